Source: an optimization exercise on an open RTL-to-GDS flow (aim: small area and a short achievable clock period). Production flows keep margins and buffers that such runs may drop.
At most, simulation tests tie the RTL to the original design; equivalence was not proved.
The runs stand in the order in which they began. Some may have run side by side, so a run need not build on the results above it, and the first need not be the original design.
Not every run is shown, and edits may drop behaviour that the tests do not exercise.
For runs 2 and 3, only the layout was checked, not whether the RTL still works.
Power figures rest on the tool's default switching activity, not on a simulated workload.

==> design/flow/config.mk <==
export PLATFORM = sky130hd
export DESIGN_NAME = divider
export DESIGN_NICKNAME = divider
export VERILOG_FILES = /design/flow/design.v
export SDC_FILE = /design/flow/constraint.sdc
export NUM_CORES = 4
export LEC_CHECK = 0
export CAP_MARGIN = 20
export CORE_MARGIN = 2
export CORE_UTILIZATION = 40
export SLEW_MARGIN = 20
==> design/flow/constraint.sdc <==
create_clock -name core_clock -period 150.0 [get_ports {clock}]
set_input_delay 30.0000 -clock core_clock [delete_from_list [all_inputs] [get_ports {clock}]]
set_output_delay 30.0000 -clock core_clock [all_outputs]
set_load 0.01 [all_outputs]
==> design/flow/design.v <==
module divider
        (
                input wire signed [31:0] data1,
                input wire signed [31:0] data2,
                input wire clock, 
                input wire reset_n,
                output reg signed [31:0] q,
                output reg signed [31:0] r
        );
        always @ ( posedge clock)
                begin
                        if ( !reset_n )
                                begin
                                        q = 0;
                                        r = 0;
                                end
                        else
                                begin
                                        q = (data2 == 0) ? 0 : (data2 == -1) ? -data1 : data1 / data2;
                                        r = data1 - (data2*q);
                                end
                end
endmodule
==> design/flow/run.sh <==
#!/bin/bash
# synth_recipe.tcl (not shown) runs the flow's synth.tcl, then flattens the netlist and writes it again
# the make line also repeats each setting of config.mk as NAME=value (left out here)
make -C /OpenROAD-flow-scripts/flow DESIGN_CONFIG=/design/flow/config.mk WORK_HOME=/design/flow/orfs CLKGATE_MAP_FILE= SYNTH_SCRIPT=/design/flow/synth_recipe.tcl finish
==> results of run 1 <==
==> per-stage QoR <==
stage / std cells / util / hold slack, ns
3_5_place_dp: 8215 / 0.431 / 30.71
5_1_grt: 8233 / 0.434 / 30.34
6_report: 8234 / 0.434 / 30.31
4_1_cts: 8231 / 0.434 / 30.27
2_1_floorplan: 6584 / - / 30.24
3_3_place_gp: 8213 / 0.431 / 30.71
==> kinds of logic after synthesis <==
kind of cell | count (synthesis) | share of synthesized area
compound gates | 1555 | 0.211
xor+xnor | 480 | 0.0873
fa+ha+maj | 1135 | 0.354
buf+inv | 923 | 0.0709
flops | 64 | 0.0259
mux | 101 | 0.0224
simple gates | 2326 | 0.229
==> flip-flops by register name, summed over array words and instances, names as in the netlist <==
signal,cells
q,32
r,32
==> worst max-delay path, delay by kind of cell <==
| family | cells | cell delay (ns) |
|---|---|---|
| buffers and inverters | 35 | 8.14 |
| AND/OR/NAND/NOR | 89 | 26.27 |
| multiplexers | 3 | 1.15 |
| AO/OA/AOI/OAI | 172 | 46.74 |
| XOR/XNOR | 17 | 3.95 |
| adder cells (fa/ha/maj) | 41 | 14.91 |
==> cell type report <==
class / count / share of cell area
tap: 1637 / 0.0383
timing repair buffer: 269 / 0.0430
clock inverter: 6 / 0.00175
inverter: 648 / 0.0455
antenna: 3 / 0.000140
multi-input combinational: 5597 / 0.843
clock buffer: 10 / 0.00428
sequential: 64 / 0.0240
==> how the worst max path moves through the flow <==
| stage | start | endpoint | depth (start not counted) |
|---|---|---|---|
| final | data2[0] | r[31]$_SDFF_PN0_ | 357 |
| after global routing | data2[0] | r[31]$_SDFF_PN0_ | 359 |
| after CTS | data2[0] | r[31]$_SDFF_PN0_ | 354 |
| after detailed placement | data2[0] | r[31]$_SDFF_PN0_ | 355 |
| after global placement | data2[0] | r[31]$_SDFF_PN0_ | 353 |
| after floorplan | data2[31] | r[31]$_SDFF_PN0_ | 387 |
==> placed cells by master (no fill, tap or decap), drive strengths merged, types with 121 or more instances in the layout <==
cell	count
o21a	151
nor2	508
buf	148
xnor2	298
a21oi	389
clkdlybuf4s50	121
xor2	174
fa	440
o21ai	289
nor3	222
nand3	127
inv	646
and2	231
a21o	195
ha	695
nand2	716
==> metal layers <==
layer  global-route usage  vias up  wire length [um]
met2                0.472     2594             85000
li1                     -    22921                 -
met5                    0        -                81
met1                0.451    24316             90600
met3               0.0685      469             22200
met4                0.134       12              9760
==> results.sh, run 1 <==
export IMPL_cts_sinks=64
export IMPL_core_um2=123000
export IMPL_max_freq_ghz=0.00763
export IMPL_drive_gt1_frac=0.0634
export IMPL_hold_violations=0
export IMPL_cpPeakStageDelay_ns=0.89
export IMPL_netlist_area_leader_share=0.178
export IMPL_yosysWarnings=1
export IMPL_period_needed_ns=131.15
export IMPL_grt_use_total=0.321
export IMPL_fin_tns_setup_ns=0
export IMPL_crit_path_end_kind="register"
export IMPL_ff_latch_area_um2=1280
export IMPL_synth_top_area_cell="fa_1"
export IMPL_hold_path_end="r[28]$_SDFF_PN0_"
export IMPL_synth_edf_count=0
export IMPL_cts_hold_buf=0
export IMPL_crit_slowest_cell="nor2b_1"
export IMPL_viasPerCell=6.11
export IMPL_fin_ws_ns=18.85
export IMPL_htree_levels=3
export IMPL_design_area_um2=53500
export IMPL_die_width_um=356
export IMPL_rsz0062_at_grt="no"
export IMPL_synth_commonest_cells="nand2_1, ha_1, inv_1"
export IMPL_critPathKind="input port to register"
export IMPL_cts_root_buf="clkbuf_16"
export IMPL_placed_area_um2=53100
export IMPL_num_rows=129
export IMPL_cts_tree="yes"
export IMPL_period_share=0.874
export IMPL_hold_class="input port to register"
export IMPL_yosysMostFrequentCell="nand2_1"
export IMPL_critPathLaunchType="input port"
export IMPL_slew_headroom=0.211
export IMPL_ios=130
export IMPL_drtPass1Iterations=6
export IMPL_routed_wirelength_mm=208
export IMPL_dp_hpwl_mm=163
export IMPL_clk_pin_slew_worst_paths_ns=0.08
export IMPL_vias=50312
export IMPL_nets=7790
export IMPL_synth_area_um2=49500
export IMPL_synth_area_per_cell_um2=7.51
export IMPL_synthDistinctLibCells=104
export IMPL_grt_max_degree=65
export IMPL_grt_ovfl_total=0
export IMPL_ant_nets=0
export IMPL_worstPathArrival_ns=131.48
export IMPL_maxCapViolCount=0
export IMPL_pre_cts_ws_ns=20.96
export IMPL_path_max_fanout=39
export IMPL_required_ns=150.33
export IMPL_synth_area_leaders="fa_1, ha_1, nand2_1"
export IMPL_status="finished clean"
export IMPL_syn_to_final_growth_pct=8.10
export IMPL_cts_resized=0
export IMPL_routabilityCongestion=1.03
export IMPL_synth_ff_type="dfxtp_1"
export IMPL_cts_buffer_depth=2
export IMPL_dieHeight_um=356
export IMPL_async_flop_share=0
export IMPL_ys_seq_elements=64
export IMPL_syn_nets=7785
export IMPL_fillerInstances=12480
export IMPL_worst_path_most_repeated_cell="ha_1"
export IMPL_setup_viol=0
export IMPL_initialDrtViolationCount=5919
export IMPL_hold_depth=3
export IMPL_synthCells=6584
export IMPL_portBuffers=129
export IMPL_min_from="reset_n"
export IMPL_slew_viol_final=0
export IMPL_die_area_um2=126000
export IMPL_post_drt_wl_per_cell_um=25.2
export IMPL_antenna_found_initial=13
export IMPL_drc_errors=0
export IMPL_numCtsBuffers=9
export IMPL_grt_first_pass_wirelength_mm=308
export IMPL_multiInputGateArea_um2=45100
export IMPL_worstMarginPinSlew_ns=1.18
export IMPL_postCtsSetupRepairBufs=0
export IMPL_first_global_vias=48520
export IMPL_synth_seq_area_share=0.0259
export IMPL_initial_utilization=0.402
Power of run 1 is left out: the tool's default activity adds up to more than one toggle a clock period on the data nets, which glitch-free logic cannot reach.
## Run 2: large edit since run 1, in outline
design/flow/design.v: 23 -> 2199 lines; modules unchanged: 0
  divider: edited, 23 -> 2199 lines, shown in part
==> module divider, changes in run 2, first 47 of 2212 lines <==
@@ -2,22 +2,2198 @@
         (
                 input wire signed [31:0] data1,
                 input wire signed [31:0] data2,
-                input wire clock, 
+                input wire clock,
                 input wire reset_n,
                 output reg signed [31:0] q,
                 output reg signed [31:0] r
         );
-        always @ ( posedge clock)
-                begin
-                        if ( !reset_n )
-                                begin
-                                        q = 0;
-                                        r = 0;
-                                end
-                        else
-                                begin
-                                        q = (data2 == 0) ? 0 : (data2 == -1) ? -data1 : data1 / data2;
-                                        r = data1 - (data2*q);
-                                end
+        wire        sa = data1[31];
+        wire        sb = data2[31];
+        wire        sq = sa ^ sb;
+        wire        bz = ~|data2;
+        wire [31:0] ora, orb;
+        assign ora[0] = 1'b0;
+        assign orb[0] = 1'b0;
+        genvar j;
+        generate
+                for (j = 1; j < 32; j = j + 1) begin : neg_in
+                        assign ora[j] = ora[j-1] | data1[j-1];
+                        assign orb[j] = orb[j-1] | data2[j-1];
                 end
+        endgenerate
+        wire [31:0] ua = data1 ^ ({32{sa}} & ora);
+        wire [31:0] ub = data2 ^ ({32{sb}} & orb);
+        wire [31:0] nb = ~ub;
+        wire [31:0] hz;
+        assign hz[31] = 1'b1;
+        generate
+                for (j = 30; j >= 0; j = j - 1) begin : hzc
+                        assign hz[j] = hz[j+1] & ~ub[j+1];
+                end
+        endgenerate
+        wire [31:0] uq;
--- a/design/flow/config.mk
+++ b/design/flow/config.mk
@@ -5,6 +5,7 @@
 export SDC_FILE = /design/flow/constraint.sdc
 export NUM_CORES = 4
 export LEC_CHECK = 0
+export ABC_AREA = 1
 export CAP_MARGIN = 20
 export CORE_MARGIN = 2
 export CORE_UTILIZATION = 40
==> run 2 against run 1 <==
Still clean on timing, DRC and antenna. Non-clock buffer count decreased by 76. Critical path depth up 253. Synthesized cell count is 13% lower. Design area shrank 29%. Critical endpoint is now r[30]$_SDFF_PN0_. Largest cell class unchanged.
==> results.sh, run 2 <==
export IMPL_postCtsSetupRepairBufs=0
export IMPL_crit_path_end_kind="register"
export IMPL_dieHeight_um=308
export IMPL_netlist_area_leader_share=0.165
export IMPL_synth_seq_area_share=0.0345
export IMPL_synth_ff_type="dfxtp_1"
export IMPL_ys_seq_elements=64
export IMPL_rsz0062_at_grt="no"
export IMPL_hold_path_end="r[31]$_SDFF_PN0_"
export IMPL_nets=5752
export IMPL_status="finished clean"
export IMPL_fin_tns_setup_ns=0
export IMPL_final_cell_mix="nand2_1, inv_1, nand3_1"
export IMPL_whs_ns=30.28
export IMPL_drtPass1Iterations=5
export IMPL_worstMarginPinSlew_ns=1.08
export IMPL_synth_edf_count=0
export IMPL_synth_area_leaders="nand2_1, nand3_2, xor2_1"
export IMPL_grt_use_total=0.229
export IMPL_post_drt_wl_per_cell_um=15.8
export IMPL_critPathTopFamily="simple AND/OR/NAND/NOR gates"
export IMPL_cts_sinks=64
export IMPL_path_max_fanout=29
export IMPL_required_ns=150.26
export IMPL_worstPathArrival_ns=103.36
export IMPL_layout_commonest_cell="nand2_1"
export IMPL_portBuffers=129
export IMPL_cts_buffer_depth=2
export IMPL_worst_path_most_repeated_cell="nand3_2"
export IMPL_core_um2=91800
export IMPL_max_freq_ghz=0.00970
export IMPL_cp_num_cells=610
export IMPL_critPathKind="input port to register"
export IMPL_hold_violations=0
export IMPL_crit_path_end="r[30]$_SDFF_PN0_"
export IMPL_numCtsBuffers=9
export IMPL_final_cells=6934
export IMPL_num_rows=111
export IMPL_placed_cells=6918
export IMPL_drive_gt1_frac=0.244
export IMPL_hold_depth=4
export IMPL_cpPeakStageDelay_ns=0.95
export IMPL_initial_utilization=0.404
export IMPL_synth_top_area_cell="nand2_1"
export IMPL_crit_buf_inv=33
export IMPL_slew_viol_final=0
export IMPL_synthDistinctLibCells=81
export IMPL_dp_hpwl_mm=85.1
export IMPL_yosysMostFrequentCell="nand2_1"
export IMPL_viasPerCell=5.01
export IMPL_critPathLaunchType="input port"
export IMPL_vias=34752
export IMPL_yosysWarnings=1
export IMPL_antenna_found_initial=3
export IMPL_grt_first_pass_wirelength_mm=175
export IMPL_crit_start="data2[2]"
export IMPL_ios=130
export IMPL_ant_nets=0
export IMPL_maxCapViolCount=0
export IMPL_synth_commonest_cells="nand2_1, inv_1, nand3_1"
export IMPL_synth_area_per_cell_um2=6.48
export IMPL_synthCells=5722
export IMPL_num_antenna_cells=0
export IMPL_syn_nets=5788
export IMPL_initialDrtViolationCount=2231
export IMPL_die_width_um=308
export IMPL_setup_viol=0
export IMPL_htree_levels=3
export IMPL_clk_pin_slew_worst_paths_ns=0.07
export IMPL_grt_max_degree=77
export IMPL_min_from="reset_n"
export IMPL_cts_resized=0
export IMPL_first_global_vias=32451
export IMPL_drc_errors=0
export IMPL_async_flop_share=0
export IMPL_synth_area_um2=37100
export IMPL_hold_class="input port to register"
export IMPL_cts_hold_buf=0
export IMPL_period_needed_ns=103.10
export IMPL_syn_to_final_growth_pct=2.14
export IMPL_die_area_um2=95200
export IMPL_slew_headroom=0.278
export IMPL_routabilityCongestion=0.917
export IMPL_routed_wirelength_mm=110
export IMPL_cts_tree="yes"
export IMPL_grt_ovfl_total=0
export IMPL_period_share=0.687
export IMPL_cts_root_buf="clkbuf_16"
export IMPL_crit_slowest_cell="a2111oi_1"
==> run 2: changes by cell type after synthesis, moves of 216 or more <==
cell,before,now
a21oi_1,388,89
and2_1,229,0
clkbuf_1,226,5
fa_1,440,0
ha_1,695,0
nand2_1,716,1635
nand3_1,125,521
nand3_2,2,454
nor3_1,219,3
xor2_1,174,417
==> run 2: kinds of logic after synthesis <==
family                     Yosys count  share of synthesized area
DFF                                 64                     0.0345
and+or+nand+nor                   3618                      0.569
xor gates and xnor gates           605                      0.161
AOI/OAI and AO/OA                  339                     0.0538
adders and majority gates            4                    0.00108
buffers and inverters             1092                      0.180
==> run 2: layout make-up <==
type                    count  area [um^2]
clock inverters             7          125
repair buffers            193         1770
flip-flops and latches     64         1280
fillers                  9945        53900
multi-input cells        4566        29400
well taps                1243         1560
inverters                 852         3470
clock buffers               9          225
==> run 2: per-stage QoR <==
stage               setup slack [ns]  cell area [um^2]   util
global route                   38.46             37900  0.413
detailed placement             46.99             37500  0.409
CTS                            47.14             37900  0.413
finish                         46.90             37900  0.413
floorplan                      63.14             37100      -
global placement               48.04             37500  0.409
==> run 2: metal layers <==
layer	up-vias	part of all wire	GRT usage
li1	17802	-	-
met1	15968	0.44	0.291
met2	823	0.48	0.411
met3	159	0.045	0.0177
met4	0	0.033	0.0701
met5	-	0	0
Power of run 2 is not shown: the default activity estimate is doubtful for this run.
==> inputs of run 3 (changes only) <==
==> design/flow/design.v (replaced) <==
module divider
        (
                input wire signed [31:0] data1,
                input wire signed [31:0] data2,
                input wire clock,
                input wire reset_n,
                output reg signed [31:0] q,
                output reg signed [31:0] r
        );
        wire        sa = data1[31];
        wire        sb = data2[31];
        wire        sq = sa ^ sb;
        wire        bz = ~|data2;
        wire ora_l0_1 = data1[1] | data1[0];
        wire ora_l0_3 = data1[3] | data1[2];
        wire ora_l0_5 = data1[5] | data1[4];
        wire ora_l0_7 = data1[7] | data1[6];
        wire ora_l0_9 = data1[9] | data1[8];
        wire ora_l0_11 = data1[11] | data1[10];
        wire ora_l0_13 = data1[13] | data1[12];
        wire ora_l0_15 = data1[15] | data1[14];
        wire ora_l0_17 = data1[17] | data1[16];
        wire ora_l0_19 = data1[19] | data1[18];
        wire ora_l0_21 = data1[21] | data1[20];
        wire ora_l0_23 = data1[23] | data1[22];
        wire ora_l0_25 = data1[25] | data1[24];
        wire ora_l0_27 = data1[27] | data1[26];
        wire ora_l0_29 = data1[29] | data1[28];
        wire ora_l1_2 = data1[2] | ora_l0_1;
        wire ora_l1_3 = ora_l0_3 | ora_l0_1;
        wire ora_l1_6 = data1[6] | ora_l0_5;
        wire ora_l1_7 = ora_l0_7 | ora_l0_5;
        wire ora_l1_10 = data1[10] | ora_l0_9;
        wire ora_l1_11 = ora_l0_11 | ora_l0_9;
        wire ora_l1_14 = data1[14] | ora_l0_13;
        wire ora_l1_15 = ora_l0_15 | ora_l0_13;
        wire ora_l1_18 = data1[18] | ora_l0_17;
        wire ora_l1_19 = ora_l0_19 | ora_l0_17;
        wire ora_l1_22 = data1[22] | ora_l0_21;
        wire ora_l1_23 = ora_l0_23 | ora_l0_21;
        wire ora_l1_26 = data1[26] | ora_l0_25;
        wire ora_l1_27 = ora_l0_27 | ora_l0_25;
        wire ora_l1_30 = data1[30] | ora_l0_29;
        wire ora_l2_4 = data1[4] | ora_l1_3;
        wire ora_l2_5 = ora_l0_5 | ora_l1_3;
        wire ora_l2_6 = ora_l1_6 | ora_l1_3;
        wire ora_l2_7 = ora_l1_7 | ora_l1_3;
        wire ora_l2_12 = data1[12] | ora_l1_11;
        wire ora_l2_13 = ora_l0_13 | ora_l1_11;
        wire ora_l2_14 = ora_l1_14 | ora_l1_11;
        wire ora_l2_15 = ora_l1_15 | ora_l1_11;
        wire ora_l2_20 = data1[20] | ora_l1_19;
        wire ora_l2_21 = ora_l0_21 | ora_l1_19;
        wire ora_l2_22 = ora_l1_22 | ora_l1_19;
        wire ora_l2_23 = ora_l1_23 | ora_l1_19;
        wire ora_l2_28 = data1[28] | ora_l1_27;
        wire ora_l2_29 = ora_l0_29 | ora_l1_27;
        wire ora_l2_30 = ora_l1_30 | ora_l1_27;
        wire ora_l3_8 = data1[8] | ora_l2_7;
        wire ora_l3_9 = ora_l0_9 | ora_l2_7;
        wire ora_l3_10 = ora_l1_10 | ora_l2_7;
        wire ora_l3_11 = ora_l1_11 | ora_l2_7;
        wire ora_l3_12 = ora_l2_12 | ora_l2_7;
        wire ora_l3_13 = ora_l2_13 | ora_l2_7;
        wire ora_l3_14 = ora_l2_14 | ora_l2_7;
        wire ora_l3_15 = ora_l2_15 | ora_l2_7;
        wire ora_l3_24 = data1[24] | ora_l2_23;
        wire ora_l3_25 = ora_l0_25 | ora_l2_23;
        wire ora_l3_26 = ora_l1_26 | ora_l2_23;
        wire ora_l3_27 = ora_l1_27 | ora_l2_23;
        wire ora_l3_28 = ora_l2_28 | ora_l2_23;
        wire ora_l3_29 = ora_l2_29 | ora_l2_23;
        wire ora_l3_30 = ora_l2_30 | ora_l2_23;
        wire ora_l4_16 = data1[16] | ora_l3_15;
        wire ora_l4_17 = ora_l0_17 | ora_l3_15;
        wire ora_l4_18 = ora_l1_18 | ora_l3_15;
        wire ora_l4_19 = ora_l1_19 | ora_l3_15;
        wire ora_l4_20 = ora_l2_20 | ora_l3_15;
        wire ora_l4_21 = ora_l2_21 | ora_l3_15;
        wire ora_l4_22 = ora_l2_22 | ora_l3_15;
        wire ora_l4_23 = ora_l2_23 | ora_l3_15;
        wire ora_l4_24 = ora_l3_24 | ora_l3_15;
        wire ora_l4_25 = ora_l3_25 | ora_l3_15;
        wire ora_l4_26 = ora_l3_26 | ora_l3_15;
        wire ora_l4_27 = ora_l3_27 | ora_l3_15;
        wire ora_l4_28 = ora_l3_28 | ora_l3_15;
        wire ora_l4_29 = ora_l3_29 | ora_l3_15;
        wire ora_l4_30 = ora_l3_30 | ora_l3_15;
        wire [31:0] ora;
        assign ora[0] = 1'b0;
        assign ora[1] = data1[0];
        assign ora[2] = ora_l0_1;
        assign ora[3] = ora_l1_2;
        assign ora[4] = ora_l1_3;
        assign ora[5] = ora_l2_4;
        assign ora[6] = ora_l2_5;
        assign ora[7] = ora_l2_6;
        assign ora[8] = ora_l2_7;
        assign ora[9] = ora_l3_8;
        assign ora[10] = ora_l3_9;
        assign ora[11] = ora_l3_10;
        assign ora[12] = ora_l3_11;
        assign ora[13] = ora_l3_12;
        assign ora[14] = ora_l3_13;
        assign ora[15] = ora_l3_14;
        assign ora[16] = ora_l3_15;
        assign ora[17] = ora_l4_16;
        assign ora[18] = ora_l4_17;
        assign ora[19] = ora_l4_18;
        assign ora[20] = ora_l4_19;
        assign ora[21] = ora_l4_20;
        assign ora[22] = ora_l4_21;
        assign ora[23] = ora_l4_22;
        assign ora[24] = ora_l4_23;
        assign ora[25] = ora_l4_24;
        assign ora[26] = ora_l4_25;
        assign ora[27] = ora_l4_26;
        assign ora[28] = ora_l4_27;
        assign ora[29] = ora_l4_28;
        assign ora[30] = ora_l4_29;
        assign ora[31] = ora_l4_30;
        wire orb_l0_1 = data2[1] | data2[0];
        wire orb_l0_3 = data2[3] | data2[2];
        wire orb_l0_5 = data2[5] | data2[4];
        wire orb_l0_7 = data2[7] | data2[6];
        wire orb_l0_9 = data2[9] | data2[8];
        wire orb_l0_11 = data2[11] | data2[10];
        wire orb_l0_13 = data2[13] | data2[12];
        wire orb_l0_15 = data2[15] | data2[14];
        wire orb_l0_17 = data2[17] | data2[16];
        wire orb_l0_19 = data2[19] | data2[18];
        wire orb_l0_21 = data2[21] | data2[20];
        wire orb_l0_23 = data2[23] | data2[22];
        wire orb_l0_25 = data2[25] | data2[24];
        wire orb_l0_27 = data2[27] | data2[26];
        wire orb_l0_29 = data2[29] | data2[28];
        wire orb_l1_2 = data2[2] | orb_l0_1;
        wire orb_l1_3 = orb_l0_3 | orb_l0_1;
        wire orb_l1_6 = data2[6] | orb_l0_5;
        wire orb_l1_7 = orb_l0_7 | orb_l0_5;
        wire orb_l1_10 = data2[10] | orb_l0_9;
        wire orb_l1_11 = orb_l0_11 | orb_l0_9;
        wire orb_l1_14 = data2[14] | orb_l0_13;
        wire orb_l1_15 = orb_l0_15 | orb_l0_13;
        wire orb_l1_18 = data2[18] | orb_l0_17;
        wire orb_l1_19 = orb_l0_19 | orb_l0_17;
        wire orb_l1_22 = data2[22] | orb_l0_21;
        wire orb_l1_23 = orb_l0_23 | orb_l0_21;
        wire orb_l1_26 = data2[26] | orb_l0_25;
        wire orb_l1_27 = orb_l0_27 | orb_l0_25;
        wire orb_l1_30 = data2[30] | orb_l0_29;
        wire orb_l2_4 = data2[4] | orb_l1_3;
        wire orb_l2_5 = orb_l0_5 | orb_l1_3;
        wire orb_l2_6 = orb_l1_6 | orb_l1_3;
        wire orb_l2_7 = orb_l1_7 | orb_l1_3;
        wire orb_l2_12 = data2[12] | orb_l1_11;
        wire orb_l2_13 = orb_l0_13 | orb_l1_11;
        wire orb_l2_14 = orb_l1_14 | orb_l1_11;
        wire orb_l2_15 = orb_l1_15 | orb_l1_11;
        wire orb_l2_20 = data2[20] | orb_l1_19;
        wire orb_l2_21 = orb_l0_21 | orb_l1_19;
        wire orb_l2_22 = orb_l1_22 | orb_l1_19;
        wire orb_l2_23 = orb_l1_23 | orb_l1_19;
        wire orb_l2_28 = data2[28] | orb_l1_27;
        wire orb_l2_29 = orb_l0_29 | orb_l1_27;
        wire orb_l2_30 = orb_l1_30 | orb_l1_27;
        wire orb_l3_8 = data2[8] | orb_l2_7;
        wire orb_l3_9 = orb_l0_9 | orb_l2_7;
        wire orb_l3_10 = orb_l1_10 | orb_l2_7;
        wire orb_l3_11 = orb_l1_11 | orb_l2_7;
        wire orb_l3_12 = orb_l2_12 | orb_l2_7;
        wire orb_l3_13 = orb_l2_13 | orb_l2_7;
        wire orb_l3_14 = orb_l2_14 | orb_l2_7;
        wire orb_l3_15 = orb_l2_15 | orb_l2_7;
        wire orb_l3_24 = data2[24] | orb_l2_23;
        wire orb_l3_25 = orb_l0_25 | orb_l2_23;
        wire orb_l3_26 = orb_l1_26 | orb_l2_23;
        wire orb_l3_27 = orb_l1_27 | orb_l2_23;
        wire orb_l3_28 = orb_l2_28 | orb_l2_23;
        wire orb_l3_29 = orb_l2_29 | orb_l2_23;
        wire orb_l3_30 = orb_l2_30 | orb_l2_23;
        wire orb_l4_16 = data2[16] | orb_l3_15;
        wire orb_l4_17 = orb_l0_17 | orb_l3_15;
        wire orb_l4_18 = orb_l1_18 | orb_l3_15;
        wire orb_l4_19 = orb_l1_19 | orb_l3_15;
        wire orb_l4_20 = orb_l2_20 | orb_l3_15;
        wire orb_l4_21 = orb_l2_21 | orb_l3_15;
        wire orb_l4_22 = orb_l2_22 | orb_l3_15;
        wire orb_l4_23 = orb_l2_23 | orb_l3_15;
        wire orb_l4_24 = orb_l3_24 | orb_l3_15;
        wire orb_l4_25 = orb_l3_25 | orb_l3_15;
        wire orb_l4_26 = orb_l3_26 | orb_l3_15;
        wire orb_l4_27 = orb_l3_27 | orb_l3_15;
        wire orb_l4_28 = orb_l3_28 | orb_l3_15;
        wire orb_l4_29 = orb_l3_29 | orb_l3_15;
        wire orb_l4_30 = orb_l3_30 | orb_l3_15;
        wire [31:0] orb;
        assign orb[0] = 1'b0;
        assign orb[1] = data2[0];
        assign orb[2] = orb_l0_1;
        assign orb[3] = orb_l1_2;
        assign orb[4] = orb_l1_3;
        assign orb[5] = orb_l2_4;
        assign orb[6] = orb_l2_5;
        assign orb[7] = orb_l2_6;
        assign orb[8] = orb_l2_7;
        assign orb[9] = orb_l3_8;
        assign orb[10] = orb_l3_9;
        assign orb[11] = orb_l3_10;
        assign orb[12] = orb_l3_11;
        assign orb[13] = orb_l3_12;
        assign orb[14] = orb_l3_13;
        assign orb[15] = orb_l3_14;
        assign orb[16] = orb_l3_15;
        assign orb[17] = orb_l4_16;
        assign orb[18] = orb_l4_17;
        assign orb[19] = orb_l4_18;
        assign orb[20] = orb_l4_19;
        assign orb[21] = orb_l4_20;
        assign orb[22] = orb_l4_21;
        assign orb[23] = orb_l4_22;
        assign orb[24] = orb_l4_23;
        assign orb[25] = orb_l4_24;
        assign orb[26] = orb_l4_25;
        assign orb[27] = orb_l4_26;
        assign orb[28] = orb_l4_27;
        assign orb[29] = orb_l4_28;
        assign orb[30] = orb_l4_29;
        assign orb[31] = orb_l4_30;
        wire [31:0] ua = data1 ^ ({32{sa}} & ora);
        wire [31:0] ub = data2 ^ ({32{sb}} & orb);
        wire [31:0] nb = ~ub;
        wire [31:0] ubr;
        genvar j;
        generate
                for (j = 0; j < 32; j = j + 1) begin : rev
                        assign ubr[j] = ub[31-j];
                end
        endgenerate
        wire hzr_l0_1 = ubr[1] | ubr[0];
        wire hzr_l0_3 = ubr[3] | ubr[2];
        wire hzr_l0_5 = ubr[5] | ubr[4];
        wire hzr_l0_7 = ubr[7] | ubr[6];
        wire hzr_l0_9 = ubr[9] | ubr[8];
        wire hzr_l0_11 = ubr[11] | ubr[10];
        wire hzr_l0_13 = ubr[13] | ubr[12];
        wire hzr_l0_15 = ubr[15] | ubr[14];
        wire hzr_l0_17 = ubr[17] | ubr[16];
        wire hzr_l0_19 = ubr[19] | ubr[18];
        wire hzr_l0_21 = ubr[21] | ubr[20];
        wire hzr_l0_23 = ubr[23] | ubr[22];
        wire hzr_l0_25 = ubr[25] | ubr[24];
        wire hzr_l0_27 = ubr[27] | ubr[26];
        wire hzr_l0_29 = ubr[29] | ubr[28];
        wire hzr_l1_2 = ubr[2] | hzr_l0_1;
        wire hzr_l1_3 = hzr_l0_3 | hzr_l0_1;
        wire hzr_l1_6 = ubr[6] | hzr_l0_5;
        wire hzr_l1_7 = hzr_l0_7 | hzr_l0_5;
        wire hzr_l1_10 = ubr[10] | hzr_l0_9;
        wire hzr_l1_11 = hzr_l0_11 | hzr_l0_9;
        wire hzr_l1_14 = ubr[14] | hzr_l0_13;
        wire hzr_l1_15 = hzr_l0_15 | hzr_l0_13;
        wire hzr_l1_18 = ubr[18] | hzr_l0_17;
        wire hzr_l1_19 = hzr_l0_19 | hzr_l0_17;
        wire hzr_l1_22 = ubr[22] | hzr_l0_21;
        wire hzr_l1_23 = hzr_l0_23 | hzr_l0_21;
        wire hzr_l1_26 = ubr[26] | hzr_l0_25;
        wire hzr_l1_27 = hzr_l0_27 | hzr_l0_25;
        wire hzr_l1_30 = ubr[30] | hzr_l0_29;
        wire hzr_l2_4 = ubr[4] | hzr_l1_3;
        wire hzr_l2_5 = hzr_l0_5 | hzr_l1_3;
        wire hzr_l2_6 = hzr_l1_6 | hzr_l1_3;
        wire hzr_l2_7 = hzr_l1_7 | hzr_l1_3;
        wire hzr_l2_12 = ubr[12] | hzr_l1_11;
        wire hzr_l2_13 = hzr_l0_13 | hzr_l1_11;
        wire hzr_l2_14 = hzr_l1_14 | hzr_l1_11;
        wire hzr_l2_15 = hzr_l1_15 | hzr_l1_11;
        wire hzr_l2_20 = ubr[20] | hzr_l1_19;
        wire hzr_l2_21 = hzr_l0_21 | hzr_l1_19;
        wire hzr_l2_22 = hzr_l1_22 | hzr_l1_19;
        wire hzr_l2_23 = hzr_l1_23 | hzr_l1_19;
        wire hzr_l2_28 = ubr[28] | hzr_l1_27;
        wire hzr_l2_29 = hzr_l0_29 | hzr_l1_27;
        wire hzr_l2_30 = hzr_l1_30 | hzr_l1_27;
        wire hzr_l3_8 = ubr[8] | hzr_l2_7;
        wire hzr_l3_9 = hzr_l0_9 | hzr_l2_7;
        wire hzr_l3_10 = hzr_l1_10 | hzr_l2_7;
        wire hzr_l3_11 = hzr_l1_11 | hzr_l2_7;
        wire hzr_l3_12 = hzr_l2_12 | hzr_l2_7;
        wire hzr_l3_13 = hzr_l2_13 | hzr_l2_7;
        wire hzr_l3_14 = hzr_l2_14 | hzr_l2_7;
        wire hzr_l3_15 = hzr_l2_15 | hzr_l2_7;
        wire hzr_l3_24 = ubr[24] | hzr_l2_23;
        wire hzr_l3_25 = hzr_l0_25 | hzr_l2_23;
        wire hzr_l3_26 = hzr_l1_26 | hzr_l2_23;
        wire hzr_l3_27 = hzr_l1_27 | hzr_l2_23;
        wire hzr_l3_28 = hzr_l2_28 | hzr_l2_23;
        wire hzr_l3_29 = hzr_l2_29 | hzr_l2_23;
        wire hzr_l3_30 = hzr_l2_30 | hzr_l2_23;
        wire hzr_l4_16 = ubr[16] | hzr_l3_15;
        wire hzr_l4_17 = hzr_l0_17 | hzr_l3_15;
        wire hzr_l4_18 = hzr_l1_18 | hzr_l3_15;
        wire hzr_l4_19 = hzr_l1_19 | hzr_l3_15;
        wire hzr_l4_20 = hzr_l2_20 | hzr_l3_15;
        wire hzr_l4_21 = hzr_l2_21 | hzr_l3_15;
        wire hzr_l4_22 = hzr_l2_22 | hzr_l3_15;
        wire hzr_l4_23 = hzr_l2_23 | hzr_l3_15;
        wire hzr_l4_24 = hzr_l3_24 | hzr_l3_15;
        wire hzr_l4_25 = hzr_l3_25 | hzr_l3_15;
        wire hzr_l4_26 = hzr_l3_26 | hzr_l3_15;
        wire hzr_l4_27 = hzr_l3_27 | hzr_l3_15;
        wire hzr_l4_28 = hzr_l3_28 | hzr_l3_15;
        wire hzr_l4_29 = hzr_l3_29 | hzr_l3_15;
        wire hzr_l4_30 = hzr_l3_30 | hzr_l3_15;
        wire [31:0] hzr;
        assign hzr[0] = 1'b0;
        assign hzr[1] = ubr[0];
        assign hzr[2] = hzr_l0_1;
        assign hzr[3] = hzr_l1_2;
        assign hzr[4] = hzr_l1_3;
        assign hzr[5] = hzr_l2_4;
        assign hzr[6] = hzr_l2_5;
        assign hzr[7] = hzr_l2_6;
        assign hzr[8] = hzr_l2_7;
        assign hzr[9] = hzr_l3_8;
        assign hzr[10] = hzr_l3_9;
        assign hzr[11] = hzr_l3_10;
        assign hzr[12] = hzr_l3_11;
        assign hzr[13] = hzr_l3_12;
        assign hzr[14] = hzr_l3_13;
        assign hzr[15] = hzr_l3_14;
        assign hzr[16] = hzr_l3_15;
        assign hzr[17] = hzr_l4_16;
        assign hzr[18] = hzr_l4_17;
        assign hzr[19] = hzr_l4_18;
        assign hzr[20] = hzr_l4_19;
        assign hzr[21] = hzr_l4_20;
        assign hzr[22] = hzr_l4_21;
        assign hzr[23] = hzr_l4_22;
        assign hzr[24] = hzr_l4_23;
        assign hzr[25] = hzr_l4_24;
        assign hzr[26] = hzr_l4_25;
        assign hzr[27] = hzr_l4_26;
        assign hzr[28] = hzr_l4_27;
        assign hzr[29] = hzr_l4_28;
        assign hzr[30] = hzr_l4_29;
        assign hzr[31] = hzr_l4_30;
        wire [31:0] hz;
        assign hz[31] = 1'b1;
        assign hz[0] = ~hzr[31];
        assign hz[1] = ~hzr[30];
        assign hz[2] = ~hzr[29];
        assign hz[3] = ~hzr[28];
        assign hz[4] = ~hzr[27];
        assign hz[5] = ~hzr[26];
        assign hz[6] = ~hzr[25];
        assign hz[7] = ~hzr[24];
        assign hz[8] = ~hzr[23];
        assign hz[9] = ~hzr[22];
        assign hz[10] = ~hzr[21];
        assign hz[11] = ~hzr[20];
        assign hz[12] = ~hzr[19];
        assign hz[13] = ~hzr[18];
        assign hz[14] = ~hzr[17];
        assign hz[15] = ~hzr[16];
        assign hz[16] = ~hzr[15];
        assign hz[17] = ~hzr[14];
        assign hz[18] = ~hzr[13];
        assign hz[19] = ~hzr[12];
        assign hz[20] = ~hzr[11];
        assign hz[21] = ~hzr[10];
        assign hz[22] = ~hzr[9];
        assign hz[23] = ~hzr[8];
        assign hz[24] = ~hzr[7];
        assign hz[25] = ~hzr[6];
        assign hz[26] = ~hzr[5];
        assign hz[27] = ~hzr[4];
        assign hz[28] = ~hzr[3];
        assign hz[29] = ~hzr[2];
        assign hz[30] = ~hzr[1];
        wire [31:0] uq;
        wire [0:0] t0, r0;
        wire [1:0] c0;
        assign t0 = ua[31];
        assign c0[0] = 1'b1;
        assign c0[1] = (t0[0] & nb[0]) | (c0[0] & (t0[0] | nb[0]));
        assign uq[31] = c0[1] & hz[0] & ~bz;
        assign r0 = t0 ^ ({1{uq[31]}} & (nb[0:0] ^ c0[0:0]));
        wire [1:0] t1, r1;
        wire [2:0] c1;
        assign t1 = {r0, ua[30]};
        assign c1[0] = 1'b1;
        assign c1[1] = (t1[0] & nb[0]) | (c1[0] & (t1[0] | nb[0]));
        assign c1[2] = (t1[1] & nb[1]) | (c1[1] & (t1[1] | nb[1]));
        assign uq[30] = c1[2] & hz[1] & ~bz;
        assign r1 = t1 ^ ({2{uq[30]}} & (nb[1:0] ^ c1[1:0]));
        wire [2:0] t2, r2;
        wire [3:0] c2;
        assign t2 = {r1, ua[29]};
        assign c2[0] = 1'b1;
        assign c2[1] = (t2[0] & nb[0]) | (c2[0] & (t2[0] | nb[0]));
        assign c2[2] = (t2[1] & nb[1]) | (c2[1] & (t2[1] | nb[1]));
        assign c2[3] = (t2[2] & nb[2]) | (c2[2] & (t2[2] | nb[2]));
        assign uq[29] = c2[3] & hz[2] & ~bz;
        assign r2 = t2 ^ ({3{uq[29]}} & (nb[2:0] ^ c2[2:0]));
        wire [3:0] t3, r3;
        wire [4:0] c3;
        assign t3 = {r2, ua[28]};
        assign c3[0] = 1'b1;
        assign c3[1] = (t3[0] & nb[0]) | (c3[0] & (t3[0] | nb[0]));
        assign c3[2] = (t3[1] & nb[1]) | (c3[1] & (t3[1] | nb[1]));
        assign c3[3] = (t3[2] & nb[2]) | (c3[2] & (t3[2] | nb[2]));
        assign c3[4] = (t3[3] & nb[3]) | (c3[3] & (t3[3] | nb[3]));
        assign uq[28] = c3[4] & hz[3] & ~bz;
        assign r3 = t3 ^ ({4{uq[28]}} & (nb[3:0] ^ c3[3:0]));
        wire [4:0] t4, r4;
        wire [5:0] c4;
        assign t4 = {r3, ua[27]};
        assign c4[0] = 1'b1;
        assign c4[1] = (t4[0] & nb[0]) | (c4[0] & (t4[0] | nb[0]));
        assign c4[2] = (t4[1] & nb[1]) | (c4[1] & (t4[1] | nb[1]));
        assign c4[3] = (t4[2] & nb[2]) | (c4[2] & (t4[2] | nb[2]));
        assign c4[4] = (t4[3] & nb[3]) | (c4[3] & (t4[3] | nb[3]));
        assign c4[5] = (t4[4] & nb[4]) | (c4[4] & (t4[4] | nb[4]));
        assign uq[27] = c4[5] & hz[4] & ~bz;
        assign r4 = t4 ^ ({5{uq[27]}} & (nb[4:0] ^ c4[4:0]));
        wire [5:0] t5, r5;
        wire [6:0] c5;
        assign t5 = {r4, ua[26]};
        assign c5[0] = 1'b1;
        assign c5[1] = (t5[0] & nb[0]) | (c5[0] & (t5[0] | nb[0]));
        assign c5[2] = (t5[1] & nb[1]) | (c5[1] & (t5[1] | nb[1]));
        assign c5[3] = (t5[2] & nb[2]) | (c5[2] & (t5[2] | nb[2]));
        assign c5[4] = (t5[3] & nb[3]) | (c5[3] & (t5[3] | nb[3]));
        assign c5[5] = (t5[4] & nb[4]) | (c5[4] & (t5[4] | nb[4]));
        assign c5[6] = (t5[5] & nb[5]) | (c5[5] & (t5[5] | nb[5]));
        assign uq[26] = c5[6] & hz[5] & ~bz;
        assign r5 = t5 ^ ({6{uq[26]}} & (nb[5:0] ^ c5[5:0]));
        wire [6:0] t6, r6;
        wire [7:0] c6;
        assign t6 = {r5, ua[25]};
        assign c6[0] = 1'b1;
        assign c6[1] = (t6[0] & nb[0]) | (c6[0] & (t6[0] | nb[0]));
        assign c6[2] = (t6[1] & nb[1]) | (c6[1] & (t6[1] | nb[1]));
        assign c6[3] = (t6[2] & nb[2]) | (c6[2] & (t6[2] | nb[2]));
        assign c6[4] = (t6[3] & nb[3]) | (c6[3] & (t6[3] | nb[3]));
        assign c6[5] = (t6[4] & nb[4]) | (c6[4] & (t6[4] | nb[4]));
        assign c6[6] = (t6[5] & nb[5]) | (c6[5] & (t6[5] | nb[5]));
        assign c6[7] = (t6[6] & nb[6]) | (c6[6] & (t6[6] | nb[6]));
        assign uq[25] = c6[7] & hz[6] & ~bz;
        assign r6 = t6 ^ ({7{uq[25]}} & (nb[6:0] ^ c6[6:0]));
        wire [7:0] t7, r7;
        wire [8:0] c7;
        assign t7 = {r6, ua[24]};
        assign c7[0] = 1'b1;
        assign c7[1] = (t7[0] & nb[0]) | (c7[0] & (t7[0] | nb[0]));
        assign c7[2] = (t7[1] & nb[1]) | (c7[1] & (t7[1] | nb[1]));
        assign c7[3] = (t7[2] & nb[2]) | (c7[2] & (t7[2] | nb[2]));
        assign c7[4] = (t7[3] & nb[3]) | (c7[3] & (t7[3] | nb[3]));
        assign c7[5] = (t7[4] & nb[4]) | (c7[4] & (t7[4] | nb[4]));
        assign c7[6] = (t7[5] & nb[5]) | (c7[5] & (t7[5] | nb[5]));
        assign c7[7] = (t7[6] & nb[6]) | (c7[6] & (t7[6] | nb[6]));
        assign c7[8] = (t7[7] & nb[7]) | (c7[7] & (t7[7] | nb[7]));
        assign uq[24] = c7[8] & hz[7] & ~bz;
        assign r7 = t7 ^ ({8{uq[24]}} & (nb[7:0] ^ c7[7:0]));
        wire [8:0] t8, r8;
        wire [9:0] c8;
        assign t8 = {r7, ua[23]};
        assign c8[0] = 1'b1;
        assign c8[1] = (t8[0] & nb[0]) | (c8[0] & (t8[0] | nb[0]));
        assign c8[2] = (t8[1] & nb[1]) | (c8[1] & (t8[1] | nb[1]));
        assign c8[3] = (t8[2] & nb[2]) | (c8[2] & (t8[2] | nb[2]));
        assign c8[4] = (t8[3] & nb[3]) | (c8[3] & (t8[3] | nb[3]));
        assign c8[5] = (t8[4] & nb[4]) | (c8[4] & (t8[4] | nb[4]));
        assign c8[6] = (t8[5] & nb[5]) | (c8[5] & (t8[5] | nb[5]));
        assign c8[7] = (t8[6] & nb[6]) | (c8[6] & (t8[6] | nb[6]));
        assign c8[8] = (t8[7] & nb[7]) | (c8[7] & (t8[7] | nb[7]));
        assign c8[9] = (t8[8] & nb[8]) | (c8[8] & (t8[8] | nb[8]));
        assign uq[23] = c8[9] & hz[8] & ~bz;
        assign r8 = t8 ^ ({9{uq[23]}} & (nb[8:0] ^ c8[8:0]));
        wire [9:0] t9, r9;
        wire [10:0] c9;
        assign t9 = {r8, ua[22]};
        assign c9[0] = 1'b1;
        assign c9[1] = (t9[0] & nb[0]) | (c9[0] & (t9[0] | nb[0]));
        assign c9[2] = (t9[1] & nb[1]) | (c9[1] & (t9[1] | nb[1]));
        assign c9[3] = (t9[2] & nb[2]) | (c9[2] & (t9[2] | nb[2]));
        assign c9[4] = (t9[3] & nb[3]) | (c9[3] & (t9[3] | nb[3]));
        assign c9[5] = (t9[4] & nb[4]) | (c9[4] & (t9[4] | nb[4]));
        assign c9[6] = (t9[5] & nb[5]) | (c9[5] & (t9[5] | nb[5]));
        assign c9[7] = (t9[6] & nb[6]) | (c9[6] & (t9[6] | nb[6]));
        assign c9[8] = (t9[7] & nb[7]) | (c9[7] & (t9[7] | nb[7]));
        assign c9[9] = (t9[8] & nb[8]) | (c9[8] & (t9[8] | nb[8]));
        assign c9[10] = (t9[9] & nb[9]) | (c9[9] & (t9[9] | nb[9]));
        assign uq[22] = c9[10] & hz[9] & ~bz;
        assign r9 = t9 ^ ({10{uq[22]}} & (nb[9:0] ^ c9[9:0]));
        wire [10:0] t10, r10;
        wire [11:0] c10;
        assign t10 = {r9, ua[21]};
        assign c10[0] = 1'b1;
        assign c10[1] = (t10[0] & nb[0]) | (c10[0] & (t10[0] | nb[0]));
        assign c10[2] = (t10[1] & nb[1]) | (c10[1] & (t10[1] | nb[1]));
        assign c10[3] = (t10[2] & nb[2]) | (c10[2] & (t10[2] | nb[2]));
        assign c10[4] = (t10[3] & nb[3]) | (c10[3] & (t10[3] | nb[3]));
        assign c10[5] = (t10[4] & nb[4]) | (c10[4] & (t10[4] | nb[4]));
        assign c10[6] = (t10[5] & nb[5]) | (c10[5] & (t10[5] | nb[5]));
        assign c10[7] = (t10[6] & nb[6]) | (c10[6] & (t10[6] | nb[6]));
        assign c10[8] = (t10[7] & nb[7]) | (c10[7] & (t10[7] | nb[7]));
        assign c10[9] = (t10[8] & nb[8]) | (c10[8] & (t10[8] | nb[8]));
        assign c10[10] = (t10[9] & nb[9]) | (c10[9] & (t10[9] | nb[9]));
        assign c10[11] = (t10[10] & nb[10]) | (c10[10] & (t10[10] | nb[10]));
        assign uq[21] = c10[11] & hz[10] & ~bz;
        assign r10 = t10 ^ ({11{uq[21]}} & (nb[10:0] ^ c10[10:0]));
        wire [11:0] t11, r11;
        wire [12:0] c11;
        assign t11 = {r10, ua[20]};
        assign c11[0] = 1'b1;
        assign c11[1] = (t11[0] & nb[0]) | (c11[0] & (t11[0] | nb[0]));
        assign c11[2] = (t11[1] & nb[1]) | (c11[1] & (t11[1] | nb[1]));
        assign c11[3] = (t11[2] & nb[2]) | (c11[2] & (t11[2] | nb[2]));
        assign c11[4] = (t11[3] & nb[3]) | (c11[3] & (t11[3] | nb[3]));
        assign c11[5] = (t11[4] & nb[4]) | (c11[4] & (t11[4] | nb[4]));
        assign c11[6] = (t11[5] & nb[5]) | (c11[5] & (t11[5] | nb[5]));
        assign c11[7] = (t11[6] & nb[6]) | (c11[6] & (t11[6] | nb[6]));
        assign c11[8] = (t11[7] & nb[7]) | (c11[7] & (t11[7] | nb[7]));
        assign c11[9] = (t11[8] & nb[8]) | (c11[8] & (t11[8] | nb[8]));
        assign c11[10] = (t11[9] & nb[9]) | (c11[9] & (t11[9] | nb[9]));
        assign c11[11] = (t11[10] & nb[10]) | (c11[10] & (t11[10] | nb[10]));
        assign c11[12] = (t11[11] & nb[11]) | (c11[11] & (t11[11] | nb[11]));
        assign uq[20] = c11[12] & hz[11] & ~bz;
        assign r11 = t11 ^ ({12{uq[20]}} & (nb[11:0] ^ c11[11:0]));
        wire [12:0] t12, r12;
        wire [13:0] c12;
        assign t12 = {r11, ua[19]};
        assign c12[0] = 1'b1;
        assign c12[1] = (t12[0] & nb[0]) | (c12[0] & (t12[0] | nb[0]));
        assign c12[2] = (t12[1] & nb[1]) | (c12[1] & (t12[1] | nb[1]));
        assign c12[3] = (t12[2] & nb[2]) | (c12[2] & (t12[2] | nb[2]));
        assign c12[4] = (t12[3] & nb[3]) | (c12[3] & (t12[3] | nb[3]));
        assign c12[5] = (t12[4] & nb[4]) | (c12[4] & (t12[4] | nb[4]));
        assign c12[6] = (t12[5] & nb[5]) | (c12[5] & (t12[5] | nb[5]));
        assign c12[7] = (t12[6] & nb[6]) | (c12[6] & (t12[6] | nb[6]));
        assign c12[8] = (t12[7] & nb[7]) | (c12[7] & (t12[7] | nb[7]));
        assign c12[9] = (t12[8] & nb[8]) | (c12[8] & (t12[8] | nb[8]));
        assign c12[10] = (t12[9] & nb[9]) | (c12[9] & (t12[9] | nb[9]));
        assign c12[11] = (t12[10] & nb[10]) | (c12[10] & (t12[10] | nb[10]));
        assign c12[12] = (t12[11] & nb[11]) | (c12[11] & (t12[11] | nb[11]));
        assign c12[13] = (t12[12] & nb[12]) | (c12[12] & (t12[12] | nb[12]));
        assign uq[19] = c12[13] & hz[12] & ~bz;
        assign r12 = t12 ^ ({13{uq[19]}} & (nb[12:0] ^ c12[12:0]));
        wire [13:0] t13, r13;
        wire [14:0] c13;
        assign t13 = {r12, ua[18]};
        assign c13[0] = 1'b1;
        assign c13[1] = (t13[0] & nb[0]) | (c13[0] & (t13[0] | nb[0]));
        assign c13[2] = (t13[1] & nb[1]) | (c13[1] & (t13[1] | nb[1]));
        assign c13[3] = (t13[2] & nb[2]) | (c13[2] & (t13[2] | nb[2]));
        assign c13[4] = (t13[3] & nb[3]) | (c13[3] & (t13[3] | nb[3]));
        assign c13[5] = (t13[4] & nb[4]) | (c13[4] & (t13[4] | nb[4]));
        assign c13[6] = (t13[5] & nb[5]) | (c13[5] & (t13[5] | nb[5]));
        assign c13[7] = (t13[6] & nb[6]) | (c13[6] & (t13[6] | nb[6]));
        assign c13[8] = (t13[7] & nb[7]) | (c13[7] & (t13[7] | nb[7]));
        assign c13[9] = (t13[8] & nb[8]) | (c13[8] & (t13[8] | nb[8]));
        assign c13[10] = (t13[9] & nb[9]) | (c13[9] & (t13[9] | nb[9]));
        assign c13[11] = (t13[10] & nb[10]) | (c13[10] & (t13[10] | nb[10]));
        assign c13[12] = (t13[11] & nb[11]) | (c13[11] & (t13[11] | nb[11]));
        assign c13[13] = (t13[12] & nb[12]) | (c13[12] & (t13[12] | nb[12]));
        assign c13[14] = (t13[13] & nb[13]) | (c13[13] & (t13[13] | nb[13]));
        assign uq[18] = c13[14] & hz[13] & ~bz;
        assign r13 = t13 ^ ({14{uq[18]}} & (nb[13:0] ^ c13[13:0]));
        wire [14:0] t14, r14;
        wire [15:0] c14;
        assign t14 = {r13, ua[17]};
        assign c14[0] = 1'b1;
        assign c14[1] = (t14[0] & nb[0]) | (c14[0] & (t14[0] | nb[0]));
        assign c14[2] = (t14[1] & nb[1]) | (c14[1] & (t14[1] | nb[1]));
        assign c14[3] = (t14[2] & nb[2]) | (c14[2] & (t14[2] | nb[2]));
        assign c14[4] = (t14[3] & nb[3]) | (c14[3] & (t14[3] | nb[3]));
        assign c14[5] = (t14[4] & nb[4]) | (c14[4] & (t14[4] | nb[4]));
        assign c14[6] = (t14[5] & nb[5]) | (c14[5] & (t14[5] | nb[5]));
        assign c14[7] = (t14[6] & nb[6]) | (c14[6] & (t14[6] | nb[6]));
        assign c14[8] = (t14[7] & nb[7]) | (c14[7] & (t14[7] | nb[7]));
        assign c14[9] = (t14[8] & nb[8]) | (c14[8] & (t14[8] | nb[8]));
        assign c14[10] = (t14[9] & nb[9]) | (c14[9] & (t14[9] | nb[9]));
        assign c14[11] = (t14[10] & nb[10]) | (c14[10] & (t14[10] | nb[10]));
        assign c14[12] = (t14[11] & nb[11]) | (c14[11] & (t14[11] | nb[11]));
        assign c14[13] = (t14[12] & nb[12]) | (c14[12] & (t14[12] | nb[12]));
        assign c14[14] = (t14[13] & nb[13]) | (c14[13] & (t14[13] | nb[13]));
        assign c14[15] = (t14[14] & nb[14]) | (c14[14] & (t14[14] | nb[14]));
        assign uq[17] = c14[15] & hz[14] & ~bz;
        assign r14 = t14 ^ ({15{uq[17]}} & (nb[14:0] ^ c14[14:0]));
        wire [15:0] t15, r15;
        wire [16:0] c15;
        assign t15 = {r14, ua[16]};
        assign c15[0] = 1'b1;
        assign c15[1] = (t15[0] & nb[0]) | (c15[0] & (t15[0] | nb[0]));
        assign c15[2] = (t15[1] & nb[1]) | (c15[1] & (t15[1] | nb[1]));
        assign c15[3] = (t15[2] & nb[2]) | (c15[2] & (t15[2] | nb[2]));
        assign c15[4] = (t15[3] & nb[3]) | (c15[3] & (t15[3] | nb[3]));
        assign c15[5] = (t15[4] & nb[4]) | (c15[4] & (t15[4] | nb[4]));
        assign c15[6] = (t15[5] & nb[5]) | (c15[5] & (t15[5] | nb[5]));
        assign c15[7] = (t15[6] & nb[6]) | (c15[6] & (t15[6] | nb[6]));
        assign c15[8] = (t15[7] & nb[7]) | (c15[7] & (t15[7] | nb[7]));
        assign c15[9] = (t15[8] & nb[8]) | (c15[8] & (t15[8] | nb[8]));
        assign c15[10] = (t15[9] & nb[9]) | (c15[9] & (t15[9] | nb[9]));
        assign c15[11] = (t15[10] & nb[10]) | (c15[10] & (t15[10] | nb[10]));
        assign c15[12] = (t15[11] & nb[11]) | (c15[11] & (t15[11] | nb[11]));
        assign c15[13] = (t15[12] & nb[12]) | (c15[12] & (t15[12] | nb[12]));
        assign c15[14] = (t15[13] & nb[13]) | (c15[13] & (t15[13] | nb[13]));
        assign c15[15] = (t15[14] & nb[14]) | (c15[14] & (t15[14] | nb[14]));
        assign c15[16] = (t15[15] & nb[15]) | (c15[15] & (t15[15] | nb[15]));
        assign uq[16] = c15[16] & hz[15] & ~bz;
        assign r15 = t15 ^ ({16{uq[16]}} & (nb[15:0] ^ c15[15:0]));
        wire [16:0] t16, r16;
        wire [17:0] c16;
        assign t16 = {r15, ua[15]};
        assign c16[0] = 1'b1;
        assign c16[1] = (t16[0] & nb[0]) | (c16[0] & (t16[0] | nb[0]));
        assign c16[2] = (t16[1] & nb[1]) | (c16[1] & (t16[1] | nb[1]));
        assign c16[3] = (t16[2] & nb[2]) | (c16[2] & (t16[2] | nb[2]));
        assign c16[4] = (t16[3] & nb[3]) | (c16[3] & (t16[3] | nb[3]));
        assign c16[5] = (t16[4] & nb[4]) | (c16[4] & (t16[4] | nb[4]));
        assign c16[6] = (t16[5] & nb[5]) | (c16[5] & (t16[5] | nb[5]));
        assign c16[7] = (t16[6] & nb[6]) | (c16[6] & (t16[6] | nb[6]));
        assign c16[8] = (t16[7] & nb[7]) | (c16[7] & (t16[7] | nb[7]));
        assign c16[9] = (t16[8] & nb[8]) | (c16[8] & (t16[8] | nb[8]));
        assign c16[10] = (t16[9] & nb[9]) | (c16[9] & (t16[9] | nb[9]));
        assign c16[11] = (t16[10] & nb[10]) | (c16[10] & (t16[10] | nb[10]));
        assign c16[12] = (t16[11] & nb[11]) | (c16[11] & (t16[11] | nb[11]));
        assign c16[13] = (t16[12] & nb[12]) | (c16[12] & (t16[12] | nb[12]));
        assign c16[14] = (t16[13] & nb[13]) | (c16[13] & (t16[13] | nb[13]));
        assign c16[15] = (t16[14] & nb[14]) | (c16[14] & (t16[14] | nb[14]));
        assign c16[16] = (t16[15] & nb[15]) | (c16[15] & (t16[15] | nb[15]));
        assign c16[17] = (t16[16] & nb[16]) | (c16[16] & (t16[16] | nb[16]));
        assign uq[15] = c16[17] & hz[16] & ~bz;
        assign r16 = t16 ^ ({17{uq[15]}} & (nb[16:0] ^ c16[16:0]));
        wire [17:0] t17, r17;
        wire [18:0] c17;
        assign t17 = {r16, ua[14]};
        assign c17[0] = 1'b1;
        assign c17[1] = (t17[0] & nb[0]) | (c17[0] & (t17[0] | nb[0]));
        assign c17[2] = (t17[1] & nb[1]) | (c17[1] & (t17[1] | nb[1]));
        assign c17[3] = (t17[2] & nb[2]) | (c17[2] & (t17[2] | nb[2]));
        assign c17[4] = (t17[3] & nb[3]) | (c17[3] & (t17[3] | nb[3]));
        assign c17[5] = (t17[4] & nb[4]) | (c17[4] & (t17[4] | nb[4]));
        assign c17[6] = (t17[5] & nb[5]) | (c17[5] & (t17[5] | nb[5]));
        assign c17[7] = (t17[6] & nb[6]) | (c17[6] & (t17[6] | nb[6]));
        assign c17[8] = (t17[7] & nb[7]) | (c17[7] & (t17[7] | nb[7]));
        assign c17[9] = (t17[8] & nb[8]) | (c17[8] & (t17[8] | nb[8]));
        assign c17[10] = (t17[9] & nb[9]) | (c17[9] & (t17[9] | nb[9]));
        assign c17[11] = (t17[10] & nb[10]) | (c17[10] & (t17[10] | nb[10]));
        assign c17[12] = (t17[11] & nb[11]) | (c17[11] & (t17[11] | nb[11]));
        assign c17[13] = (t17[12] & nb[12]) | (c17[12] & (t17[12] | nb[12]));
        assign c17[14] = (t17[13] & nb[13]) | (c17[13] & (t17[13] | nb[13]));
        assign c17[15] = (t17[14] & nb[14]) | (c17[14] & (t17[14] | nb[14]));
        assign c17[16] = (t17[15] & nb[15]) | (c17[15] & (t17[15] | nb[15]));
        assign c17[17] = (t17[16] & nb[16]) | (c17[16] & (t17[16] | nb[16]));
        assign c17[18] = (t17[17] & nb[17]) | (c17[17] & (t17[17] | nb[17]));
        assign uq[14] = c17[18] & hz[17] & ~bz;
        assign r17 = t17 ^ ({18{uq[14]}} & (nb[17:0] ^ c17[17:0]));
        wire [18:0] t18, r18;
        wire [19:0] c18;
        assign t18 = {r17, ua[13]};
        assign c18[0] = 1'b1;
        assign c18[1] = (t18[0] & nb[0]) | (c18[0] & (t18[0] | nb[0]));
        assign c18[2] = (t18[1] & nb[1]) | (c18[1] & (t18[1] | nb[1]));
        assign c18[3] = (t18[2] & nb[2]) | (c18[2] & (t18[2] | nb[2]));
        assign c18[4] = (t18[3] & nb[3]) | (c18[3] & (t18[3] | nb[3]));
        assign c18[5] = (t18[4] & nb[4]) | (c18[4] & (t18[4] | nb[4]));
        assign c18[6] = (t18[5] & nb[5]) | (c18[5] & (t18[5] | nb[5]));
        assign c18[7] = (t18[6] & nb[6]) | (c18[6] & (t18[6] | nb[6]));
        assign c18[8] = (t18[7] & nb[7]) | (c18[7] & (t18[7] | nb[7]));
        assign c18[9] = (t18[8] & nb[8]) | (c18[8] & (t18[8] | nb[8]));
        assign c18[10] = (t18[9] & nb[9]) | (c18[9] & (t18[9] | nb[9]));
        assign c18[11] = (t18[10] & nb[10]) | (c18[10] & (t18[10] | nb[10]));
        assign c18[12] = (t18[11] & nb[11]) | (c18[11] & (t18[11] | nb[11]));
        assign c18[13] = (t18[12] & nb[12]) | (c18[12] & (t18[12] | nb[12]));
        assign c18[14] = (t18[13] & nb[13]) | (c18[13] & (t18[13] | nb[13]));
        assign c18[15] = (t18[14] & nb[14]) | (c18[14] & (t18[14] | nb[14]));
        assign c18[16] = (t18[15] & nb[15]) | (c18[15] & (t18[15] | nb[15]));
        assign c18[17] = (t18[16] & nb[16]) | (c18[16] & (t18[16] | nb[16]));
        assign c18[18] = (t18[17] & nb[17]) | (c18[17] & (t18[17] | nb[17]));
        assign c18[19] = (t18[18] & nb[18]) | (c18[18] & (t18[18] | nb[18]));
        assign uq[13] = c18[19] & hz[18] & ~bz;
        assign r18 = t18 ^ ({19{uq[13]}} & (nb[18:0] ^ c18[18:0]));
        wire [19:0] t19, r19;
        wire [20:0] c19;
        assign t19 = {r18, ua[12]};
        assign c19[0] = 1'b1;
        assign c19[1] = (t19[0] & nb[0]) | (c19[0] & (t19[0] | nb[0]));
        assign c19[2] = (t19[1] & nb[1]) | (c19[1] & (t19[1] | nb[1]));
        assign c19[3] = (t19[2] & nb[2]) | (c19[2] & (t19[2] | nb[2]));
        assign c19[4] = (t19[3] & nb[3]) | (c19[3] & (t19[3] | nb[3]));
        assign c19[5] = (t19[4] & nb[4]) | (c19[4] & (t19[4] | nb[4]));
        assign c19[6] = (t19[5] & nb[5]) | (c19[5] & (t19[5] | nb[5]));
        assign c19[7] = (t19[6] & nb[6]) | (c19[6] & (t19[6] | nb[6]));
        assign c19[8] = (t19[7] & nb[7]) | (c19[7] & (t19[7] | nb[7]));
        assign c19[9] = (t19[8] & nb[8]) | (c19[8] & (t19[8] | nb[8]));
        assign c19[10] = (t19[9] & nb[9]) | (c19[9] & (t19[9] | nb[9]));
        assign c19[11] = (t19[10] & nb[10]) | (c19[10] & (t19[10] | nb[10]));
        assign c19[12] = (t19[11] & nb[11]) | (c19[11] & (t19[11] | nb[11]));
        assign c19[13] = (t19[12] & nb[12]) | (c19[12] & (t19[12] | nb[12]));
        assign c19[14] = (t19[13] & nb[13]) | (c19[13] & (t19[13] | nb[13]));
        assign c19[15] = (t19[14] & nb[14]) | (c19[14] & (t19[14] | nb[14]));
        assign c19[16] = (t19[15] & nb[15]) | (c19[15] & (t19[15] | nb[15]));
        assign c19[17] = (t19[16] & nb[16]) | (c19[16] & (t19[16] | nb[16]));
        assign c19[18] = (t19[17] & nb[17]) | (c19[17] & (t19[17] | nb[17]));
        assign c19[19] = (t19[18] & nb[18]) | (c19[18] & (t19[18] | nb[18]));
        assign c19[20] = (t19[19] & nb[19]) | (c19[19] & (t19[19] | nb[19]));
        assign uq[12] = c19[20] & hz[19] & ~bz;
        assign r19 = t19 ^ ({20{uq[12]}} & (nb[19:0] ^ c19[19:0]));
        wire [20:0] t20, r20;
        wire [21:0] c20;
        assign t20 = {r19, ua[11]};
        assign c20[0] = 1'b1;
        assign c20[1] = (t20[0] & nb[0]) | (c20[0] & (t20[0] | nb[0]));
        assign c20[2] = (t20[1] & nb[1]) | (c20[1] & (t20[1] | nb[1]));
        assign c20[3] = (t20[2] & nb[2]) | (c20[2] & (t20[2] | nb[2]));
        assign c20[4] = (t20[3] & nb[3]) | (c20[3] & (t20[3] | nb[3]));
        assign c20[5] = (t20[4] & nb[4]) | (c20[4] & (t20[4] | nb[4]));
        assign c20[6] = (t20[5] & nb[5]) | (c20[5] & (t20[5] | nb[5]));
        assign c20[7] = (t20[6] & nb[6]) | (c20[6] & (t20[6] | nb[6]));
        assign c20[8] = (t20[7] & nb[7]) | (c20[7] & (t20[7] | nb[7]));
        assign c20[9] = (t20[8] & nb[8]) | (c20[8] & (t20[8] | nb[8]));
        assign c20[10] = (t20[9] & nb[9]) | (c20[9] & (t20[9] | nb[9]));
        assign c20[11] = (t20[10] & nb[10]) | (c20[10] & (t20[10] | nb[10]));
        assign c20[12] = (t20[11] & nb[11]) | (c20[11] & (t20[11] | nb[11]));
        assign c20[13] = (t20[12] & nb[12]) | (c20[12] & (t20[12] | nb[12]));
        assign c20[14] = (t20[13] & nb[13]) | (c20[13] & (t20[13] | nb[13]));
        assign c20[15] = (t20[14] & nb[14]) | (c20[14] & (t20[14] | nb[14]));
        assign c20[16] = (t20[15] & nb[15]) | (c20[15] & (t20[15] | nb[15]));
        assign c20[17] = (t20[16] & nb[16]) | (c20[16] & (t20[16] | nb[16]));
        assign c20[18] = (t20[17] & nb[17]) | (c20[17] & (t20[17] | nb[17]));
        assign c20[19] = (t20[18] & nb[18]) | (c20[18] & (t20[18] | nb[18]));
        assign c20[20] = (t20[19] & nb[19]) | (c20[19] & (t20[19] | nb[19]));
        assign c20[21] = (t20[20] & nb[20]) | (c20[20] & (t20[20] | nb[20]));
        assign uq[11] = c20[21] & hz[20] & ~bz;
        assign r20 = t20 ^ ({21{uq[11]}} & (nb[20:0] ^ c20[20:0]));
        wire [21:0] t21, r21;
        wire [22:0] c21;
        assign t21 = {r20, ua[10]};
        assign c21[0] = 1'b1;
        assign c21[1] = (t21[0] & nb[0]) | (c21[0] & (t21[0] | nb[0]));
        assign c21[2] = (t21[1] & nb[1]) | (c21[1] & (t21[1] | nb[1]));
        assign c21[3] = (t21[2] & nb[2]) | (c21[2] & (t21[2] | nb[2]));
        assign c21[4] = (t21[3] & nb[3]) | (c21[3] & (t21[3] | nb[3]));
        assign c21[5] = (t21[4] & nb[4]) | (c21[4] & (t21[4] | nb[4]));
        assign c21[6] = (t21[5] & nb[5]) | (c21[5] & (t21[5] | nb[5]));
        assign c21[7] = (t21[6] & nb[6]) | (c21[6] & (t21[6] | nb[6]));
        assign c21[8] = (t21[7] & nb[7]) | (c21[7] & (t21[7] | nb[7]));
        assign c21[9] = (t21[8] & nb[8]) | (c21[8] & (t21[8] | nb[8]));
        assign c21[10] = (t21[9] & nb[9]) | (c21[9] & (t21[9] | nb[9]));
        assign c21[11] = (t21[10] & nb[10]) | (c21[10] & (t21[10] | nb[10]));
        assign c21[12] = (t21[11] & nb[11]) | (c21[11] & (t21[11] | nb[11]));
        assign c21[13] = (t21[12] & nb[12]) | (c21[12] & (t21[12] | nb[12]));
        assign c21[14] = (t21[13] & nb[13]) | (c21[13] & (t21[13] | nb[13]));
        assign c21[15] = (t21[14] & nb[14]) | (c21[14] & (t21[14] | nb[14]));
        assign c21[16] = (t21[15] & nb[15]) | (c21[15] & (t21[15] | nb[15]));
        assign c21[17] = (t21[16] & nb[16]) | (c21[16] & (t21[16] | nb[16]));
        assign c21[18] = (t21[17] & nb[17]) | (c21[17] & (t21[17] | nb[17]));
        assign c21[19] = (t21[18] & nb[18]) | (c21[18] & (t21[18] | nb[18]));
        assign c21[20] = (t21[19] & nb[19]) | (c21[19] & (t21[19] | nb[19]));
        assign c21[21] = (t21[20] & nb[20]) | (c21[20] & (t21[20] | nb[20]));
        assign c21[22] = (t21[21] & nb[21]) | (c21[21] & (t21[21] | nb[21]));
        assign uq[10] = c21[22] & hz[21] & ~bz;
        assign r21 = t21 ^ ({22{uq[10]}} & (nb[21:0] ^ c21[21:0]));
        wire [22:0] t22, r22;
        wire [23:0] c22;
        assign t22 = {r21, ua[9]};
        assign c22[0] = 1'b1;
        assign c22[1] = (t22[0] & nb[0]) | (c22[0] & (t22[0] | nb[0]));
        assign c22[2] = (t22[1] & nb[1]) | (c22[1] & (t22[1] | nb[1]));
        assign c22[3] = (t22[2] & nb[2]) | (c22[2] & (t22[2] | nb[2]));
        assign c22[4] = (t22[3] & nb[3]) | (c22[3] & (t22[3] | nb[3]));
        assign c22[5] = (t22[4] & nb[4]) | (c22[4] & (t22[4] | nb[4]));
        assign c22[6] = (t22[5] & nb[5]) | (c22[5] & (t22[5] | nb[5]));
        assign c22[7] = (t22[6] & nb[6]) | (c22[6] & (t22[6] | nb[6]));
        assign c22[8] = (t22[7] & nb[7]) | (c22[7] & (t22[7] | nb[7]));
        assign c22[9] = (t22[8] & nb[8]) | (c22[8] & (t22[8] | nb[8]));
        assign c22[10] = (t22[9] & nb[9]) | (c22[9] & (t22[9] | nb[9]));
        assign c22[11] = (t22[10] & nb[10]) | (c22[10] & (t22[10] | nb[10]));
        assign c22[12] = (t22[11] & nb[11]) | (c22[11] & (t22[11] | nb[11]));
        assign c22[13] = (t22[12] & nb[12]) | (c22[12] & (t22[12] | nb[12]));
        assign c22[14] = (t22[13] & nb[13]) | (c22[13] & (t22[13] | nb[13]));
        assign c22[15] = (t22[14] & nb[14]) | (c22[14] & (t22[14] | nb[14]));
        assign c22[16] = (t22[15] & nb[15]) | (c22[15] & (t22[15] | nb[15]));
        assign c22[17] = (t22[16] & nb[16]) | (c22[16] & (t22[16] | nb[16]));
        assign c22[18] = (t22[17] & nb[17]) | (c22[17] & (t22[17] | nb[17]));
        assign c22[19] = (t22[18] & nb[18]) | (c22[18] & (t22[18] | nb[18]));
        assign c22[20] = (t22[19] & nb[19]) | (c22[19] & (t22[19] | nb[19]));
        assign c22[21] = (t22[20] & nb[20]) | (c22[20] & (t22[20] | nb[20]));
        assign c22[22] = (t22[21] & nb[21]) | (c22[21] & (t22[21] | nb[21]));
        assign c22[23] = (t22[22] & nb[22]) | (c22[22] & (t22[22] | nb[22]));
        assign uq[9] = c22[23] & hz[22] & ~bz;
        assign r22 = t22 ^ ({23{uq[9]}} & (nb[22:0] ^ c22[22:0]));
        wire [23:0] t23, r23;
        wire [24:0] c23;
        assign t23 = {r22, ua[8]};
        assign c23[0] = 1'b1;
        assign c23[1] = (t23[0] & nb[0]) | (c23[0] & (t23[0] | nb[0]));
        assign c23[2] = (t23[1] & nb[1]) | (c23[1] & (t23[1] | nb[1]));
        assign c23[3] = (t23[2] & nb[2]) | (c23[2] & (t23[2] | nb[2]));
        assign c23[4] = (t23[3] & nb[3]) | (c23[3] & (t23[3] | nb[3]));
        assign c23[5] = (t23[4] & nb[4]) | (c23[4] & (t23[4] | nb[4]));
        assign c23[6] = (t23[5] & nb[5]) | (c23[5] & (t23[5] | nb[5]));
        assign c23[7] = (t23[6] & nb[6]) | (c23[6] & (t23[6] | nb[6]));
        assign c23[8] = (t23[7] & nb[7]) | (c23[7] & (t23[7] | nb[7]));
        assign c23[9] = (t23[8] & nb[8]) | (c23[8] & (t23[8] | nb[8]));
        assign c23[10] = (t23[9] & nb[9]) | (c23[9] & (t23[9] | nb[9]));
        assign c23[11] = (t23[10] & nb[10]) | (c23[10] & (t23[10] | nb[10]));
        assign c23[12] = (t23[11] & nb[11]) | (c23[11] & (t23[11] | nb[11]));
        assign c23[13] = (t23[12] & nb[12]) | (c23[12] & (t23[12] | nb[12]));
        assign c23[14] = (t23[13] & nb[13]) | (c23[13] & (t23[13] | nb[13]));
        assign c23[15] = (t23[14] & nb[14]) | (c23[14] & (t23[14] | nb[14]));
        assign c23[16] = (t23[15] & nb[15]) | (c23[15] & (t23[15] | nb[15]));
        assign c23[17] = (t23[16] & nb[16]) | (c23[16] & (t23[16] | nb[16]));
        assign c23[18] = (t23[17] & nb[17]) | (c23[17] & (t23[17] | nb[17]));
        assign c23[19] = (t23[18] & nb[18]) | (c23[18] & (t23[18] | nb[18]));
        assign c23[20] = (t23[19] & nb[19]) | (c23[19] & (t23[19] | nb[19]));
        assign c23[21] = (t23[20] & nb[20]) | (c23[20] & (t23[20] | nb[20]));
        assign c23[22] = (t23[21] & nb[21]) | (c23[21] & (t23[21] | nb[21]));
        assign c23[23] = (t23[22] & nb[22]) | (c23[22] & (t23[22] | nb[22]));
        assign c23[24] = (t23[23] & nb[23]) | (c23[23] & (t23[23] | nb[23]));
        assign uq[8] = c23[24] & hz[23] & ~bz;
        assign r23 = t23 ^ ({24{uq[8]}} & (nb[23:0] ^ c23[23:0]));
        wire [24:0] t24, r24;
        wire [25:0] c24;
        assign t24 = {r23, ua[7]};
        assign c24[0] = 1'b1;
        assign c24[1] = (t24[0] & nb[0]) | (c24[0] & (t24[0] | nb[0]));
        assign c24[2] = (t24[1] & nb[1]) | (c24[1] & (t24[1] | nb[1]));
        assign c24[3] = (t24[2] & nb[2]) | (c24[2] & (t24[2] | nb[2]));
        assign c24[4] = (t24[3] & nb[3]) | (c24[3] & (t24[3] | nb[3]));
        assign c24[5] = (t24[4] & nb[4]) | (c24[4] & (t24[4] | nb[4]));
        assign c24[6] = (t24[5] & nb[5]) | (c24[5] & (t24[5] | nb[5]));
        assign c24[7] = (t24[6] & nb[6]) | (c24[6] & (t24[6] | nb[6]));
        assign c24[8] = (t24[7] & nb[7]) | (c24[7] & (t24[7] | nb[7]));
        assign c24[9] = (t24[8] & nb[8]) | (c24[8] & (t24[8] | nb[8]));
        assign c24[10] = (t24[9] & nb[9]) | (c24[9] & (t24[9] | nb[9]));
        assign c24[11] = (t24[10] & nb[10]) | (c24[10] & (t24[10] | nb[10]));
        assign c24[12] = (t24[11] & nb[11]) | (c24[11] & (t24[11] | nb[11]));
        assign c24[13] = (t24[12] & nb[12]) | (c24[12] & (t24[12] | nb[12]));
        assign c24[14] = (t24[13] & nb[13]) | (c24[13] & (t24[13] | nb[13]));
        assign c24[15] = (t24[14] & nb[14]) | (c24[14] & (t24[14] | nb[14]));
        assign c24[16] = (t24[15] & nb[15]) | (c24[15] & (t24[15] | nb[15]));
        assign c24[17] = (t24[16] & nb[16]) | (c24[16] & (t24[16] | nb[16]));
        assign c24[18] = (t24[17] & nb[17]) | (c24[17] & (t24[17] | nb[17]));
        assign c24[19] = (t24[18] & nb[18]) | (c24[18] & (t24[18] | nb[18]));
        assign c24[20] = (t24[19] & nb[19]) | (c24[19] & (t24[19] | nb[19]));
        assign c24[21] = (t24[20] & nb[20]) | (c24[20] & (t24[20] | nb[20]));
        assign c24[22] = (t24[21] & nb[21]) | (c24[21] & (t24[21] | nb[21]));
        assign c24[23] = (t24[22] & nb[22]) | (c24[22] & (t24[22] | nb[22]));
        assign c24[24] = (t24[23] & nb[23]) | (c24[23] & (t24[23] | nb[23]));
        assign c24[25] = (t24[24] & nb[24]) | (c24[24] & (t24[24] | nb[24]));
        assign uq[7] = c24[25] & hz[24] & ~bz;
        assign r24 = t24 ^ ({25{uq[7]}} & (nb[24:0] ^ c24[24:0]));
        wire [25:0] t25, r25;
        wire [26:0] c25;
        assign t25 = {r24, ua[6]};
        assign c25[0] = 1'b1;
        assign c25[1] = (t25[0] & nb[0]) | (c25[0] & (t25[0] | nb[0]));
        assign c25[2] = (t25[1] & nb[1]) | (c25[1] & (t25[1] | nb[1]));
        assign c25[3] = (t25[2] & nb[2]) | (c25[2] & (t25[2] | nb[2]));
        assign c25[4] = (t25[3] & nb[3]) | (c25[3] & (t25[3] | nb[3]));
        assign c25[5] = (t25[4] & nb[4]) | (c25[4] & (t25[4] | nb[4]));
        assign c25[6] = (t25[5] & nb[5]) | (c25[5] & (t25[5] | nb[5]));
        assign c25[7] = (t25[6] & nb[6]) | (c25[6] & (t25[6] | nb[6]));
        assign c25[8] = (t25[7] & nb[7]) | (c25[7] & (t25[7] | nb[7]));
        assign c25[9] = (t25[8] & nb[8]) | (c25[8] & (t25[8] | nb[8]));
        assign c25[10] = (t25[9] & nb[9]) | (c25[9] & (t25[9] | nb[9]));
        assign c25[11] = (t25[10] & nb[10]) | (c25[10] & (t25[10] | nb[10]));
        assign c25[12] = (t25[11] & nb[11]) | (c25[11] & (t25[11] | nb[11]));
        assign c25[13] = (t25[12] & nb[12]) | (c25[12] & (t25[12] | nb[12]));
        assign c25[14] = (t25[13] & nb[13]) | (c25[13] & (t25[13] | nb[13]));
        assign c25[15] = (t25[14] & nb[14]) | (c25[14] & (t25[14] | nb[14]));
        assign c25[16] = (t25[15] & nb[15]) | (c25[15] & (t25[15] | nb[15]));
        assign c25[17] = (t25[16] & nb[16]) | (c25[16] & (t25[16] | nb[16]));
        assign c25[18] = (t25[17] & nb[17]) | (c25[17] & (t25[17] | nb[17]));
        assign c25[19] = (t25[18] & nb[18]) | (c25[18] & (t25[18] | nb[18]));
        assign c25[20] = (t25[19] & nb[19]) | (c25[19] & (t25[19] | nb[19]));
        assign c25[21] = (t25[20] & nb[20]) | (c25[20] & (t25[20] | nb[20]));
        assign c25[22] = (t25[21] & nb[21]) | (c25[21] & (t25[21] | nb[21]));
        assign c25[23] = (t25[22] & nb[22]) | (c25[22] & (t25[22] | nb[22]));
        assign c25[24] = (t25[23] & nb[23]) | (c25[23] & (t25[23] | nb[23]));
        assign c25[25] = (t25[24] & nb[24]) | (c25[24] & (t25[24] | nb[24]));
        assign c25[26] = (t25[25] & nb[25]) | (c25[25] & (t25[25] | nb[25]));
        assign uq[6] = c25[26] & hz[25] & ~bz;
        assign r25 = t25 ^ ({26{uq[6]}} & (nb[25:0] ^ c25[25:0]));
        wire [26:0] t26, r26;
        wire [27:0] c26;
        assign t26 = {r25, ua[5]};
        assign c26[0] = 1'b1;
        assign c26[1] = (t26[0] & nb[0]) | (c26[0] & (t26[0] | nb[0]));
        assign c26[2] = (t26[1] & nb[1]) | (c26[1] & (t26[1] | nb[1]));
        assign c26[3] = (t26[2] & nb[2]) | (c26[2] & (t26[2] | nb[2]));
        assign c26[4] = (t26[3] & nb[3]) | (c26[3] & (t26[3] | nb[3]));
        assign c26[5] = (t26[4] & nb[4]) | (c26[4] & (t26[4] | nb[4]));
        assign c26[6] = (t26[5] & nb[5]) | (c26[5] & (t26[5] | nb[5]));
        assign c26[7] = (t26[6] & nb[6]) | (c26[6] & (t26[6] | nb[6]));
        assign c26[8] = (t26[7] & nb[7]) | (c26[7] & (t26[7] | nb[7]));
        assign c26[9] = (t26[8] & nb[8]) | (c26[8] & (t26[8] | nb[8]));
        assign c26[10] = (t26[9] & nb[9]) | (c26[9] & (t26[9] | nb[9]));
        assign c26[11] = (t26[10] & nb[10]) | (c26[10] & (t26[10] | nb[10]));
        assign c26[12] = (t26[11] & nb[11]) | (c26[11] & (t26[11] | nb[11]));
        assign c26[13] = (t26[12] & nb[12]) | (c26[12] & (t26[12] | nb[12]));
        assign c26[14] = (t26[13] & nb[13]) | (c26[13] & (t26[13] | nb[13]));
        assign c26[15] = (t26[14] & nb[14]) | (c26[14] & (t26[14] | nb[14]));
        assign c26[16] = (t26[15] & nb[15]) | (c26[15] & (t26[15] | nb[15]));
        assign c26[17] = (t26[16] & nb[16]) | (c26[16] & (t26[16] | nb[16]));
        assign c26[18] = (t26[17] & nb[17]) | (c26[17] & (t26[17] | nb[17]));
        assign c26[19] = (t26[18] & nb[18]) | (c26[18] & (t26[18] | nb[18]));
        assign c26[20] = (t26[19] & nb[19]) | (c26[19] & (t26[19] | nb[19]));
        assign c26[21] = (t26[20] & nb[20]) | (c26[20] & (t26[20] | nb[20]));
        assign c26[22] = (t26[21] & nb[21]) | (c26[21] & (t26[21] | nb[21]));
        assign c26[23] = (t26[22] & nb[22]) | (c26[22] & (t26[22] | nb[22]));
        assign c26[24] = (t26[23] & nb[23]) | (c26[23] & (t26[23] | nb[23]));
        assign c26[25] = (t26[24] & nb[24]) | (c26[24] & (t26[24] | nb[24]));
        assign c26[26] = (t26[25] & nb[25]) | (c26[25] & (t26[25] | nb[25]));
        assign c26[27] = (t26[26] & nb[26]) | (c26[26] & (t26[26] | nb[26]));
        assign uq[5] = c26[27] & hz[26] & ~bz;
        assign r26 = t26 ^ ({27{uq[5]}} & (nb[26:0] ^ c26[26:0]));
        wire [27:0] t27, r27;
        wire [28:0] c27;
        assign t27 = {r26, ua[4]};
        assign c27[0] = 1'b1;
        assign c27[1] = (t27[0] & nb[0]) | (c27[0] & (t27[0] | nb[0]));
        assign c27[2] = (t27[1] & nb[1]) | (c27[1] & (t27[1] | nb[1]));
        assign c27[3] = (t27[2] & nb[2]) | (c27[2] & (t27[2] | nb[2]));
        assign c27[4] = (t27[3] & nb[3]) | (c27[3] & (t27[3] | nb[3]));
        assign c27[5] = (t27[4] & nb[4]) | (c27[4] & (t27[4] | nb[4]));
        assign c27[6] = (t27[5] & nb[5]) | (c27[5] & (t27[5] | nb[5]));
        assign c27[7] = (t27[6] & nb[6]) | (c27[6] & (t27[6] | nb[6]));
        assign c27[8] = (t27[7] & nb[7]) | (c27[7] & (t27[7] | nb[7]));
        assign c27[9] = (t27[8] & nb[8]) | (c27[8] & (t27[8] | nb[8]));
        assign c27[10] = (t27[9] & nb[9]) | (c27[9] & (t27[9] | nb[9]));
        assign c27[11] = (t27[10] & nb[10]) | (c27[10] & (t27[10] | nb[10]));
        assign c27[12] = (t27[11] & nb[11]) | (c27[11] & (t27[11] | nb[11]));
        assign c27[13] = (t27[12] & nb[12]) | (c27[12] & (t27[12] | nb[12]));
        assign c27[14] = (t27[13] & nb[13]) | (c27[13] & (t27[13] | nb[13]));
        assign c27[15] = (t27[14] & nb[14]) | (c27[14] & (t27[14] | nb[14]));
        assign c27[16] = (t27[15] & nb[15]) | (c27[15] & (t27[15] | nb[15]));
        assign c27[17] = (t27[16] & nb[16]) | (c27[16] & (t27[16] | nb[16]));
        assign c27[18] = (t27[17] & nb[17]) | (c27[17] & (t27[17] | nb[17]));
        assign c27[19] = (t27[18] & nb[18]) | (c27[18] & (t27[18] | nb[18]));
        assign c27[20] = (t27[19] & nb[19]) | (c27[19] & (t27[19] | nb[19]));
        assign c27[21] = (t27[20] & nb[20]) | (c27[20] & (t27[20] | nb[20]));
        assign c27[22] = (t27[21] & nb[21]) | (c27[21] & (t27[21] | nb[21]));
        assign c27[23] = (t27[22] & nb[22]) | (c27[22] & (t27[22] | nb[22]));
        assign c27[24] = (t27[23] & nb[23]) | (c27[23] & (t27[23] | nb[23]));
        assign c27[25] = (t27[24] & nb[24]) | (c27[24] & (t27[24] | nb[24]));
        assign c27[26] = (t27[25] & nb[25]) | (c27[25] & (t27[25] | nb[25]));
        assign c27[27] = (t27[26] & nb[26]) | (c27[26] & (t27[26] | nb[26]));
        assign c27[28] = (t27[27] & nb[27]) | (c27[27] & (t27[27] | nb[27]));
        assign uq[4] = c27[28] & hz[27] & ~bz;
        assign r27 = t27 ^ ({28{uq[4]}} & (nb[27:0] ^ c27[27:0]));
        wire [28:0] t28, r28;
        wire [29:0] c28;
        assign t28 = {r27, ua[3]};
        assign c28[0] = 1'b1;
        assign c28[1] = (t28[0] & nb[0]) | (c28[0] & (t28[0] | nb[0]));
        assign c28[2] = (t28[1] & nb[1]) | (c28[1] & (t28[1] | nb[1]));
        assign c28[3] = (t28[2] & nb[2]) | (c28[2] & (t28[2] | nb[2]));
        assign c28[4] = (t28[3] & nb[3]) | (c28[3] & (t28[3] | nb[3]));
        assign c28[5] = (t28[4] & nb[4]) | (c28[4] & (t28[4] | nb[4]));
        assign c28[6] = (t28[5] & nb[5]) | (c28[5] & (t28[5] | nb[5]));
        assign c28[7] = (t28[6] & nb[6]) | (c28[6] & (t28[6] | nb[6]));
        assign c28[8] = (t28[7] & nb[7]) | (c28[7] & (t28[7] | nb[7]));
        assign c28[9] = (t28[8] & nb[8]) | (c28[8] & (t28[8] | nb[8]));
        assign c28[10] = (t28[9] & nb[9]) | (c28[9] & (t28[9] | nb[9]));
        assign c28[11] = (t28[10] & nb[10]) | (c28[10] & (t28[10] | nb[10]));
        assign c28[12] = (t28[11] & nb[11]) | (c28[11] & (t28[11] | nb[11]));
        assign c28[13] = (t28[12] & nb[12]) | (c28[12] & (t28[12] | nb[12]));
        assign c28[14] = (t28[13] & nb[13]) | (c28[13] & (t28[13] | nb[13]));
        assign c28[15] = (t28[14] & nb[14]) | (c28[14] & (t28[14] | nb[14]));
        assign c28[16] = (t28[15] & nb[15]) | (c28[15] & (t28[15] | nb[15]));
        assign c28[17] = (t28[16] & nb[16]) | (c28[16] & (t28[16] | nb[16]));
        assign c28[18] = (t28[17] & nb[17]) | (c28[17] & (t28[17] | nb[17]));
        assign c28[19] = (t28[18] & nb[18]) | (c28[18] & (t28[18] | nb[18]));
        assign c28[20] = (t28[19] & nb[19]) | (c28[19] & (t28[19] | nb[19]));
        assign c28[21] = (t28[20] & nb[20]) | (c28[20] & (t28[20] | nb[20]));
        assign c28[22] = (t28[21] & nb[21]) | (c28[21] & (t28[21] | nb[21]));
        assign c28[23] = (t28[22] & nb[22]) | (c28[22] & (t28[22] | nb[22]));
        assign c28[24] = (t28[23] & nb[23]) | (c28[23] & (t28[23] | nb[23]));
        assign c28[25] = (t28[24] & nb[24]) | (c28[24] & (t28[24] | nb[24]));
        assign c28[26] = (t28[25] & nb[25]) | (c28[25] & (t28[25] | nb[25]));
        assign c28[27] = (t28[26] & nb[26]) | (c28[26] & (t28[26] | nb[26]));
        assign c28[28] = (t28[27] & nb[27]) | (c28[27] & (t28[27] | nb[27]));
        assign c28[29] = (t28[28] & nb[28]) | (c28[28] & (t28[28] | nb[28]));
        assign uq[3] = c28[29] & hz[28] & ~bz;
        assign r28 = t28 ^ ({29{uq[3]}} & (nb[28:0] ^ c28[28:0]));
        wire [29:0] t29, r29;
        wire [30:0] c29;
        assign t29 = {r28, ua[2]};
        assign c29[0] = 1'b1;
        assign c29[1] = (t29[0] & nb[0]) | (c29[0] & (t29[0] | nb[0]));
        assign c29[2] = (t29[1] & nb[1]) | (c29[1] & (t29[1] | nb[1]));
        assign c29[3] = (t29[2] & nb[2]) | (c29[2] & (t29[2] | nb[2]));
        assign c29[4] = (t29[3] & nb[3]) | (c29[3] & (t29[3] | nb[3]));
        assign c29[5] = (t29[4] & nb[4]) | (c29[4] & (t29[4] | nb[4]));
        assign c29[6] = (t29[5] & nb[5]) | (c29[5] & (t29[5] | nb[5]));
        assign c29[7] = (t29[6] & nb[6]) | (c29[6] & (t29[6] | nb[6]));
        assign c29[8] = (t29[7] & nb[7]) | (c29[7] & (t29[7] | nb[7]));
        assign c29[9] = (t29[8] & nb[8]) | (c29[8] & (t29[8] | nb[8]));
        assign c29[10] = (t29[9] & nb[9]) | (c29[9] & (t29[9] | nb[9]));
        assign c29[11] = (t29[10] & nb[10]) | (c29[10] & (t29[10] | nb[10]));
        assign c29[12] = (t29[11] & nb[11]) | (c29[11] & (t29[11] | nb[11]));
        assign c29[13] = (t29[12] & nb[12]) | (c29[12] & (t29[12] | nb[12]));
        assign c29[14] = (t29[13] & nb[13]) | (c29[13] & (t29[13] | nb[13]));
        assign c29[15] = (t29[14] & nb[14]) | (c29[14] & (t29[14] | nb[14]));
        assign c29[16] = (t29[15] & nb[15]) | (c29[15] & (t29[15] | nb[15]));
        assign c29[17] = (t29[16] & nb[16]) | (c29[16] & (t29[16] | nb[16]));
        assign c29[18] = (t29[17] & nb[17]) | (c29[17] & (t29[17] | nb[17]));
        assign c29[19] = (t29[18] & nb[18]) | (c29[18] & (t29[18] | nb[18]));
        assign c29[20] = (t29[19] & nb[19]) | (c29[19] & (t29[19] | nb[19]));
        assign c29[21] = (t29[20] & nb[20]) | (c29[20] & (t29[20] | nb[20]));
        assign c29[22] = (t29[21] & nb[21]) | (c29[21] & (t29[21] | nb[21]));
        assign c29[23] = (t29[22] & nb[22]) | (c29[22] & (t29[22] | nb[22]));
        assign c29[24] = (t29[23] & nb[23]) | (c29[23] & (t29[23] | nb[23]));
        assign c29[25] = (t29[24] & nb[24]) | (c29[24] & (t29[24] | nb[24]));
        assign c29[26] = (t29[25] & nb[25]) | (c29[25] & (t29[25] | nb[25]));
        assign c29[27] = (t29[26] & nb[26]) | (c29[26] & (t29[26] | nb[26]));
        assign c29[28] = (t29[27] & nb[27]) | (c29[27] & (t29[27] | nb[27]));
        assign c29[29] = (t29[28] & nb[28]) | (c29[28] & (t29[28] | nb[28]));
        assign c29[30] = (t29[29] & nb[29]) | (c29[29] & (t29[29] | nb[29]));
        assign uq[2] = c29[30] & hz[29] & ~bz;
        assign r29 = t29 ^ ({30{uq[2]}} & (nb[29:0] ^ c29[29:0]));
        wire [30:0] t30, r30;
        wire [31:0] c30;
        assign t30 = {r29, ua[1]};
        assign c30[0] = 1'b1;
        assign c30[1] = (t30[0] & nb[0]) | (c30[0] & (t30[0] | nb[0]));
        assign c30[2] = (t30[1] & nb[1]) | (c30[1] & (t30[1] | nb[1]));
        assign c30[3] = (t30[2] & nb[2]) | (c30[2] & (t30[2] | nb[2]));
        assign c30[4] = (t30[3] & nb[3]) | (c30[3] & (t30[3] | nb[3]));
        assign c30[5] = (t30[4] & nb[4]) | (c30[4] & (t30[4] | nb[4]));
        assign c30[6] = (t30[5] & nb[5]) | (c30[5] & (t30[5] | nb[5]));
        assign c30[7] = (t30[6] & nb[6]) | (c30[6] & (t30[6] | nb[6]));
        assign c30[8] = (t30[7] & nb[7]) | (c30[7] & (t30[7] | nb[7]));
        assign c30[9] = (t30[8] & nb[8]) | (c30[8] & (t30[8] | nb[8]));
        assign c30[10] = (t30[9] & nb[9]) | (c30[9] & (t30[9] | nb[9]));
        assign c30[11] = (t30[10] & nb[10]) | (c30[10] & (t30[10] | nb[10]));
        assign c30[12] = (t30[11] & nb[11]) | (c30[11] & (t30[11] | nb[11]));
        assign c30[13] = (t30[12] & nb[12]) | (c30[12] & (t30[12] | nb[12]));
        assign c30[14] = (t30[13] & nb[13]) | (c30[13] & (t30[13] | nb[13]));
        assign c30[15] = (t30[14] & nb[14]) | (c30[14] & (t30[14] | nb[14]));
        assign c30[16] = (t30[15] & nb[15]) | (c30[15] & (t30[15] | nb[15]));
        assign c30[17] = (t30[16] & nb[16]) | (c30[16] & (t30[16] | nb[16]));
        assign c30[18] = (t30[17] & nb[17]) | (c30[17] & (t30[17] | nb[17]));
        assign c30[19] = (t30[18] & nb[18]) | (c30[18] & (t30[18] | nb[18]));
        assign c30[20] = (t30[19] & nb[19]) | (c30[19] & (t30[19] | nb[19]));
        assign c30[21] = (t30[20] & nb[20]) | (c30[20] & (t30[20] | nb[20]));
        assign c30[22] = (t30[21] & nb[21]) | (c30[21] & (t30[21] | nb[21]));
        assign c30[23] = (t30[22] & nb[22]) | (c30[22] & (t30[22] | nb[22]));
        assign c30[24] = (t30[23] & nb[23]) | (c30[23] & (t30[23] | nb[23]));
        assign c30[25] = (t30[24] & nb[24]) | (c30[24] & (t30[24] | nb[24]));
        assign c30[26] = (t30[25] & nb[25]) | (c30[25] & (t30[25] | nb[25]));
        assign c30[27] = (t30[26] & nb[26]) | (c30[26] & (t30[26] | nb[26]));
        assign c30[28] = (t30[27] & nb[27]) | (c30[27] & (t30[27] | nb[27]));
        assign c30[29] = (t30[28] & nb[28]) | (c30[28] & (t30[28] | nb[28]));
        assign c30[30] = (t30[29] & nb[29]) | (c30[29] & (t30[29] | nb[29]));
        assign c30[31] = (t30[30] & nb[30]) | (c30[30] & (t30[30] | nb[30]));
        assign uq[1] = c30[31] & hz[30] & ~bz;
        assign r30 = t30 ^ ({31{uq[1]}} & (nb[30:0] ^ c30[30:0]));
        wire [31:0] t31, r31;
        wire [32:0] c31;
        assign t31 = {r30, ua[0]};
        assign c31[0] = 1'b1;
        assign c31[1] = (t31[0] & nb[0]) | (c31[0] & (t31[0] | nb[0]));
        assign c31[2] = (t31[1] & nb[1]) | (c31[1] & (t31[1] | nb[1]));
        assign c31[3] = (t31[2] & nb[2]) | (c31[2] & (t31[2] | nb[2]));
        assign c31[4] = (t31[3] & nb[3]) | (c31[3] & (t31[3] | nb[3]));
        assign c31[5] = (t31[4] & nb[4]) | (c31[4] & (t31[4] | nb[4]));
        assign c31[6] = (t31[5] & nb[5]) | (c31[5] & (t31[5] | nb[5]));
        assign c31[7] = (t31[6] & nb[6]) | (c31[6] & (t31[6] | nb[6]));
        assign c31[8] = (t31[7] & nb[7]) | (c31[7] & (t31[7] | nb[7]));
        assign c31[9] = (t31[8] & nb[8]) | (c31[8] & (t31[8] | nb[8]));
        assign c31[10] = (t31[9] & nb[9]) | (c31[9] & (t31[9] | nb[9]));
        assign c31[11] = (t31[10] & nb[10]) | (c31[10] & (t31[10] | nb[10]));
        assign c31[12] = (t31[11] & nb[11]) | (c31[11] & (t31[11] | nb[11]));
        assign c31[13] = (t31[12] & nb[12]) | (c31[12] & (t31[12] | nb[12]));
        assign c31[14] = (t31[13] & nb[13]) | (c31[13] & (t31[13] | nb[13]));
        assign c31[15] = (t31[14] & nb[14]) | (c31[14] & (t31[14] | nb[14]));
        assign c31[16] = (t31[15] & nb[15]) | (c31[15] & (t31[15] | nb[15]));
        assign c31[17] = (t31[16] & nb[16]) | (c31[16] & (t31[16] | nb[16]));
        assign c31[18] = (t31[17] & nb[17]) | (c31[17] & (t31[17] | nb[17]));
        assign c31[19] = (t31[18] & nb[18]) | (c31[18] & (t31[18] | nb[18]));
        assign c31[20] = (t31[19] & nb[19]) | (c31[19] & (t31[19] | nb[19]));
        assign c31[21] = (t31[20] & nb[20]) | (c31[20] & (t31[20] | nb[20]));
        assign c31[22] = (t31[21] & nb[21]) | (c31[21] & (t31[21] | nb[21]));
        assign c31[23] = (t31[22] & nb[22]) | (c31[22] & (t31[22] | nb[22]));
        assign c31[24] = (t31[23] & nb[23]) | (c31[23] & (t31[23] | nb[23]));
        assign c31[25] = (t31[24] & nb[24]) | (c31[24] & (t31[24] | nb[24]));
        assign c31[26] = (t31[25] & nb[25]) | (c31[25] & (t31[25] | nb[25]));
        assign c31[27] = (t31[26] & nb[26]) | (c31[26] & (t31[26] | nb[26]));
        assign c31[28] = (t31[27] & nb[27]) | (c31[27] & (t31[27] | nb[27]));
        assign c31[29] = (t31[28] & nb[28]) | (c31[28] & (t31[28] | nb[28]));
        assign c31[30] = (t31[29] & nb[29]) | (c31[29] & (t31[29] | nb[29]));
        assign c31[31] = (t31[30] & nb[30]) | (c31[30] & (t31[30] | nb[30]));
        assign c31[32] = (t31[31] & nb[31]) | (c31[31] & (t31[31] | nb[31]));
        assign uq[0] = c31[32] & hz[31] & ~bz;
        assign r31 = t31 ^ ({32{uq[0]}} & (nb[31:0] ^ c31[31:0]));
        wire [31:0] uqh = {uq[31:1], 1'b0};
        wire orqh_l0_1 = uqh[1] | uqh[0];
        wire orqh_l0_3 = uqh[3] | uqh[2];
        wire orqh_l0_5 = uqh[5] | uqh[4];
        wire orqh_l0_7 = uqh[7] | uqh[6];
        wire orqh_l0_9 = uqh[9] | uqh[8];
        wire orqh_l0_11 = uqh[11] | uqh[10];
        wire orqh_l0_13 = uqh[13] | uqh[12];
        wire orqh_l0_15 = uqh[15] | uqh[14];
        wire orqh_l0_17 = uqh[17] | uqh[16];
        wire orqh_l0_19 = uqh[19] | uqh[18];
        wire orqh_l0_21 = uqh[21] | uqh[20];
        wire orqh_l0_23 = uqh[23] | uqh[22];
        wire orqh_l0_25 = uqh[25] | uqh[24];
        wire orqh_l0_27 = uqh[27] | uqh[26];
        wire orqh_l0_29 = uqh[29] | uqh[28];
        wire orqh_l1_2 = uqh[2] | orqh_l0_1;
        wire orqh_l1_3 = orqh_l0_3 | orqh_l0_1;
        wire orqh_l1_6 = uqh[6] | orqh_l0_5;
        wire orqh_l1_7 = orqh_l0_7 | orqh_l0_5;
        wire orqh_l1_10 = uqh[10] | orqh_l0_9;
        wire orqh_l1_11 = orqh_l0_11 | orqh_l0_9;
        wire orqh_l1_14 = uqh[14] | orqh_l0_13;
        wire orqh_l1_15 = orqh_l0_15 | orqh_l0_13;
        wire orqh_l1_18 = uqh[18] | orqh_l0_17;
        wire orqh_l1_19 = orqh_l0_19 | orqh_l0_17;
        wire orqh_l1_22 = uqh[22] | orqh_l0_21;
        wire orqh_l1_23 = orqh_l0_23 | orqh_l0_21;
        wire orqh_l1_26 = uqh[26] | orqh_l0_25;
        wire orqh_l1_27 = orqh_l0_27 | orqh_l0_25;
        wire orqh_l1_30 = uqh[30] | orqh_l0_29;
        wire orqh_l2_4 = uqh[4] | orqh_l1_3;
        wire orqh_l2_5 = orqh_l0_5 | orqh_l1_3;
        wire orqh_l2_6 = orqh_l1_6 | orqh_l1_3;
        wire orqh_l2_7 = orqh_l1_7 | orqh_l1_3;
        wire orqh_l2_12 = uqh[12] | orqh_l1_11;
        wire orqh_l2_13 = orqh_l0_13 | orqh_l1_11;
        wire orqh_l2_14 = orqh_l1_14 | orqh_l1_11;
        wire orqh_l2_15 = orqh_l1_15 | orqh_l1_11;
        wire orqh_l2_20 = uqh[20] | orqh_l1_19;
        wire orqh_l2_21 = orqh_l0_21 | orqh_l1_19;
        wire orqh_l2_22 = orqh_l1_22 | orqh_l1_19;
        wire orqh_l2_23 = orqh_l1_23 | orqh_l1_19;
        wire orqh_l2_28 = uqh[28] | orqh_l1_27;
        wire orqh_l2_29 = orqh_l0_29 | orqh_l1_27;
        wire orqh_l2_30 = orqh_l1_30 | orqh_l1_27;
        wire orqh_l3_8 = uqh[8] | orqh_l2_7;
        wire orqh_l3_9 = orqh_l0_9 | orqh_l2_7;
        wire orqh_l3_10 = orqh_l1_10 | orqh_l2_7;
        wire orqh_l3_11 = orqh_l1_11 | orqh_l2_7;
        wire orqh_l3_12 = orqh_l2_12 | orqh_l2_7;
        wire orqh_l3_13 = orqh_l2_13 | orqh_l2_7;
        wire orqh_l3_14 = orqh_l2_14 | orqh_l2_7;
        wire orqh_l3_15 = orqh_l2_15 | orqh_l2_7;
        wire orqh_l3_24 = uqh[24] | orqh_l2_23;
        wire orqh_l3_25 = orqh_l0_25 | orqh_l2_23;
        wire orqh_l3_26 = orqh_l1_26 | orqh_l2_23;
        wire orqh_l3_27 = orqh_l1_27 | orqh_l2_23;
        wire orqh_l3_28 = orqh_l2_28 | orqh_l2_23;
        wire orqh_l3_29 = orqh_l2_29 | orqh_l2_23;
        wire orqh_l3_30 = orqh_l2_30 | orqh_l2_23;
        wire orqh_l4_16 = uqh[16] | orqh_l3_15;
        wire orqh_l4_17 = orqh_l0_17 | orqh_l3_15;
        wire orqh_l4_18 = orqh_l1_18 | orqh_l3_15;
        wire orqh_l4_19 = orqh_l1_19 | orqh_l3_15;
        wire orqh_l4_20 = orqh_l2_20 | orqh_l3_15;
        wire orqh_l4_21 = orqh_l2_21 | orqh_l3_15;
        wire orqh_l4_22 = orqh_l2_22 | orqh_l3_15;
        wire orqh_l4_23 = orqh_l2_23 | orqh_l3_15;
        wire orqh_l4_24 = orqh_l3_24 | orqh_l3_15;
        wire orqh_l4_25 = orqh_l3_25 | orqh_l3_15;
        wire orqh_l4_26 = orqh_l3_26 | orqh_l3_15;
        wire orqh_l4_27 = orqh_l3_27 | orqh_l3_15;
        wire orqh_l4_28 = orqh_l3_28 | orqh_l3_15;
        wire orqh_l4_29 = orqh_l3_29 | orqh_l3_15;
        wire orqh_l4_30 = orqh_l3_30 | orqh_l3_15;
        wire [31:0] orqh;
        assign orqh[0] = 1'b0;
        assign orqh[1] = uqh[0];
        assign orqh[2] = orqh_l0_1;
        assign orqh[3] = orqh_l1_2;
        assign orqh[4] = orqh_l1_3;
        assign orqh[5] = orqh_l2_4;
        assign orqh[6] = orqh_l2_5;
        assign orqh[7] = orqh_l2_6;
        assign orqh[8] = orqh_l2_7;
        assign orqh[9] = orqh_l3_8;
        assign orqh[10] = orqh_l3_9;
        assign orqh[11] = orqh_l3_10;
        assign orqh[12] = orqh_l3_11;
        assign orqh[13] = orqh_l3_12;
        assign orqh[14] = orqh_l3_13;
        assign orqh[15] = orqh_l3_14;
        assign orqh[16] = orqh_l3_15;
        assign orqh[17] = orqh_l4_16;
        assign orqh[18] = orqh_l4_17;
        assign orqh[19] = orqh_l4_18;
        assign orqh[20] = orqh_l4_19;
        assign orqh[21] = orqh_l4_20;
        assign orqh[22] = orqh_l4_21;
        assign orqh[23] = orqh_l4_22;
        assign orqh[24] = orqh_l4_23;
        assign orqh[25] = orqh_l4_24;
        assign orqh[26] = orqh_l4_25;
        assign orqh[27] = orqh_l4_26;
        assign orqh[28] = orqh_l4_27;
        assign orqh[29] = orqh_l4_28;
        assign orqh[30] = orqh_l4_29;
        assign orqh[31] = orqh_l4_30;
        wire [31:0] orq = {orqh[31:1] | {31{uq[0]}}, 1'b0};
        wire orr_l0_1 = r31[1] | r31[0];
        wire orr_l0_3 = r31[3] | r31[2];
        wire orr_l0_5 = r31[5] | r31[4];
        wire orr_l0_7 = r31[7] | r31[6];
        wire orr_l0_9 = r31[9] | r31[8];
        wire orr_l0_11 = r31[11] | r31[10];
        wire orr_l0_13 = r31[13] | r31[12];
        wire orr_l0_15 = r31[15] | r31[14];
        wire orr_l0_17 = r31[17] | r31[16];
        wire orr_l0_19 = r31[19] | r31[18];
        wire orr_l0_21 = r31[21] | r31[20];
        wire orr_l0_23 = r31[23] | r31[22];
        wire orr_l0_25 = r31[25] | r31[24];
        wire orr_l0_27 = r31[27] | r31[26];
        wire orr_l0_29 = r31[29] | r31[28];
        wire orr_l1_2 = r31[2] | orr_l0_1;
        wire orr_l1_3 = orr_l0_3 | orr_l0_1;
        wire orr_l1_6 = r31[6] | orr_l0_5;
        wire orr_l1_7 = orr_l0_7 | orr_l0_5;
        wire orr_l1_10 = r31[10] | orr_l0_9;
        wire orr_l1_11 = orr_l0_11 | orr_l0_9;
        wire orr_l1_14 = r31[14] | orr_l0_13;
        wire orr_l1_15 = orr_l0_15 | orr_l0_13;
        wire orr_l1_18 = r31[18] | orr_l0_17;
        wire orr_l1_19 = orr_l0_19 | orr_l0_17;
        wire orr_l1_22 = r31[22] | orr_l0_21;
        wire orr_l1_23 = orr_l0_23 | orr_l0_21;
        wire orr_l1_26 = r31[26] | orr_l0_25;
        wire orr_l1_27 = orr_l0_27 | orr_l0_25;
        wire orr_l1_30 = r31[30] | orr_l0_29;
        wire orr_l2_4 = r31[4] | orr_l1_3;
        wire orr_l2_5 = orr_l0_5 | orr_l1_3;
        wire orr_l2_6 = orr_l1_6 | orr_l1_3;
        wire orr_l2_7 = orr_l1_7 | orr_l1_3;
        wire orr_l2_12 = r31[12] | orr_l1_11;
        wire orr_l2_13 = orr_l0_13 | orr_l1_11;
        wire orr_l2_14 = orr_l1_14 | orr_l1_11;
        wire orr_l2_15 = orr_l1_15 | orr_l1_11;
        wire orr_l2_20 = r31[20] | orr_l1_19;
        wire orr_l2_21 = orr_l0_21 | orr_l1_19;
        wire orr_l2_22 = orr_l1_22 | orr_l1_19;
        wire orr_l2_23 = orr_l1_23 | orr_l1_19;
        wire orr_l2_28 = r31[28] | orr_l1_27;
        wire orr_l2_29 = orr_l0_29 | orr_l1_27;
        wire orr_l2_30 = orr_l1_30 | orr_l1_27;
        wire orr_l3_8 = r31[8] | orr_l2_7;
        wire orr_l3_9 = orr_l0_9 | orr_l2_7;
        wire orr_l3_10 = orr_l1_10 | orr_l2_7;
        wire orr_l3_11 = orr_l1_11 | orr_l2_7;
        wire orr_l3_12 = orr_l2_12 | orr_l2_7;
        wire orr_l3_13 = orr_l2_13 | orr_l2_7;
        wire orr_l3_14 = orr_l2_14 | orr_l2_7;
        wire orr_l3_15 = orr_l2_15 | orr_l2_7;
        wire orr_l3_24 = r31[24] | orr_l2_23;
        wire orr_l3_25 = orr_l0_25 | orr_l2_23;
        wire orr_l3_26 = orr_l1_26 | orr_l2_23;
        wire orr_l3_27 = orr_l1_27 | orr_l2_23;
        wire orr_l3_28 = orr_l2_28 | orr_l2_23;
        wire orr_l3_29 = orr_l2_29 | orr_l2_23;
        wire orr_l3_30 = orr_l2_30 | orr_l2_23;
        wire orr_l4_16 = r31[16] | orr_l3_15;
        wire orr_l4_17 = orr_l0_17 | orr_l3_15;
        wire orr_l4_18 = orr_l1_18 | orr_l3_15;
        wire orr_l4_19 = orr_l1_19 | orr_l3_15;
        wire orr_l4_20 = orr_l2_20 | orr_l3_15;
        wire orr_l4_21 = orr_l2_21 | orr_l3_15;
        wire orr_l4_22 = orr_l2_22 | orr_l3_15;
        wire orr_l4_23 = orr_l2_23 | orr_l3_15;
        wire orr_l4_24 = orr_l3_24 | orr_l3_15;
        wire orr_l4_25 = orr_l3_25 | orr_l3_15;
        wire orr_l4_26 = orr_l3_26 | orr_l3_15;
        wire orr_l4_27 = orr_l3_27 | orr_l3_15;
        wire orr_l4_28 = orr_l3_28 | orr_l3_15;
        wire orr_l4_29 = orr_l3_29 | orr_l3_15;
        wire orr_l4_30 = orr_l3_30 | orr_l3_15;
        wire [31:0] orr;
        assign orr[0] = 1'b0;
        assign orr[1] = r31[0];
        assign orr[2] = orr_l0_1;
        assign orr[3] = orr_l1_2;
        assign orr[4] = orr_l1_3;
        assign orr[5] = orr_l2_4;
        assign orr[6] = orr_l2_5;
        assign orr[7] = orr_l2_6;
        assign orr[8] = orr_l2_7;
        assign orr[9] = orr_l3_8;
        assign orr[10] = orr_l3_9;
        assign orr[11] = orr_l3_10;
        assign orr[12] = orr_l3_11;
        assign orr[13] = orr_l3_12;
        assign orr[14] = orr_l3_13;
        assign orr[15] = orr_l3_14;
        assign orr[16] = orr_l3_15;
        assign orr[17] = orr_l4_16;
        assign orr[18] = orr_l4_17;
        assign orr[19] = orr_l4_18;
        assign orr[20] = orr_l4_19;
        assign orr[21] = orr_l4_20;
        assign orr[22] = orr_l4_21;
        assign orr[23] = orr_l4_22;
        assign orr[24] = orr_l4_23;
        assign orr[25] = orr_l4_24;
        assign orr[26] = orr_l4_25;
        assign orr[27] = orr_l4_26;
        assign orr[28] = orr_l4_27;
        assign orr[29] = orr_l4_28;
        assign orr[30] = orr_l4_29;
        assign orr[31] = orr_l4_30;
        wire [31:0] qs = uq ^ ({32{sq}} & orq);
        wire [31:0] rs = r31 ^ ({32{sa}} & orr);
        always @(posedge clock) begin
                if (!reset_n) begin
                        q <= 32'd0;
                        r <= 32'd0;
                end else begin
                        q <= qs;
                        r <= rs;
                end
        end
endmodule
==> design/flow/flow/run.sh (new file) <==
#!/bin/bash
# Standard ORFS layout, but technology mapping in synthesis uses flow/abc.script
# (no delay-driven upsizing); everything else is the standard flow.
set -euo pipefail
HERE=$(pwd)
# synthesis script: the standard flow's, with abc pointed at our own mapping script
{
  echo 'proc abc {args} {'
  echo '  set i [lsearch -exact $args -script]'
  echo "  lset args [expr {\$i + 1}] $HERE/flow/abc.script"
  echo '  yosys abc {*}$args'
  echo '}'
  cat synth_recipe.tcl
} > own_synth.tcl
sed "s#SYNTH_SCRIPT=[^ ]*#SYNTH_SCRIPT=$HERE/own_synth.tcl#" standard.sh > own_standard.sh
grep -q "SYNTH_SCRIPT=$HERE/own_synth.tcl" own_standard.sh
bash own_standard.sh > flow_make.log 2>&1
==> design/flow/flow/abc.script (new file) <==
strash
dch
map -B 0.9
topo
stime -c
==> design/flow/standard.sh (new file) <==
#!/bin/bash
# synth_recipe.tcl (not shown) runs the flow's synth.tcl, then flattens the netlist and writes it again
# the make line also repeats each setting of config.mk as NAME=value (left out here)
make -C /OpenROAD-flow-scripts/flow DESIGN_CONFIG=/design/flow/config.mk WORK_HOME=/design/flow/orfs CLKGATE_MAP_FILE= SYNTH_SCRIPT=/design/flow/synth_recipe.tcl "${@:-finish}"
--- a/design/flow/config.mk
+++ b/design/flow/config.mk
@@ -5,7 +5,6 @@
 export SDC_FILE = /design/flow/constraint.sdc
 export NUM_CORES = 4
 export LEC_CHECK = 0
-export ABC_AREA = 1
 export CAP_MARGIN = 20
 export CORE_MARGIN = 2
 export CORE_UTILIZATION = 40
removed: design/flow/run.sh
==> run 3 against run 2 <==
Via count up 12%. Still clean. Sequential share of layout area is 0.50 points higher. Die area down 21%. Global-route usage is 7.8 points higher. Cell count grew 5.0%.
==> results.sh, run 3 <==
export IMPL_dieHeight_um=275
export IMPL_synth_area_um2=29300
export IMPL_routed_wirelength_mm=119
export IMPL_hold_violations=0
export IMPL_hold_depth=4
export IMPL_crit_start="data2[5]"
export IMPL_layout_commonest_cell="nand2_1"
export IMPL_path_max_fanout=60
export IMPL_crit_path_end_kind="register"
export IMPL_clk_pin_slew_worst_paths_ns=0.07
export IMPL_critPathKind="input port to register"
export IMPL_nets=6380
export IMPL_core_um2=72800
export IMPL_rsz0062_at_grt="no"
export IMPL_grt_ovfl_total=0
export IMPL_yosysWarnings=1
export IMPL_syn_to_final_growth_pct=12.3
export IMPL_antenna_found_initial=2
export IMPL_crit_slowest_cell="nor2_1"
export IMPL_fillerInstances=8352
export IMPL_viasPerCell=5.33
export IMPL_grt_max_degree=61
export IMPL_cp_num_cells=600
export IMPL_worstPathArrival_ns=119.30
export IMPL_die_width_um=275
export IMPL_post_drt_wl_per_cell_um=16.4
export IMPL_synth_area_leaders="nand2_1, nand3_1, xor2_1"
export IMPL_critPathTopFamily="simple AND/OR/NAND/NOR gates"
export IMPL_grt_first_pass_wirelength_mm=184
export IMPL_placed_area_um2=32600
export IMPL_required_ns=150.29
export IMPL_initialDrtViolationCount=3390
export IMPL_first_global_vias=33407
export IMPL_synthCells=6095
export IMPL_cts_tree="yes"
export IMPL_critPathLaunchType="input port"
export IMPL_yosysMostFrequentCell="nand2_1"
export IMPL_status="finished clean"
export IMPL_crit_buf_inv=53
export IMPL_vias=38810
export IMPL_dp_hpwl_mm=90.9
export IMPL_ios=130
export IMPL_setup_viol=0
export IMPL_synth_area_per_cell_um2=4.81
export IMPL_drc_errors=0
export IMPL_synth_edf_count=0
export IMPL_cts_buffer_depth=2
export IMPL_worstMarginPinSlew_ns=1.11
export IMPL_period_needed_ns=119.02
export IMPL_drtPass1Iterations=9
export IMPL_cts_hold_buf=0
export IMPL_postCtsSetupRepairBufs=0
export IMPL_synth_ff_type="dfxtp_1"
export IMPL_cts_resized=0
export IMPL_portBuffers=129
export IMPL_grt_use_total=0.308
export IMPL_syn_nets=6161
export IMPL_slew_viol_final=0
export IMPL_die_area_um2=75600
export IMPL_synthDistinctLibCells=34
export IMPL_hold_class="input port to register"
export IMPL_ff_latch_area_um2=1280
export IMPL_final_cell_mix="nand2_1, nand3_1, clkinv_1"
export IMPL_slew_headroom=0.258
export IMPL_netlist_area_leader_share=0.277
export IMPL_worst_path_most_repeated_cell="nand3_1"
export IMPL_multiInputGateArea_um2=24600
export IMPL_post_route_util=0.453
export IMPL_drive_gt1_frac=0.0421
export IMPL_initial_utilization=0.403
export IMPL_synth_commonest_cells="nand2_1, nand3_1, clkinv_1"
export IMPL_ant_nets=0
export IMPL_max_freq_ghz=0.00840
export IMPL_period_share=0.793
export IMPL_cts_sinks=64
export IMPL_num_rows=99
export IMPL_ys_seq_elements=64
export IMPL_min_from="reset_n"
export IMPL_crit_path_end="r[18]$_SDFF_PN0_"
export IMPL_numCtsBuffers=9
export IMPL_synth_seq_area_share=0.0437
export IMPL_maxCapViolCount=0
export IMPL_cts_root_buf="clkbuf_16"
export IMPL_routabilityCongestion=0.964
export IMPL_cpPeakStageDelay_ns=0.92
export IMPL_synth_top_area_cell="nand2_1"
export IMPL_htree_levels=3
export IMPL_async_flop_share=0
export IMPL_fin_tns_setup_ns=0
export IMPL_design_area_um2=33000
export IMPL_hold_path_end="r[15]$_SDFF_PN0_"
run 3: cell count changes in the layout (fill, tap and decap cells not counted), moves of 213 or more:
cell | before | now
nand2_1 | 1635 | 2158
clkinv_1 | 11 | 961
nand3_1 | 521 | 1060
nand3_2 | 454 | 0
nor2_1 | 394 | 607
inv_1 | 644 | 0
run 3: logic make-up (layout without fill, tap and decap cells):
group	count (synthesis)	in the layout	share of synthesized area
buffers and inverters	967	1191	0.124
DFF	64	64	0.0437
AOI/OAI and AO/OA	347	347	0.0651
other	0	1	0
and+or+nand+nor	4216	4216	0.618
xor gates and xnor gates	501	501	0.150
run 3: metrics by stage:
step                      hold WS [ns]  setup slack (ns)  std cells
after CTS                        30.18             31.94       7277
after floorplan                  30.10             42.54       6095
after detailed placement         30.58             31.64       7261
final                            30.20             30.98       7279
after global placement           30.57             34.03       7261
after global routing             30.21             18.54       7279
run 3: per-layer routing:
metal / share of wire / global-route usage / up-vias / wire length (um)
li1: - / - / 19887 / -
met1: 0.44 / 0.411 / 17256 / 52700
met2: 0.45 / 0.514 / 1436 / 53700
met3: 0.076 / 0.0343 / 231 / 9090
met4: 0.033 / 0.101 / 0 / 3920
met5: 0 / 0 / - / 0
run 3: cell type report:
type,instances,area share
Sequential cell,64,0.0389
Timing Repair Buffer,208,0.0565
Inverter,967,0.110
Clock buffer,9,0.00683
Multi-Input combinational cell,5064,0.747
Antenna cell,1,0.0000759
Clock inverter,7,0.00380
Tap cell,959,0.0364
Power of run 3 is not shown: the default activity estimate is doubtful for this run.
==> run 4: too many edits to list; what changed since run 3 <==
design/flow/design.v: 1331 -> 2787 lines; modules unchanged: 0
  divider: edited, 1331 -> 2787 lines, shown in part
==> module divider as of run 4, first 50 of 2787 lines <==
module divider
        (
                input wire signed [31:0] data1,
                input wire signed [31:0] data2,
                input wire clock,
                input wire reset_n,
                output reg signed [31:0] q,
                output reg signed [31:0] r
        );
        wire        sa = data1[31];
        wire        sb = data2[31];
        wire        sq = sa ^ sb;
        wire        bz = ~|data2;
        wire [31:0] ora, orb;
        assign ora[0] = 1'b0;
        assign orb[0] = 1'b0;
        genvar j;
        generate
                for (j = 1; j < 32; j = j + 1) begin : neg_in
                        assign ora[j] = ora[j-1] | data1[j-1];
                        assign orb[j] = orb[j-1] | data2[j-1];
                end
        endgenerate
        wire [31:0] ua = data1 ^ ({32{sa}} & ora);
        wire [31:0] ub = data2 ^ ({32{sb}} & orb);
        wire [31:0] nb = ~ub;
        wire [31:0] hz;
        assign hz[31] = 1'b1;
        generate
                for (j = 30; j >= 0; j = j - 1) begin : hzc
                        assign hz[j] = hz[j+1] & ~ub[j+1];
                end
        endgenerate
        wire [31:0] uq;
        wire [0:0] t0, r0;
        assign t0 = ua[31];
        wire g0_b0 = t0[0] | nb[0];
        assign uq[31] = g0_b0 & hz[0] & ~bz;
        assign r0[0] = t0[0] ^ (uq[31] & (nb[0] ^ 1'b1));
        wire [1:0] t1, r1;
        assign t1 = {r0, ua[30]};
        wire g1_b0 = t1[0] | nb[0];
        wire g1_b1 = t1[1] & nb[1];
        wire p1_b1 = t1[1] | nb[1];
        wire g1_0 = g1_b1 | (p1_b1 & g1_b0);
        assign uq[30] = g1_0 & hz[1] & ~bz;
        assign r1[0] = t1[0] ^ (uq[30] & (nb[0] ^ 1'b1));
        assign r1[1] = t1[1] ^ (uq[30] & (nb[1] ^ g1_b0));
        wire [2:0] t2, r2;
        assign t2 = {r1, ua[29]};
removed: design/flow/flow/run.sh
removed: design/flow/flow/abc.script
removed: design/flow/standard.sh
==> design/flow/run.sh (new file) <==
#!/bin/bash
# synth_recipe.tcl (not shown) runs the flow's synth.tcl, then flattens the netlist and writes it again
# the make line also repeats each setting of config.mk as NAME=value (left out here)
make -C /OpenROAD-flow-scripts/flow DESIGN_CONFIG=/design/flow/config.mk WORK_HOME=/design/flow/orfs CLKGATE_MAP_FILE= SYNTH_SCRIPT=/design/flow/synth_recipe.tcl finish
--- a/design/flow/config.mk
+++ b/design/flow/config.mk
@@ -5,6 +5,7 @@
 export SDC_FILE = /design/flow/constraint.sdc
 export NUM_CORES = 4
 export LEC_CHECK = 0
+export ABC_AREA = 1
 export CAP_MARGIN = 20
 export CORE_MARGIN = 2
 export CORE_UTILIZATION = 40
==> run 4 against run 3 <==
Still clean on timing, DRC and antenna. Sequential share of layout area is 0.57 points lower. Cell count is 4.5% higher. Worst hold slack better by 0.16 ns. Via count is 1.6% higher. Design area is 17% higher. Worst setup slack better by 33 ns. Count of clock-buffer cells in the layout stayed put. Critical endpoint is now q[31]$_SDFF_PN0_.
==> results.sh, run 4 <==
export IMPL_status="finished clean"
export IMPL_vias=39412
export IMPL_die_width_um=312
export IMPL_cts_sinks=64
export IMPL_seqPwrFrac=0.067
export IMPL_layout_commonest_cell="nand2_1"
export IMPL_htree_levels=3
export IMPL_synth_top_area_cell="nand2_1"
export IMPL_syn_nets=6452
export IMPL_routabilityCongestion=0.900
export IMPL_power_density_nw_per_um2=9.37
export IMPL_numCtsBuffers=9
export IMPL_final_cell_mix="nand2_1, inv_1, nand3_1"
export IMPL_ios=130
export IMPL_clk_pin_slew_worst_paths_ns=0.08
export IMPL_swShare=0.623
export IMPL_initial_utilization=0.405
export IMPL_netlist_area_leader_share=0.201
export IMPL_ir_drop_mv=0.00532
export IMPL_max_freq_ghz=0.0116
export IMPL_p_switching_uw=225
export IMPL_synthDistinctLibCells=87
export IMPL_cts_tree="yes"
export IMPL_total_power_uw=362
export IMPL_cts_buffer_depth=2
export IMPL_slew_headroom=0.236
export IMPL_crit_path_end="q[31]$_SDFF_PN0_"
export IMPL_yosysWarnings=1
export IMPL_post_drt_wl_per_cell_um=16.1
export IMPL_syn_to_final_growth_pct=2.07
export IMPL_num_rows=112
export IMPL_synth_seq_area_share=0.0339
export IMPL_grt_first_pass_wirelength_mm=196
export IMPL_postCtsSetupRepairBufs=0
export IMPL_placed_area_um2=38300
export IMPL_worstMarginPinSlew_ns=1.14
export IMPL_viasPerCell=5.18
export IMPL_synth_area_per_cell_um2=5.92
export IMPL_comb_power_share=0.866
export IMPL_die_area_um2=97000
export IMPL_synth_commonest_cells="nand2_1, inv_1, nand3_1"
export IMPL_crit_path_end_kind="register"
export IMPL_synth_ff_type="dfxtp_1"
export IMPL_setup_viol=0
export IMPL_cts_root_buf="clkbuf_16"
export IMPL_cts_hold_buf=0
export IMPL_critPathLaunchType="input port"
export IMPL_fillerInstances=10258
export IMPL_async_flop_share=0
export IMPL_yosysMostFrequentCell="nand2_1"
export IMPL_drc_errors=0
export IMPL_hold_depth=4
export IMPL_dieHeight_um=312
export IMPL_drtPass1Iterations=8
export IMPL_portBuffers=129
export IMPL_rsz0062_at_grt="no"
export IMPL_grt_use_total=0.248
export IMPL_ant_nets=0
export IMPL_core_um2=93500
export IMPL_clkPwrFrac=0.067
export IMPL_slew_viol_final=0
export IMPL_antenna_found_initial=2
export IMPL_cpPeakStageDelay_ns=0.69
export IMPL_synth_area_leaders="nand2_1, xor2_1, nand3_1"
export IMPL_ys_seq_elements=64
export IMPL_design_area_um2=38600
export IMPL_grt_max_degree=57
export IMPL_cts_resized=0
export IMPL_period_needed_ns=85.91
export IMPL_worstPathArrival_ns=86.21
export IMPL_crit_slowest_cell="a21boi_4"
export IMPL_grt_ovfl_total=0
export IMPL_critPathKind="input port to register"
export IMPL_worst_path_most_repeated_cell="nand2_4"
export IMPL_maxCapViolCount=0
export IMPL_hold_class="input port to register"
export IMPL_hold_violations=0
export IMPL_drive_gt1_frac=0.181
export IMPL_power_leakage_nw=19.5
export IMPL_first_global_vias=36100
export IMPL_path_max_fanout=27
export IMPL_required_ns=150.30
export IMPL_synthCells=6386
export IMPL_dp_hpwl_mm=96.3
export IMPL_synth_area_um2=37800
export IMPL_initialDrtViolationCount=3181
export IMPL_routed_wirelength_mm=123
export IMPL_post_route_util=0.413
export IMPL_fin_tns_setup_ns=0
export IMPL_p_int_uw=136
export IMPL_period_share=0.573
export IMPL_crit_start="data2[2]"
export IMPL_synth_edf_count=0
export IMPL_nets=6414
run 4: changes by cell type after synthesis, moves of 67 or more:
cell / previous run / this run
clkbuf_8: 0 / 161
clkinv_1: 967 / 31
inv_1: 0 / 665
nand2_1: 2163 / 2021
nand2_2: 0 / 283
nand2_4: 0 / 134
nand3_1: 1061 / 644
nand3_2: 0 / 137
nand3_4: 0 / 67
nor2_1: 608 / 435
o21ai_1: 0 / 139
run 4: power by group through the flow:
| stage | combinational, mW | clock (mW) | sequential [mW] |
|---|---|---|---|
| 6_report | 0.313 | 0.0241 | 0.0244 |
| 5_1_grt | 0.349 | 0.0255 | 0.0250 |
| 4_1_cts | 0.311 | 0.0250 | 0.0245 |
| 3_5_place_dp | 0.310 | 0 | 0.0249 |
| 3_3_place_gp | 0.308 | 0 | 0.0249 |
| 2_1_floorplan | 0.250 | 0 | 0.0275 |
run 4: area by class of cell:
type	count	area (um^2)	share of cell area
timing repair buffer	195	1810	0.0468
tap	1254	1570	0.0406
sequential	64	1280	0.0332
multi-input combinational	5280	30500	0.789
clock inverter	7	70.1	0.00181
antenna	1	2.50	0.0000648
inverter	798	3200	0.0828
clock buffer	9	225	0.00583
run 4: worst min-delay path by stage:
stage,to,from,slack (ns)
6_report,r[2]$_SDFF_PN0_,reset_n,30.35
2_1_floorplan,r[0]$_SDFF_PN0_,data1[0],30.27
4_1_cts,r[2]$_SDFF_PN0_,reset_n,30.31
3_5_place_dp,q[12],q[12]$_SDFF_PN0_,30.74
3_3_place_gp,r[9],r[9]$_SDFF_PN0_,30.74
5_1_grt,r[29]$_SDFF_PN0_,reset_n,30.35
run 4: metal layers:
layer  up-vias  wire [um]  GRT usage
li1      20236          -          -
met1     17901      57800      0.343
met2      1107      54600      0.411
met3       166       7020     0.0200
met4         2       3450     0.0687
met5         -          7          0
run 4: stage by stage:
stage | std cells | setup WS [ns] | hold WS [ns]
finish | 7608 | 64.09 | 30.35
global route | 7607 | 58.42 | 30.35
CTS | 7605 | 63.65 | 30.31
detailed placement | 7589 | 63.45 | 30.74
global placement | 7589 | 64.41 | 30.74
floorplan | 6386 | 78.43 | 30.27
run 4: logic make-up after synthesis:
logic type / Yosys count / share of synthesized area
flops: 64 / 0.0339
xor+xnor: 489 / 0.119
simple gates: 4131 / 0.567
buf+inv: 1042 / 0.169
fa+ha+maj: 3 / 0.000827
compound gates: 657 / 0.109
run 4: worst max-delay path: cells and delay by family:
kind | cells | cell delay (ns)
xor gates and xnor gates | 13 | 3.46
AOI/OAI and AO/OA | 28 | 6.97
and+or+nand+nor | 349 | 40.72
buffers and inverters | 29 | 4.67
==> inputs of run 5 (changes only) <==
--- a/design/flow/config.mk
+++ b/design/flow/config.mk
@@ -8,5 +8,6 @@
 export ABC_AREA = 1
 export CAP_MARGIN = 20
 export CORE_MARGIN = 2
-export CORE_UTILIZATION = 40
+export CORE_UTILIZATION = 60
+export PLACE_DENSITY = 0.8
 export SLEW_MARGIN = 20
==> run 5 against run 4 <==
Still clean on timing, DRC and antenna. Fmax is 0.72% lower. Combinational power hardly changed. Count of clock-buffer cells in the layout stayed put. Die area is 33% lower. Cell count is 5.4% lower. Synthesized cell count stayed put. Worst setup slack worse by 0.62 ns. Clock power is 19% higher. Design area is 1.4% lower. First-iteration DRC count is 6.3% higher. Largest cell class unchanged.
==> results.sh, run 5 <==
export IMPL_nets=6409
export IMPL_ys_seq_elements=64
export IMPL_grt_use_total=0.340
export IMPL_period_needed_ns=86.53
export IMPL_drc_errors=0
export IMPL_placed_area_um2=37700
export IMPL_hold_violations=0
export IMPL_design_area_um2=38100
export IMPL_routed_wirelength_mm=112
export IMPL_swShare=0.614
export IMPL_synth_edf_count=0
export IMPL_max_freq_ghz=0.0116
export IMPL_die_width_um=255
export IMPL_final_cells=7194
export IMPL_cts_buffer_depth=2
export IMPL_whs_ns=30.28
export IMPL_path_max_fanout=27
export IMPL_period_share=0.577
export IMPL_cts_root_buf="clkbuf_16"
export IMPL_cpPeakStageDelay_ns=0.87
export IMPL_p_switching_uw=223
export IMPL_syn_to_final_growth_pct=0.599
export IMPL_synth_seq_area_share=0.0339
export IMPL_layout_commonest_cell="nand2_1"
export IMPL_numCtsBuffers=9
export IMPL_synthDistinctLibCells=87
export IMPL_yosysMostFrequentCell="nand2_1"
export IMPL_ant_nets=0
export IMPL_clkPwrFrac=0.079
export IMPL_critPathTopFamily="simple AND/OR/NAND/NOR gates"
export IMPL_netlist_area_leader_share=0.201
export IMPL_synth_top_area_cell="nand2_1"
export IMPL_synth_area_um2=37800
export IMPL_power_leakage_nw=19.5
export IMPL_rsz0062_at_grt="no"
export IMPL_routabilityCongestion=0.980
export IMPL_crit_slowest_cell="a21boi_4"
export IMPL_seqPwrFrac=0.067
export IMPL_synth_area_leaders="nand2_1, xor2_1, nand3_1"
export IMPL_htree_levels=3
export IMPL_synth_ff_type="dfxtp_1"
export IMPL_critPathLaunchType="input port"
export IMPL_critPathKind="input port to register"
export IMPL_slew_headroom=0.264
export IMPL_ios=130
export IMPL_drtPass1Iterations=7
export IMPL_initialDrtViolationCount=3382
export IMPL_cts_resized=0
export IMPL_cts_sinks=64
export IMPL_hold_class="input port to register"
export IMPL_p_int_uw=140
export IMPL_vias=40132
export IMPL_power_density_nw_per_um2=9.52
export IMPL_setup_viol=0
export IMPL_final_cell_mix="nand2_1, inv_1, nand3_1"
export IMPL_worstMarginPinSlew_ns=1.10
export IMPL_ir_drop_mv=0.00714
export IMPL_placed_cells=7178
export IMPL_postCtsSetupRepairBufs=0
export IMPL_num_rows=92
export IMPL_synth_area_per_cell_um2=5.92
export IMPL_comb_power_share=0.854
export IMPL_status="finished clean"
export IMPL_worst_path_most_repeated_cell="nand2_4"
export IMPL_initial_utilization=0.603
export IMPL_antenna_found_initial=2
export IMPL_cts_hold_buf=0
export IMPL_maxCapViolCount=0
export IMPL_drive_gt1_frac=0.179
export IMPL_cts_tree="yes"
export IMPL_grt_max_degree=62
export IMPL_num_antenna_cells=0
export IMPL_async_flop_share=0
export IMPL_viasPerCell=5.58
export IMPL_dieHeight_um=255
export IMPL_portBuffers=129
export IMPL_dp_hpwl_mm=86.6
export IMPL_post_drt_wl_per_cell_um=15.6
export IMPL_syn_nets=6452
export IMPL_crit_path_end_kind="register"
export IMPL_yosysWarnings=1
export IMPL_synthCells=6386
export IMPL_die_area_um2=65100
export IMPL_grt_first_pass_wirelength_mm=181
export IMPL_slew_viol_final=0
export IMPL_clk_pin_slew_worst_paths_ns=0.07
export IMPL_required_ns=150.30
export IMPL_fin_tns_setup_ns=0
export IMPL_first_global_vias=36263
export IMPL_worstPathArrival_ns=86.83
export IMPL_grt_ovfl_total=0
export IMPL_crit_buf_inv=26
export IMPL_synth_commonest_cells="nand2_1, inv_1, nand3_1"
export IMPL_core_um2=62700
## run 5: cell count changes in the layout (fill, tap and decap cells not counted), sizes merged
cell,delta
buf,-5
clkinvlp,-1
clkinv,-1
diode,-1
bufinv,+2
## run 5: layer usage
metal / GRT usage / share of wire / up-vias / wire [um]
met5: 0 / 0 / - / 0
met4: 0.174 / 0.054 / 0 / 6050
met3: 0.0419 / 0.078 / 350 / 8720
met2: 0.570 / 0.45 / 1600 / 50200
met1: 0.427 / 0.42 / 17971 / 47000
li1: - / - / 20211 / -
## run 5: final timing paths
path	endpoint	slack, ns	startpoint	cells past startpoint
worst min-delay path	r[2]$_SDFF_PN0_	30.28	reset_n	4
worst max-delay path	q[31]$_SDFF_PN0_	63.47	data2[1]	413
## run 5: layout make-up
cell class,count,area (um^2)
Multi-Input combinational cell,5280,30400
Fill cell,6214,24700
Inverter,798,3200
Timing Repair Buffer,190,1730
Sequential cell,64,1280
Tap cell,846,1060
Clock buffer,9,225
Clock inverter,7,128
## run 5: per-stage QoR
stage          setup WS, ns  utilization  total power, mW
2_1_floorplan         78.43            -            0.278
3_3_place_gp          65.24        0.601            0.324
3_5_place_dp          64.03        0.601            0.329
4_1_cts               64.25        0.607            0.359
5_1_grt               58.22        0.607            0.397
6_report              63.47        0.607            0.362
## run 5: power groups by stage
stage | sequential [mW] | combinational, mW | clock [mW]
2_1_floorplan | 0.0275 | 0.250 | 0
3_3_place_gp | 0.0247 | 0.299 | 0
3_5_place_dp | 0.0247 | 0.304 | 0
4_1_cts | 0.0244 | 0.305 | 0.0288
5_1_grt | 0.0249 | 0.343 | 0.0293
6_report | 0.0243 | 0.310 | 0.0286
## run 5: worst min-delay path, cell delays in order
cell and delay, ns:
buf_2 0.10, buf_4 0.34, nand2_1 0.15, nor2_1 0.03
## run 5: cell families after synthesis
| logic type | after synthesis | synth area share |
|---|---|---|
| AND/OR/NAND/NOR | 4131 | 0.567 |
| buffers and inverters | 1042 | 0.169 |
| AO/OA/AOI/OAI | 657 | 0.109 |
| XOR/XNOR | 489 | 0.119 |
| flip-flops | 64 | 0.0339 |
| adder cells (fa/ha/maj) | 3 | 0.000827 |
==> inputs of run 6 (changes only) <==
==> design/flow/flow/run.sh (new file) <==
#!/bin/bash
# The standard ORFS layout with two changes:
#  - synthesis maps with flow/abc.script (area-oriented, no upsizing to a
#    0-delay target), so the netlist starts small;
#  - repair_timing (after CTS and after global routing) aims for a setup
#    slack of flow/setup_margin ns instead of 0, sizing up only the gates
#    the placed design needs to run faster.
# The design's SDC and clock period are used unchanged everywhere.
set -euo pipefail
HERE=$(pwd)
MARGIN=$(cat flow/setup_margin)
{
  echo 'proc abc {args} {'
  echo '  set i [lsearch -exact $args -script]'
  echo "  lset args [expr {\$i + 1}] $HERE/flow/abc.script"
  echo '  yosys abc {*}$args'
  echo '}'
  cat synth_recipe.tcl
} > own_synth.tcl
sed "s#SYNTH_SCRIPT=[^ ]*#SYNTH_SCRIPT=$HERE/own_synth.tcl#" standard.sh > own_standard.sh
grep -q "SYNTH_SCRIPT=$HERE/own_synth.tcl" own_standard.sh
bash own_standard.sh SETUP_SLACK_MARGIN=$MARGIN finish > flow_make.log 2>&1
==> design/flow/flow/abc.script (new file) <==
strash
dch
map -B 0.9
topo
stime -c
==> design/flow/flow/setup_margin (new file) <==
60
==> design/flow/standard.sh (new file) <==
#!/bin/bash
# synth_recipe.tcl (not shown) runs the flow's synth.tcl, then flattens the netlist and writes it again
# the make line also repeats each setting of config.mk as NAME=value (left out here)
make -C /OpenROAD-flow-scripts/flow DESIGN_CONFIG=/design/flow/config.mk WORK_HOME=/design/flow/orfs CLKGATE_MAP_FILE= SYNTH_SCRIPT=/design/flow/synth_recipe.tcl "${@:-finish}"
==> design/flow/config.mk (replaced) <==
export PLATFORM = sky130hd
export DESIGN_NAME = divider
export DESIGN_NICKNAME = divider
export VERILOG_FILES = /design/flow/design.v
export SDC_FILE = /design/flow/constraint.sdc
export NUM_CORES = 4
export LEC_CHECK = 0
export CAP_MARGIN = 20
export CORE_MARGIN = 2
export CORE_UTILIZATION = 40
export SLEW_MARGIN = 20
removed: design/flow/run.sh
==> run 6 against run 5 <==
Still clean. Combinational power fell by 7.4%. Design area shrank 7.2%. Worst setup slack better by 1.9 ns. First-iteration DRC count is 26% higher. Sequential power about the same. Fmax is 2.2% higher. Critical path type unchanged. Critical endpoint unchanged. Highest routed layer is now met5.
==> results.sh, run 6 <==
export IMPL_first_global_vias=35282
export IMPL_clk_pin_slew_worst_paths_ns=0.07
export IMPL_synth_area_leaders="nand2_1, nand3_1, xor2_1"
export IMPL_required_ns=150.28
export IMPL_dp_hpwl_mm=95.3
export IMPL_synth_area_um2=29500
export IMPL_synth_commonest_cells="nand2_1, nand3_1, clkinv_1"
export IMPL_cts_root_buf="clkbuf_16"
export IMPL_crit_start="data2[18]"
export IMPL_syn_nets=6208
export IMPL_num_rows=99
export IMPL_hold_violations=0
export IMPL_routabilityCongestion=0.984
export IMPL_synth_simple_area_share=0.590
export IMPL_syn_to_final_growth_pct=19.6
export IMPL_grt_use_total=0.323
export IMPL_synth_area_per_cell_um2=4.81
export IMPL_crit_path_end_kind="register"
export IMPL_drc_errors=0
export IMPL_setup_viol=0
export IMPL_clkPwrFrac=0.076
export IMPL_swShare=0.614
export IMPL_dieHeight_um=276
export IMPL_period_needed_ns=84.63
export IMPL_yosysMostFrequentCell="nand2_1"
export IMPL_period_share=0.564
export IMPL_slew_viol_final=0
export IMPL_die_area_um2=76000
export IMPL_cts_tree="yes"
export IMPL_synth_ff_type="dfxtp_1"
export IMPL_drtPass1Iterations=26
export IMPL_comb_power_share=0.851
export IMPL_power_density_nw_per_um2=9.53
export IMPL_synth_xor_area_share=0.145
export IMPL_hold_depth=4
export IMPL_drive_gt1_frac=0.0831
export IMPL_crit_slowest_cell="a31oi_1"
export IMPL_slew_headroom=0.178
export IMPL_grt_first_pass_wirelength_mm=194
export IMPL_synthCells=6142
export IMPL_nets=6514
export IMPL_rsz0062_at_grt="no"
export IMPL_yosysWarnings=1
export IMPL_max_freq_ghz=0.0118
export IMPL_viasPerCell=5.56
export IMPL_synth_compound_area_share=0.119
export IMPL_synth_seq_area_share=0.0434
export IMPL_yosys_area_share_adder=0.00102
export IMPL_worstPathArrival_ns=84.91
export IMPL_initialDrtViolationCount=4260
export IMPL_synth_top_family_by_area="simple AND/OR/NAND/NOR gates"
export IMPL_maxCapViolCount=0
export IMPL_core_um2=73100
export IMPL_async_flop_share=0
export IMPL_power_leakage_nw=16.4
export IMPL_final_cell_mix="nand2_1, nand3_1, clkinv_1"
export IMPL_grt_ovfl_total=0
export IMPL_path_max_fanout=23
export IMPL_cts_buffer_depth=2
export IMPL_worstMarginPinSlew_ns=1.22
export IMPL_synthDistinctLibCells=34
export IMPL_initial_utilization=0.404
export IMPL_antenna_found_initial=4
export IMPL_netlist_area_leader_share=0.310
export IMPL_critPathKind="input port to register"
export IMPL_critPathLaunchType="input port"
export IMPL_htree_levels=3
export IMPL_hold_class="input port to register"
export IMPL_crit_path_end="q[31]$_SDFF_PN0_"
export IMPL_post_drt_wl_per_cell_um=17.4
export IMPL_fin_tns_setup_ns=0
export IMPL_die_width_um=276
export IMPL_ant_nets=0
export IMPL_layout_commonest_cell="nand2_1"
export IMPL_seqPwrFrac=0.073
export IMPL_cpPeakStageDelay_ns=0.50
export IMPL_synth_mux_area_frac=0
export IMPL_ir_drop_mv=0.00494
export IMPL_p_switching_uw=207
export IMPL_synth_edf_count=0
export IMPL_synth_top_area_cell="nand2_1"
export IMPL_p_int_uw=130
export IMPL_routed_wirelength_mm=129
export IMPL_ios=130
export IMPL_status="finished clean"
export IMPL_numCtsBuffers=9
export IMPL_cts_sinks=64
export IMPL_placed_cells=7320
export IMPL_final_cells=7414
export IMPL_fillerInstances=8051
export IMPL_ys_seq_elements=64
export IMPL_grt_max_degree=55
export IMPL_portBuffers=129
export IMPL_vias=41258
export IMPL_worst_path_most_repeated_cell="nand2_1"
==> run 6: changes by cell type in the layout (fill, tap and decap cells not counted), sizes merged, moves of 3 or more <==
| cell | previous run | this run |
|---|---|---|
| buf | 65 | 160 |
| bufinv | 8 | 2 |
| clkdlybuf4s50 | 125 | 114 |
| clkinv | 40 | 779 |
| clkinvlp | 1 | 6 |
| dlymetal6s2s | 0 | 12 |
| inv | 756 | 18 |
| nand2 | 2443 | 2446 |
| nand3 | 848 | 852 |
==> run 6: cell families after synthesis <==
family,count (synthesis)
DFF,64
and+or+nand+nor,4131
AOI/OAI and AO/OA,657
adders and majority gates,3
buffers and inverters,798
xor gates and xnor gates,489
==> run 6: power groups by stage <==
| stage | Sequential (mW) | Combinational (mW) | Clock [mW] |
|---|---|---|---|
| after floorplan | 0.0275 | 0.188 | 0 |
| after global placement | 0.0249 | 0.265 | 0 |
| after detailed placement | 0.0250 | 0.267 | 0 |
| after CTS | 0.0246 | 0.269 | 0.0261 |
| after global routing | 0.0250 | 0.318 | 0.0263 |
| final | 0.0245 | 0.287 | 0.0255 |
==> run 6: final cells by class <==
cell class / count / area, um^2 / share of cell area
timing repair buffer: 288 / 2600 / 0.0736
sequential: 64 / 1280 / 0.0363
inverter: 798 / 3060 / 0.0866
tap: 959 / 1200 / 0.0340
antenna: 2 / 5.00 / 0.000142
clock inverter: 7 / 103 / 0.00291
clock buffer: 9 / 225 / 0.00638
multi-input combinational: 5287 / 26800 / 0.760
==> run 6: worst max-delay path: cells and delay by family <==
family / cells / cell delay [ns]
simple gates: 335 / 39.41
xor+xnor: 11 / 2.64
compound gates: 32 / 5.97
buf+inv: 47 / 6.65
==> run 6: how the worst min path moves through the flow <==
stage | slack [ns] | from | end
5_1_grt | 30.17 | reset_n | q[8]$_SDFF_PN0_
6_report | 30.15 | reset_n | r[26]$_SDFF_PN0_
3_5_place_dp | 30.56 | reset_n | r[26]$_SDFF_PN0_
4_1_cts | 30.13 | reset_n | r[26]$_SDFF_PN0_
2_1_floorplan | 30.10 | reset_n | q[31]$_SDFF_PN0_
3_3_place_gp | 30.56 | reset_n | r[26]$_SDFF_PN0_
==> run 6: per-stage QoR <==
stage | util | setup slack [ns] | cell area, um^2 | power (mW) | hold slack (ns)
finish | 0.483 | 65.37 | 35300 | 0.337 | 30.15
detailed placement | 0.452 | 49.26 | 33000 | 0.292 | 30.56
CTS | 0.461 | 60.01 | 33700 | 0.320 | 30.13
global route | 0.483 | 59.54 | 35300 | 0.369 | 30.17
floorplan | - | 60.26 | 29500 | 0.216 | 30.10
global placement | 0.452 | 51.11 | 33000 | 0.290 | 30.56
==> run 6: repair_timing <==
action | 4_1_cts | 5_1_grt
setup buffers | 15 | 52
endpoints found under the setup margin | 64 | 64
gates resized for setup | 80 | 270
gates cloned | 0 | 9
pin swaps | 6 | 45
hold buffers | 0 | 0
==> run 6: routing by layer <==
metal	share of wire	track usage	up-vias
li1	-	-	20485
met1	0.41	0.418	18365
met2	0.44	0.526	2034
met3	0.10	0.0565	372
met4	0.046	0.139	2
met5	0.00010	0	-
## Run 7: large edit since run 6, in outline
design/flow/design.v: 2787 -> 3170 lines; modules unchanged: 0
  divider: edited, 2787 -> 3170 lines, shown in part
==> module divider, changes in run 7, first 41 of 3382 lines <==
@@ -12,25 +12,232 @@
         wire        sq = sa ^ sb;
         wire        bz = ~|data2;
         wire [31:0] ora, orb;
-        assign ora[0] = 1'b0;
         assign orb[0] = 1'b0;
         genvar j;
         generate
                 for (j = 1; j < 32; j = j + 1) begin : neg_in
-                        assign ora[j] = ora[j-1] | data1[j-1];
                         assign orb[j] = orb[j-1] | data2[j-1];
                 end
         endgenerate
+        wire ora_l0_1 = data1[1] | data1[0];
+        wire ora_l0_3 = data1[3] | data1[2];
+        wire ora_l0_5 = data1[5] | data1[4];
+        wire ora_l0_7 = data1[7] | data1[6];
+        wire ora_l0_9 = data1[9] | data1[8];
+        wire ora_l0_11 = data1[11] | data1[10];
+        wire ora_l0_13 = data1[13] | data1[12];
+        wire ora_l0_15 = data1[15] | data1[14];
+        wire ora_l0_17 = data1[17] | data1[16];
+        wire ora_l0_19 = data1[19] | data1[18];
+        wire ora_l0_21 = data1[21] | data1[20];
+        wire ora_l0_23 = data1[23] | data1[22];
+        wire ora_l0_25 = data1[25] | data1[24];
+        wire ora_l0_27 = data1[27] | data1[26];
+        wire ora_l0_29 = data1[29] | data1[28];
+        wire ora_l1_2 = data1[2] | ora_l0_1;
+        wire ora_l1_3 = ora_l0_3 | ora_l0_1;
+        wire ora_l1_6 = data1[6] | ora_l0_5;
+        wire ora_l1_7 = ora_l0_7 | ora_l0_5;
+        wire ora_l1_10 = data1[10] | ora_l0_9;
+        wire ora_l1_11 = ora_l0_11 | ora_l0_9;
+        wire ora_l1_14 = data1[14] | ora_l0_13;
+        wire ora_l1_15 = ora_l0_15 | ora_l0_13;
+        wire ora_l1_18 = data1[18] | ora_l0_17;
+        wire ora_l1_19 = ora_l0_19 | ora_l0_17;
+        wire ora_l1_22 = data1[22] | ora_l0_21;
+        wire ora_l1_23 = ora_l0_23 | ora_l0_21;
+        wire ora_l1_26 = data1[26] | ora_l0_25;
removed: design/flow/flow/run.sh
removed: design/flow/flow/abc.script
removed: design/flow/flow/setup_margin
removed: design/flow/standard.sh
==> design/flow/run.sh (new file) <==
#!/bin/bash
# synth_recipe.tcl (not shown) runs the flow's synth.tcl, then flattens the netlist and writes it again
# the make line also repeats each setting of config.mk as NAME=value (left out here)
make -C /OpenROAD-flow-scripts/flow DESIGN_CONFIG=/design/flow/config.mk WORK_HOME=/design/flow/orfs CLKGATE_MAP_FILE= SYNTH_SCRIPT=/design/flow/synth_recipe.tcl finish
--- a/design/flow/config.mk
+++ b/design/flow/config.mk
@@ -5,6 +5,7 @@
 export SDC_FILE = /design/flow/constraint.sdc
 export NUM_CORES = 4
 export LEC_CHECK = 0
+export ABC_AREA = 1
 export CAP_MARGIN = 20
 export CORE_MARGIN = 2
 export CORE_UTILIZATION = 40
==> run 7 against run 6 <==
Fmax increased by 3.6%. Core utilization decreased by 7.0 points. Area after synthesis increased by 30%. Synthesized cell count increased by 13%. Worst hold slack got worse by 0.021 ns. Sequential power increased by 2%. Critical path type unchanged. Largest cell class unchanged. Highest routed layer is now met4.
==> results.sh, run 7 <==
export IMPL_status="finished clean"
export IMPL_slew_headroom=0.299
export IMPL_dp_hpwl_mm=112
export IMPL_ant_nets=0
export IMPL_htree_levels=3
export IMPL_die_area_um2=98400
export IMPL_routabilityCongestion=0.988
export IMPL_drtPass1Iterations=7
export IMPL_cpPeakStageDelay_ns=0.74
export IMPL_fin_ws_ns=68.33
export IMPL_ys_seq_elements=64
export IMPL_initialDrtViolationCount=4048
export IMPL_syn_to_final_growth_pct=2.37
export IMPL_fin_tns_setup_ns=0
export IMPL_clkPwrFrac=0.068
export IMPL_max_freq_ghz=0.0122
export IMPL_async_flop_share=0
export IMPL_p_int_uw=153
export IMPL_num_antenna_cells=0
export IMPL_path_max_fanout=66
export IMPL_crit_path_end_kind="register"
export IMPL_synth_commonest_cells="nand2_1, nand3_1, inv_1"
export IMPL_hold_class="input port to register"
export IMPL_synth_mux_area_frac=0
export IMPL_yosysMostFrequentCell="nand2_1"
export IMPL_final_cell_mix="nand2_1, nand3_1, inv_1"
export IMPL_yosys_area_share_adder=0.000326
export IMPL_synthDistinctLibCells=100
export IMPL_swShare=0.628
export IMPL_antenna_found_initial=3
export IMPL_portBuffers=129
export IMPL_vias=43573
export IMPL_numCtsBuffers=9
export IMPL_cts_resized=0
export IMPL_hold_path_end="q[21]$_SDFF_PN0_"
export IMPL_synth_simple_area_share=0.584
export IMPL_period_share=0.544
export IMPL_cts_buffer_depth=2
export IMPL_first_global_vias=38182
export IMPL_dieHeight_um=314
export IMPL_grt_use_total=0.275
export IMPL_synth_xor_area_share=0.113
export IMPL_synth_top_area_cell="nand2_1"
export IMPL_pre_cts_ws_ns=68.49
export IMPL_final_cells=8168
export IMPL_rsz0062_at_grt="no"
export IMPL_power_density_nw_per_um2=10.5
export IMPL_seqPwrFrac=0.061
export IMPL_worstMarginPinSlew_ns=1.05
export IMPL_ir_drop_mv=0.00949
export IMPL_hold_violations=0
export IMPL_worst_path_most_repeated_cell="nand2_2"
export IMPL_crit_start="data2[31]"
export IMPL_fillerInstances=10613
export IMPL_critPathLaunchType="input port"
export IMPL_post_drt_wl_per_cell_um=17.2
export IMPL_synth_seq_area_share=0.0334
export IMPL_synth_compound_area_share=0.0996
export IMPL_syn_nets=7015
export IMPL_synth_top_family_by_area="simple AND/OR/NAND/NOR gates"
export IMPL_drc_errors=0
export IMPL_hold_depth=3
export IMPL_maxCapViolCount=0
export IMPL_setup_viol=0
export IMPL_yosysWarnings=1
export IMPL_power_leakage_nw=20.5
export IMPL_core_um2=95000
export IMPL_cts_hold_buf=0
export IMPL_synth_area_leaders="nand2_1, nand3_1, xor2_1"
export IMPL_placed_cells=8151
export IMPL_ios=130
export IMPL_layout_commonest_cell="nand2_1"
export IMPL_synth_edf_count=0
export IMPL_initial_utilization=0.404
export IMPL_p_switching_uw=258
export IMPL_whs_ns=30.13
export IMPL_comb_power_share=0.871
export IMPL_die_width_um=314
export IMPL_critPathKind="input port to register"
export IMPL_synth_ff_type="dfxtp_1"
export IMPL_cts_root_buf="clkbuf_16"
export IMPL_netlist_area_leader_share=0.226
export IMPL_synth_area_per_cell_um2=5.52
export IMPL_crit_slowest_cell="nor2_2"
export IMPL_routed_wirelength_mm=141
export IMPL_worstPathArrival_ns=82.02
export IMPL_min_from="reset_n"
export IMPL_grt_first_pass_wirelength_mm=216
export IMPL_grt_ovfl_total=0
export IMPL_grt_max_degree=67
export IMPL_drive_gt1_frac=0.148
export IMPL_viasPerCell=5.33
export IMPL_clk_pin_slew_worst_paths_ns=0.09
export IMPL_num_rows=113
export IMPL_synthCells=6948
export IMPL_cts_tree="yes"
export IMPL_required_ns=150.36
export IMPL_period_needed_ns=81.67
export IMPL_slew_viol_final=0
export IMPL_postCtsSetupRepairBufs=0
export IMPL_nets=6965
export IMPL_synth_area_um2=38400
export IMPL_cts_sinks=64
run 7: changes by cell type in the layout (fill, tap and decap cells not counted), moves of 43 or more:
cell / change
o21ai_1: +90
a21oi_1: -83
nand3_2: +161
or2_1: +43
nand2_2: +259
inv_2: +67
buf_4: -74
inv_1: +768
o21ai_0: -145
clkinv_1: -745
run 7: worst max path at each step:
stage / end / depth (start not counted) / slack (ns)
after detailed placement: q[21]$_SDFF_PN0_ / 349 / 68.49
after CTS: q[21]$_SDFF_PN0_ / 349 / 68.71
after global placement: q[21]$_SDFF_PN0_ / 344 / 69.08
after floorplan: r[19]$_SDFF_PN0_ / 377 / 83.13
after global routing: q[21]$_SDFF_PN0_ / 353 / 63.50
final: q[21]$_SDFF_PN0_ / 349 / 68.33
run 7: power groups by stage:
stage / Clock (mW) / Combinational [mW] / Sequential [mW]
6_report: 0.0279 / 0.358 / 0.0249
2_1_floorplan: 0 / 0.281 / 0.0278
3_5_place_dp: 0 / 0.353 / 0.0255
4_1_cts: 0.0282 / 0.354 / 0.0252
3_3_place_gp: 0 / 0.350 / 0.0255
5_1_grt: 0.0288 / 0.400 / 0.0255
run 7: cell families after synthesis:
family                   after synthesis
buffers and inverters               1164
flip-flops                            64
XOR/XNOR                             478
AO/OA/AOI/OAI                        596
AND/OR/NAND/NOR                     4645
adder cells (fa/ha/maj)                1
run 7: per-stage QoR:
stage / utilization / total power [mW] / instance area, um^2
floorplan: - / 0.309 / 38400
global placement: 0.410 / 0.375 / 38900
detailed placement: 0.410 / 0.378 / 38900
CTS: 0.413 / 0.407 / 39300
global route: 0.414 / 0.454 / 39300
finish: 0.414 / 0.411 / 39300
run 7: cell type report:
| cell class | instances | area (um^2) | share of cell area |
|---|---|---|---|
| inverter | 901 | 3510 | 0.0894 |
| timing repair buffer | 202 | 1840 | 0.0469 |
| sequential | 64 | 1280 | 0.0326 |
| clock buffer | 10 | 239 | 0.00608 |
| tap | 1265 | 1580 | 0.0403 |
| clock inverter | 6 | 91.3 | 0.00232 |
| multi-input combinational | 5720 | 30700 | 0.782 |
run 7: worst max-delay path: cells and delay by family:
kind	cells	cell delay [ns]
AOI/OAI and AO/OA	20	5.60
xor gates and xnor gates	18	5.59
adders and majority gates	1	0.37
buffers and inverters	38	6.49
and+or+nand+nor	272	33.64
run 7: per-layer routing:
| metal | vias to the layer above | global-route usage | routed length, um |
|---|---|---|---|
| met2 | 1647 | 0.449 | 62300 |
| met4 | 0 | 0.103 | 5810 |
| li1 | 21998 | - | - |
| met3 | 263 | 0.0288 | 10200 |
| met5 | - | 0 | 0 |
| met1 | 19665 | 0.371 | 62600 |
==> inputs of run 8 (changes only) <==
==> design/flow/flow/run.sh (new file) <==
#!/bin/bash
set -euo pipefail
MARGIN=$(cat flow/setup_margin)
bash standard.sh SETUP_SLACK_MARGIN=$MARGIN SKIP_GATE_CLONING=1 finish > flow_make.log 2>&1
==> design/flow/flow/setup_margin (new file) <==
76
==> design/flow/standard.sh (new file) <==
#!/bin/bash
# synth_recipe.tcl (not shown) runs the flow's synth.tcl, then flattens the netlist and writes it again
# the make line also repeats each setting of config.mk as NAME=value (left out here)
make -C /OpenROAD-flow-scripts/flow DESIGN_CONFIG=/design/flow/config.mk WORK_HOME=/design/flow/orfs CLKGATE_MAP_FILE= SYNTH_SCRIPT=/design/flow/synth_recipe.tcl "${@:-finish}"
removed: design/flow/run.sh
==> run 8 against run 7 <==
Die area unchanged. Power up 5.1%. Critical path depth up 30. Worst setup slack better by 7.4 ns. First-iteration DRC count up 8.0%. Area after synthesis unchanged. Design area up 5.3%. Sequential share of layout area down 0.17 points. Via count up 1.5%. Routed wire length up 2.9%. Core utilization up 2.2 points. Critical endpoint is now r[31]$_SDFF_PN0_. Largest cell class unchanged. Highest routed layer unchanged.
==> results.sh, run 8 <==
export IMPL_dp_hpwl_mm=112
export IMPL_final_cell_mix="nand2_1, nand3_1, inv_1"
export IMPL_critPathLaunchType="input port"
export IMPL_die_width_um=314
export IMPL_synth_xor_area_share=0.113
export IMPL_routabilityCongestion=0.988
export IMPL_num_rows=113
export IMPL_netlist_area_leader_share=0.226
export IMPL_synth_simple_area_share=0.584
export IMPL_grt_ovfl_total=0
export IMPL_numCtsBuffers=9
export IMPL_setup_viol=0
export IMPL_grt_first_pass_wirelength_mm=221
export IMPL_synth_top_family_by_area="simple AND/OR/NAND/NOR gates"
export IMPL_worst_path_most_repeated_cell="nand2_2"
export IMPL_crit_start="data2[1]"
export IMPL_ys_seq_elements=64
export IMPL_power_leakage_nw=21.3
export IMPL_yosysWarnings=1
export IMPL_slew_headroom=0.251
export IMPL_critPathKind="input port to register"
export IMPL_p_switching_uw=268
export IMPL_required_ns=150.30
export IMPL_maxCapViolCount=0
export IMPL_crit_buf_inv=49
export IMPL_clkPwrFrac=0.065
export IMPL_power_density_nw_per_um2=10.4
export IMPL_synthCells=6948
export IMPL_cts_sinks=64
export IMPL_grt_max_degree=60
export IMPL_min_from="reset_n"
export IMPL_crit_slowest_cell="clkdlybuf4s50_1"
export IMPL_crit_path_end_kind="register"
export IMPL_viasPerCell=5.35
export IMPL_path_max_fanout=23
export IMPL_initialDrtViolationCount=4371
export IMPL_comb_power_share=0.877
export IMPL_drtPass1Iterations=9
export IMPL_total_power_uw=432
export IMPL_async_flop_share=0
export IMPL_seqPwrFrac=0.058
export IMPL_synth_ff_type="dfxtp_1"
export IMPL_critPathTopFamily="simple AND/OR/NAND/NOR gates"
export IMPL_synth_area_per_cell_um2=5.52
export IMPL_nets=7060
export IMPL_synth_mux_area_frac=0
export IMPL_antenna_found_initial=3
export IMPL_period_needed_ns=74.26
export IMPL_p_int_uw=164
export IMPL_ir_drop_mv=0.00801
export IMPL_rsz0062_at_grt="yes"
export IMPL_vias=44228
export IMPL_first_global_vias=38857
export IMPL_grt_use_total=0.282
export IMPL_layout_commonest_cell="nand2_1"
export IMPL_cts_buffer_depth=2
export IMPL_slew_viol_final=0
export IMPL_hold_violations=0
export IMPL_yosysMostFrequentCell="nand2_1"
export IMPL_worstPathArrival_ns=74.56
export IMPL_cts_tree="yes"
export IMPL_cts_root_buf="clkbuf_16"
export IMPL_swShare=0.621
export IMPL_ant_nets=0
export IMPL_drc_errors=0
export IMPL_yosys_area_share_adder=0.000326
export IMPL_max_freq_ghz=0.0135
export IMPL_hold_class="input port to register"
export IMPL_synth_commonest_cells="nand2_1, nand3_1, inv_1"
export IMPL_synth_area_um2=38400
export IMPL_cpPeakStageDelay_ns=0.46
export IMPL_htree_levels=3
export IMPL_status="finished clean"
export IMPL_routed_wirelength_mm=145
export IMPL_worstMarginPinSlew_ns=1.12
export IMPL_clk_pin_slew_worst_paths_ns=0.10
export IMPL_post_drt_wl_per_cell_um=17.5
export IMPL_period_share=0.495
export IMPL_initial_utilization=0.404
export IMPL_syn_to_final_growth_pct=7.84
export IMPL_dieHeight_um=314
export IMPL_core_um2=95000
export IMPL_ios=130
export IMPL_portBuffers=129
export IMPL_synth_edf_count=0
export IMPL_synth_top_area_cell="nand2_1"
export IMPL_synthDistinctLibCells=100
export IMPL_synth_area_leaders="nand2_1, nand3_1, xor2_1"
export IMPL_synth_seq_area_share=0.0334
export IMPL_die_area_um2=98400
export IMPL_fin_tns_setup_ns=0
export IMPL_syn_nets=7015
export IMPL_drive_gt1_frac=0.178
export IMPL_synth_compound_area_share=0.0996
run 8: cell count changes in the layout (fill, tap and decap cells not counted), sizes merged:
| cell | change |
|---|---|
| buf | +95 |
| clkdlybuf4s50 | -6 |
| clkinv | +1 |
| diode | +1 |
| dlygate4sd2 | +3 |
| dlymetal6s2s | +3 |
| inv | -1 |
run 8: final timing paths:
check / to / slack (ns) / depth (start not counted)
worst min-delay path: q[21]$_SDFF_PN0_ / 30.12 / 3
worst max-delay path: r[31]$_SDFF_PN0_ / 75.74 / 379
run 8: metrics by stage:
stage                     hold slack [ns]  instances  setup WS (ns)   util  cell area (um^2)
after detailed placement            30.54       8151          68.49  0.410             38900
final                               30.12       8264          75.74  0.436             41400
after CTS                           30.09       8240          76.01  0.429             40700
after global placement              30.54       8151          69.08  0.410             38900
after global routing                30.13       8264          71.65  0.436             41400
after floorplan                     30.18       6948          83.13      -             38400
run 8: worst min-delay path, stage by stage:
cell and delay [ns]:
buf_2 0.31, nand2_1 0.15, nor2_1 0.04
run 8: area by class of cell:
| type | count | area, um^2 |
|---|---|---|
| timing repair buffer | 297 | 2800 |
| multi-input combinational | 5720 | 31800 |
| fill | 10415 | 53600 |
| clock buffer | 10 | 239 |
| inverter | 901 | 3580 |
| sequential | 64 | 1280 |
| tap | 1265 | 1580 |
| clock inverter | 6 | 91.3 |
| antenna | 1 | 2.50 |
run 8: layer usage:
layer / track usage / wire length [um] / up-vias
met5: 0 / 0 / -
met2: 0.464 / 64600 / 1714
met3: 0.0288 / 10500 / 264
li1: - / - / 22170
met1: 0.378 / 63500 / 20080
met4: 0.106 / 6280 / 0
run 8: timing repair:
item / in CTS / in global routing
endpoints found under the setup margin: 64 / 64
setup buffers: 73 / 22
gates cloned: 0 / 0
pin swaps: 24 / 28
gates resized for setup: 137 / 96
hold buffers: 0 / 0
run 8: power groups by stage:
stage               registers (mW)  logic, mW  clock network (mW)
finish                      0.0250      0.379              0.0280
CTS                         0.0252      0.369              0.0282
detailed placement          0.0255      0.353                   0
global placement            0.0255      0.350                   0
floorplan                   0.0278      0.281                   0
global route                0.0255      0.421              0.0288
run 8: cells by family after synthesis:
kind of cell / count (synthesis)
AO/OA/AOI/OAI: 596
adder cells (fa/ha/maj): 1
AND/OR/NAND/NOR: 4645
XOR/XNOR: 478
buffers and inverters: 1164
flip-flops: 64
--- run 9: outline of the changes from run 8 ---
design/flow/design.v: 3170 -> 3190 lines; modules unchanged: 0
  divider: edited, 3170 -> 3190 lines, shown in part
==> module divider, changes in run 9, first 40 of 2788 lines <==
@@ -348,16 +348,18 @@
         wire g6_1 = g6_b2 | (p6_b2 & g6_0);
         wire g6_2 = g6_b3 | (p6_b3 & g6_1);
         wire g6_3 = g6_b4 | (p6_b4 & g6_2);
-        wire g6_4 = g6_b5 | (p6_b5 & g6_3);
-        wire g6_5 = g6_b6 | (p6_b6 & g6_4);
-        assign uq[25] = g6_5 & hz[6] & ~bz;
+        wire g6_4 = g6_b6 | (p6_b6 & g6_b5);
+        wire p6_4 = p6_b6 & p6_b5;
+        wire g6_5 = g6_b5 | (p6_b5 & g6_3);
+        wire g6_6 = g6_4 | (p6_4 & g6_3);
+        assign uq[25] = g6_6 & hz[6] & ~bz;
         assign r6[0] = t6[0] ^ (uq[25] & (nb[0] ^ 1'b1));
         assign r6[1] = t6[1] ^ (uq[25] & (nb[1] ^ g6_b0));
         assign r6[2] = t6[2] ^ (uq[25] & (nb[2] ^ g6_0));
         assign r6[3] = t6[3] ^ (uq[25] & (nb[3] ^ g6_1));
         assign r6[4] = t6[4] ^ (uq[25] & (nb[4] ^ g6_2));
         assign r6[5] = t6[5] ^ (uq[25] & (nb[5] ^ g6_3));
-        assign r6[6] = t6[6] ^ (uq[25] & (nb[6] ^ g6_4));
+        assign r6[6] = t6[6] ^ (uq[25] & (nb[6] ^ g6_5));
         wire [7:0] t7, r7;
         assign t7 = {r6, ua[24]};
         wire g7_b0 = t7[0] | nb[0];
@@ -379,20 +381,22 @@
         wire g7_1 = g7_b2 | (p7_b2 & g7_0);
         wire g7_2 = g7_b3 | (p7_b3 & g7_1);
         wire g7_3 = g7_b4 | (p7_b4 & g7_2);
-        wire g7_4 = g7_b5 | (p7_b5 & g7_3);
-        wire g7_5 = g7_b7 | (p7_b7 & g7_b6);
-        wire p7_5 = p7_b7 & p7_b6;
-        wire g7_6 = g7_b6 | (p7_b6 & g7_4);
-        wire g7_7 = g7_5 | (p7_5 & g7_4);
-        assign uq[24] = g7_7 & hz[7] & ~bz;
+        wire g7_4 = g7_b6 | (p7_b6 & g7_b5);
+        wire p7_4 = p7_b6 & p7_b5;
+        wire g7_5 = g7_b7 | (p7_b7 & g7_4);
+        wire p7_5 = p7_b7 & p7_4;
+        wire g7_6 = g7_b5 | (p7_b5 & g7_3);
+        wire g7_7 = g7_4 | (p7_4 & g7_3);
+        wire g7_8 = g7_5 | (p7_5 & g7_3);
removed: design/flow/flow/run.sh
removed: design/flow/flow/setup_margin
removed: design/flow/standard.sh
==> design/flow/run.sh (new file) <==
#!/bin/bash
# synth_recipe.tcl (not shown) runs the flow's synth.tcl, then flattens the netlist and writes it again
# the make line also repeats each setting of config.mk as NAME=value (left out here)
make -C /OpenROAD-flow-scripts/flow DESIGN_CONFIG=/design/flow/config.mk WORK_HOME=/design/flow/orfs CLKGATE_MAP_FILE= SYNTH_SCRIPT=/design/flow/synth_recipe.tcl finish
==> run 9 against run 8 <==
Sequential share of layout area increased by 0.077 points. Combinational power rose by 5.8%. Routed wire length shrank 3.1%.
==> results.sh, run 9 <==
export IMPL_rsz0062_at_grt="no"
export IMPL_grt_max_degree=70
export IMPL_numCtsBuffers=9
export IMPL_synth_area_leaders="nand2_1, nand3_1, xor2_1"
export IMPL_vias=42988
export IMPL_worstPathArrival_ns=79.25
export IMPL_antenna_found_initial=3
export IMPL_initialDrtViolationCount=3771
export IMPL_synthDistinctLibCells=96
export IMPL_total_power_uw=448
export IMPL_layout_commonest_cell="nand2_1"
export IMPL_crit_slowest_cell="a21boi_2"
export IMPL_core_um2=98600
export IMPL_dieHeight_um=320
export IMPL_num_rows=115
export IMPL_cts_tree="yes"
export IMPL_slew_viol_final=0
export IMPL_synthCells=6800
export IMPL_cts_hold_buf=0
export IMPL_postCtsSetupRepairBufs=0
export IMPL_drive_gt1_frac=0.198
export IMPL_netlist_area_leader_share=0.203
export IMPL_critPathKind="input port to register"
export IMPL_post_drt_wl_per_cell_um=17.4
export IMPL_dp_hpwl_mm=108
export IMPL_die_width_um=320
export IMPL_portBuffers=129
export IMPL_grt_ovfl_total=0
export IMPL_cts_root_buf="clkbuf_16"
export IMPL_period_needed_ns=78.95
export IMPL_clk_pin_slew_worst_paths_ns=0.07
export IMPL_drc_errors=0
export IMPL_crit_path_end_kind="register"
export IMPL_yosysWarnings=1
export IMPL_maxCapViolCount=0
export IMPL_status="finished clean"
export IMPL_drtPass1Iterations=6
export IMPL_max_freq_ghz=0.0127
export IMPL_period_share=0.526
export IMPL_grt_use_total=0.265
export IMPL_routed_wirelength_mm=140
export IMPL_initial_utilization=0.404
export IMPL_synth_edf_count=0
export IMPL_ant_nets=0
export IMPL_setup_viol=0
export IMPL_worst_path_most_repeated_cell="nand2_2"
export IMPL_synth_top_area_cell="nand2_1"
export IMPL_ys_seq_elements=64
export IMPL_hold_class="input port to register"
export IMPL_die_area_um2=102000
export IMPL_htree_levels=3
export IMPL_hold_violations=0
export IMPL_routabilityCongestion=0.965
export IMPL_viasPerCell=5.34
export IMPL_syn_nets=6867
export IMPL_nets=6828
export IMPL_slew_headroom=0.229
export IMPL_power_leakage_nw=20.4
export IMPL_synth_seq_area_share=0.0322
export IMPL_cts_resized=0
export IMPL_required_ns=150.30
export IMPL_worstMarginPinSlew_ns=1.14
export IMPL_cts_buffer_depth=2
export IMPL_synth_commonest_cells="nand2_1, nand3_1, inv_1"
export IMPL_fin_tns_setup_ns=0
export IMPL_async_flop_share=0
export IMPL_ios=130
export IMPL_yosysMostFrequentCell="nand2_1"
export IMPL_synth_ff_type="dfxtp_1"
export IMPL_grt_first_pass_wirelength_mm=215
export IMPL_final_cell_mix="nand2_1, nand3_1, inv_1"
export IMPL_critPathLaunchType="input port"
export IMPL_syn_to_final_growth_pct=1.38
export IMPL_cpPeakStageDelay_ns=0.74
export IMPL_placed_cells=8036
export IMPL_first_global_vias=37929
export IMPL_cts_sinks=64
export IMPL_final_cells=8054
export IMPL_path_max_fanout=69
export IMPL_synth_area_per_cell_um2=5.86
export IMPL_power_density_nw_per_um2=11.1
export IMPL_ir_drop_mv=0.00704
export IMPL_synth_area_um2=39800
## run 9: worst max-delay path, delay by kind of cell
| kind | cells | cell delay (ns) |
|---|---|---|
| AND/OR/NAND/NOR | 286 | 32.33 |
| XOR/XNOR | 17 | 4.83 |
| adder cells (fa/ha/maj) | 1 | 0.27 |
| AO/OA/AOI/OAI | 26 | 6.48 |
| buffers and inverters | 37 | 5.01 |
## run 9: path summary, 6_finish.rpt
path	start	endpoint	slack, ns	cells past startpoint
min	reset_n	q[22]$_SDFF_PN0_	30.36	4
max	data2[31]	r[11]$_SDFF_PN0_	71.05	367
## run 9: logic make-up (layout without fill, tap and decap cells)
logic type               count (synthesis)  after routing  synth area share
AND/OR/NAND/NOR                       4568           4568             0.586
buffers and inverters                 1076           1042             0.169
AO/OA/AOI/OAI                          630            630             0.106
XOR/XNOR                               461            461             0.107
flip-flops                              64             64            0.0322
adder cells (fa/ha/maj)                  1              1          0.000314
other                                    0              1                 0
## run 9: through the flow
step	cell area, um^2	util	hold slack [ns]	setup slack, ns
floorplan	39800	-	30.25	83.39
global placement	40100	0.407	30.74	71.59
detailed placement	40100	0.407	30.73	70.82
CTS	40300	0.409	30.33	71.12
global route	40400	0.410	30.37	65.96
finish	40400	0.410	30.36	71.05
## run 9: per-layer routing
metal	up-vias	track usage	wire length, um
li1	21599	-	-
met1	19685	0.369	64400
met2	1467	0.427	61200
met3	237	0.0245	9620
met4	0	0.0872	5160
met5	-	0	0
## run 9: where the power goes
| group | internal [mW] | leakage [nW] | switching (mW) | total, mW |
|---|---|---|---|---|
| sequential | 0.0231 | 0.533 | 0.00216 | 0.0252 |
| clock | 0.0117 | 0.139 | 0.0103 | 0.0220 |
| combinational | 0.127 | 19.8 | 0.274 | 0.401 |
| total | 0.161 | 20.4 | 0.286 | 0.448 |
## run 9: area by class of cell
| type | count | area, um^2 |
|---|---|---|
| Tap cell | 1287 | 1610 |
| Inverter | 824 | 3350 |
| Fill cell | 10725 | 58200 |
| Sequential cell | 64 | 1280 |
| Clock inverter | 6 | 43.8 |
| Multi-Input combinational cell | 5660 | 32000 |
| Timing Repair Buffer | 202 | 1840 |
| Clock buffer | 10 | 239 |
| Antenna cell | 1 | 2.50 |
--- run 10: outline of the changes from run 9 ---
design/flow/design.v: 3190 -> 3170 lines; modules unchanged: 0
  divider: edited, 3190 -> 3170 lines, shown in part
==> module divider, changes in run 10, first 38 of 2250 lines <==
@@ -934,54 +934,52 @@
         wire g16_1 = g16_b2 | (p16_b2 & g16_0);
         wire g16_2 = g16_b3 | (p16_b3 & g16_1);
         wire g16_3 = g16_b4 | (p16_b4 & g16_2);
-        wire g16_4 = g16_b6 | (p16_b6 & g16_b5);
-        wire p16_4 = p16_b6 & p16_b5;
-        wire g16_5 = g16_b7 | (p16_b7 & g16_4);
-        wire p16_5 = p16_b7 & p16_4;
-        wire g16_6 = g16_b8 | (p16_b8 & g16_5);
-        wire p16_6 = p16_b8 & p16_5;
+        wire g16_4 = g16_b5 | (p16_b5 & g16_3);
+        wire g16_5 = g16_b6 | (p16_b6 & g16_4);
+        wire g16_6 = g16_b8 | (p16_b8 & g16_b7);
+        wire p16_6 = p16_b8 & p16_b7;
         wire g16_7 = g16_b9 | (p16_b9 & g16_6);
         wire p16_7 = p16_b9 & p16_6;
-        wire g16_8 = g16_b5 | (p16_b5 & g16_3);
-        wire g16_9 = g16_4 | (p16_4 & g16_3);
-        wire g16_10 = g16_5 | (p16_5 & g16_3);
-        wire g16_11 = g16_6 | (p16_6 & g16_3);
-        wire g16_12 = g16_7 | (p16_7 & g16_3);
-        wire g16_13 = g16_b11 | (p16_b11 & g16_b10);
-        wire p16_13 = p16_b11 & p16_b10;
-        wire g16_14 = g16_b12 | (p16_b12 & g16_13);
-        wire p16_14 = p16_b12 & p16_13;
-        wire g16_15 = g16_b13 | (p16_b13 & g16_14);
-        wire p16_15 = p16_b13 & p16_14;
-        wire g16_16 = g16_b14 | (p16_b14 & g16_15);
-        wire p16_16 = p16_b14 & p16_15;
-        wire g16_17 = g16_b10 | (p16_b10 & g16_12);
-        wire g16_18 = g16_13 | (p16_13 & g16_12);
-        wire g16_19 = g16_14 | (p16_14 & g16_12);
-        wire g16_20 = g16_15 | (p16_15 & g16_12);
-        wire g16_21 = g16_16 | (p16_16 & g16_12);
-        wire g16_22 = g16_b16 | (p16_b16 & g16_b15);
-        wire p16_22 = p16_b16 & p16_b15;
-        wire g16_23 = g16_b15 | (p16_b15 & g16_21);
-        wire g16_24 = g16_22 | (p16_22 & g16_21);
==> run 10 against run 9 <==
Non-clock buffer count is 2 lower. Sequential share of layout area up 0.087 points. Die area shrank 3.7%. Fmax down 1.5%. Routed wire length is 6.2% lower. Area after synthesis is 3.7% lower. Synthesized cell count grew 2.0%. Cell count up 1.3%. Power down 9.5%. Global-route usage down 0.29 points. First-iteration DRC count down 17%. Highest routed layer unchanged.
==> results.sh, run 10 <==
export IMPL_status="finished clean"
export IMPL_hold_class="input port to register"
export IMPL_ys_seq_elements=64
export IMPL_yosysWarnings=1
export IMPL_period_needed_ns=80.17
export IMPL_drtPass1Iterations=5
export IMPL_cts_buffer_depth=2
export IMPL_synthCells=6935
export IMPL_cts_tree="yes"
export IMPL_critPathKind="input port to register"
export IMPL_die_area_um2=98400
export IMPL_synth_ff_type="dfxtp_1"
export IMPL_hold_violations=0
export IMPL_slew_headroom=0.270
export IMPL_dp_hpwl_mm=105
export IMPL_maxCapViolCount=0
export IMPL_grt_first_pass_wirelength_mm=208
export IMPL_drive_gt1_frac=0.148
export IMPL_synth_area_leaders="nand2_1, nand3_1, xor2_1"
export IMPL_initialDrtViolationCount=3113
export IMPL_crit_start="data2[31]"
export IMPL_critPathLaunchType="input port"
export IMPL_synth_area_um2=38400
export IMPL_grt_max_degree=53
export IMPL_ios=130
export IMPL_num_rows=113
export IMPL_synth_commonest_cells="nand2_1, nand3_1, inv_1"
export IMPL_core_um2=95000
export IMPL_synth_seq_area_share=0.0334
export IMPL_final_cell_mix="nand2_1, nand3_1, inv_1"
export IMPL_routed_wirelength_mm=132
export IMPL_placed_cells=8139
export IMPL_layout_commonest_cell="nand2_1"
export IMPL_max_freq_ghz=0.0125
export IMPL_synth_area_per_cell_um2=5.53
export IMPL_worstPathArrival_ns=80.48
export IMPL_nets=6953
export IMPL_drc_errors=0
export IMPL_required_ns=150.31
export IMPL_grt_use_total=0.262
export IMPL_path_max_fanout=52
export IMPL_synthDistinctLibCells=97
export IMPL_vias=43218
export IMPL_routabilityCongestion=0.969
export IMPL_cts_resized=0
export IMPL_worst_path_most_repeated_cell="nand2_2"
export IMPL_viasPerCell=5.30
export IMPL_syn_to_final_growth_pct=2.45
export IMPL_synth_edf_count=0
export IMPL_netlist_area_leader_share=0.231
export IMPL_htree_levels=3
export IMPL_postCtsSetupRepairBufs=0
export IMPL_period_share=0.534
export IMPL_async_flop_share=0
export IMPL_hold_depth=3
export IMPL_ant_nets=0
export IMPL_initial_utilization=0.404
export IMPL_placed_area_um2=38900
export IMPL_crit_path_end_kind="register"
export IMPL_fin_tns_setup_ns=0
export IMPL_rsz0062_at_grt="no"
export IMPL_clk_pin_slew_worst_paths_ns=0.06
export IMPL_grt_ovfl_total=0
export IMPL_portBuffers=129
export IMPL_power_density_nw_per_um2=10.3
export IMPL_fillerInstances=10581
export IMPL_numCtsBuffers=9
export IMPL_cts_hold_buf=0
export IMPL_final_cells=8156
export IMPL_post_route_util=0.414
export IMPL_worstMarginPinSlew_ns=1.10
export IMPL_yosysMostFrequentCell="nand2_1"
export IMPL_antenna_found_initial=1
export IMPL_post_drt_wl_per_cell_um=16.2
export IMPL_die_width_um=314
export IMPL_cts_sinks=64
export IMPL_ir_drop_mv=0.00805
export IMPL_first_global_vias=39359
export IMPL_setup_viol=0
export IMPL_power_leakage_nw=20.6
export IMPL_design_area_um2=39300
export IMPL_dieHeight_um=314
export IMPL_syn_nets=7002
export IMPL_synth_top_area_cell="nand2_1"
export IMPL_cpPeakStageDelay_ns=0.73
export IMPL_crit_slowest_cell="a21boi_2"
export IMPL_cts_root_buf="clkbuf_16"
export IMPL_slew_viol_final=0
export IMPL_crit_path_end="r[16]$_SDFF_PN0_"
-- run 10: cell type report --
cell class              instances  area, um^2  share of cell area
flip-flops and latches         64        1280              0.0326
multi-input cells            5719       30800               0.783
diodes                          1        2.50           0.0000637
clock buffers                  10         239             0.00608
inverters                     892        3490              0.0888
clock inverters                 5         104             0.00264
repair buffers                200        1810              0.0461
well taps                    1265        1580              0.0403
-- run 10: worst min-delay path by stage --
| stage | slack [ns] | start | endpoint |
|---|---|---|---|
| floorplan | 30.18 | reset_n | q[0]$_SDFF_PN0_ |
| global placement | 30.65 | reset_n | r[4]$_SDFF_PN0_ |
| detailed placement | 30.64 | reset_n | r[8]$_SDFF_PN0_ |
| CTS | 30.18 | reset_n | r[21]$_SDFF_PN0_ |
| global route | 30.25 | reset_n | r[24]$_SDFF_PN0_ |
| finish | 30.21 | reset_n | r[9]$_SDFF_PN0_ |
-- run 10: cells by family (layout without fill, tap and decap cells) --
group	count (synthesis)	count (layout)	synth area share
AO/OA/AOI/OAI	634	634	0.104
XOR/XNOR	454	454	0.108
adder cells (fa/ha/maj)	2	2	0.000587
buffers and inverters	1152	1107	0.169
flip-flops	64	64	0.0334
other	0	1	0
AND/OR/NAND/NOR	4629	4629	0.585
-- run 10: worst max-delay path, delay by kind of cell --
kind,cells,cell delay (ns)
xor+xnor,16,3.91
buf+inv,48,7.21
compound gates,23,6.11
fa+ha+maj,1,0.41
simple gates,284,32.57
-- run 10: layer usage --
layer	part of all wire	vias up	GRT usage
li1	-	22002	-
met1	0.44	19722	0.330
met2	0.48	1275	0.467
met3	0.055	219	0.0245
met4	0.028	0	0.0849
met5	0	-	0
-- run 10: stage by stage --
step / power, mW / hold slack, ns / setup slack, ns
after floorplan: 0.306 / 30.18 / 83.00
after global placement: 0.372 / 30.65 / 70.92
after detailed placement: 0.375 / 30.64 / 69.85
after CTS: 0.405 / 30.18 / 70.15
after global routing: 0.450 / 30.25 / 64.38
final: 0.405 / 30.21 / 69.83
-- run 10: where the power goes --
part           leakage (nW)  total [mW]  internal (mW)  switching, mW
Sequential            0.532      0.0249         0.0231        0.00178
Combinational          19.9       0.353          0.113          0.240
Clock                 0.169      0.0275         0.0166         0.0109
Total                  20.6       0.405          0.153          0.253
==> inputs of run 11 (changes only) <==
==> design/flow/design.v: back to that of run 7 <==
==> design/flow/flow/run.sh (new file) <==
#!/bin/bash
# The standard layout (standard.sh, standard synthesis included), except
# that repair_timing after CTS and after global routing aims for a setup
# slack of flow/setup_margin ns instead of 0, using gate up-sizing only (no
# buffering, pin swaps or cloning), so the netlist keeps the synthesized
# structure. The design's SDC and clock period are used unchanged.
set -euo pipefail
MARGIN=$(cat flow/setup_margin)
bash standard.sh SETUP_SLACK_MARGIN=$MARGIN SETUP_MOVE_SEQUENCE=sizeup \
  SKIP_GATE_CLONING=1 SKIP_PIN_SWAP=1 finish > flow_make.log 2>&1
==> design/flow/flow/setup_margin (new file) <==
74
==> design/flow/standard.sh (new file) <==
#!/bin/bash
# synth_recipe.tcl (not shown) runs the flow's synth.tcl, then flattens the netlist and writes it again
# the make line also repeats each setting of config.mk as NAME=value (left out here)
make -C /OpenROAD-flow-scripts/flow DESIGN_CONFIG=/design/flow/config.mk WORK_HOME=/design/flow/orfs CLKGATE_MAP_FILE= SYNTH_SCRIPT=/design/flow/synth_recipe.tcl "${@:-finish}"
removed: design/flow/run.sh
==> run 11 against run 10 <==
Still clean on timing, DRC and antenna. Worst hold slack worse by 0.12 ns. Worst setup slack better by 5.3 ns. Count of clock-buffer cells in the layout unchanged. Critical path depth down 33. Cell count is 0.15% higher. Routed wire length is 11% higher. Via count up 2.7%. Fmax is 7.1% higher. Power rose by 11%. Area after synthesis is essentially flat. Global-route usage is 1.4 points higher. Core utilization is 4.9 points higher. Critical path type unchanged. Highest routed layer unchanged.
==> results.sh, run 11 <==
export IMPL_status="finished clean"
export IMPL_crit_path_end_kind="register"
export IMPL_synth_top_area_cell="nand2_1"
export IMPL_postCtsSetupRepairBufs=0
export IMPL_yosysMostFrequentCell="nand2_1"
export IMPL_synth_seq_area_share=0.0334
export IMPL_synth_area_per_cell_um2=5.52
export IMPL_grt_max_degree=67
export IMPL_fillerInstances=10147
export IMPL_cts_hold_buf=0
export IMPL_numCtsBuffers=9
export IMPL_portBuffers=129
export IMPL_crit_start="data2[18]"
export IMPL_nets=6965
export IMPL_placed_area_um2=38900
export IMPL_design_area_um2=44000
export IMPL_synth_ff_type="dfxtp_1"
export IMPL_wl_met1_mm=62.4
export IMPL_cts_tree="yes"
export IMPL_cts_root_buf="clkbuf_16"
export IMPL_synthDistinctLibCells=100
export IMPL_htree_levels=3
export IMPL_synth_area_leaders="nand2_1, nand3_1, xor2_1"
export IMPL_setup_viol=0
export IMPL_required_ns=150.36
export IMPL_worstPathArrival_ns=75.23
export IMPL_hold_class="input port to register"
export IMPL_vias=44387
export IMPL_worstMarginPinSlew_ns=1.10
export IMPL_comb_power_share=0.882
export IMPL_rsz0062_at_grt="yes"
export IMPL_die_area_um2=98400
export IMPL_ant_nets=0
export IMPL_antenna_found_initial=3
export IMPL_drtPass1Iterations=6
export IMPL_wl_met3_mm=11.1
export IMPL_synth_commonest_cells="nand2_1, nand3_1, inv_1"
export IMPL_slew_viol_final=0
export IMPL_routed_top_layer="met4"
export IMPL_initialDrtViolationCount=3985
export IMPL_path_max_fanout=66
export IMPL_cts_sinks=64
export IMPL_hold_violations=0
export IMPL_layout_commonest_cell="nand2_1"
export IMPL_core_um2=95000
export IMPL_ios=130
export IMPL_power_leakage_nw=21.8
export IMPL_min_from="data1[0]"
export IMPL_dp_hpwl_mm=112
export IMPL_synth_edf_count=0
export IMPL_yosysWarnings=1
export IMPL_num_antenna_cells=0
export IMPL_crit_path_end="q[21]$_SDFF_PN0_"
export IMPL_grt_use_total=0.276
export IMPL_power_density_nw_per_um2=10.2
export IMPL_swShare=0.629
export IMPL_initial_utilization=0.404
export IMPL_routabilityCongestion=0.988
export IMPL_p_switching_uw=283
export IMPL_drive_gt1_frac=0.233
export IMPL_final_cell_mix="nand2_1, inv_1, nand3_1"
export IMPL_ir_drop_mv=0.0102
export IMPL_worst_path_most_repeated_cell="nand2_4"
export IMPL_period_share=0.499
export IMPL_netlist_area_leader_share=0.226
export IMPL_p_int_uw=166
export IMPL_syn_to_final_growth_pct=14.5
export IMPL_grt_first_pass_wirelength_mm=217
export IMPL_syn_nets=7015
export IMPL_cts_buffer_depth=2
export IMPL_maxCapViolCount=0
export IMPL_wl_met2_mm=65.2
export IMPL_hold_depth=5
export IMPL_routed_wirelength_mm=146
export IMPL_ys_seq_elements=64
export IMPL_fin_tns_setup_ns=0
export IMPL_critPathKind="input port to register"
export IMPL_dieHeight_um=314
export IMPL_drc_errors=0
export IMPL_die_width_um=314
export IMPL_seqPwrFrac=0.056
export IMPL_cpPeakStageDelay_ns=0.82
export IMPL_clk_pin_slew_worst_paths_ns=0.10
export IMPL_clkPwrFrac=0.062
export IMPL_max_freq_ghz=0.0134
export IMPL_first_global_vias=38420
export IMPL_grt_ovfl_total=0
export IMPL_num_rows=113
export IMPL_synth_area_um2=38400
export IMPL_slew_headroom=0.261
export IMPL_post_drt_wl_per_cell_um=17.8
export IMPL_async_flop_share=0
export IMPL_critPathLaunchType="input port"
export IMPL_viasPerCell=5.43
export IMPL_period_needed_ns=74.87
export IMPL_synthCells=6948
export IMPL_crit_slowest_cell="a21oi_4"
[run 11: cell types whose count changed in the layout (fill, tap and decap cells not counted), sizes merged, moves of 14 or more]
cell	delta
nand4	+34
clkdlybuf4s50	-22
dlymetal6s2s	+21
xor2	+20
a21oi	-17
a31oi	-15
nand3	-14
[run 11: stage by stage]
step / power [mW] / instances / util / worst slack, ns / hold WS, ns
6_report: 0.449 / 8168 / 0.463 / 75.13 / 30.10
5_1_grt: 0.493 / 8168 / 0.463 / 72.22 / 30.13
4_1_cts: 0.412 / 8167 / 0.421 / 74.05 / 30.09
3_5_place_dp: 0.378 / 8151 / 0.410 / 68.49 / 30.54
3_3_place_gp: 0.375 / 8151 / 0.410 / 69.08 / 30.54
2_1_floorplan: 0.309 / 6948 / - / 83.13 / 30.18
[run 11: cells by family after synthesis]
kind of cell / share of synthesized area
simple gates: 0.584
buf+inv: 0.170
compound gates: 0.0996
xor+xnor: 0.113
flops: 0.0334
fa+ha+maj: 0.000326
[run 11: layout make-up]
type	count	area [um^2]	area share
sequential	64	1280	0.0292
multi-input combinational	5720	35000	0.797
clock buffer	10	239	0.00544
timing repair buffer	202	1950	0.0445
tap	1265	1580	0.0360
clock inverter	6	91.3	0.00208
inverter	901	3760	0.0855
[run 11: critical path, delay by kind of cell]
family	cells	cell delay, ns
compound gates	26	6.78
xor+xnor	17	4.12
simple gates	260	29.62
buf+inv	36	4.28
[run 11: how the worst min path moves through the flow]
stage | to
after global routing | q[22]$_SDFF_PN0_
after CTS | q[20]$_SDFF_PN0_
after detailed placement | q[23]$_SDFF_PN0_
final | r[0]$_SDFF_PN0_
after global placement | q[20]$_SDFF_PN0_
after floorplan | q[0]$_SDFF_PN0_
[run 11: power by group through the flow]
stage,Sequential [mW],Combinational [mW],Clock (mW)
after floorplan,0.0278,0.281,0
after global placement,0.0255,0.350,0
after detailed placement,0.0255,0.353,0
final,0.0250,0.396,0.0279
after global routing,0.0255,0.438,0.0288
after CTS,0.0252,0.358,0.0282
[run 11: timing repair]
action / in CTS / in global routing
pin swaps: 0 / 0
resized for setup: 119 / 862
setup endpoints to repair: 64 / 64
[run 11: routing by layer]
layer / GRT usage / vias to the layer above
met5: 0 / -
met4: 0.107 / 0
met3: 0.0303 / 337
met2: 0.451 / 1864
met1: 0.371 / 20209
li1: - / 21977
==> inputs of run 12 (changes only) <==
==> design/flow/design.v: back to that of run 10 <==
==> run 12 against run 11 <==
Power is 0.40% lower. Worst hold slack better by 0.12 ns. Area after synthesis hardly changed. Still clean. First-iteration DRC count is 22% lower. Routed wire length is 6.1% lower. Global-route usage is 1.3 points lower. Cell count is 0.15% lower. Combinational power hardly changed. Largest cell class unchanged. Worst setup slack better by 0.72 ns. Highest routed layer unchanged. Die area hardly changed. Fmax is 0.97% higher. Critical endpoint is now r[18]$_SDFF_PN0_. Core utilization is 0.75 points higher. Largest power group unchanged.
==> results.sh, run 12 <==
export IMPL_status="finished clean"
export IMPL_syn_to_final_growth_pct=16.5
export IMPL_die_width_um=314
export IMPL_post_route_util=0.470
export IMPL_dp_hpwl_mm=105
export IMPL_routed_wirelength_mm=137
export IMPL_cpPeakStageDelay_ns=0.76
export IMPL_design_area_um2=44700
export IMPL_p_switching_uw=279
export IMPL_yosysWarnings=1
export IMPL_clkPwrFrac=0.062
export IMPL_synth_area_um2=38400
export IMPL_worstMarginPinSlew_ns=1.08
export IMPL_slew_headroom=0.274
export IMPL_comb_power_share=0.883
export IMPL_num_rows=113
export IMPL_placed_area_um2=38900
export IMPL_synthDistinctLibCells=97
export IMPL_post_drt_wl_per_cell_um=16.8
export IMPL_swShare=0.623
export IMPL_vias=44011
export IMPL_synth_area_leaders="nand2_1, nand3_1, xor2_1"
export IMPL_nets=6953
export IMPL_ios=130
export IMPL_drive_gt1_frac=0.254
export IMPL_core_um2=95000
export IMPL_drc_errors=0
export IMPL_critPathLaunchType="input port"
export IMPL_placed_cells=8139
export IMPL_rsz0062_at_grt="yes"
export IMPL_drtPass1Iterations=9
export IMPL_viasPerCell=5.40
export IMPL_path_max_fanout=52
export IMPL_syn_nets=7002
export IMPL_synth_ff_type="dfxtp_1"
export IMPL_netlist_area_leader_share=0.231
export IMPL_worst_path_most_repeated_cell="nand2_4"
export IMPL_grt_ovfl_total=0
export IMPL_antenna_found_initial=0
export IMPL_layout_commonest_cell="nand2_1"
export IMPL_routabilityCongestion=0.969
export IMPL_fin_ws_ns=75.84
export IMPL_cts_hold_buf=0
export IMPL_total_power_uw=447
export IMPL_p_int_uw=169
export IMPL_synth_commonest_cells="nand2_1, nand3_1, inv_1"
export IMPL_hold_class="input port to register"
export IMPL_period_needed_ns=74.16
export IMPL_htree_levels=3
export IMPL_grt_max_degree=53
export IMPL_yosysMostFrequentCell="nand2_1"
export IMPL_postCtsSetupRepairBufs=0
export IMPL_hold_depth=3
export IMPL_numCtsBuffers=9
export IMPL_critPathKind="input port to register"
export IMPL_power_leakage_nw=22.1
export IMPL_crit_path_end_kind="register"
export IMPL_hold_violations=0
export IMPL_max_freq_ghz=0.0135
export IMPL_cts_root_buf="clkbuf_16"
export IMPL_setup_viol=0
export IMPL_crit_slowest_cell="a21boi_4"
export IMPL_async_flop_share=0
export IMPL_final_cell_mix="nand2_1, inv_1, nand3_1"
export IMPL_clk_pin_slew_worst_paths_ns=0.06
export IMPL_whs_ns=30.21
export IMPL_first_global_vias=39565
export IMPL_die_area_um2=98400
export IMPL_maxCapViolCount=0
export IMPL_power_density_nw_per_um2=10.0
export IMPL_ys_seq_elements=64
export IMPL_pre_cts_ws_ns=69.85
export IMPL_cts_tree="yes"
export IMPL_cts_buffer_depth=2
export IMPL_period_share=0.494
export IMPL_synthCells=6935
export IMPL_synth_seq_area_share=0.0334
export IMPL_ir_drop_mv=0.00821
export IMPL_required_ns=150.36
export IMPL_worstPathArrival_ns=74.52
export IMPL_synth_edf_count=0
export IMPL_initialDrtViolationCount=3102
export IMPL_fin_tns_setup_ns=0
export IMPL_ant_nets=0
export IMPL_final_cells=8156
export IMPL_seqPwrFrac=0.056
export IMPL_cts_sinks=64
export IMPL_initial_utilization=0.404
export IMPL_portBuffers=129
export IMPL_grt_first_pass_wirelength_mm=209
export IMPL_synth_area_per_cell_um2=5.53
export IMPL_synth_top_area_cell="nand2_1"
export IMPL_slew_viol_final=0
export IMPL_grt_use_total=0.263
export IMPL_dieHeight_um=314
[run 12: final timing paths]
path	start	endpoint
hold / removal	reset_n	r[9]$_SDFF_PN0_
setup / recovery	data2[14]	r[18]$_SDFF_PN0_
[run 12: power groups by stage]
stage               clock, mW  combinational, mW  sequential [mW]
floorplan                   0              0.278           0.0280
global placement            0              0.347           0.0252
detailed placement          0              0.350           0.0254
CTS                    0.0287              0.356           0.0250
global route           0.0289              0.438           0.0254
finish                 0.0275              0.395           0.0249
[run 12: final cells by class]
type,instances,area (um^2)
inverter,892,3760
antenna,1,2.50
sequential,64,1280
tap,1265,1580
clock buffer,10,239
clock inverter,5,104
multi-input combinational,5719,35700
timing repair buffer,200,2020
fill,10099,50300
[run 12: worst max-delay path, delay by kind of cell]
kind,cells,cell delay (ns)
buffers and inverters,47,5.17
AND/OR/NAND/NOR,275,29.18
XOR/XNOR,12,2.54
AO/OA/AOI/OAI,31,7.25
[run 12: timing repair]
| item | in CTS | in global routing |
|---|---|---|
| pin swaps | 0 | 0 |
| resized for setup | 113 | 1084 |
| setup endpoints to repair | 64 | 64 |
[run 12: layer usage]
metal	GRT usage	vias to the layer above	share of wire
met2	0.469	1343	0.48
met5	0	-	0
met3	0.0261	308	0.057
met1	0.330	20372	0.42
li1	-	21988	-
met4	0.0846	0	0.037
[run 12: cell families (layout without fill, tap and decap cells)]
group,count (synthesis),after routing,synth area share
buffers and inverters,1152,1107,0.169
flip-flops,64,64,0.0334
AND/OR/NAND/NOR,4629,4629,0.585
XOR/XNOR,454,454,0.108
adder cells (fa/ha/maj),2,2,0.000587
AO/OA/AOI/OAI,634,634,0.104
other,0,1,0
==> inputs of run 13 (changes only) <==
--- a/design/flow/design.v
+++ b/design/flow/design.v
@@ -632,40 +632,38 @@
         wire g12_1 = g12_b2 | (p12_b2 & g12_0);
         wire g12_2 = g12_b3 | (p12_b3 & g12_1);
         wire g12_3 = g12_b4 | (p12_b4 & g12_2);
-        wire g12_4 = g12_b6 | (p12_b6 & g12_b5);
-        wire p12_4 = p12_b6 & p12_b5;
-        wire g12_5 = g12_b7 | (p12_b7 & g12_4);
-        wire p12_5 = p12_b7 & p12_4;
-        wire g12_6 = g12_b8 | (p12_b8 & g12_5);
-        wire p12_6 = p12_b8 & p12_5;
+        wire g12_4 = g12_b5 | (p12_b5 & g12_3);
+        wire g12_5 = g12_b6 | (p12_b6 & g12_4);
+        wire g12_6 = g12_b8 | (p12_b8 & g12_b7);
+        wire p12_6 = p12_b8 & p12_b7;
         wire g12_7 = g12_b9 | (p12_b9 & g12_6);
         wire p12_7 = p12_b9 & p12_6;
-        wire g12_8 = g12_b5 | (p12_b5 & g12_3);
-        wire g12_9 = g12_4 | (p12_4 & g12_3);
-        wire g12_10 = g12_5 | (p12_5 & g12_3);
-        wire g12_11 = g12_6 | (p12_6 & g12_3);
-        wire g12_12 = g12_7 | (p12_7 & g12_3);
-        wire g12_13 = g12_b11 | (p12_b11 & g12_b10);
-        wire p12_13 = p12_b11 & p12_b10;
-        wire g12_14 = g12_b12 | (p12_b12 & g12_13);
-        wire p12_14 = p12_b12 & p12_13;
-        wire g12_15 = g12_b10 | (p12_b10 & g12_12);
-        wire g12_16 = g12_13 | (p12_13 & g12_12);
-        wire g12_17 = g12_14 | (p12_14 & g12_12);
-        assign uq[19] = g12_17 & hz[12] & ~bz;
+        wire g12_8 = g12_b10 | (p12_b10 & g12_7);
+        wire p12_8 = p12_b10 & p12_7;
+        wire g12_9 = g12_b11 | (p12_b11 & g12_8);
+        wire p12_9 = p12_b11 & p12_8;
+        wire g12_10 = g12_b12 | (p12_b12 & g12_9);
+        wire p12_10 = p12_b12 & p12_9;
+        wire g12_11 = g12_b7 | (p12_b7 & g12_5);
+        wire g12_12 = g12_6 | (p12_6 & g12_5);
+        wire g12_13 = g12_7 | (p12_7 & g12_5);
+        wire g12_14 = g12_8 | (p12_8 & g12_5);
+        wire g12_15 = g12_9 | (p12_9 & g12_5);
+        wire g12_16 = g12_10 | (p12_10 & g12_5);
+        assign uq[19] = g12_16 & hz[12] & ~bz;
         assign r12[0] = t12[0] ^ (uq[19] & (nb[0] ^ 1'b1));
         assign r12[1] = t12[1] ^ (uq[19] & (nb[1] ^ g12_b0));
         assign r12[2] = t12[2] ^ (uq[19] & (nb[2] ^ g12_0));
         assign r12[3] = t12[3] ^ (uq[19] & (nb[3] ^ g12_1));
         assign r12[4] = t12[4] ^ (uq[19] & (nb[4] ^ g12_2));
         assign r12[5] = t12[5] ^ (uq[19] & (nb[5] ^ g12_3));
-        assign r12[6] = t12[6] ^ (uq[19] & (nb[6] ^ g12_8));
-        assign r12[7] = t12[7] ^ (uq[19] & (nb[7] ^ g12_9));
-        assign r12[8] = t12[8] ^ (uq[19] & (nb[8] ^ g12_10));
-        assign r12[9] = t12[9] ^ (uq[19] & (nb[9] ^ g12_11));
-        assign r12[10] = t12[10] ^ (uq[19] & (nb[10] ^ g12_12));
-        assign r12[11] = t12[11] ^ (uq[19] & (nb[11] ^ g12_15));
-        assign r12[12] = t12[12] ^ (uq[19] & (nb[12] ^ g12_16));
+        assign r12[6] = t12[6] ^ (uq[19] & (nb[6] ^ g12_4));
+        assign r12[7] = t12[7] ^ (uq[19] & (nb[7] ^ g12_5));
+        assign r12[8] = t12[8] ^ (uq[19] & (nb[8] ^ g12_11));
+        assign r12[9] = t12[9] ^ (uq[19] & (nb[9] ^ g12_12));
+        assign r12[10] = t12[10] ^ (uq[19] & (nb[10] ^ g12_13));
+        assign r12[11] = t12[11] ^ (uq[19] & (nb[11] ^ g12_14));
+        assign r12[12] = t12[12] ^ (uq[19] & (nb[12] ^ g12_15));
         wire [13:0] t13, r13;
         assign t13 = {r12, ua[18]};
         wire g13_b0 = t13[0] | nb[0];
@@ -699,44 +697,42 @@
         wire g13_1 = g13_b2 | (p13_b2 & g13_0);
         wire g13_2 = g13_b3 | (p13_b3 & g13_1);
         wire g13_3 = g13_b4 | (p13_b4 & g13_2);
-        wire g13_4 = g13_b6 | (p13_b6 & g13_b5);
-        wire p13_4 = p13_b6 & p13_b5;
-        wire g13_5 = g13_b7 | (p13_b7 & g13_4);
-        wire p13_5 = p13_b7 & p13_4;
-        wire g13_6 = g13_b8 | (p13_b8 & g13_5);
-        wire p13_6 = p13_b8 & p13_5;
+        wire g13_4 = g13_b5 | (p13_b5 & g13_3);
+        wire g13_5 = g13_b6 | (p13_b6 & g13_4);
+        wire g13_6 = g13_b8 | (p13_b8 & g13_b7);
+        wire p13_6 = p13_b8 & p13_b7;
         wire g13_7 = g13_b9 | (p13_b9 & g13_6);
         wire p13_7 = p13_b9 & p13_6;
-        wire g13_8 = g13_b5 | (p13_b5 & g13_3);
-        wire g13_9 = g13_4 | (p13_4 & g13_3);
-        wire g13_10 = g13_5 | (p13_5 & g13_3);
-        wire g13_11 = g13_6 | (p13_6 & g13_3);
-        wire g13_12 = g13_7 | (p13_7 & g13_3);
-        wire g13_13 = g13_b11 | (p13_b11 & g13_b10);
-        wire p13_13 = p13_b11 & p13_b10;
-        wire g13_14 = g13_b12 | (p13_b12 & g13_13);
-        wire p13_14 = p13_b12 & p13_13;
-        wire g13_15 = g13_b13 | (p13_b13 & g13_14);
-        wire p13_15 = p13_b13 & p13_14;
-        wire g13_16 = g13_b10 | (p13_b10 & g13_12);
-        wire g13_17 = g13_13 | (p13_13 & g13_12);
-        wire g13_18 = g13_14 | (p13_14 & g13_12);
-        wire g13_19 = g13_15 | (p13_15 & g13_12);
-        assign uq[18] = g13_19 & hz[13] & ~bz;
+        wire g13_8 = g13_b10 | (p13_b10 & g13_7);
+        wire p13_8 = p13_b10 & p13_7;
+        wire g13_9 = g13_b11 | (p13_b11 & g13_8);
+        wire p13_9 = p13_b11 & p13_8;
+        wire g13_10 = g13_b12 | (p13_b12 & g13_9);
+        wire p13_10 = p13_b12 & p13_9;
+        wire g13_11 = g13_b13 | (p13_b13 & g13_10);
+        wire p13_11 = p13_b13 & p13_10;
+        wire g13_12 = g13_b7 | (p13_b7 & g13_5);
+        wire g13_13 = g13_6 | (p13_6 & g13_5);
+        wire g13_14 = g13_7 | (p13_7 & g13_5);
+        wire g13_15 = g13_8 | (p13_8 & g13_5);
+        wire g13_16 = g13_9 | (p13_9 & g13_5);
+        wire g13_17 = g13_10 | (p13_10 & g13_5);
+        wire g13_18 = g13_11 | (p13_11 & g13_5);
+        assign uq[18] = g13_18 & hz[13] & ~bz;
         assign r13[0] = t13[0] ^ (uq[18] & (nb[0] ^ 1'b1));
         assign r13[1] = t13[1] ^ (uq[18] & (nb[1] ^ g13_b0));
         assign r13[2] = t13[2] ^ (uq[18] & (nb[2] ^ g13_0));
         assign r13[3] = t13[3] ^ (uq[18] & (nb[3] ^ g13_1));
         assign r13[4] = t13[4] ^ (uq[18] & (nb[4] ^ g13_2));
         assign r13[5] = t13[5] ^ (uq[18] & (nb[5] ^ g13_3));
-        assign r13[6] = t13[6] ^ (uq[18] & (nb[6] ^ g13_8));
-        assign r13[7] = t13[7] ^ (uq[18] & (nb[7] ^ g13_9));
-        assign r13[8] = t13[8] ^ (uq[18] & (nb[8] ^ g13_10));
-        assign r13[9] = t13[9] ^ (uq[18] & (nb[9] ^ g13_11));
-        assign r13[10] = t13[10] ^ (uq[18] & (nb[10] ^ g13_12));
-        assign r13[11] = t13[11] ^ (uq[18] & (nb[11] ^ g13_16));
-        assign r13[12] = t13[12] ^ (uq[18] & (nb[12] ^ g13_17));
-        assign r13[13] = t13[13] ^ (uq[18] & (nb[13] ^ g13_18));
+        assign r13[6] = t13[6] ^ (uq[18] & (nb[6] ^ g13_4));
+        assign r13[7] = t13[7] ^ (uq[18] & (nb[7] ^ g13_5));
+        assign r13[8] = t13[8] ^ (uq[18] & (nb[8] ^ g13_12));
+        assign r13[9] = t13[9] ^ (uq[18] & (nb[9] ^ g13_13));
+        assign r13[10] = t13[10] ^ (uq[18] & (nb[10] ^ g13_14));
+        assign r13[11] = t13[11] ^ (uq[18] & (nb[11] ^ g13_15));
+        assign r13[12] = t13[12] ^ (uq[18] & (nb[12] ^ g13_16));
+        assign r13[13] = t13[13] ^ (uq[18] & (nb[13] ^ g13_17));
         wire [14:0] t14, r14;
         assign t14 = {r13, ua[17]};
         wire g14_b0 = t14[0] | nb[0];
@@ -772,48 +768,44 @@
         wire g14_1 = g14_b2 | (p14_b2 & g14_0);
         wire g14_2 = g14_b3 | (p14_b3 & g14_1);
         wire g14_3 = g14_b4 | (p14_b4 & g14_2);
-        wire g14_4 = g14_b6 | (p14_b6 & g14_b5);
-        wire p14_4 = p14_b6 & p14_b5;
-        wire g14_5 = g14_b7 | (p14_b7 & g14_4);
-        wire p14_5 = p14_b7 & p14_4;
-        wire g14_6 = g14_b8 | (p14_b8 & g14_5);
-        wire p14_6 = p14_b8 & p14_5;
+        wire g14_4 = g14_b5 | (p14_b5 & g14_3);
+        wire g14_5 = g14_b6 | (p14_b6 & g14_4);
+        wire g14_6 = g14_b8 | (p14_b8 & g14_b7);
+        wire p14_6 = p14_b8 & p14_b7;
         wire g14_7 = g14_b9 | (p14_b9 & g14_6);
         wire p14_7 = p14_b9 & p14_6;
-        wire g14_8 = g14_b5 | (p14_b5 & g14_3);
-        wire g14_9 = g14_4 | (p14_4 & g14_3);
-        wire g14_10 = g14_5 | (p14_5 & g14_3);
-        wire g14_11 = g14_6 | (p14_6 & g14_3);
-        wire g14_12 = g14_7 | (p14_7 & g14_3);
-        wire g14_13 = g14_b11 | (p14_b11 & g14_b10);
-        wire p14_13 = p14_b11 & p14_b10;
-        wire g14_14 = g14_b12 | (p14_b12 & g14_13);
-        wire p14_14 = p14_b12 & p14_13;
-        wire g14_15 = g14_b13 | (p14_b13 & g14_14);
-        wire p14_15 = p14_b13 & p14_14;
-        wire g14_16 = g14_b14 | (p14_b14 & g14_15);
-        wire p14_16 = p14_b14 & p14_15;
-        wire g14_17 = g14_b10 | (p14_b10 & g14_12);
-        wire g14_18 = g14_13 | (p14_13 & g14_12);
-        wire g14_19 = g14_14 | (p14_14 & g14_12);
-        wire g14_20 = g14_15 | (p14_15 & g14_12);
-        wire g14_21 = g14_16 | (p14_16 & g14_12);
-        assign uq[17] = g14_21 & hz[14] & ~bz;
+        wire g14_8 = g14_b10 | (p14_b10 & g14_7);
+        wire p14_8 = p14_b10 & p14_7;
+        wire g14_9 = g14_b11 | (p14_b11 & g14_8);
+        wire p14_9 = p14_b11 & p14_8;
+        wire g14_10 = g14_b12 | (p14_b12 & g14_9);
+        wire p14_10 = p14_b12 & p14_9;
+        wire g14_11 = g14_b13 | (p14_b13 & g14_10);
+        wire p14_11 = p14_b13 & p14_10;
+        wire g14_12 = g14_b7 | (p14_b7 & g14_5);
+        wire g14_13 = g14_6 | (p14_6 & g14_5);
+        wire g14_14 = g14_7 | (p14_7 & g14_5);
+        wire g14_15 = g14_8 | (p14_8 & g14_5);
+        wire g14_16 = g14_9 | (p14_9 & g14_5);
+        wire g14_17 = g14_10 | (p14_10 & g14_5);
+        wire g14_18 = g14_11 | (p14_11 & g14_5);
+        wire g14_19 = g14_b14 | (p14_b14 & g14_18);
+        assign uq[17] = g14_19 & hz[14] & ~bz;
         assign r14[0] = t14[0] ^ (uq[17] & (nb[0] ^ 1'b1));
         assign r14[1] = t14[1] ^ (uq[17] & (nb[1] ^ g14_b0));
         assign r14[2] = t14[2] ^ (uq[17] & (nb[2] ^ g14_0));
         assign r14[3] = t14[3] ^ (uq[17] & (nb[3] ^ g14_1));
         assign r14[4] = t14[4] ^ (uq[17] & (nb[4] ^ g14_2));
         assign r14[5] = t14[5] ^ (uq[17] & (nb[5] ^ g14_3));
-        assign r14[6] = t14[6] ^ (uq[17] & (nb[6] ^ g14_8));
-        assign r14[7] = t14[7] ^ (uq[17] & (nb[7] ^ g14_9));
-        assign r14[8] = t14[8] ^ (uq[17] & (nb[8] ^ g14_10));
-        assign r14[9] = t14[9] ^ (uq[17] & (nb[9] ^ g14_11));
-        assign r14[10] = t14[10] ^ (uq[17] & (nb[10] ^ g14_12));
-        assign r14[11] = t14[11] ^ (uq[17] & (nb[11] ^ g14_17));
-        assign r14[12] = t14[12] ^ (uq[17] & (nb[12] ^ g14_18));
-        assign r14[13] = t14[13] ^ (uq[17] & (nb[13] ^ g14_19));
-        assign r14[14] = t14[14] ^ (uq[17] & (nb[14] ^ g14_20));
+        assign r14[6] = t14[6] ^ (uq[17] & (nb[6] ^ g14_4));
+        assign r14[7] = t14[7] ^ (uq[17] & (nb[7] ^ g14_5));
+        assign r14[8] = t14[8] ^ (uq[17] & (nb[8] ^ g14_12));
+        assign r14[9] = t14[9] ^ (uq[17] & (nb[9] ^ g14_13));
+        assign r14[10] = t14[10] ^ (uq[17] & (nb[10] ^ g14_14));
+        assign r14[11] = t14[11] ^ (uq[17] & (nb[11] ^ g14_15));
+        assign r14[12] = t14[12] ^ (uq[17] & (nb[12] ^ g14_16));
+        assign r14[13] = t14[13] ^ (uq[17] & (nb[13] ^ g14_17));
+        assign r14[14] = t14[14] ^ (uq[17] & (nb[14] ^ g14_18));
         wire [15:0] t15, r15;
         assign t15 = {r14, ua[16]};
         wire g15_b0 = t15[0] | nb[0];
@@ -851,50 +843,48 @@
         wire g15_1 = g15_b2 | (p15_b2 & g15_0);
         wire g15_2 = g15_b3 | (p15_b3 & g15_1);
         wire g15_3 = g15_b4 | (p15_b4 & g15_2);
-        wire g15_4 = g15_b6 | (p15_b6 & g15_b5);
-        wire p15_4 = p15_b6 & p15_b5;
-        wire g15_5 = g15_b7 | (p15_b7 & g15_4);
-        wire p15_5 = p15_b7 & p15_4;
-        wire g15_6 = g15_b8 | (p15_b8 & g15_5);
-        wire p15_6 = p15_b8 & p15_5;
+        wire g15_4 = g15_b5 | (p15_b5 & g15_3);
+        wire g15_5 = g15_b6 | (p15_b6 & g15_4);
+        wire g15_6 = g15_b8 | (p15_b8 & g15_b7);
+        wire p15_6 = p15_b8 & p15_b7;
         wire g15_7 = g15_b9 | (p15_b9 & g15_6);
         wire p15_7 = p15_b9 & p15_6;
-        wire g15_8 = g15_b5 | (p15_b5 & g15_3);
-        wire g15_9 = g15_4 | (p15_4 & g15_3);
-        wire g15_10 = g15_5 | (p15_5 & g15_3);
-        wire g15_11 = g15_6 | (p15_6 & g15_3);
-        wire g15_12 = g15_7 | (p15_7 & g15_3);
-        wire g15_13 = g15_b11 | (p15_b11 & g15_b10);
-        wire p15_13 = p15_b11 & p15_b10;
-        wire g15_14 = g15_b12 | (p15_b12 & g15_13);
-        wire p15_14 = p15_b12 & p15_13;
-        wire g15_15 = g15_b13 | (p15_b13 & g15_14);
-        wire p15_15 = p15_b13 & p15_14;
-        wire g15_16 = g15_b14 | (p15_b14 & g15_15);
-        wire p15_16 = p15_b14 & p15_15;
-        wire g15_17 = g15_b10 | (p15_b10 & g15_12);
-        wire g15_18 = g15_13 | (p15_13 & g15_12);
-        wire g15_19 = g15_14 | (p15_14 & g15_12);
-        wire g15_20 = g15_15 | (p15_15 & g15_12);
-        wire g15_21 = g15_16 | (p15_16 & g15_12);
-        wire g15_22 = g15_b15 | (p15_b15 & g15_21);
-        assign uq[16] = g15_22 & hz[15] & ~bz;
+        wire g15_8 = g15_b10 | (p15_b10 & g15_7);
+        wire p15_8 = p15_b10 & p15_7;
+        wire g15_9 = g15_b11 | (p15_b11 & g15_8);
+        wire p15_9 = p15_b11 & p15_8;
+        wire g15_10 = g15_b12 | (p15_b12 & g15_9);
+        wire p15_10 = p15_b12 & p15_9;
+        wire g15_11 = g15_b13 | (p15_b13 & g15_10);
+        wire p15_11 = p15_b13 & p15_10;
+        wire g15_12 = g15_b7 | (p15_b7 & g15_5);
+        wire g15_13 = g15_6 | (p15_6 & g15_5);
+        wire g15_14 = g15_7 | (p15_7 & g15_5);
+        wire g15_15 = g15_8 | (p15_8 & g15_5);
+        wire g15_16 = g15_9 | (p15_9 & g15_5);
+        wire g15_17 = g15_10 | (p15_10 & g15_5);
+        wire g15_18 = g15_11 | (p15_11 & g15_5);
+        wire g15_19 = g15_b15 | (p15_b15 & g15_b14);
+        wire p15_19 = p15_b15 & p15_b14;
+        wire g15_20 = g15_b14 | (p15_b14 & g15_18);
+        wire g15_21 = g15_19 | (p15_19 & g15_18);
+        assign uq[16] = g15_21 & hz[15] & ~bz;
         assign r15[0] = t15[0] ^ (uq[16] & (nb[0] ^ 1'b1));
         assign r15[1] = t15[1] ^ (uq[16] & (nb[1] ^ g15_b0));
         assign r15[2] = t15[2] ^ (uq[16] & (nb[2] ^ g15_0));
         assign r15[3] = t15[3] ^ (uq[16] & (nb[3] ^ g15_1));
         assign r15[4] = t15[4] ^ (uq[16] & (nb[4] ^ g15_2));
         assign r15[5] = t15[5] ^ (uq[16] & (nb[5] ^ g15_3));
-        assign r15[6] = t15[6] ^ (uq[16] & (nb[6] ^ g15_8));
-        assign r15[7] = t15[7] ^ (uq[16] & (nb[7] ^ g15_9));
-        assign r15[8] = t15[8] ^ (uq[16] & (nb[8] ^ g15_10));
-        assign r15[9] = t15[9] ^ (uq[16] & (nb[9] ^ g15_11));
-        assign r15[10] = t15[10] ^ (uq[16] & (nb[10] ^ g15_12));
-        assign r15[11] = t15[11] ^ (uq[16] & (nb[11] ^ g15_17));
-        assign r15[12] = t15[12] ^ (uq[16] & (nb[12] ^ g15_18));
-        assign r15[13] = t15[13] ^ (uq[16] & (nb[13] ^ g15_19));
-        assign r15[14] = t15[14] ^ (uq[16] & (nb[14] ^ g15_20));
-        assign r15[15] = t15[15] ^ (uq[16] & (nb[15] ^ g15_21));
+        assign r15[6] = t15[6] ^ (uq[16] & (nb[6] ^ g15_4));
+        assign r15[7] = t15[7] ^ (uq[16] & (nb[7] ^ g15_5));
+        assign r15[8] = t15[8] ^ (uq[16] & (nb[8] ^ g15_12));
+        assign r15[9] = t15[9] ^ (uq[16] & (nb[9] ^ g15_13));
+        assign r15[10] = t15[10] ^ (uq[16] & (nb[10] ^ g15_14));
+        assign r15[11] = t15[11] ^ (uq[16] & (nb[11] ^ g15_15));
+        assign r15[12] = t15[12] ^ (uq[16] & (nb[12] ^ g15_16));
+        assign r15[13] = t15[13] ^ (uq[16] & (nb[13] ^ g15_17));
+        assign r15[14] = t15[14] ^ (uq[16] & (nb[14] ^ g15_18));
+        assign r15[15] = t15[15] ^ (uq[16] & (nb[15] ^ g15_20));
         wire [16:0] t16, r16;
         assign t16 = {r15, ua[15]};
         wire g16_b0 = t16[0] | nb[0];
==> design/flow/run.sh (new file) <==
#!/bin/bash
# synth_recipe.tcl (not shown) runs the flow's synth.tcl, then flattens the netlist and writes it again
# the make line also repeats each setting of config.mk as NAME=value (left out here)
make -C /OpenROAD-flow-scripts/flow DESIGN_CONFIG=/design/flow/config.mk WORK_HOME=/design/flow/orfs CLKGATE_MAP_FILE= SYNTH_SCRIPT=/design/flow/synth_recipe.tcl finish
removed: design/flow/flow/run.sh
removed: design/flow/flow/setup_margin
removed: design/flow/standard.sh
==> run 13 against run 12 <==
Still clean on timing, DRC and antenna. Die area decreased by 3.4%. Non-clock buffer count decreased by 2. Sequential share of layout area rose by 0.49 points. Synthesized cell count down 2.2%. Count of clock-buffer cells in the layout is 1 higher. Sequential power is 2% higher. Largest power group unchanged. Highest routed layer is now met5.
==> results.sh, run 13 <==
export IMPL_status="finished clean"
export IMPL_drc_errors=0
export IMPL_whs_ns=30.07
export IMPL_power_leakage_nw=20.1
export IMPL_dieHeight_um=308
export IMPL_initial_utilization=0.404
export IMPL_ios=130
export IMPL_syn_to_final_growth_pct=2.91
export IMPL_synth_area_leaders="nand2_1, nand3_1, xor2_1"
export IMPL_ant_nets=0
export IMPL_required_ns=150.24
export IMPL_drtPass1Iterations=6
export IMPL_portBuffers=129
export IMPL_async_flop_share=0
export IMPL_synth_commonest_cells="nand2_1, nand3_1, inv_1"
export IMPL_synth_seq_area_share=0.0346
export IMPL_maxCapViolCount=0
export IMPL_pre_cts_ws_ns=70.09
export IMPL_grt_use_total=0.277
export IMPL_hold_depth=3
export IMPL_drive_gt1_frac=0.130
export IMPL_cpPeakStageDelay_ns=0.85
export IMPL_cts_sinks=64
export IMPL_yosysWarnings=1
export IMPL_cts_root_buf="clkbuf_16"
export IMPL_comb_power_share=0.871
export IMPL_swShare=0.628
export IMPL_hold_class="input port to register"
export IMPL_placed_cells=7910
export IMPL_slew_viol_final=0
export IMPL_grt_first_pass_wirelength_mm=210
export IMPL_critPathKind="input port to register"
export IMPL_die_area_um2=95000
export IMPL_synth_edf_count=0
export IMPL_worstMarginPinSlew_ns=1.09
export IMPL_seqPwrFrac=0.064
export IMPL_p_switching_uw=251
export IMPL_crit_slowest_cell="a21boi_2"
export IMPL_max_freq_ghz=0.0125
export IMPL_nets=6802
export IMPL_hold_violations=0
export IMPL_layout_commonest_cell="nand2_1"
export IMPL_vias=42404
export IMPL_path_max_fanout=49
export IMPL_cts_resized=0
export IMPL_p_int_uw=149
export IMPL_routabilityCongestion=0.963
export IMPL_final_cell_mix="nand2_1, nand3_1, inv_1"
export IMPL_post_drt_wl_per_cell_um=17.0
export IMPL_hold_path_end="q[12]$_SDFF_PN0_"
export IMPL_grt_max_degree=55
export IMPL_ir_drop_mv=0.00928
export IMPL_dp_hpwl_mm=107
export IMPL_slew_headroom=0.274
export IMPL_initialDrtViolationCount=3391
export IMPL_synth_area_um2=37000
export IMPL_final_cells=7927
export IMPL_clkPwrFrac=0.065
export IMPL_grt_ovfl_total=0
export IMPL_viasPerCell=5.35
export IMPL_numCtsBuffers=9
export IMPL_antenna_found_initial=5
export IMPL_cts_buffer_depth=2
export IMPL_period_share=0.535
export IMPL_fin_tns_setup_ns=0
export IMPL_synth_area_per_cell_um2=5.46
export IMPL_synth_top_area_cell="nand2_1"
export IMPL_power_density_nw_per_um2=10.5
export IMPL_min_from="reset_n"
export IMPL_critPathLaunchType="input port"
export IMPL_die_width_um=308
export IMPL_netlist_area_leader_share=0.232
export IMPL_synthDistinctLibCells=85
export IMPL_num_rows=111
export IMPL_htree_levels=3
export IMPL_clk_pin_slew_worst_paths_ns=0.09
export IMPL_crit_path_end_kind="register"
export IMPL_synth_ff_type="dfxtp_1"
export IMPL_first_global_vias=37810
export IMPL_setup_viol=0
export IMPL_cts_tree="yes"
export IMPL_core_um2=91700
export IMPL_cts_hold_buf=0
export IMPL_ys_seq_elements=64
export IMPL_fillerInstances=10198
export IMPL_yosysMostFrequentCell="nand2_1"
export IMPL_worstPathArrival_ns=80.53
export IMPL_routed_wirelength_mm=135
export IMPL_period_needed_ns=80.29
export IMPL_fin_ws_ns=69.71
export IMPL_syn_nets=6851
export IMPL_worst_path_most_repeated_cell="nand2_1"
export IMPL_synthCells=6784
export IMPL_postCtsSetupRepairBufs=0
export IMPL_rsz0062_at_grt="no"
[run 13: changes by cell type after synthesis, sizes merged, moves of 8 or more]
cell | previous run | this run
nand2 | 2698 | 2577
nor2 | 552 | 517
a21oi | 232 | 213
clkbuf | 110 | 92
buf | 146 | 163
a31oi | 37 | 22
xor2 | 401 | 416
nor3 | 24 | 38
o21ai | 275 | 286
clkinv | 37 | 27
nand3 | 1000 | 1008
nand3b | 38 | 30
nand4 | 193 | 201
or2 | 88 | 80
[run 13: cell type report]
| class | count | area, um^2 | share of cell area |
|---|---|---|---|
| Inverter | 888 | 3460 | 0.0908 |
| Multi-Input combinational cell | 5574 | 29800 | 0.781 |
| Clock inverter | 5 | 80.1 | 0.00210 |
| Sequential cell | 64 | 1280 | 0.0336 |
| Tap cell | 1186 | 1480 | 0.0389 |
| Timing Repair Buffer | 198 | 1800 | 0.0471 |
| Clock buffer | 11 | 243 | 0.00637 |
| Antenna cell | 1 | 2.50 | 0.0000657 |
[run 13: worst max-delay path, delay by kind of cell]
| kind | cells | cell delay [ns] |
|---|---|---|
| XOR/XNOR | 15 | 4.55 |
| AO/OA/AOI/OAI | 18 | 5.11 |
| buffers and inverters | 34 | 6.32 |
| AND/OR/NAND/NOR | 290 | 34.22 |
[run 13: worst max-delay path by stage]
stage | startpoint | endpoint | slack [ns] | cells after the start
floorplan | data2[31] | r[20]$_SDFF_PN0_ | 83.32 | 380
global route | data1[0] | r[21]$_SDFF_PN0_ | 64.76 | 354
CTS | data1[0] | q[8]$_SDFF_PN0_ | 70.35 | 358
finish | data1[0] | q[25]$_SDFF_PN0_ | 69.71 | 357
global placement | data1[0] | q[8]$_SDFF_PN0_ | 70.89 | 357
detailed placement | data1[0] | q[8]$_SDFF_PN0_ | 70.09 | 357
[run 13: cell families (layout without fill, tap and decap cells)]
| logic type | count (synthesis) | after routing | synth area share |
|---|---|---|---|
| buffers and inverters | 1146 | 1102 | 0.167 |
| and+or+nand+nor | 4489 | 4489 | 0.579 |
| AOI/OAI and AO/OA | 609 | 609 | 0.0997 |
| DFF | 64 | 64 | 0.0346 |
| other | 0 | 1 | 0 |
| adders and majority gates | 2 | 2 | 0.000608 |
| xor gates and xnor gates | 474 | 474 | 0.119 |
[run 13: per-layer routing]
| metal | global-route usage | up-vias | wire [um] |
|---|---|---|---|
| met4 | 0.129 | 2 | 6930 |
| met3 | 0.0294 | 290 | 10200 |
| met2 | 0.448 | 1617 | 58500 |
| li1 | - | 21487 | - |
| met1 | 0.369 | 19008 | 59400 |
| met5 | 0 | - | 13 |
[run 13: metrics by stage]
step	cell area, um^2	utilization	power [mW]
3_5_place_dp	37800	0.412	0.369
3_3_place_gp	37800	0.412	0.367
4_1_cts	38100	0.416	0.397
2_1_floorplan	37000	-	0.298
6_report	38100	0.416	0.400
5_1_grt	38100	0.416	0.443
[run 13: power by group through the flow]
stage / Combinational, mW / Sequential (mW) / Clock (mW)
after floorplan: 0.269 / 0.0285 / 0
after global placement: 0.341 / 0.0260 / 0
after detailed placement: 0.343 / 0.0260 / 0
after CTS: 0.344 / 0.0257 / 0.0266
after global routing: 0.390 / 0.0260 / 0.0271
final: 0.349 / 0.0255 / 0.0260
==> inputs of run 14 (changes only) <==
==> design/flow/flow/run.sh (new file) <==
#!/bin/bash
# The standard layout (standard.sh, standard synthesis included), run in
# two parts: up to CTS, the post-CTS repair_timing aims for a setup slack of
# flow/setup_margin ns instead of 0, using gate up-sizing only (no
# buffering, pin swaps or cloning), so the netlist keeps the synthesized
# structure; the rest (global route with its usual repairs, detailed route,
# finish) is standard. The design's SDC and clock period are used unchanged.
set -euo pipefail
MARGIN=$(cat flow/setup_margin)
bash standard.sh SETUP_SLACK_MARGIN=$MARGIN SETUP_MOVE_SEQUENCE=sizeup \
  SKIP_GATE_CLONING=1 SKIP_PIN_SWAP=1 cts > flow_make_cts.log 2>&1
bash standard.sh finish > flow_make.log 2>&1
==> design/flow/flow/setup_margin (new file) <==
74
==> design/flow/standard.sh (new file) <==
#!/bin/bash
# synth_recipe.tcl (not shown) runs the flow's synth.tcl, then flattens the netlist and writes it again
# the make line also repeats each setting of config.mk as NAME=value (left out here)
make -C /OpenROAD-flow-scripts/flow DESIGN_CONFIG=/design/flow/config.mk WORK_HOME=/design/flow/orfs CLKGATE_MAP_FILE= SYNTH_SCRIPT=/design/flow/synth_recipe.tcl "${@:-finish}"
removed: design/flow/run.sh
==> run 14 against run 13 <==
Critical path type unchanged. Sequential cell count unchanged. Routed wire length is 0.30% higher. Fmax up 4.9%.
==> results.sh, run 14 <==
export IMPL_synth_area_leaders="nand2_1, nand3_1, xor2_1"
export IMPL_synth_compound_area_share=0.0997
export IMPL_ant_nets=0
export IMPL_synth_seq_area_share=0.0346
export IMPL_yosysMostFrequentCell="nand2_1"
export IMPL_yosysWarnings=1
export IMPL_rsz0062_at_grt="no"
export IMPL_routabilityCongestion=0.963
export IMPL_hold_path_end="q[12]$_SDFF_PN0_"
export IMPL_comb_power_share=0.872
export IMPL_fin_ws_ns=73.46
export IMPL_syn_to_final_growth_pct=4.39
export IMPL_numCtsBuffers=9
export IMPL_period_needed_ns=76.54
export IMPL_synth_commonest_cells="nand2_1, nand3_1, inv_1"
export IMPL_synth_edf_count=0
export IMPL_async_flop_share=0
export IMPL_portBuffers=129
export IMPL_num_antenna_cells=0
export IMPL_cp_num_cells=363
export IMPL_cpPeakStageDelay_ns=0.80
export IMPL_hold_violations=0
export IMPL_dieHeight_um=308
export IMPL_pre_cts_ws_ns=70.09
export IMPL_routed_wirelength_mm=135
export IMPL_slew_headroom=0.198
export IMPL_ios=130
export IMPL_synthDistinctLibCells=85
export IMPL_critPathTopFamily="simple AND/OR/NAND/NOR gates"
export IMPL_synth_ff_type="dfxtp_1"
export IMPL_drtPass1Iterations=8
export IMPL_die_area_um2=95000
export IMPL_synth_xor_area_share=0.119
export IMPL_nets=6802
export IMPL_cts_hold_buf=0
export IMPL_post_drt_wl_per_cell_um=17.1
export IMPL_max_freq_ghz=0.0131
export IMPL_power_density_nw_per_um2=10.4
export IMPL_required_ns=150.22
export IMPL_maxCapViolCount=0
export IMPL_slew_viol_final=0
export IMPL_clk_pin_slew_worst_paths_ns=0.09
export IMPL_antenna_found_initial=4
export IMPL_initialDrtViolationCount=3516
export IMPL_drc_errors=0
export IMPL_ir_drop_mv=0.0106
export IMPL_layout_commonest_cell="nand2_1"
export IMPL_num_rows=111
export IMPL_setup_viol=0
export IMPL_hold_depth=3
export IMPL_status="finished clean"
export IMPL_min_from="reset_n"
export IMPL_synthCells=6784
export IMPL_grt_ovfl_total=0
export IMPL_power_leakage_nw=20.2
export IMPL_p_switching_uw=253
export IMPL_cts_sinks=64
export IMPL_p_int_uw=150
export IMPL_post_route_util=0.422
export IMPL_dp_hpwl_mm=107
export IMPL_yosys_area_share_adder=0.000608
export IMPL_netlist_area_leader_share=0.232
export IMPL_synth_area_per_cell_um2=5.46
export IMPL_cts_tree="yes"
export IMPL_htree_levels=3
export IMPL_viasPerCell=5.35
export IMPL_grt_first_pass_wirelength_mm=211
export IMPL_worst_path_most_repeated_cell="nand2_1"
export IMPL_drive_gt1_frac=0.137
export IMPL_total_power_uw=403
export IMPL_seqPwrFrac=0.063
export IMPL_syn_nets=6851
export IMPL_grt_use_total=0.279
export IMPL_synth_top_area_cell="nand2_1"
export IMPL_final_cell_mix="nand2_1, nand3_1, inv_1"
export IMPL_crit_buf_inv=28
export IMPL_synth_top_family_by_area="simple AND/OR/NAND/NOR gates"
export IMPL_crit_path_end_kind="register"
export IMPL_critPathKind="input port to register"
export IMPL_die_width_um=308
export IMPL_critPathLaunchType="input port"
export IMPL_worstPathArrival_ns=76.76
export IMPL_worstMarginPinSlew_ns=1.20
export IMPL_core_um2=91700
export IMPL_swShare=0.627
export IMPL_initial_utilization=0.404
export IMPL_cts_root_buf="clkbuf_16"
export IMPL_path_max_fanout=29
export IMPL_synth_area_um2=37000
export IMPL_period_share=0.510
export IMPL_clkPwrFrac=0.064
export IMPL_first_global_vias=38025
export IMPL_cts_buffer_depth=2
export IMPL_crit_slowest_cell="a21boi_4"
export IMPL_fin_tns_setup_ns=0
export IMPL_synth_mux_area_frac=0
export IMPL_ys_seq_elements=64
export IMPL_grt_max_degree=55
export IMPL_synth_simple_area_share=0.579
export IMPL_hold_class="input port to register"
export IMPL_vias=42399
-- run 14: cell counts after synthesis --
No cell type changed its count.
-- run 14: cell families (layout without fill, tap and decap cells) --
kind of cell / count (synthesis) / in the layout
buf+inv: 1146 / 1102
compound gates: 609 / 609
simple gates: 4489 / 4489
fa+ha+maj: 2 / 2
xor+xnor: 474 / 474
flops: 64 / 64
-- run 14: metrics by stage --
step                      cells  cell area [um^2]  hold WS, ns
after floorplan            6784             37000        30.23
after global placement     7910             37800        30.48
after detailed placement   7910             37800        30.48
after CTS                  7926             38700        30.04
after global routing       7926             38700        30.06
final                      7926             38700        30.08
-- run 14: metal layers --
layer | wire, um | part of all wire | global-route usage
met5 | 13 | 0.000096 | 0
met4 | 7350 | 0.054 | 0.133
met3 | 10500 | 0.077 | 0.0314
met1 | 59300 | 0.44 | 0.369
met2 | 58300 | 0.43 | 0.449
-- run 14: area by class of cell --
cell class	count	area, um^2
multi-input cells	5574	30200
clock buffers	11	243
inverters	888	3550
clock inverters	5	80.1
well taps	1186	1480
fillers	10141	53000
repair buffers	198	1830
flip-flops and latches	64	1280
-- run 14: worst max path at each step --
stage               startpoint          endpoint
finish               data2[22]  r[31]$_SDFF_PN0_
detailed placement    data1[0]   q[8]$_SDFF_PN0_
floorplan            data2[31]  r[20]$_SDFF_PN0_
CTS                   data1[1]  r[31]$_SDFF_PN0_
global placement      data1[0]   q[8]$_SDFF_PN0_
global route          data1[1]  r[21]$_SDFF_PN0_
-- run 14: power by group through the flow --
stage	Combinational (mW)	Sequential, mW	Clock, mW
after floorplan	0.269	0.0285	0
after global placement	0.341	0.0260	0
after detailed placement	0.343	0.0260	0
after CTS	0.348	0.0257	0.0266
after global routing	0.394	0.0260	0.0271
final	0.352	0.0255	0.0260
-- run 14: repair_timing --
item,CTS,global route
buffers inserted,0,0
endpoints found under the setup margin,64,0
resized for setup,111,0
-- run 14: tightest hold or removal path, stage by stage --
cell and delay [ns]:
buf_2 0.26, nand2_1 0.13, nor2_1 0.04
==> inputs of run 15 (changes only) <==
==> design/flow/flow/run.sh (replaced) <==
#!/bin/bash
# The standard layout (standard.sh, standard synthesis included), except
# that the buffers ORFS puts on every input and output port are
# sky130_fd_sc_hd__buf_1 cells, instead of the delay cells
# (clkdlybuf4s50_1) that buffer_ports picks by itself. Every port still
# gets its own buffer; the design's SDC and clock period are unchanged.
set -euo pipefail
bash standard.sh "BUFFER_PORTS_ARGS=-buffer_cell sky130_fd_sc_hd__buf_1" finish > flow_make.log 2>&1
removed: design/flow/flow/setup_margin
==> run 15 against run 14 <==
Sequential power hardly changed. First-iteration DRC count is 3.7% higher. Fmax is 3.7% lower. Sequential cell count stayed put. Routed wire length is 1.3% lower. Still clean. Largest cell class unchanged. Worst setup slack worse by 2.9 ns. Core utilization is 1.4 points lower. Count of clock-buffer cells in the layout is 1 lower. Sequential share of layout area is 0.12 points higher.
==> results.sh, run 15 <==
export IMPL_setup_viol=0
export IMPL_min_from="reset_n"
export IMPL_drc_errors=0
export IMPL_synthDistinctLibCells=85
export IMPL_critPathLaunchType="input port"
export IMPL_routed_top_layer="met4"
export IMPL_crit_path_end_kind="register"
export IMPL_cts_buffer_depth=2
export IMPL_grt_use_total=0.275
export IMPL_cts_hold_buf=0
export IMPL_numCtsBuffers=9
export IMPL_wl_met1_mm=59.5
export IMPL_async_flop_share=0
export IMPL_syn_nets=6851
export IMPL_hold_class="input port to register"
export IMPL_synth_area_um2=37000
export IMPL_cts_tree="yes"
export IMPL_routed_wirelength_mm=134
export IMPL_worstPathArrival_ns=79.75
export IMPL_htree_levels=3
export IMPL_clk_pin_slew_worst_paths_ns=0.10
export IMPL_ant_nets=0
export IMPL_synth_area_per_cell_um2=5.46
export IMPL_grt_first_pass_wirelength_mm=207
export IMPL_synth_area_leaders="nand2_1, nand3_1, xor2_1"
export IMPL_ys_seq_elements=64
export IMPL_core_um2=91700
export IMPL_post_route_util=0.407
export IMPL_initialDrtViolationCount=3645
export IMPL_grt_max_degree=55
export IMPL_synth_edf_count=0
export IMPL_syn_to_final_growth_pct=0.855
export IMPL_wl_met3_mm=9.39
export IMPL_die_area_um2=95000
export IMPL_cts_resized=0
export IMPL_first_global_vias=36983
export IMPL_portBuffers=129
export IMPL_viasPerCell=5.33
export IMPL_die_width_um=308
export IMPL_netlist_area_leader_share=0.232
export IMPL_slew_headroom=0.222
export IMPL_num_rows=111
export IMPL_drtPass1Iterations=6
export IMPL_status="finished clean"
export IMPL_worst_path_most_repeated_cell="nand2_2"
export IMPL_final_cell_mix="nand2_1, nand3_1, inv_1"
export IMPL_period_needed_ns=79.48
export IMPL_hold_violations=0
export IMPL_cts_root_buf="clkbuf_16"
export IMPL_cpPeakStageDelay_ns=0.87
export IMPL_dieHeight_um=308
export IMPL_postCtsSetupRepairBufs=0
export IMPL_fillerInstances=10280
export IMPL_slew_viol_final=0
export IMPL_ir_drop_mv=0.00846
export IMPL_path_max_fanout=49
export IMPL_power_density_nw_per_um2=10.5
export IMPL_fin_tns_setup_ns=0
export IMPL_yosysMostFrequentCell="nand2_1"
export IMPL_required_ns=150.27
export IMPL_antenna_found_initial=3
export IMPL_synth_commonest_cells="nand2_1, nand3_1, inv_1"
export IMPL_synth_ff_type="dfxtp_1"
export IMPL_grt_ovfl_total=0
export IMPL_vias=42266
export IMPL_ff_latch_area_um2=1280
export IMPL_post_drt_wl_per_cell_um=16.9
export IMPL_multiInputGateArea_um2=29800
export IMPL_crit_start="data2[0]"
export IMPL_power_leakage_nw=19.8
export IMPL_crit_slowest_cell="a21boi_2"
export IMPL_initial_utilization=0.404
export IMPL_max_freq_ghz=0.0126
export IMPL_worstMarginPinSlew_ns=1.16
export IMPL_cts_sinks=64
export IMPL_ios=130
export IMPL_layout_commonest_cell="nand2_1"
export IMPL_synthCells=6784
export IMPL_synth_top_area_cell="nand2_1"
export IMPL_dp_hpwl_mm=107
export IMPL_nets=6805
export IMPL_maxCapViolCount=0
export IMPL_synth_seq_area_share=0.0346
export IMPL_period_share=0.530
export IMPL_drive_gt1_frac=0.130
export IMPL_yosysWarnings=1
export IMPL_routabilityCongestion=0.970
export IMPL_rsz0062_at_grt="no"
export IMPL_critPathKind="input port to register"
export IMPL_wl_met2_mm=58.9
==> run 15: cell counts after synthesis <==
Identical to the previous run, type by type.
==> run 15: metal layers <==
metal | up-vias | GRT usage
li1 | 21501 | -
met1 | 19030 | 0.368
met2 | 1497 | 0.448
met3 | 238 | 0.0302
met4 | 0 | 0.108
met5 | - | 0
==> run 15: report_power, final <==
part | switching [mW] | total [mW] | internal (mW)
Combinational | 0.237 | 0.339 | 0.102
Sequential | 0.00233 | 0.0256 | 0.0233
Clock | 0.0110 | 0.0260 | 0.0149
Total | 0.250 | 0.391 | 0.141
==> run 15: final timing paths <==
check               end  depth (start not counted)  slack [ns]
max    r[20]$_SDFF_PN0_                        360       70.52
min    q[12]$_SDFF_PN0_                          4       30.09
==> run 15: cells by family (layout without fill, tap and decap cells) <==
| family | count (synthesis) | in the layout | synth area share |
|---|---|---|---|
| other | 0 | 1 | 0 |
| XOR/XNOR | 474 | 474 | 0.119 |
| adder cells (fa/ha/maj) | 2 | 2 | 0.000608 |
| AND/OR/NAND/NOR | 4489 | 4489 | 0.579 |
| buffers and inverters | 1146 | 1105 | 0.167 |
| AO/OA/AOI/OAI | 609 | 609 | 0.0997 |
| flip-flops | 64 | 64 | 0.0346 |
==> run 15: critical path, delay by kind of cell <==
family | cells | cell delay, ns
xor+xnor | 13 | 3.50
compound gates | 17 | 5.01
simple gates | 292 | 34.06
buf+inv | 38 | 6.92
==> run 15: layout make-up <==
type / count / share of cell area
clock buffer: 10 / 0.00640
sequential: 64 / 0.0343
antenna: 1 / 0.0000670
tap: 1186 / 0.0397
timing repair buffer: 201 / 0.0278
multi-input combinational: 5574 / 0.797
clock inverter: 6 / 0.00221
inverter: 888 / 0.0927
==> run 15: through the flow <==
step / power [mW] / hold slack [ns] / cells / setup WS, ns / cell area [um^2]
5_1_grt: 0.434 / 30.09 / 7930 / 65.33 / 37400
2_1_floorplan: 0.298 / 30.23 / 6784 / 83.32 / 37000
4_1_cts: 0.388 / 30.06 / 7929 / 71.13 / 37300
6_report: 0.391 / 30.09 / 7930 / 70.52 / 37400
3_3_place_gp: 0.358 / 30.39 / 7913 / 71.76 / 37000
3_5_place_dp: 0.360 / 30.39 / 7913 / 70.89 / 37000
==> inputs of run 16 (changes only) <==
==> design/flow/flow/run.sh (replaced) <==
#!/bin/bash
# The standard layout (standard.sh, standard synthesis included), with
# two changes:
#  - the buffers ORFS puts on every input and output port are
#    sky130_fd_sc_hd__buf_1 cells instead of the delay cells
#    (clkdlybuf4s50_1) that buffer_ports picks by itself; every port still
#    gets its own buffer;
#  - the post-CTS repair_timing aims for a setup slack of flow/setup_margin
#    ns instead of 0, using gate up-sizing only (no buffering, pin swaps or
#    cloning), so the netlist keeps the synthesized structure.
# The rest (global route with its usual repairs, detailed route, finish) is
# standard. The design's SDC and clock period are used unchanged.
set -euo pipefail
MARGIN=$(cat flow/setup_margin)
IOBUF="BUFFER_PORTS_ARGS=-buffer_cell sky130_fd_sc_hd__buf_1"
bash standard.sh "$IOBUF" SETUP_SLACK_MARGIN=$MARGIN SETUP_MOVE_SEQUENCE=sizeup \
  SKIP_GATE_CLONING=1 SKIP_PIN_SWAP=1 cts > flow_make_cts.log 2>&1
bash standard.sh "$IOBUF" finish > flow_make.log 2>&1
==> design/flow/flow/setup_margin (new file) <==
74
==> run 16 against run 15 <==
Non-clock buffer count up 1. Fmax rose by 3.8%. Sequential share of layout area barely moved. Worst hold slack got worse by 0.0039 ns. Worst setup slack gained 2.9 ns. Cell count about the same. Power rose by 0.53%. Sequential power is essentially flat.
==> results.sh, run 16 <==
export IMPL_num_rows=111
export IMPL_fillerInstances=10248
export IMPL_first_global_vias=37023
export IMPL_viasPerCell=5.34
export IMPL_antenna_found_initial=3
export IMPL_fin_tns_setup_ns=0
export IMPL_required_ns=150.26
export IMPL_worst_path_most_repeated_cell="nand2_1"
export IMPL_crit_slowest_cell="a21boi_4"
export IMPL_portBuffers=129
export IMPL_vias=42358
export IMPL_grt_max_degree=55
export IMPL_synth_area_leaders="nand2_1, nand3_1, xor2_1"
export IMPL_critPathLaunchType="input port"
export IMPL_worstPathArrival_ns=76.84
export IMPL_syn_to_final_growth_pct=1.77
export IMPL_nets=6806
export IMPL_slew_viol_final=0
export IMPL_rsz0062_at_grt="no"
export IMPL_worstMarginPinSlew_ns=1.17
export IMPL_period_needed_ns=76.58
export IMPL_layout_commonest_cell="nand2_1"
export IMPL_cts_root_buf="clkbuf_16"
export IMPL_async_flop_share=0
export IMPL_grt_ovfl_total=0
export IMPL_path_max_fanout=49
export IMPL_yosysMostFrequentCell="nand2_1"
export IMPL_grt_use_total=0.275
export IMPL_routed_wirelength_mm=134
export IMPL_hold_class="input port to register"
export IMPL_grt_first_pass_wirelength_mm=208
export IMPL_synth_seq_area_share=0.0346
export IMPL_ff_latch_area_um2=1280
export IMPL_cts_sinks=64
export IMPL_ios=130
export IMPL_numCtsBuffers=9
export IMPL_yosysWarnings=1
export IMPL_final_cell_mix="nand2_1, nand3_1, inv_1"
export IMPL_core_um2=91700
export IMPL_synth_area_per_cell_um2=5.46
export IMPL_drtPass1Iterations=6
export IMPL_synth_ff_type="dfxtp_1"
export IMPL_drive_gt1_frac=0.133
export IMPL_initialDrtViolationCount=3648
export IMPL_postCtsSetupRepairBufs=0
export IMPL_dieHeight_um=308
export IMPL_maxCapViolCount=0
export IMPL_synthCells=6784
export IMPL_max_freq_ghz=0.0131
export IMPL_die_width_um=308
export IMPL_synth_top_area_cell="nand2_1"
export IMPL_ant_nets=0
export IMPL_power_leakage_nw=19.9
export IMPL_synthDistinctLibCells=85
export IMPL_hold_violations=0
export IMPL_synth_commonest_cells="nand2_1, nand3_1, inv_1"
export IMPL_syn_nets=6851
export IMPL_synth_area_um2=37000
export IMPL_cts_buffer_depth=2
export IMPL_total_power_uw=393
export IMPL_die_area_um2=95000
export IMPL_htree_levels=3
export IMPL_ys_seq_elements=64
export IMPL_multiInputGateArea_um2=30000
export IMPL_cpPeakStageDelay_ns=0.77
export IMPL_critPathKind="input port to register"
export IMPL_post_drt_wl_per_cell_um=16.9
export IMPL_status="finished clean"
export IMPL_clk_pin_slew_worst_paths_ns=0.07
export IMPL_initial_utilization=0.404
export IMPL_power_density_nw_per_um2=10.4
export IMPL_cts_tree="yes"
export IMPL_period_share=0.511
export IMPL_crit_path_end_kind="register"
export IMPL_netlist_area_leader_share=0.232
export IMPL_synth_edf_count=0
export IMPL_slew_headroom=0.216
export IMPL_drc_errors=0
export IMPL_setup_viol=0
export IMPL_routabilityCongestion=0.970
export IMPL_ir_drop_mv=0.00818
export IMPL_dp_hpwl_mm=107
## run 16: worst max-delay path, delay by kind of cell
kind,cells,cell delay [ns]
and+or+nand+nor,299,33.72
AOI/OAI and AO/OA,17,4.75
buffers and inverters,37,4.90
xor gates and xnor gates,15,3.17
## run 16: final timing paths
path,from,end,slack [ns],depth (start not counted)
hold / removal,data1[0],r[0]$_SDFF_PN0_,30.08,5
setup / recovery,data1[8],q[6]$_SDFF_PN0_,73.42,368
## run 16: where the power goes
group	switching [mW]	internal (mW)
Combinational	0.238	0.103
Sequential	0.00237	0.0233
Clock	0.0110	0.0149
## run 16: final cells by class
cell class                 count  share of cell area
sequential                    64              0.0340
clock inverter                 6             0.00219
timing repair buffer         202              0.0294
multi-input combinational   5574               0.795
clock buffer                  10             0.00634
antenna                        1           0.0000664
inverter                     888              0.0939
tap                         1186              0.0394
## run 16: stage by stage
step	cell area, um^2	hold slack (ns)	setup slack (ns)	util	instances
6_report	37700	30.08	73.42	0.411	7931
5_1_grt	37700	30.10	68.37	0.411	7931
4_1_cts	37700	30.06	74.03	0.411	7929
3_5_place_dp	37000	30.39	70.89	0.404	7913
3_3_place_gp	37000	30.39	71.76	0.404	7913
2_1_floorplan	37000	30.23	83.32	-	6784
## run 16: metal layers
layer | share of wire | global-route usage | vias to the layer above
li1 | - | - | 21514
met1 | 0.45 | 0.369 | 19092
met2 | 0.44 | 0.447 | 1517
met3 | 0.068 | 0.0288 | 233
met4 | 0.046 | 0.113 | 2
met5 | 0.00010 | 0 | -
## run 16: cells by family (layout without fill, tap and decap cells)
family                     after synthesis  in the layout  synth area share
xor gates and xnor gates               474            474             0.119
other                                    0              1                 0
adders and majority gates                2              2          0.000608
buffers and inverters                 1146           1106             0.167
DFF                                     64             64            0.0346
and+or+nand+nor                       4489           4489             0.579
AOI/OAI and AO/OA                      609            609            0.0997
## run 16: timing repair
| action | CTS | global route |
|---|---|---|
| hold buffers | 0 | 0 |
| setup endpoints to repair | 64 | 0 |
| hold endpoints to repair | 0 | 0 |
| resized for setup | 67 | 0 |
==> inputs of run 17 (changes only) <==
==> design/flow/flow/setup_margin (replaced) <==
75
==> run 17 against run 16 <==
Largest power group unchanged. Clock power is essentially flat. Still clean. Synthesized cell count is the same. Sequential share of layout area is essentially flat.
==> results.sh, run 17 <==
export IMPL_critPathLaunchType="input port"
export IMPL_netlist_area_leader_share=0.232
export IMPL_synth_area_per_cell_um2=5.46
export IMPL_die_area_um2=95000
export IMPL_routabilityCongestion=0.970
export IMPL_cts_tree="yes"
export IMPL_vias=42535
export IMPL_ir_drop_mv=0.00886
export IMPL_placed_cells=7913
export IMPL_fillerInstances=10197
export IMPL_drive_gt1_frac=0.141
export IMPL_drtPass1Iterations=6
export IMPL_numCtsBuffers=9
export IMPL_worst_path_most_repeated_cell="nand2_2"
export IMPL_synth_ff_type="dfxtp_1"
export IMPL_dieHeight_um=308
export IMPL_period_share=0.504
export IMPL_setup_viol=0
export IMPL_clk_pin_slew_worst_paths_ns=0.10
export IMPL_synth_area_um2=37000
export IMPL_post_drt_wl_per_cell_um=16.9
export IMPL_core_um2=91700
export IMPL_die_width_um=308
export IMPL_slew_headroom=0.219
export IMPL_multiInputGateArea_um2=30400
export IMPL_cts_root_buf="clkbuf_16"
export IMPL_yosysWarnings=1
export IMPL_final_cell_mix="nand2_1, nand3_1, inv_1"
export IMPL_num_rows=111
export IMPL_nets=6806
export IMPL_antenna_found_initial=3
export IMPL_cpPeakStageDelay_ns=0.78
export IMPL_postCtsSetupRepairBufs=0
export IMPL_yosysMostFrequentCell="nand2_1"
export IMPL_synthCells=6784
export IMPL_synthDistinctLibCells=85
export IMPL_first_global_vias=37143
export IMPL_fin_tns_setup_ns=0
export IMPL_ys_seq_elements=64
export IMPL_synth_edf_count=0
export IMPL_syn_to_final_growth_pct=3.01
export IMPL_ant_nets=0
export IMPL_whs_ns=30.08
export IMPL_htree_levels=3
export IMPL_synth_commonest_cells="nand2_1, nand3_1, inv_1"
export IMPL_path_max_fanout=54
export IMPL_rsz0062_at_grt="no"
export IMPL_grt_use_total=0.276
export IMPL_slew_viol_final=0
export IMPL_layout_commonest_cell="nand2_1"
export IMPL_initial_utilization=0.404
export IMPL_synth_area_leaders="nand2_1, nand3_1, xor2_1"
export IMPL_grt_ovfl_total=0
export IMPL_critPathKind="input port to register"
export IMPL_drc_errors=0
export IMPL_maxCapViolCount=0
export IMPL_post_route_util=0.416
export IMPL_ff_latch_area_um2=1280
export IMPL_async_flop_share=0
export IMPL_syn_nets=6851
export IMPL_power_leakage_nw=19.9
export IMPL_dp_hpwl_mm=107
export IMPL_hold_class="input port to register"
export IMPL_viasPerCell=5.36
export IMPL_grt_first_pass_wirelength_mm=208
export IMPL_power_density_nw_per_um2=10.4
export IMPL_worstMarginPinSlew_ns=1.17
export IMPL_crit_path_end_kind="register"
export IMPL_status="finished clean"
export IMPL_portBuffers=129
export IMPL_worstPathArrival_ns=75.87
export IMPL_routed_wirelength_mm=134
export IMPL_hold_violations=0
export IMPL_max_freq_ghz=0.0132
export IMPL_initialDrtViolationCount=3708
export IMPL_synth_seq_area_share=0.0346
export IMPL_grt_max_degree=55
export IMPL_ios=130
export IMPL_cts_hold_buf=0
export IMPL_required_ns=150.27
export IMPL_synth_top_area_cell="nand2_1"
export IMPL_crit_slowest_cell="a21boi_4"
export IMPL_final_cells=7931
export IMPL_period_needed_ns=75.60
export IMPL_cts_buffer_depth=2
export IMPL_cts_sinks=64
## run 17: cell counts after synthesis
Identical to the previous run, type by type.
## run 17: path summary, 6_finish.rpt
kind                               end  cells past startpoint  slack (ns)  startpoint
worst min-delay path  q[12]$_SDFF_PN0_                      4       30.08     reset_n
worst max-delay path  r[20]$_SDFF_PN0_                    366       74.40   data2[31]
## run 17: cell families after synthesis
group                    Yosys count  share of synthesized area
AND/OR/NAND/NOR                 4489                      0.579
flip-flops                        64                     0.0346
XOR/XNOR                         474                      0.119
AO/OA/AOI/OAI                    609                     0.0997
buffers and inverters           1146                      0.167
adder cells (fa/ha/maj)            2                   0.000608
## run 17: layout make-up
type | instances | area share
sequential | 64 | 0.0336
antenna | 1 | 0.0000656
timing repair buffer | 202 | 0.0294
clock buffer | 10 | 0.00626
tap | 1186 | 0.0389
inverter | 888 | 0.0939
multi-input combinational | 5574 | 0.796
clock inverter | 6 | 0.00216
## run 17: repair_timing
| item | in CTS | in global routing |
|---|---|---|
| gates resized for setup | 157 | 0 |
| setup endpoints to repair | 64 | 0 |
| hold endpoints to repair | 0 | 0 |
## run 17: metrics by stage
step	worst slack (ns)	total power, mW	instance area (um^2)
2_1_floorplan	83.32	0.298	37000
3_3_place_gp	71.76	0.358	37000
3_5_place_dp	70.89	0.360	37000
4_1_cts	75.01	0.393	38100
5_1_grt	69.58	0.439	38100
6_report	74.40	0.397	38100
## run 17: metal layers
metal,vias to the layer above,track usage,part of all wire
met5,-,0,0.00010
li1,21512,-,-
met4,2,0.116,0.049
met3,251,0.0295,0.069
met1,19249,0.370,0.45
met2,1521,0.447,0.44
## run 17: report_power, final
group | total, mW | leakage (nW) | switching, mW | internal [mW]
clock | 0.0260 | 0.158 | 0.0111 | 0.0149
combinational | 0.345 | 19.3 | 0.240 | 0.105
sequential | 0.0256 | 0.532 | 0.00237 | 0.0233
## run 17: critical path, delay by kind of cell
kind / cells / cell delay, ns
simple gates: 303 / 33.49
compound gates: 23 / 5.76
buf+inv: 30 / 3.56
xor+xnor: 10 / 2.73

re-timing with driven ports:
The flow's constraints put no driver on any port. The routed layouts listed below were extracted and timed again, unchanged, in two steps. Step 1: set_driving_cell puts a clkbuf_16 on clock and a buf_2 on each other input, an assumption about the parent block. Step 2 times the ports against the registers' clock, not the clock port: input delays grow and output delays shrink by t, the midpoint of the rising clock arrivals with the driver on. Slacks: ideal ports / drivers / drivers and shift; pairs: ideal ports / drivers.
| run | t, ns | setup slack, ns | worst hold slack (ns) | worst setup path at the end |
|---|---|---|---|---|
| run 1 | 0.433 | 18.855 / 18.868 / 18.435 | 30.309 / 30.277 / 30.710 | input to register |
| run 2 | 0.416 | 46.897 / 46.923 / 46.507 | 30.275 / 30.241 / 30.657 | input to register |
| run 3 | 0.438 | 30.984 / 31.013 / 30.575 | 30.196 / 30.159 / 30.597 | input to register |
| run 4 | 0.454 | 64.088 / 64.128 / 63.675 | 30.351 / 30.307 / 30.742 | input to register |
| run 5 | 0.459 | 63.466 / 63.503 / 63.044 | 30.283 / 30.242 / 30.701 | input to register |
| run 6 | 0.451 | 65.368 / 65.400 / 64.949 | 30.151 / 30.112 / 30.563 | input to register |
| run 7 | 0.466 | 68.333 / 68.371 / 67.905 | 30.130 / 30.088 / 30.554 | input to register |
| run 8 | 0.469 | 75.737 / 75.781 / 75.312 | 30.121 / 30.075 / 30.543 | input to register |
| run 9 | 0.451 | 71.048 / 71.091 / 70.640 | 30.357 / 30.311 / 30.753 | input to register |
| run 10 | 0.496 | 69.826 / 69.878 / 69.381 | 30.215 / 30.165 / 30.661 | input to register |
| run 11 | 0.467 | 75.127 / 75.153 / 74.687 | 30.098 / 30.060 / 30.527 | input to register |
| run 12 | 0.493 | 75.843 / 75.882 / 75.389 | 30.213 / 30.163 / 30.657 | input to register |
| run 13 | 0.445 | 69.708 / 69.720 / 69.276 | 30.070 / 30.035 / 30.480 | input to register |
| run 14 | 0.447 | 73.461 / 73.490 / 73.043 | 30.076 / 30.038 / 30.485 | input to register |
| run 15 | 0.452 | 70.516 / 70.551 / 70.099 | 30.085 / 30.050 / 30.383 | input to register |
| run 16 | 0.449 | 73.420 / 73.451 / 73.002 | 30.081 / 30.046 / 30.384 | input to register |
| run 17 | 0.454 | 74.402 / 74.389 / 73.936 | 30.076 / 30.041 / 30.383 | input to register |
After both steps every run listed still meets setup and hold. For run 17, which loses most, drivers alone change the setup slack by -0.013 ns; drivers and shift together by -0.466 ns.
